What follows belongs to an exercise in optimizing a design on an open flow for small area, a short achievable clock period and few clock cycles per item; a production flow would make more cautious choices.
Where RTL was checked, it was by simulation tests only, not by an equivalence proof against the original.
Runs are listed by start time; runs that overlapped did not see each other's results, and the first one shown may already differ from the original design.
Not every run is shown, and edits may drop behaviour that the tests do not exercise.
The RTL of runs 2 to 8, 11 to 15, 17 and 19 was laid out without a check of its function.
The clock input has no modelled driver; a real chip could not lean on it and would need a root buffer or a full tree.

--- flow/design.v ---
module intensity_kernel(clk, rst_n, s_axis_tdata, s_axis_tvalid, s_axis_tuser, s_axis_tlast, s_axis_tready, m_axis_tdata, m_axis_tvalid, m_axis_tuser, m_axis_tlast, m_axis_tready, org_pixels);
    input wire clk;
    input wire rst_n;
    input wire [PXL_D_WIDTH*3-1:0] s_axis_tdata;
    input wire s_axis_tvalid;
    input wire s_axis_tuser;
    input wire s_axis_tlast;
    output wire s_axis_tready;
    output wire [PXL_D_WIDTH-1:0] m_axis_tdata;
    output wire m_axis_tvalid;
    output wire m_axis_tuser;
    output wire m_axis_tlast;
    input wire m_axis_tready;
	output wire [PXL_D_WIDTH*3-1:0] org_pixels;
parameter PXL_D_WIDTH = 8;
parameter VERT_SIZE = 720;
wire [PXL_D_WIDTH-1:0] pxl_r;
wire [PXL_D_WIDTH-1:0] pxl_g;
wire [PXL_D_WIDTH-1:0] pxl_b;
assign pxl_r = s_axis_tdata[PXL_D_WIDTH*3-1:PXL_D_WIDTH*2];
assign pxl_g = s_axis_tdata[PXL_D_WIDTH*2-1:PXL_D_WIDTH*1];
assign pxl_b = s_axis_tdata[PXL_D_WIDTH*1-1:PXL_D_WIDTH*0];
reg [PXL_D_WIDTH-1:0] r0_pxl_r;
reg [PXL_D_WIDTH-1:0] r0_pxl_g;
reg [PXL_D_WIDTH-1:0] r0_pxl_b;
reg r0_s_axis_tvalid;
reg r0_s_axis_tuser;
reg r0_s_axis_tlast;
reg [PXL_D_WIDTH*3-1:0] r0_org_pixels;
reg [PXL_D_WIDTH*2-1:0] r1_pxl_r;
reg [PXL_D_WIDTH*2-1:0] r1_pxl_g;
reg [PXL_D_WIDTH*2-1:0] r1_pxl_b;
reg r1_s_axis_tvalid;
reg r1_s_axis_tuser;
reg r1_s_axis_tlast;
reg [PXL_D_WIDTH*3-1:0] r1_org_pixels;
reg [PXL_D_WIDTH*2-1:0] s2_pxl_rg;
reg [PXL_D_WIDTH*2-1:0] p2_pxl_b;
reg r2_s_axis_tvalid;
reg r2_s_axis_tuser;
reg r2_s_axis_tlast;
reg [PXL_D_WIDTH*3-1:0] r2_org_pixels;
reg [PXL_D_WIDTH*2-1:0] s3_pxl_rgb;
reg r3_s_axis_tvalid;
reg r3_s_axis_tuser;
reg r3_s_axis_tlast;
reg [PXL_D_WIDTH*3-1:0] r3_org_pixels;
reg [PXL_D_WIDTH-1:0] r4_pxl_intense;
reg r4_s_axis_tvalid;
reg r4_s_axis_tuser;
reg r4_s_axis_tlast;
reg [PXL_D_WIDTH*3-1:0] r4_org_pixels;
wire stall;
assign stall = ~m_axis_tready;
always @(posedge clk or negedge rst_n) begin
    if (!rst_n) begin
        r0_pxl_r <=  0;
        r0_pxl_g <=  0;
        r0_pxl_b <=  0;
        r0_s_axis_tvalid <=  0;
        r0_s_axis_tuser <=  0;
        r0_s_axis_tlast <=  0;
		r0_org_pixels <=  0;
        r1_pxl_r <=  0;
        r1_pxl_g <=  0;
        r1_pxl_b <=  0;
        r1_s_axis_tvalid <=  0;
        r1_s_axis_tuser <=  0;
        r1_s_axis_tlast <=  0;
		r1_org_pixels <=  0;
        s2_pxl_rg <=  0;
        p2_pxl_b  <=  0;
        r2_s_axis_tvalid <=  0;
        r2_s_axis_tuser <=  0;
        r2_s_axis_tlast <=  0;
		r2_org_pixels <=  0;
        s3_pxl_rgb <=  0;
        r3_s_axis_tvalid <=  0;
        r3_s_axis_tuser <=  0;
        r3_s_axis_tlast <=  0;
		r3_org_pixels <=  0;
        r4_pxl_intense <=  0;
        r4_s_axis_tvalid <=  0;
        r4_s_axis_tuser <=  0;
        r4_s_axis_tlast <=  0;
		r4_org_pixels <=  0;
    end else if (!stall) begin
        r0_pxl_r <=  pxl_r;
        r0_pxl_g <=  pxl_g;
        r0_pxl_b <=  pxl_b;
        r0_s_axis_tvalid <=  s_axis_tvalid;
        r0_s_axis_tuser <=  s_axis_tuser;
        r0_s_axis_tlast <=  s_axis_tlast;
		r0_org_pixels <= s_axis_tdata;
        r1_pxl_r <=  r0_pxl_r * 8'd77;
        r1_pxl_g <=  r0_pxl_g * 8'd151;
        r1_pxl_b <=  r0_pxl_b * 8'd28;
        r1_s_axis_tvalid <=  r0_s_axis_tvalid;
        r1_s_axis_tuser <=  r0_s_axis_tuser;
        r1_s_axis_tlast <=  r0_s_axis_tlast;
		r1_org_pixels <=  r0_org_pixels;
        s2_pxl_rg <=  r1_pxl_r + r1_pxl_g;
        p2_pxl_b  <=  r1_pxl_b;
        r2_s_axis_tvalid <=  r1_s_axis_tvalid;
        r2_s_axis_tuser <=  r1_s_axis_tuser;
        r2_s_axis_tlast <=  r1_s_axis_tlast;
		r2_org_pixels <=  r1_org_pixels;
        s3_pxl_rgb <=  s2_pxl_rg + p2_pxl_b;
        r3_s_axis_tvalid <=  r2_s_axis_tvalid;
        r3_s_axis_tuser <=  r2_s_axis_tuser;
        r3_s_axis_tlast <=  r2_s_axis_tlast;
		r3_org_pixels <=  r2_org_pixels;
        r4_pxl_intense <=  s3_pxl_rgb >> 8;
        r4_s_axis_tvalid <=  r3_s_axis_tvalid;
        r4_s_axis_tuser <=  r3_s_axis_tuser;
        r4_s_axis_tlast <=  r3_s_axis_tlast;
		r4_org_pixels <=  r3_org_pixels;
    end
end
assign s_axis_tready = m_axis_tready;
assign m_axis_tdata = r4_pxl_intense;
assign m_axis_tvalid = r4_s_axis_tvalid;
assign m_axis_tuser = r4_s_axis_tuser;
assign m_axis_tlast = r4_s_axis_tlast;
assign org_pixels = r4_org_pixels;
endmodule
module stencil_buf(clk, rst_n, s_axis_tdata, s_axis_tvalid, s_axis_tuser, s_axis_tlast, s_axis_tready, do_00, do_01, do_02, do_10, do_11, do_12, do_20, do_21, do_22, m_axis_tvalid, m_axis_tuser, m_axis_tlast, m_axis_tready, in_org_pixels, out_org_pixels);
    input wire clk;
    input wire rst_n;
    input wire [7:0] s_axis_tdata;
    input wire s_axis_tvalid;
    input wire s_axis_tuser;
    input wire s_axis_tlast;
    output wire s_axis_tready;
    output wire [PXL_D_WIDTH-1:0] do_00;
    output wire [PXL_D_WIDTH-1:0] do_01;
    output wire [PXL_D_WIDTH-1:0] do_02;
    output wire [PXL_D_WIDTH-1:0] do_10;
    output wire [PXL_D_WIDTH-1:0] do_11;
    output wire [PXL_D_WIDTH-1:0] do_12;
    output wire [PXL_D_WIDTH-1:0] do_20;
    output wire [PXL_D_WIDTH-1:0] do_21;
    output wire [PXL_D_WIDTH-1:0] do_22;
    output wire m_axis_tvalid;
    output wire m_axis_tuser;
    output wire m_axis_tlast;
    input wire m_axis_tready;
	input wire [PXL_D_WIDTH*3-1:0] in_org_pixels;
	output wire [PXL_D_WIDTH*3-1:0] out_org_pixels;
parameter PXL_D_WIDTH = 8;
parameter IN_HORZ_SIZE = 1280;
parameter IN_VERT_SIZE = 720;
integer i;
reg [7:0] st_buf [IN_HORZ_SIZE*2+2:0];
reg r0_s_axis_tvalid;
reg r0_s_axis_tuser;
reg r0_s_axis_tlast;
reg [PXL_D_WIDTH*3-1:0] r0_org_pixels;
wire stall;
assign stall = ~m_axis_tready;
always @(posedge clk or negedge rst_n) begin
    if (!rst_n) begin
        r0_s_axis_tvalid <=  1'b0;
        r0_s_axis_tuser <= 1'b0;
        r0_s_axis_tlast <= 1'b0;
		r0_org_pixels <=  0;
        for (i=0; i<IN_HORZ_SIZE*2+3; i = i+1) begin
            st_buf[i] <=  8'hff;
        end
    end else if (!stall) begin
        r0_s_axis_tvalid <=  s_axis_tvalid;
        if (s_axis_tvalid) begin
            st_buf[0] <=  s_axis_tdata;
            for (i=0; i<IN_HORZ_SIZE*2+2; i = i+1) begin
                st_buf[i+1] <=  st_buf[i];
            end
            r0_s_axis_tuser <=  s_axis_tuser;
            r0_s_axis_tlast <= s_axis_tlast;
			r0_org_pixels <=  in_org_pixels;
        end
    end
end
assign s_axis_tready = m_axis_tready;
assign do_00 = st_buf[2562];
assign do_01 = st_buf[2561];
assign do_02 = st_buf[2560];
assign do_10 = st_buf[1282];
assign do_11 = st_buf[1281];
assign do_12 = st_buf[1280];
assign do_20 = st_buf[2];
assign do_21 = st_buf[1];
assign do_22 = st_buf[0];
assign m_axis_tvalid = r0_s_axis_tvalid;
assign m_axis_tuser  = r0_s_axis_tuser;
assign m_axis_tlast  = r0_s_axis_tlast;
assign out_org_pixels = r0_org_pixels;
endmodule
module sharpening_kernel(
    input wire clk,
    input wire rst_n,
    input wire s_axis_tvalid,
    input wire s_axis_tuser,
    input wire s_axis_tlast,
    output wire s_axis_tready,
    input wire [PXL_D_WIDTH-1:0] din0,  
    input wire [PXL_D_WIDTH-1:0] din1,  
    input wire [PXL_D_WIDTH-1:0] din2,  
    input wire [PXL_D_WIDTH-1:0] din3,  
    input wire [PXL_D_WIDTH-1:0] din4,  
    output wire [PXL_D_WIDTH*3-1:0] m_axis_tdata,
    output wire m_axis_tvalid,
    output wire m_axis_tuser,
    output wire m_axis_tlast,
    input wire m_axis_tready,
    input wire [PXL_D_WIDTH*3-1:0] in_org_pixels,
    input wire hwsw_sel
);
parameter PXL_D_WIDTH = 8;
reg signed [PXL_D_WIDTH+2:0] detail_val;  
reg r0_s_axis_tvalid;
reg r0_s_axis_tuser;
reg r0_s_axis_tlast;
reg [PXL_D_WIDTH*3-1:0] r0_org_pixels;
reg [PXL_D_WIDTH-1:0] sharp_r, sharp_g, sharp_b;
reg r1_s_axis_tvalid;
reg r1_s_axis_tuser;
reg r1_s_axis_tlast;
reg [PXL_D_WIDTH*3-1:0] r1_org_pixels;
wire stall;
assign stall = ~m_axis_tready;
reg signed [11:0] temp_r, temp_g, temp_b; 
always @(*) begin
        temp_r = $signed({1'b0, r0_org_pixels[23:16]}) + detail_val;
        temp_g = $signed({1'b0, r0_org_pixels[15:8]}) + detail_val;
        temp_b = $signed({1'b0, r0_org_pixels[7:0]}) + detail_val;
end
always @(posedge clk or negedge rst_n) begin
    if (!rst_n) begin
        detail_val       <= '0;
        r0_s_axis_tvalid <= 1'b0;
        r0_s_axis_tuser  <= 1'b0;
        r0_s_axis_tlast  <= 1'b0;
        r0_org_pixels    <= '0;
        sharp_r          <= '0;
        sharp_g          <= '0;
        sharp_b          <= '0;
        r1_s_axis_tvalid <= 1'b0;
        r1_s_axis_tuser  <= 1'b0;
        r1_s_axis_tlast  <= 1'b0;
        r1_org_pixels    <= '0;
    end
    else if (!stall) begin
        detail_val <=  ($signed({1'b0, din0}) * 4) - 
                         ($signed({1'b0, din1}) + $signed({1'b0, din2}) + 
                          $signed({1'b0, din3}) + $signed({1'b0, din4}));
        r0_s_axis_tvalid <=  s_axis_tvalid;
        r0_s_axis_tuser  <=  s_axis_tuser;
        r0_s_axis_tlast  <=  s_axis_tlast;
        r0_org_pixels    <=  in_org_pixels;
        if (temp_r[11]) sharp_r <=  8'd0;        
        else if (temp_r > 255) sharp_r <=  8'd255;  
        else sharp_r <=  temp_r[7:0];
        if (temp_g[11]) sharp_g <=  8'd0;
        else if (temp_g > 255) sharp_g <=  8'd255;
        else sharp_g <=  temp_g[7:0];
        if (temp_b[11]) sharp_b <=  8'd0;
        else if (temp_b > 255) sharp_b <=  8'd255;
        else sharp_b <=  temp_b[7:0];
        r1_s_axis_tvalid <=  r0_s_axis_tvalid;
        r1_s_axis_tuser  <=  r0_s_axis_tuser;
        r1_s_axis_tlast  <=  r0_s_axis_tlast;
        r1_org_pixels    <=  r0_org_pixels;
    end
end
assign s_axis_tready = m_axis_tready;
assign m_axis_tdata  = (hwsw_sel) ? {sharp_r, sharp_g, sharp_b} : r1_org_pixels;
assign m_axis_tvalid = r1_s_axis_tvalid;
assign m_axis_tuser  = r1_s_axis_tuser;
assign m_axis_tlast  = r1_s_axis_tlast;
endmodule
module sharpening_hw(clk, rst_n, s_axis_tdata, s_axis_tvalid, s_axis_tuser, s_axis_tlast, s_axis_tready, m_axis_tdata, m_axis_tvalid, m_axis_tuser, m_axis_tlast, m_axis_tready, hwsw_sel);
    input wire clk;
    input wire rst_n;
    input wire [PXL_D_WIDTH*3-1:0] s_axis_tdata;
    input wire s_axis_tvalid;
    input wire s_axis_tuser;
    input wire s_axis_tlast;
    output wire s_axis_tready;
    output wire [PXL_D_WIDTH*3-1:0] m_axis_tdata;
    output wire m_axis_tvalid;
    output wire m_axis_tuser;
    output wire m_axis_tlast;
    input wire m_axis_tready;
    input wire hwsw_sel;
    wire [PXL_D_WIDTH-1:0] wire0_axis_tdata;
    wire wire0_axis_tvalid;
    wire wire0_axis_tuser;
    wire wire0_axis_tlast;
    wire wire0_axis_tready;
    wire [PXL_D_WIDTH*3-1:0] wire0_org_pixels;
    wire [PXL_D_WIDTH-1:0] wire1_axis_tdata;
    wire wire1_axis_tvalid;
    wire wire1_axis_tuser;
    wire wire1_axis_tlast;
    wire wire1_axis_tready;
    wire [PXL_D_WIDTH*3-1:0] wire1_org_pixels;
    wire [PXL_D_WIDTH-1:0] do_00;
    wire [PXL_D_WIDTH-1:0] do_01;
    wire [PXL_D_WIDTH-1:0] do_02;
    wire [PXL_D_WIDTH-1:0] do_10;
    wire [PXL_D_WIDTH-1:0] do_11;
    wire [PXL_D_WIDTH-1:0] do_12;
    wire [PXL_D_WIDTH-1:0] do_20;
    wire [PXL_D_WIDTH-1:0] do_21;
    wire [PXL_D_WIDTH-1:0] do_22;
parameter PXL_D_WIDTH = 8;
intensity_kernel ik0(.clk(clk), .rst_n(rst_n), .s_axis_tdata(s_axis_tdata), .s_axis_tvalid(s_axis_tvalid), .s_axis_tuser(s_axis_tuser), .s_axis_tlast(s_axis_tlast), .s_axis_tready(s_axis_tready), .m_axis_tdata(wire0_axis_tdata), .m_axis_tvalid(wire0_axis_tvalid), .m_axis_tuser(wire0_axis_tuser), .m_axis_tlast(wire0_axis_tlast), .m_axis_tready(wire0_axis_tready), .org_pixels(wire0_org_pixels));
stencil_buf sb0(.clk(clk), .rst_n(rst_n), .s_axis_tdata(wire0_axis_tdata), .s_axis_tvalid(wire0_axis_tvalid), .s_axis_tuser(wire0_axis_tuser), .s_axis_tlast(wire0_axis_tlast), .s_axis_tready(wire0_axis_tready), .do_00(do_00), .do_01(do_01), .do_02(do_02), .do_10(do_10), .do_11(do_11), .do_12(do_12), .do_20(do_20), .do_21(do_21), .do_22(do_22), .m_axis_tvalid(wire1_axis_tvalid), .m_axis_tuser(wire1_axis_tuser), .m_axis_tlast(wire1_axis_tlast), .m_axis_tready(wire1_axis_tready), .in_org_pixels(wire0_org_pixels), .out_org_pixels(wire1_org_pixels));
sharpening_kernel ek0(
    .clk(clk), 
    .rst_n(rst_n), 
    .s_axis_tvalid(wire1_axis_tvalid), 
    .s_axis_tuser(wire1_axis_tuser), 
    .s_axis_tlast(wire1_axis_tlast), 
    .s_axis_tready(wire1_axis_tready), 
    .din0(do_11),  
    .din1(do_01),  
    .din2(do_21),  
    .din3(do_10),  
    .din4(do_12),  
    .m_axis_tdata(m_axis_tdata), 
    .m_axis_tvalid(m_axis_tvalid), 
    .m_axis_tuser(m_axis_tuser), 
    .m_axis_tlast(m_axis_tlast), 
    .m_axis_tready(m_axis_tready), 
    .in_org_pixels(wire1_org_pixels), 
    .hwsw_sel(hwsw_sel)
);
endmodule
--- flow/run.sh ---
#!/bin/bash
# synth_recipe.tcl (not shown) runs the flow's synth.tcl, then flattens the netlist and writes it again
# the make line also repeats each setting of config.mk as NAME=value (left out here)
make -C /OpenROAD-flow-scripts/flow DESIGN_CONFIG=/design/flow/config.mk WORK_HOME=/design/flow/orfs CLKGATE_MAP_FILE= SYNTH_SCRIPT=/design/flow/synth_recipe.tcl finish
--- flow/config.mk ---
export PLATFORM = sky130hd
export DESIGN_NAME = sharpening_hw
export DESIGN_NICKNAME = sharpening_hw
export VERILOG_FILES = /design/flow/design.v
export SDC_FILE = /design/flow/constraint.sdc
export NUM_CORES = 8
export LEC_CHECK = 0
export CAP_MARGIN = 20
export CORE_MARGIN = 2
export CORE_UTILIZATION = 55
export SLEW_MARGIN = 20
--- flow/constraint.sdc ---
create_clock -name core_clock -period 5.0 [get_ports {clk}]
set_input_delay 1.0000 -clock core_clock [delete_from_list [all_inputs] [get_ports {clk}]]
set_output_delay 1.0000 -clock core_clock [all_outputs]
set_load 0.01 [all_outputs]
==> flow_summary.ini, run 1 <==
[synthesis]
synth_seq_area_share_pct = 67.9
yosys_warnings = 4
synth_nets = 88301
ys.flop_type = dfstp_2
ys_ff_latch = 20825
syn_area_sq_um = 805000
syn_avg_cell_area_sq_um = 9.14
syn_inst = 88067
synth_cell_type_count = 61
async_flop_share_pct = 100
synth-edff-count = 0

[detailed_routing]
num_vias = 524441
post_drt_wl_per_cell_microns = 13.0
drtAntennaViolNets = 0
via_per_inst = 4.84
totalWireLength_microns = 1410000
dr.first_iter.drc_count = 36271
route.detailed.drc = 0
drt_first_pass_iters = 6

[sta]
rsz0062_at_grt = false
hold_viol = 0
maxSlewViolCount = 0
finClkSkew_ns = 0.0479
fin_tns_setup_ns = 0
post-route-period-util_pct = 87.8
maxSlewHeadroom_pct = 27.8
final-setup-viol-count = 0
fmax_ghz = 0.228
tightest_slew_ns = 1.08
setup_ws_ns = 0.610
finalCriticalPeriod_ns = 4.39

[worst_setup_path]
rr_startpoint = sb0.st_buf[1][0]
end_kind = register
worst_setup_path_start_kind = register
worstPathCellList = ha_1 > inv_1 > fa_1 > inv_1 > a21oi_1 > o21bai_1 > xor2_1 > fa_1 > fa_1 > inv_1 > ha_1 > o21ai_1 > a21boi_0 > o21ai_1 > a21boi_1 > o21ai_0 > nand4b_1 > o311ai_1
crit_fanout = 3
cpPeakStageDelay_ns = 0.55
required_ns = 6.13
cp.arrival_ns = 5.52
r2r_slack_ns = 0.61
r2r_cells = 18
crit_type = reg -> reg
slowest_stage = dfstp_2
startpoint = sb0.st_buf[1][0]

[floorplanning]
die_y_microns = 1210
initial_utilization_pct = 55.1
rows = 444
core_area_sq_um = 1460000
dieArea_sq_um = 1470000
die_w_microns = 1210
io-pin-count = 59

[finish]
drive_gt1_share_pct = 28.9
syn_to_final_growth_pct = 12.4
final_net_count = 87576
finalCoreUtilization_pct = 61.9
finalInstanceArea_sq_um = 904000
nFillCells = 124752
ff_latch_area_sq_um = 547000
multi_input_area_sq_um = 240000

[global_route]
grt_remaining_overflow = 0
grt_pass1_wl_microns = 2510000
antenna_found_initial = 6
grt_max_degree = 199
track_usage_pct = 19.2
grt_pass1_vias = 531766

[hold_path]
whs_path_depth = 3
hold_class = in -> reg
worstHoldStart = m_axis_tready

[cts]
cts.reportedPaths.clkPinSlew_ns = 0.06
clkLatencyLatePin_ns = 1.30
cts-root-buf = clkbuf_16
cts_buffer_depth = 6
cts_tree = yes
htreeDepth = 8
cts_hold_repair.buffers = 1
cts.sinks = 20825
cts_resized = 0
cts_inserted_buffers = 2292
postCtsSetupRepairBufs = 0

[placement]
place.gp.congestion = 0.730
dpl.hpwl_microns = 790000
pre_cts_slack_ns = 0.660
numPortBuffers = 58
postPlaceCellArea_sq_um = 830000

[run]
maxCapViolCount = 0

[status]
status = finished clean
-- per-stage QoR --
stage	hold WS [ns]	std cells
2_1_floorplan	0.435	88067
3_3_place_gp	0.437	104448
3_5_place_dp	0.440	104448
4_1_cts	0.00661	108375
5_1_grt	0.0753	108380
6_report	0.155	108380
-- state kept, by name, summed over array words and instances (netlist names), 23 cells and up --
register / flops
sb0.r0_org_pixels: 24
sb0.st_buf: 20496
ik0.r3_org_pixels: 24
ek0.r1_org_pixels: 24
ek0.r0_org_pixels: 24
ik0.r2_org_pixels: 24
ik0.r1_org_pixels: 23
ik0.r4_org_pixels: 24
-- final cells by class --
class                           count  share of cell area [%]
Multi-Input combinational cell  62481                    26.5
Antenna cell                        5                 0.00138
Timing Repair Buffer             1588                    2.07
Sequential cell                 20825                    60.5
Inverter                          154                  0.0639
Clock buffer                     3467                    7.67
Tap cell                        19401                    2.68
Clock inverter                    459                   0.522
-- synthesized netlist by cell type, drive strengths merged, types with 42 or more instances --
| library cell | count | area share, % |
|---|---|---|
| inv | 154 | 0.072 |
| o21ai | 63 | 0.039 |
| dfrtp | 329 | 1.0 |
| nor2 | 47 | 0.022 |
| nand2 | 61595 | 29 |
| a21oi | 52 | 0.032 |
| dfstp | 20496 | 67 |
| fa | 49 | 0.12 |
| ha | 154 | 0.24 |
| xnor2 | 42 | 0.046 |
| buf | 672 | 0.35 |
| clkbuf | 3935 | 1.8 |
| mux2 | 263 | 0.37 |
-- metal layers --
metal	global-route usage [%]	share of wire, %	wire, microns
met1	27.7	50	701000
met2	31.6	45	638000
met3	2.32	2.7	37400
met4	4.36	2.2	30600
met5	0	0	0
-- critical path: cells and delay by family, from the launching register on --
family / cells / cell delay [ns]
adder cells (fa/ha/maj): 5 / 1.89
AO/OA/AOI/OAI: 8 / 1.23
flip-flops: 1 / 0.55
XOR/XNOR: 1 / 0.27
buffers and inverters: 3 / 0.19
AND/OR/NAND/NOR: 1 / 0.12
-- path summary, 6_finish.rpt --
| check | to |
|---|---|
| hold / removal | ek0.sharp_r[0] |
| min in group asynchronous | ik0.r4_pxl_intense[2] |
| hold reg to reg | sb0.st_buf[430][6] |
| setup reg to reg | ek0.detail_val[9] |
| max in group asynchronous | sb0.st_buf[985][7] |
| setup / recovery | ek0.detail_val[9] |
-- cells by family after synthesis --
logic type	after synthesis	share of synthesized area [%]
buffers and inverters	4761	2.26
DFF	20825	67.9
AOI/OAI and AO/OA	227	0.181
adders and majority gates	203	0.361
muxes	264	0.369
and+or+nand+nor	61730	28.8
xor gates and xnor gates	57	0.0620
-- cells in the final DEF (no fill, tap or decap), drive strengths merged, types with 15 or more instances in the layout --
master,instances
a21oi,52
clkinv,324
a211oi,17
clkinvlp,17
dfstp,20496
nand2,61595
clkbuf,3467
nor2,47
bufinv,89
fa,49
clkdlybuf4s50,56
ha,154
nor3,20
inv,183
dfrtp,329
xnor2,42
xor2,15
buf,1531
o21ai,63
mux2,263
a21o,25
Testbench counts, summed over its fixed seeds: cycles 41,024, pixels 40,960.
Power of run 1 is not shown: the default activity estimate is doubtful for this run.
==> run 2: changes to the inputs <==
==> flow/design.v (replaced) <==
module intensity_kernel(
    input  wire [23:0] rgb,
    output wire [7:0]  y
);
    wire [15:0] sum = 16'd77 * rgb[23:16] + 16'd151 * rgb[15:8] + 16'd28 * rgb[7:0];
    assign y = sum[15:8];
endmodule
module stencil_buf #(
    parameter W = 1280,
    parameter L = 40
) (
    input  wire       clk,
    input  wire       rst_n,
    input  wire       we,
    input  wire [7:0] y_in,
    output wire [7:0] y_m1,
    output wire [7:0] y_m1280,
    output wire [7:0] y_m1281,
    output wire [7:0] y_m1282,
    output wire [7:0] y_m2561
);
    localparam R = W / L;
    localparam NB = 8 * L * R;
    reg [NB-1:0] line1;
    reg [NB-1:0] line2;
    reg [7:0] ya;     
    reg [7:0] yb1;    
    reg [7:0] yb2;    
    reg [11:0] cnt;
    reg        full1;   
    reg        full2;   
    wire [7:0] tap1 = line1[NB-1 -: 8];
    wire [7:0] tap2 = line2[NB-1 -: 8];
    wire [7:0] t1m = full1 ? tap1 : 8'hff;
    wire [7:0] t2m = full2 ? tap2 : 8'hff;
    integer r, i;
    always @(posedge clk) begin
        for (r = 0; r < R; r = r + 1) begin
            for (i = 1; i < L; i = i + 1) begin
                line1[(r*L+i)*8 +: 8] <= line1[(r*L+i-1)*8 +: 8];
                line2[(r*L+i)*8 +: 8] <= line2[(r*L+i-1)*8 +: 8];
            end
            if (we) begin
                line1[(r*L)*8 +: 8] <= (r == 0) ? y_in : line1[((r-1)*L+L-1)*8 +: 8];
                line2[(r*L)*8 +: 8] <= (r == 0) ? yb1  : line2[((r-1)*L+L-1)*8 +: 8];
            end else begin
                line1[(r*L)*8 +: 8] <= line1[(r*L+L-1)*8 +: 8];
                line2[(r*L)*8 +: 8] <= line2[(r*L+L-1)*8 +: 8];
            end
        end
    end
    always @(posedge clk or negedge rst_n) begin
        if (!rst_n) begin
            ya    <= 8'hff;
            yb1   <= 8'hff;
            yb2   <= 8'hff;
            cnt   <= 12'd0;
            full1 <= 1'b0;
            full2 <= 1'b0;
        end else if (we) begin
            ya  <= y_in;
            yb1 <= t1m;
            yb2 <= yb1;
            if (!full2) cnt <= cnt + 12'd1;
            if (cnt == W - 1) full1 <= 1'b1;
            if (cnt == 2 * W) full2 <= 1'b1;
        end
    end
    assign y_m1    = ya;
    assign y_m1280 = t1m;
    assign y_m1281 = yb1;
    assign y_m1282 = yb2;
    assign y_m2561 = t2m;
endmodule
module sharpening_kernel(
    input  wire [7:0]  c,       
    input  wire [7:0]  up,      
    input  wire [7:0]  dn,      
    input  wire [7:0]  lf,      
    input  wire [7:0]  rt,      
    output wire signed [10:0] detail
);
    assign detail = $signed({1'b0, c, 2'b00}) -
                    $signed({3'b000, up} + {3'b000, dn} + {3'b000, lf} + {3'b000, rt});
endmodule
module sharpening_clamp(
    input  wire [23:0] rgb,
    input  wire signed [10:0] detail,
    output wire [23:0] sharp
);
    function [7:0] addclamp(input [7:0] v, input signed [10:0] d);
        reg signed [11:0] t;
        begin
            t = $signed({4'b0000, v}) + d;
            if (t[11]) addclamp = 8'd0;
            else if (t[10:8] != 3'b000) addclamp = 8'd255;
            else addclamp = t[7:0];
        end
    endfunction
    assign sharp = {addclamp(rgb[23:16], detail), addclamp(rgb[15:8], detail), addclamp(rgb[7:0], detail)};
endmodule
module sharpening_hw(clk, rst_n, s_axis_tdata, s_axis_tvalid, s_axis_tuser, s_axis_tlast, s_axis_tready, m_axis_tdata, m_axis_tvalid, m_axis_tuser, m_axis_tlast, m_axis_tready, hwsw_sel);
    input wire clk;
    input wire rst_n;
    input wire [23:0] s_axis_tdata;
    input wire s_axis_tvalid;
    input wire s_axis_tuser;
    input wire s_axis_tlast;
    output wire s_axis_tready;
    output wire [23:0] m_axis_tdata;
    output wire m_axis_tvalid;
    output wire m_axis_tuser;
    output wire m_axis_tlast;
    input wire m_axis_tready;
    input wire hwsw_sel;
    localparam W = 1280;
    localparam L = 40;
    reg        v0, v1, v3, ov, kv;
    reg [25:0] d0;               
    reg [25:0] d1;
    reg [7:0]  y1;
    reg [25:0] d3;
    reg signed [10:0] det3;
    reg [49:0] od, kd;           
    reg [5:0]  ph;
    reg        started;
    wire stall = kv;
    wire proc  = v1 & (ph == 6'd0) & ~stall;
    wire e1    = ~v1 | proc;
    wire e0    = ~v0 | e1;
    assign s_axis_tready = e0;
    wire [7:0] y0;
    intensity_kernel ik0(.rgb(d0[23:0]), .y(y0));
    wire [7:0] n_dn, n_rt, n_c, n_lf, n_up;
    stencil_buf #(.W(W), .L(L)) sb0(
        .clk(clk), .rst_n(rst_n), .we(proc), .y_in(y1),
        .y_m1(n_dn), .y_m1280(n_rt), .y_m1281(n_c), .y_m1282(n_lf), .y_m2561(n_up));
    wire signed [10:0] det;
    sharpening_kernel ek0(.c(n_c), .up(n_up), .dn(n_dn), .lf(n_lf), .rt(n_rt), .detail(det));
    wire [23:0] sharp3;
    sharpening_clamp ec0(.rgb(d3[23:0]), .detail(det3), .sharp(sharp3));
    wire [49:0] res3 = {d3[25:24], sharp3, d3[23:0]};
    wire pop = ov & m_axis_tready;
    wire in3 = v3 & ~stall;
    always @(posedge clk or negedge rst_n) begin
        if (!rst_n) begin
            v0 <= 1'b0;
            v1 <= 1'b0;
            v3 <= 1'b0;
            ov <= 1'b0;
            kv <= 1'b0;
            ph <= 6'd0;
            started <= 1'b0;
        end else begin
            if (e0) v0 <= s_axis_tvalid;
            if (e1) v1 <= v0;
            if (~stall) v3 <= proc;
            if (proc) started <= 1'b1;
            if (~proc & (started | (ph != 6'd0)))
                ph <= (ph == L - 1) ? 6'd0 : ph + 6'd1;
            if (~ov | pop) begin
                ov <= kv | in3;
                kv <= 1'b0;
            end else if (in3) begin
                kv <= 1'b1;
            end
        end
    end
    always @(posedge clk) begin
        if (e0) d0 <= {s_axis_tuser, s_axis_tlast, s_axis_tdata};
        if (e1) begin
            d1 <= d0;
            y1 <= y0;
        end
        if (~stall) begin
            d3 <= d1;
            det3 <= det;
        end
        if (~ov | pop) od <= kv ? kd : res3;
        else if (in3) kd <= res3;
    end
    assign m_axis_tvalid = ov;
    assign m_axis_tuser  = od[49];
    assign m_axis_tlast  = od[48];
    assign m_axis_tdata  = hwsw_sel ? od[47:24] : od[23:0];
endmodule
==> run 2 against run 1 <==
Now fails the layout checks on setup timing. Clock skew is 0.071 ns higher. Final cell count is 66% lower. Synthesized area is 46% lower. Count of clock-buffer cells in the layout is 830 lower. Register-to-register slack worse by 2.0 ns. Hold slack better by 0.11 ns. Die area is 46% lower. Sequential cell count is 98 lower. Critical path type unchanged.
==> flow_summary.ini, run 2 <==
[worst_setup_path]
end_kind = register
worst_setup_path_start_kind = register
crit_fanout = 5
slowest_stage = fa_1
crit_type = reg -> reg
r2r_slack_ns = -1.40
cpPeakStageDelay_ns = 0.54
required_ns = 5.96
cp.arrival_ns = 7.36
worstPathCellList = ha_1 > ha_2 > inv_2 > fa_1 > fa_1 > inv_2 > ha_4 > buf_4 > a311o_1 > xor2_1 > ha_1 > ha_4 > inv_2 > fa_1 > inv_2 > fa_1 > fa_1 > ha_4 > nand4_1 > and3_4 > a21oi_4 > o31a_1 > nor2_2 > xnor2_1
critPathMostFrequentCell = fa_1

[synthesis]
syn_area_sq_um = 431000
ys_ff_latch = 20727
synth.most_common_cell = dfxtp_1
netlist_top_cells_area = dfxtp_1, nand2_1, edfxtp_1, ha_1, fa_1
synth_seq_area_share_pct = 96.8
synth_cell_type_count = 76
ys.flop_type = dfxtp_1
syn_avg_cell_area_sq_um = 18.5
synth-edff-count = 197
ys_top_cells_by_count = dfxtp_1, nand2_1, edfxtp_1
syn_inst = 23276
post-synth-top-area-cell = dfxtp_1
async_flop_share_pct = 0.241
yosys_warnings = 3
synth_nets = 23513
synth_top_area_share_pct = 95.2

[finish]
final_net_count = 25397
top_regs = sb0.line1: 10240 flops, sb0.line2: 10240 flops
drive_gt1_share_pct = 12.2
syn_to_final_growth_pct = 17.8
final_cell_mix = dfxtp_1, clkbuf_16, nand2_1
layout_commonest_cell = dfxtp_1

[floorplanning]
dieArea_sq_um = 790000
die_w_microns = 889
core_area_sq_um = 782000
io-pin-count = 59
die_y_microns = 889
rows = 325
initial_utilization_pct = 55.1

[detailed_routing]
drtAntennaViolNets = 0
route.detailed.drc = 0
dr.first_iter.drc_count = 6169
totalWireLength_microns = 478000
num_vias = 149810
post_drt_wl_per_cell_microns = 12.9
drt_first_pass_iters = 5
via_per_inst = 4.04

[sta]
maxSlewViolCount = 0
fmax_ghz = 0.156
setup_ws_ns = -1.40
tightest_slew_ns = 1.03
hold_viol = 0
rsz0062_at_grt = true
finClkSkew_ns = 0.119
final-setup-viol-count = 8
hold-worst-slack_ns = 0.267
maxSlewHeadroom_pct = 30.8
post-route-period-util_pct = 128
finalCriticalPeriod_ns = 6.40

[global_route]
grt_remaining_overflow = 0
antenna_found_initial = 6
grt_max_degree = 115
grt_pass1_vias = 153936
track_usage_pct = 12.3
grt_pass1_wl_microns = 799000

[run]
maxCapViolCount = 0

[placement]
numPortBuffers = 58
dpl.hpwl_microns = 219000
place.gp.congestion = 0.711

[cts]
cts_inserted_buffers = 1848
cts_buffer_depth = 5
cts_tree = yes
clkLatencyLatePin_ns = 1.26
cts.reportedPaths.clkPinSlew_ns = 0.06
cts-root-buf = clkbuf_16
cts.sinks = 20727
htreeDepth = 7

[hold_path]
hold_class = reg -> reg

[status]
status = finished with violations
failed_checks = setup timing
run 2: final cells by class:
| type | count | area [sq um] |
|---|---|---|
| fill | 53871 | 274000 |
| clock buffer | 2637 | 54400 |
| sequential | 20727 | 417000 |
| multi-input combinational | 2277 | 12700 |
| antenna | 4 | 10.0 |
| timing repair buffer | 168 | 1550 |
| clock inverter | 653 | 8130 |
| inverter | 138 | 518 |
| tap | 10464 | 13100 |
run 2: cell families after synthesis:
group | synth area share (%)
AOI/OAI and AO/OA | 0.276
buffers and inverters | 0.267
and+or+nand+nor | 1.62
DFF | 96.8
muxes | 0.151
adders and majority gates | 0.724
xor gates and xnor gates | 0.128
run 2: path summary, 6_finish.rpt:
kind / start / endpoint / depth (start not counted)
setup / recovery: d0[20] / y1[5] / 24
hold / removal: sb0.line2[111] / sb0.line2[119] / 0
setup reg to reg: d0[20] / y1[5] / 24
hold reg to reg: sb0.line2[111] / sb0.line2[119] / 0
max in group asynchronous: rst_n / kv / 3
min in group asynchronous: rst_n / v3 / 3
run 2: timing repair:
item	in CTS	in global routing
pin swaps	5	12
endpoints found under the hold margin	26	0
endpoints found under the setup margin	8	8
hold buffers	1	0
gates resized for setup	11	25
buffers inserted	4	2
run 2: metal layers:
| metal | global-route usage, % | part of all wire (%) | routed length, microns |
|---|---|---|---|
| met5 | 0 | 0 | 0 |
| met4 | 5.92 | 3.7 | 17600 |
| met3 | 3.08 | 3.9 | 18700 |
| met2 | 16.5 | 38 | 184000 |
| met1 | 18.7 | 54 | 258000 |
run 2: critical path: cells and delay by family (launching register included):
kind            cells  cell delay [ns]
compound gates      3             0.72
xor+xnor            2             0.28
fa+ha+maj          11             4.09
buf+inv             5             0.30
flops               1             0.46
simple gates        3             0.35
run 2: through the flow:
step | area (sq um) | setup TNS, ns | setup WS, ns | util, % | std cells
6_report | 508000 | -10.41 | -1.40 | 64.9 | 37068
5_1_grt | 508000 | -12.06 | -1.64 | 64.9 | 37065
4_1_cts | 507000 | -10.64 | -1.43 | 64.9 | 37062
3_5_place_dp | 445000 | -11.50 | -1.65 | 56.9 | 33767
3_3_place_gp | 445000 | -11.72 | -1.66 | 56.9 | 33767
2_1_floorplan | 431000 | -8.85 | -1.28 | - | 23276
Power of run 2 is not shown: the default activity estimate is doubtful for this run.
==> run 3: changes to the inputs <==
==> flow/design.v (replaced) <==
module intensity_kernel(
    input  wire [23:0] rgb,
    output wire [14:0] pr,      
    output wire [15:0] pg,      
    output wire [10:0] pb       
);
    assign pr = 15'd77  * rgb[23:16];
    assign pg = 16'd151 * rgb[15:8];
    assign pb = 11'd7   * rgb[7:0];
endmodule
module intensity_sum(
    input  wire [14:0] pr,
    input  wire [15:0] pg,
    input  wire [10:0] pb,
    output wire [7:0]  y
);
    wire [15:0] sum = {1'b0, pr} + pg + {3'b000, pb, 2'b00};
    assign y = sum[15:8];
endmodule
module stencil_buf #(
    parameter W = 1280,
    parameter L = 40
) (
    input  wire       clk,
    input  wire       rst_n,
    input  wire       we,
    input  wire [7:0] y_in,
    output wire [7:0] y_m1,
    output wire [7:0] y_m1280,
    output wire [7:0] y_m1281,
    output wire [7:0] y_m1282,
    output wire [7:0] y_m2561
);
    localparam R = W / L;
    localparam NB = 8 * L * R;
    reg [NB-1:0] line1;
    reg [NB-1:0] line2;
    reg [7:0] ya0;    
    reg [7:0] ya1;    
    reg [7:0] yb0;    
    reg [7:0] yb1;    
    reg [7:0] yb2;    
    reg [7:0] yc;     
    reg [11:0] cnt;
    reg        full1;   
    reg        full2;   
    wire [7:0] tap1 = line1[NB-1 -: 8];
    wire [7:0] tap2 = line2[NB-1 -: 8];
    integer r, i;
    always @(posedge clk) begin
        for (r = 0; r < R; r = r + 1) begin
            for (i = 1; i < L; i = i + 1) begin
                line1[(r*L+i)*8 +: 8] <= line1[(r*L+i-1)*8 +: 8];
                line2[(r*L+i)*8 +: 8] <= line2[(r*L+i-1)*8 +: 8];
            end
            if (we) begin
                line1[(r*L)*8 +: 8] <= (r == 0) ? y_in : line1[((r-1)*L+L-1)*8 +: 8];
                line2[(r*L)*8 +: 8] <= (r == 0) ? yb0  : line2[((r-1)*L+L-1)*8 +: 8];
            end else begin
                line1[(r*L)*8 +: 8] <= line1[(r*L+L-1)*8 +: 8];
                line2[(r*L)*8 +: 8] <= line2[(r*L+L-1)*8 +: 8];
            end
        end
    end
    always @(posedge clk or negedge rst_n) begin
        if (!rst_n) begin
            ya0   <= 8'hff;
            ya1   <= 8'hff;
            yb0   <= 8'hff;
            yb1   <= 8'hff;
            yb2   <= 8'hff;
            yc    <= 8'hff;
            cnt   <= 12'd0;
            full1 <= 1'b0;
            full2 <= 1'b0;
        end else if (we) begin
            ya0 <= y_in;
            ya1 <= ya0;
            yb0 <= full1 ? tap1 : 8'hff;
            yb1 <= yb0;
            yb2 <= yb1;
            yc  <= full2 ? tap2 : 8'hff;
            if (!full2) cnt <= cnt + 12'd1;
            if (cnt == W - 1) full1 <= 1'b1;
            if (cnt == 2 * W) full2 <= 1'b1;
        end
    end
    assign y_m1    = ya1;
    assign y_m1280 = yb0;
    assign y_m1281 = yb1;
    assign y_m1282 = yb2;
    assign y_m2561 = yc;
endmodule
module sharpening_kernel(
    input  wire [7:0]  c,       
    input  wire [7:0]  up,      
    input  wire [7:0]  dn,      
    input  wire [7:0]  lf,      
    input  wire [7:0]  rt,      
    output wire signed [10:0] detail
);
    assign detail = $signed({1'b0, c, 2'b00}) -
                    $signed({3'b000, up} + {3'b000, dn} + {3'b000, lf} + {3'b000, rt});
endmodule
module sharpening_clamp(
    input  wire [23:0] rgb,
    input  wire signed [10:0] detail,
    output wire [23:0] sharp
);
    function [7:0] addclamp(input [7:0] v, input signed [10:0] d);
        reg signed [11:0] t;
        begin
            t = $signed({4'b0000, v}) + d;
            if (t[11]) addclamp = 8'd0;
            else if (t[10:8] != 3'b000) addclamp = 8'd255;
            else addclamp = t[7:0];
        end
    endfunction
    assign sharp = {addclamp(rgb[23:16], detail), addclamp(rgb[15:8], detail), addclamp(rgb[7:0], detail)};
endmodule
module sharpening_hw(clk, rst_n, s_axis_tdata, s_axis_tvalid, s_axis_tuser, s_axis_tlast, s_axis_tready, m_axis_tdata, m_axis_tvalid, m_axis_tuser, m_axis_tlast, m_axis_tready, hwsw_sel);
    input wire clk;
    input wire rst_n;
    input wire [23:0] s_axis_tdata;
    input wire s_axis_tvalid;
    input wire s_axis_tuser;
    input wire s_axis_tlast;
    output wire s_axis_tready;
    output wire [23:0] m_axis_tdata;
    output wire m_axis_tvalid;
    output wire m_axis_tuser;
    output wire m_axis_tlast;
    input wire m_axis_tready;
    input wire hwsw_sel;
    localparam W = 1280;
    localparam L = 40;
    reg        va, vb, v3, v4, ov, kv;
    reg [25:0] da, db, d3, d4;       
    reg [14:0] pra;
    reg [15:0] pga;
    reg [10:0] pba;
    reg [7:0]  yb;
    reg signed [10:0] det4;
    reg [49:0] od, kd;               
    reg [5:0]  ph;                   
    reg        started;
    reg        adv;                  
    reg        proc;                 
    wire [14:0] pr;
    wire [15:0] pg;
    wire [10:0] pb;
    intensity_kernel ik0(.rgb(s_axis_tdata), .pr(pr), .pg(pg), .pb(pb));
    wire [7:0] ysum;
    intensity_sum is0(.pr(pra), .pg(pga), .pb(pba), .y(ysum));
    wire [7:0] n_dn, n_rt, n_c, n_lf, n_up;
    stencil_buf #(.W(W), .L(L)) sb0(
        .clk(clk), .rst_n(rst_n), .we(proc), .y_in(yb),
        .y_m1(n_dn), .y_m1280(n_rt), .y_m1281(n_c), .y_m1282(n_lf), .y_m2561(n_up));
    wire signed [10:0] det;
    sharpening_kernel ek0(.c(n_c), .up(n_up), .dn(n_dn), .lf(n_lf), .rt(n_rt), .detail(det));
    wire [23:0] sharp4;
    sharpening_clamp ec0(.rgb(d4[23:0]), .detail(det4), .sharp(sharp4));
    wire [49:0] res4 = {d4[25:24], sharp4, d4[23:0]};
    wire pop  = ov & m_axis_tready;
    wire in_o = v4 & ~kv;
    wire load_o = ~ov | pop;
    wire       kv_n = load_o ? 1'b0 : (kv | in_o);
    wire       vb_n = adv ? va : vb;
    wire       ph_hold = proc | (~started & (ph == 6'd0));
    wire [5:0] ph_n = ph_hold ? ph : ((ph == L - 1) ? 6'd0 : ph + 6'd1);
    wire       ok_n = (ph_n == 6'd0) & ~kv_n;
    always @(posedge clk or negedge rst_n) begin
        if (!rst_n) begin
            va <= 1'b0;
            vb <= 1'b0;
            v3 <= 1'b0;
            v4 <= 1'b0;
            ov <= 1'b0;
            kv <= 1'b0;
            ph <= 6'd0;
            started <= 1'b0;
            adv <= 1'b1;
            proc <= 1'b0;
        end else begin
            if (adv) begin
                va <= s_axis_tvalid;
                vb <= va;
            end
            if (~kv) begin
                v3 <= proc;
                v4 <= v3;
            end
            if (proc) started <= 1'b1;
            ph <= ph_n;
            ov <= load_o ? (kv | in_o) : 1'b1;
            kv <= kv_n;
            adv  <= ~vb_n | ok_n;
            proc <= vb_n & ok_n;
        end
    end
    always @(posedge clk) begin
        if (adv) begin
            da  <= {s_axis_tuser, s_axis_tlast, s_axis_tdata};
            pra <= pr;
            pga <= pg;
            pba <= pb;
            db  <= da;
            yb  <= ysum;
        end
        if (~kv) begin
            d3   <= db;
            d4   <= d3;
            det4 <= det;
        end
        if (load_o) od <= kv ? kd : res4;
        else if (in_o) kd <= res4;
    end
    assign s_axis_tready = adv;
    assign m_axis_tvalid = ov;
    assign m_axis_tuser  = od[49];
    assign m_axis_tlast  = od[48];
    assign m_axis_tdata  = hwsw_sel ? od[47:24] : od[23:0];
endmodule
--- a/flow/config.mk
+++ b/flow/config.mk
@@ -8,4 +8,5 @@
 export CAP_MARGIN = 20
 export CORE_MARGIN = 2
 export CORE_UTILIZATION = 55
+export SETUP_SLACK_MARGIN = 2.2
 export SLEW_MARGIN = 20
==> run 3 against run 2 <==
The run now finishes clean. Sequential share of layout area decreased by 0.20 points. Hold slack got worse by 0.12 ns. Final cell count decreased by 2.0%.
==> flow_summary.ini, run 3 <==
[cts]
cts_tree = yes
cts_buffer_depth = 5
cts.reportedPaths.clkPinSlew_ns = 0.06
cts_inserted_buffers = 1866
cts-root-buf = clkbuf_16
htreeDepth = 7
cts.sinks = 20818
clkLatencyLatePin_ns = 1.27

[sta]
hold_viol = 0
final-setup-viol-count = 0
setup_ws_ns = 1.17
post-route-period-util_pct = 76.6
finalCriticalPeriod_ns = 3.83
fmax_ghz = 0.261
tightest_slew_ns = 0.954
hold-worst-slack_ns = 0.148
maxSlewViolCount = 0
maxSlewHeadroom_pct = 36.4
finClkSkew_ns = 0.102
rsz0062_at_grt = true

[global_route]
grt_pass1_wl_microns = 781000
antenna_found_initial = 27
grt_pass1_vias = 150421
grt_max_degree = 90
track_usage_pct = 11.9
grt_remaining_overflow = 0

[floorplanning]
die_y_microns = 892
die_w_microns = 892
dieArea_sq_um = 796000
rows = 326
io-pin-count = 59
core_area_sq_um = 787000
initial_utilization_pct = 55.1

[run]
maxCapViolCount = 0

[hold_path]
hold_class = in -> reg
worstHoldStart = s_axis_tdata[23]

[worst_setup_path]
required_ns = 5.90
slowest_stage = dfstp_2
crit_fanout = 5
worstPathCellList = ha_4 > a21o_1 > a21oi_2 > nor2b_1 > o21a_1 > o41ai_2 > xnor2_1 > fa_1 > fa_1 > inv_2 > ha_4 > or3_1 > o21ai_1 > a21oi_1 > xor2_1
end_kind = register
cp.arrival_ns = 4.73
crit_type = reg -> reg
rr_startpoint = sb0.yc[1]
worst_setup_path_start_kind = register
startpoint = sb0.yc[1]
cpPeakStageDelay_ns = 0.56

[synthesis]
synth_seq_area_share_pct = 96.8
synth.most_common_cell = dfxtp_1
syn_inst = 22415
async_flop_share_pct = 0.370
netlist_top_cells_area = dfxtp_1, edfxtp_1, mux2_2, ha_1, dfstp_2
synth-edff-count = 261
yosys_warnings = 3
synth_cell_type_count = 77
syn_area_sq_um = 434000
synth_top_area_share_pct = 94.5
ys.flop_type = dfxtp_1
ys_ff_latch = 20818
synth_nets = 22656
ys_top_cells_by_count = dfxtp_1, mux2_2, edfxtp_1
syn_avg_cell_area_sq_um = 19.3
post-synth-top-area-cell = dfxtp_1

[status]
status = finished clean

[detailed_routing]
drtAntennaViolNets = 0
num_vias = 146641
via_per_inst = 4.04
post_drt_wl_per_cell_microns = 12.7
dr.first_iter.drc_count = 6327
route.detailed.drc = 0
totalWireLength_microns = 461000
drt_first_pass_iters = 7

[placement]
pre_cts_slack_ns = -0.154
place.gp.congestion = 0.690
numPortBuffers = 58
postPlaceCellArea_sq_um = 448000
dpl.hpwl_microns = 212000

[finish]
final_cell_mix = dfxtp_1, clkbuf_16, mux2_2
finalInstanceArea_sq_um = 512000
drive_gt1_share_pct = 15.0
layout_commonest_cell = dfxtp_1
top_regs = sb0.line1: 10240 flops, sb0.line2: 10240 flops
finalCoreUtilization_pct = 65.1
syn_to_final_growth_pct = 18.1
final_net_count = 24576
==> run 3: cell types whose count changed after synthesis, moves of 15 or more <==
cell and delta:
buf_2 -90, ha_1 +16, inv_1 +24, nand2_1 -1530
xnor2_1 +15, edfxtp_1 +64, clkbuf_1 +44, dfstp_2 +25
mux2_2 +493, o21ai_0 +38
==> run 3: metrics by stage <==
stage          TNS, ns  std cells
2_1_floorplan        0      22415
3_3_place_gp    -0.285      32932
3_5_place_dp    -0.241      32932
4_1_cts              0      36303
5_1_grt              0      36311
6_report             0      36322
==> run 3: area by class of cell <==
| class | instances | area, sq um |
|---|---|---|
| repair buffers | 138 | 1430 |
| fillers | 53361 | 275000 |
| well taps | 10496 | 13100 |
| inverters | 161 | 607 |
| clock inverters | 651 | 8250 |
| diodes | 13 | 32.5 |
| flip-flops and latches | 20818 | 420000 |
| clock buffers | 2695 | 54900 |
| multi-input cells | 1350 | 13900 |
==> run 3: worst max-delay path, delay by kind of cell, from the launching register on <==
kind | cells | cell delay [ns]
flops | 1 | 0.56
simple gates | 2 | 0.41
xor+xnor | 2 | 0.32
compound gates | 6 | 0.91
buf+inv | 1 | 0.05
fa+ha+maj | 4 | 1.33
==> run 3: path summary, 6_finish.rpt <==
path | to | slack (ns) | cells past startpoint
max | det4[9] | 1.17 | 15
max reg2reg | det4[9] | 1.17 | 15
min in group asynchronous | ph[2] | 0.35 | 2
min reg2reg | sb0.line2[4542] | 0.25 | 0
min | da[23] | 0.15 | 1
max in group asynchronous | sb0.yc[5] | 3.67 | 3
==> run 3: kinds of logic (layout without fill, tap and decap cells) <==
| logic type | after synthesis | after routing | synth area share (%) |
|---|---|---|---|
| buf+inv | 248 | 3645 | 0.218 |
| xor+xnor | 74 | 74 | 0.149 |
| other cells | 0 | 13 | 0 |
| simple gates | 255 | 255 | 0.285 |
| mux | 553 | 553 | 1.44 |
| fa+ha+maj | 210 | 210 | 0.710 |
| flops | 20818 | 20818 | 96.8 |
| compound gates | 257 | 258 | 0.402 |
==> run 3: timing repair <==
action                                 4_1_cts  5_1_grt
gates cloned                                 1        1
setup endpoints to repair                   75       79
buffers inserted                            23        5
pin swaps                                   46       33
gates resized for setup                    258       62
endpoints found under the hold margin       14        0
hold buffers                                 1        0
==> run 3: metal layers <==
metal	part of all wire (%)	GRT usage (%)	vias up
li1	-	-	74322
met1	55	18.6	68741
met2	37	15.0	2099
met3	4.4	3.17	1475
met4	3.7	5.70	4
met5	0.0052	0	-
Power of run 3 is not shown: the default activity estimate is doubtful for this run.
==> run 4: changes to the inputs <==
--- a/flow/design.v
+++ b/flow/design.v
@@ -25,27 +25,25 @@
     input  wire       rst_n,
     input  wire       we,
     input  wire [7:0] y_in,
-    output wire [7:0] y_m1,
-    output wire [7:0] y_m1280,
-    output wire [7:0] y_m1281,
-    output wire [7:0] y_m1282,
-    output wire [7:0] y_m2561
+    output wire signed [10:0] d_p,
+    output wire [8:0] d_q
 );
     localparam R = W / L;
     localparam NB = 8 * L * R;
     reg [NB-1:0] line1;
     reg [NB-1:0] line2;
     reg [7:0] ya0;    
-    reg [7:0] ya1;    
     reg [7:0] yb0;    
     reg [7:0] yb1;    
-    reg [7:0] yb2;    
-    reg [7:0] yc;     
+    reg signed [10:0] dp;    
+    reg [8:0]  dq;           
     reg [11:0] cnt;
     reg        full1;   
     reg        full2;   
     wire [7:0] tap1 = line1[NB-1 -: 8];
     wire [7:0] tap2 = line2[NB-1 -: 8];
+    wire [7:0] t1m = full1 ? tap1 : 8'hff;
+    wire [7:0] t2m = full2 ? tap2 : 8'hff;
     integer r, i;
     always @(posedge clk) begin
         for (r = 0; r < R; r = r + 1) begin
@@ -65,42 +63,33 @@
     always @(posedge clk or negedge rst_n) begin
         if (!rst_n) begin
             ya0   <= 8'hff;
-            ya1   <= 8'hff;
             yb0   <= 8'hff;
             yb1   <= 8'hff;
-            yb2   <= 8'hff;
-            yc    <= 8'hff;
+            dp    <= 11'sd0;
+            dq    <= 9'd0;
             cnt   <= 12'd0;
             full1 <= 1'b0;
             full2 <= 1'b0;
         end else if (we) begin
             ya0 <= y_in;
-            ya1 <= ya0;
-            yb0 <= full1 ? tap1 : 8'hff;
+            yb0 <= t1m;
             yb1 <= yb0;
-            yb2 <= yb1;
-            yc  <= full2 ? tap2 : 8'hff;
+            dp  <= $signed({1'b0, yb0, 2'b00}) - $signed({3'b000, ya0} + {3'b000, yb1});
+            dq  <= {1'b0, t1m} + {1'b0, t2m};
             if (!full2) cnt <= cnt + 12'd1;
             if (cnt == W - 1) full1 <= 1'b1;
             if (cnt == 2 * W) full2 <= 1'b1;
         end
     end
-    assign y_m1    = ya1;
-    assign y_m1280 = yb0;
-    assign y_m1281 = yb1;
-    assign y_m1282 = yb2;
-    assign y_m2561 = yc;
+    assign d_p = dp;
+    assign d_q = dq;
 endmodule
 module sharpening_kernel(
-    input  wire [7:0]  c,       
-    input  wire [7:0]  up,      
-    input  wire [7:0]  dn,      
-    input  wire [7:0]  lf,      
-    input  wire [7:0]  rt,      
+    input  wire signed [10:0] d_p,    
+    input  wire [8:0]  d_q,           
     output wire signed [10:0] detail
 );
-    assign detail = $signed({1'b0, c, 2'b00}) -
-                    $signed({3'b000, up} + {3'b000, dn} + {3'b000, lf} + {3'b000, rt});
+    assign detail = d_p - $signed({2'b00, d_q});
 endmodule
 module sharpening_clamp(
     input  wire [23:0] rgb,
@@ -152,12 +141,12 @@
     intensity_kernel ik0(.rgb(s_axis_tdata), .pr(pr), .pg(pg), .pb(pb));
     wire [7:0] ysum;
     intensity_sum is0(.pr(pra), .pg(pga), .pb(pba), .y(ysum));
-    wire [7:0] n_dn, n_rt, n_c, n_lf, n_up;
+    wire signed [10:0] n_p;
+    wire [8:0] n_q;
     stencil_buf #(.W(W), .L(L)) sb0(
-        .clk(clk), .rst_n(rst_n), .we(proc), .y_in(yb),
-        .y_m1(n_dn), .y_m1280(n_rt), .y_m1281(n_c), .y_m1282(n_lf), .y_m2561(n_up));
+        .clk(clk), .rst_n(rst_n), .we(proc), .y_in(yb), .d_p(n_p), .d_q(n_q));
     wire signed [10:0] det;
-    sharpening_kernel ek0(.c(n_c), .up(n_up), .dn(n_dn), .lf(n_lf), .rt(n_rt), .detail(det));
+    sharpening_kernel ek0(.d_p(n_p), .d_q(n_q), .detail(det));
     wire [23:0] sharp4;
     sharpening_clamp ec0(.rgb(d4[23:0]), .detail(det4), .sharp(sharp4));
     wire [49:0] res4 = {d4[25:24], sharp4, d4[23:0]};
--- a/flow/config.mk
+++ b/flow/config.mk
@@ -5,8 +5,11 @@
 export SDC_FILE = /design/flow/constraint.sdc
 export NUM_CORES = 8
 export LEC_CHECK = 0
+export ABC_CLOCK_PERIOD_IN_PS = 2500
 export CAP_MARGIN = 20
 export CORE_MARGIN = 2
-export CORE_UTILIZATION = 55
-export SETUP_SLACK_MARGIN = 2.2
+export CORE_UTILIZATION = 70
+export CTS_CLUSTER_DIAMETER = 100
+export CTS_CLUSTER_SIZE = 28
+export SETUP_SLACK_MARGIN = 2.5
 export SLEW_MARGIN = 20
==> run 4 against run 3 <==
Via count shrank 6.1%. Clock skew is 0.056 ns lower. First-iteration DRC count increased by 4.9%. Core utilization rose by 11 points. Global-route usage increased by 2.7 points. Still clean on timing, DRC and antenna. Final cell count fell by 13%. Count of clock-buffer cells in the layout shrank 1832. Register-to-register slack improved by 0.74 ns. Cell area fell by 8.5%. Routed wire length increased by 0.46%. Non-clock buffer count up 42.
==> flow_summary.ini, run 4 <==
[floorplanning]
dieArea_sq_um = 626000
initial_utilization_pct = 70.2
rows = 289
core_area_sq_um = 618000
die_w_microns = 791
die_y_microns = 791
io-pin-count = 59

[sta]
fmax_ghz = 0.305
hold_viol = 0
tightest_slew_ns = 1.05
fin_tns_setup_ns = 0
finalCriticalPeriod_ns = 3.28
maxSlewViolCount = 0
finClkSkew_ns = 0.0461
rsz0062_at_grt = true
post-route-period-util_pct = 65.5
maxSlewHeadroom_pct = 30.1
final-setup-viol-count = 0

[synthesis]
synth_nets = 22679
ys_top_cells_by_count = dfxtp_1, mux2_2, edfxtp_1
ys.flop_type = dfxtp_1
synth_seq_area_share_pct = 96.7
synth.most_common_cell = dfxtp_1
synth_cell_type_count = 71
ys_ff_latch = 20814
post-synth-top-area-cell = dfxtp_1
netlist_top_cells_area = dfxtp_1, edfxtp_1, mux2_2, ha_1, dfrtp_1
yosys_warnings = 3
synth_top_area_share_pct = 94.5
syn_avg_cell_area_sq_um = 19.3
syn_area_sq_um = 434000
synth-edff-count = 261
async_flop_share_pct = 0.351
syn_inst = 22438

[cts]
cts.reportedPaths.clkPinSlew_ns = 0.10
htreeDepth = 6
cts_inserted_buffers = 815
clkLatencyLatePin_ns = 1.13
cts_buffer_depth = 4
cts.sinks = 20814
cts-root-buf = clkbuf_16
cts_tree = yes

[global_route]
grt_pass1_wl_microns = 746000
grt_remaining_overflow = 0
track_usage_pct = 14.6
antenna_found_initial = 21
grt_pass1_vias = 139097
grt_max_degree = 103

[worst_setup_path]
cpPeakStageDelay_ns = 0.55
startpoint = s_axis_tdata[15]
required_ns = 5.86
worst_setup_path_start_kind = input pin
rr_startpoint = sb0.yb1[0]
worstPathCellList = buf_8 > fa_1 > inv_2 > fa_2 > inv_2 > fa_2 > ha_4 > ha_4 > buf_12 > a21oi_4 > o21bai_4 > a211oi_4 > a21oi_2 > xor2_1
crit_fanout = 2
crit_buf_inv = 4
end_kind = register
cp.arrival_ns = 4.13
critPathTopFamily = adder cells
slowest_stage = fa_1
crit_type = in -> reg

[detailed_routing]
totalWireLength_microns = 463000
route.detailed.drc = 0
via_per_inst = 4.36
post_drt_wl_per_cell_microns = 14.7
dr.first_iter.drc_count = 6636
drt_first_pass_iters = 5
drtAntennaViolNets = 0
num_vias = 137629

[status]
status = finished clean

[finish]
finalInstanceArea_sq_um = 469000
layout_commonest_cell = dfxtp_1
final_net_count = 23587
top_regs = sb0.line1: 10240 flops, sb0.line2: 10240 flops
stdcell_count = 31584
syn_to_final_growth_pct = 8.01
final_cell_mix = dfxtp_1, clkbuf_16, mux2_2
drive_gt1_share_pct = 7.92

[placement]
dpl.hpwl_microns = 232000
numPortBuffers = 58
postPlaceCellArea_sq_um = 445000
place.gp.congestion = 0.721
dp_cells = 30600

[run]
maxCapViolCount = 0

[hold_path]
hold_class = in -> reg
worstHoldStart = s_axis_tdata[19]
[run 4: cell type report]
cell class,instances,area [sq um]
diodes,4,10.0
clock buffers,863,21000
clock inverters,40,624
fillers,35081,150000
inverters,157,597
multi-input cells,1378,14500
flip-flops and latches,20814,420000
well taps,8148,10200
repair buffers,180,1860
[run 4: what timing repair did]
action | 4_1_cts | 5_1_grt
gates resized for setup | 375 | 70
pin swaps | 95 | 59
setup buffers | 49 | 24
hold endpoints to repair | 19 | 0
gates cloned | 3 | 0
hold buffers | 1 | 0
setup endpoints to repair | 145 | 180
[run 4: cell families (layout without fill, tap and decap cells)]
logic type | Yosys count | in the layout | share of synthesized area [%]
flops | 20814 | 20814 | 96.7
mux | 569 | 569 | 1.47
compound gates | 258 | 258 | 0.391
simple gates | 251 | 251 | 0.290
buf+inv | 246 | 1240 | 0.226
fa+ha+maj | 210 | 210 | 0.687
xor+xnor | 90 | 90 | 0.182
other cells | 0 | 4 | 0
[run 4: path summary, 6_finish.rpt]
check / endpoint / slack [ns] / cells after the start
worst min-delay path: da[19] / 0.15 / 1
worst min register to register: sb0.line1[8909] / 0.29 / 0
max in group asynchronous: proc / 3.52 / 3
worst max-delay path: pga[14] / 1.72 / 14
min in group asynchronous: ov / 0.41 / 2
worst max register to register: sb0.dp[8] / 1.91 / 14
[run 4: worst register-to-register path, delay by kind of cell (launching register included)]
family	cells	cell delay, ns
AOI/OAI and AO/OA	4	0.74
xor gates and xnor gates	2	0.27
adders and majority gates	3	0.79
buffers and inverters	3	0.23
DFF	1	0.57
muxes	1	0.26
and+or+nand+nor	1	0.14
[run 4: through the flow]
stage	util [%]	setup slack, ns	hold slack [ns]
after floorplan	-	0.886	0.310
after global placement	72.0	0.118	0.310
after detailed placement	72.0	0.164	0.312
after CTS	75.7	1.80	0.0488
after global routing	75.8	1.76	0.0426
final	75.8	1.72	0.151
[run 4: per-layer routing]
metal / part of all wire (%) / up-vias / wire, microns / track usage (%)
li1: - / 70870 / - / -
met1: 55 / 64645 / 255000 / 23.7
met2: 39 / 1226 / 181000 / 20.5
met3: 3.2 / 886 / 14900 / 2.25
met4: 2.6 / 2 / 12000 / 3.95
met5: 0.0028 / - / 13 / 0
Power of run 4 is not shown: the default activity estimate is doubtful for this run.
==> run 5: changes to the inputs <==
--- a/flow/config.mk
+++ b/flow/config.mk
@@ -8,8 +8,8 @@
 export ABC_CLOCK_PERIOD_IN_PS = 2500
 export CAP_MARGIN = 20
 export CORE_MARGIN = 2
-export CORE_UTILIZATION = 70
-export CTS_CLUSTER_DIAMETER = 100
-export CTS_CLUSTER_SIZE = 28
+export CORE_UTILIZATION = 80
+export CTS_CLUSTER_DIAMETER = 80
+export CTS_CLUSTER_SIZE = 24
 export SETUP_SLACK_MARGIN = 2.5
 export SLEW_MARGIN = 20
==> run 5 against run 4 <==
The flow now stops in 3_5_place_dp. Synthesized area unchanged. Synthesized cell count is the same.
==> flow_summary.ini, run 5 <==
[floorplanning]
initial_utilization_pct = 80.3
die_w_microns = 740
die_y_microns = 740
rows = 270
io-pin-count = 59

[synthesis]
yosys_warnings = 3
ys.flop_type = dfxtp_1
netlist_top_cells_area = dfxtp_1, edfxtp_1, mux2_2, ha_1, dfrtp_1
syn_area_sq_um = 434000
ys_top_cells_by_count = dfxtp_1, mux2_2, edfxtp_1
syn_inst = 22438
synth.most_common_cell = dfxtp_1
synth-edff-count = 261
synth_top_area_share_pct = 94.5
async_flop_share_pct = 0.351
synth_seq_area_share_pct = 96.7
synth_nets = 22679
synth_cell_type_count = 71
post-synth-top-area-cell = dfxtp_1
syn_avg_cell_area_sq_um = 19.3
ys_ff_latch = 20814

[placement]
place.gp.congestion = 0.756
numPortBuffers = 58
dpl.hpwl_microns = 376000

[status]
status = aborted with a tool error
tool.error = [ERROR DPL-0033] detailed placement checks failed during check placement.
stop_stage = 3_5_place_dp
run 5: cell counts after synthesis:
Identical to the previous run, type by type.
run 5: how the worst min path moves through the flow:
stage / end / slack, ns / depth (start not counted)
after floorplan: sb0.line1[10000] / 0.31 / 0
after global placement: sb0.line2[753] / 0.31 / 0
run 5: logic make-up after synthesis:
| family | share of synthesized area, % |
|---|---|
| flip-flops | 96.7 |
| multiplexers | 1.47 |
| AO/OA/AOI/OAI | 0.391 |
| AND/OR/NAND/NOR | 0.290 |
| buffers and inverters | 0.226 |
| adder cells (fa/ha/maj) | 0.687 |
| XOR/XNOR | 0.182 |
run 5: stage by stage:
| step | cell area, sq um | TNS, ns |
|---|---|---|
| after floorplan | 434000 | 0 |
| after global placement | 444000 | -0.0405 |
==> run 6: changes to the inputs <==
==> flow/design.v (replaced) <==
module intensity_kernel(
    input  wire [23:0] rgb,
    output wire [7:0]  y
);
    wire [15:0] sum = 16'd77 * rgb[23:16] + 16'd151 * rgb[15:8] + 16'd28 * rgb[7:0];
    assign y = sum[15:8];
endmodule
module stencil_buf #(
    parameter W = 1280,
    parameter L = 40
) (
    input  wire       clk,
    input  wire       rst_n,
    input  wire       we,
    input  wire [7:0] y_in,
    output wire signed [10:0] detail
);
    localparam R = W / L;
    localparam NB = 8 * L * R;
    reg [NB-1:0] line1;
    reg [NB-1:0] line2;
    reg [7:0] yc;                
    reg [8:0] sh;                
    reg [8:0] sv;                
    reg signed [10:0] det;
    reg [11:0] cnt;
    reg        full1;   
    reg        full2;   
    wire       full1_n = full1 | (we & (cnt == W - 1));
    wire       full2_n = full2 | (we & (cnt == 2 * W));
    wire [7:0] pre1 = full1_n ? line1[NB-9 -: 8] : 8'hff;
    wire [7:0] pre2 = full2_n ? line2[NB-9 -: 8] : 8'hff;
    wire [7:0] t1m  = full1 ? line1[NB-1 -: 8] : 8'hff;
    integer r, i;
    always @(posedge clk) begin
        for (r = 0; r < R; r = r + 1) begin
            for (i = 1; i < L; i = i + 1) begin
                line1[(r*L+i)*8 +: 8] <= line1[(r*L+i-1)*8 +: 8];
                line2[(r*L+i)*8 +: 8] <= line2[(r*L+i-1)*8 +: 8];
            end
            if (we) begin
                line1[(r*L)*8 +: 8] <= (r == 0) ? y_in : line1[((r-1)*L+L-1)*8 +: 8];
                line2[(r*L)*8 +: 8] <= (r == 0) ? yc   : line2[((r-1)*L+L-1)*8 +: 8];
            end else begin
                line1[(r*L)*8 +: 8] <= line1[(r*L+L-1)*8 +: 8];
                line2[(r*L)*8 +: 8] <= line2[(r*L+L-1)*8 +: 8];
            end
        end
        sv <= {1'b0, pre1} + {1'b0, pre2};
        if (we) det <= $signed({1'b0, yc, 2'b00}) - $signed({2'b00, sh}) - $signed({2'b00, sv});
    end
    always @(posedge clk or negedge rst_n) begin
        if (!rst_n) begin
            yc    <= 8'hff;
            sh    <= 9'd510;
            cnt   <= 12'd0;
            full1 <= 1'b0;
            full2 <= 1'b0;
        end else if (we) begin
            yc <= t1m;
            sh <= {1'b0, y_in} + {1'b0, yc};
            if (!full2) cnt <= cnt + 12'd1;
            full1 <= full1_n;
            full2 <= full2_n;
        end
    end
    assign detail = det;
endmodule
module sharpening_kernel(
    input  wire [23:0] rgb,
    input  wire signed [10:0] detail,
    output wire [23:0] sharp
);
    function [7:0] addclamp(input [7:0] v, input signed [10:0] d);
        reg signed [11:0] t;
        begin
            t = $signed({4'b0000, v}) + d;
            if (t[11]) addclamp = 8'd0;
            else if (t[10:8] != 3'b000) addclamp = 8'd255;
            else addclamp = t[7:0];
        end
    endfunction
    assign sharp = {addclamp(rgb[23:16], detail), addclamp(rgb[15:8], detail), addclamp(rgb[7:0], detail)};
endmodule
module sharpening_hw(clk, rst_n, s_axis_tdata, s_axis_tvalid, s_axis_tuser, s_axis_tlast, s_axis_tready, m_axis_tdata, m_axis_tvalid, m_axis_tuser, m_axis_tlast, m_axis_tready, hwsw_sel);
    input wire clk;
    input wire rst_n;
    input wire [23:0] s_axis_tdata;
    input wire s_axis_tvalid;
    input wire s_axis_tuser;
    input wire s_axis_tlast;
    output wire s_axis_tready;
    output wire [23:0] m_axis_tdata;
    output wire m_axis_tvalid;
    output wire m_axis_tuser;
    output wire m_axis_tlast;
    input wire m_axis_tready;
    input wire hwsw_sel;
    localparam W = 1280;
    localparam L = 40;
    reg        vb, v3, ov, kv;
    reg [25:0] db, d3;               
    reg [7:0]  yb;
    reg [49:0] od, kd;               
    reg [5:0]  ph;                   
    reg        started;
    reg        adv;                  
    reg        proc;                 
    wire [7:0] y;
    intensity_kernel ik0(.rgb(s_axis_tdata), .y(y));
    wire signed [10:0] det3;
    stencil_buf #(.W(W), .L(L)) sb0(
        .clk(clk), .rst_n(rst_n), .we(proc), .y_in(yb), .detail(det3));
    wire [23:0] sharp3;
    sharpening_kernel ek0(.rgb(d3[23:0]), .detail(det3), .sharp(sharp3));
    wire [49:0] res3 = {d3[25:24], sharp3, d3[23:0]};
    wire pop  = ov & m_axis_tready;
    wire in_o = v3 & ~kv;
    wire load_o = ~ov | pop;
    wire       kv_n = load_o ? 1'b0 : (kv | in_o);
    wire       vb_n = adv ? s_axis_tvalid : vb;
    wire       ph_hold = proc | (~started & (ph == 6'd0));
    wire [5:0] ph_n = ph_hold ? ph : ((ph == L - 1) ? 6'd0 : ph + 6'd1);
    wire       ok_n = (ph_n == 6'd0) & ~kv_n;
    always @(posedge clk or negedge rst_n) begin
        if (!rst_n) begin
            vb <= 1'b0;
            v3 <= 1'b0;
            ov <= 1'b0;
            kv <= 1'b0;
            ph <= 6'd0;
            started <= 1'b0;
            adv <= 1'b1;
            proc <= 1'b0;
        end else begin
            vb <= vb_n;
            if (~kv) v3 <= proc;
            if (proc) started <= 1'b1;
            ph <= ph_n;
            ov <= load_o ? (kv | in_o) : 1'b1;
            kv <= kv_n;
            adv  <= ~vb_n | ok_n;
            proc <= vb_n & ok_n;
        end
    end
    always @(posedge clk) begin
        if (adv) begin
            db <= {s_axis_tuser, s_axis_tlast, s_axis_tdata};
            yb <= y;
        end
        if (~kv) d3 <= db;
        if (load_o) od <= kv ? kd : res3;
        else if (in_o) kd <= res3;
    end
    assign s_axis_tready = adv;
    assign m_axis_tvalid = ov;
    assign m_axis_tuser  = od[49];
    assign m_axis_tlast  = od[48];
    assign m_axis_tdata  = hwsw_sel ? od[47:24] : od[23:0];
endmodule
--- a/flow/config.mk
+++ b/flow/config.mk
@@ -8,8 +8,8 @@
 export ABC_CLOCK_PERIOD_IN_PS = 2500
 export CAP_MARGIN = 20
 export CORE_MARGIN = 2
-export CORE_UTILIZATION = 80
-export CTS_CLUSTER_DIAMETER = 80
+export CORE_UTILIZATION = 70
+export CTS_CLUSTER_DIAMETER = 100
 export CTS_CLUSTER_SIZE = 24
 export SETUP_SLACK_MARGIN = 2.5
 export SLEW_MARGIN = 20
==> run 6 against run 5 <==
Synthesized area fell by 0.85%. Synthesized cell count fell by 1.1%. Now fails the layout checks on antenna rules, setup timing.
==> flow_summary.ini, run 6 <==
[synthesis]
synth-simple-area-share_pct = 0.248
yosys_warnings = 3
syn_avg_cell_area_sq_um = 19.4
synth_cell_type_count = 73
synthAdderAreaFrac_pct = 0.717
syn_inst = 22199
synth_top_family_by_area = multiplexers
post-synth-top-area-cell = dfxtp_1
netlist_top_cells_area = dfxtp_1, mux2_2, edfxtp_1, ha_1, fa_1
ys_top_cells_by_count = dfxtp_1, mux2_2, inv_1
ys.flop_type = dfxtp_1
synth_nets = 22437
synth.most_common_cell = dfxtp_1
synth_seq_area_share_pct = 96.8
syn_area_sq_um = 430000
synth-compound-area-share_pct = 0.347
synth_xor_area_share_pct = 0.143
synth_top_area_share_pct = 95.4
ys_ff_latch = 20704
muxShareOfSynthArea_pct = 1.48
async_flop_share_pct = 0.213
synth-edff-count = 171

[worst_setup_path]
cp.arrival_ns = 6.25
slowest_stage = fa_2
worst_setup_path_start_kind = input pin
cpPeakStageDelay_ns = 0.55
required_ns = 5.90
crit_fanout = 4
worstPathCellList = buf_6 > buf_12 > fa_1 > ha_2 > inv_2 > fa_2 > inv_2 > ha_4 > inv_2 > fa_1 > fa_1 > inv_2 > fa_1 > inv_2 > fa_1 > inv_1 > ha_2 > or3_4 > o22a_1 > o21ai_4 > o21bai_1 > buf_4 > xor2_1
end_kind = register
crit_type = in -> reg

[sta]
fmax_ghz = 0.187
final-setup-viol-count = 8
finClkSkew_ns = 0.0443
post-route-period-util_pct = 107
maxSlewViolCount = 0
setup_ws_ns = -0.352
rsz0062_at_grt = true
maxSlewHeadroom_pct = 46.0
hold_viol = 0
fin_tns_setup_ns = -2.10
finalCriticalPeriod_ns = 5.35
tightest_slew_ns = 0.810

[floorplanning]
initial_utilization_pct = 70.3
core_area_sq_um = 612000
die_w_microns = 788
io-pin-count = 59
die_y_microns = 788
rows = 287
dieArea_sq_um = 621000

[detailed_routing]
num_vias = 137031
post_drt_wl_per_cell_microns = 14.8
via_per_inst = 4.35
totalWireLength_microns = 465000
drt_first_pass_iters = 5
drtAntennaViolNets = 1
dr.first_iter.drc_count = 6469
route.detailed.drc = 0

[placement]
numPortBuffers = 58
dpl.hpwl_microns = 230000
postPlaceCellArea_sq_um = 442000
place.gp.congestion = 0.740

[cts]
clkLatencyLatePin_ns = 1.15
cts.reportedPaths.clkPinSlew_ns = 0.10
cts.sinks = 20704
cts_tree = yes
cts-root-buf = clkbuf_16
cts_inserted_buffers = 933
cts_buffer_depth = 4
htreeDepth = 6

[global_route]
track_usage_pct = 14.8
grt_pass1_vias = 139737
antenna_found_initial = 30
grt_pass1_wl_microns = 753000
grt_remaining_overflow = 0
grt_max_degree = 96

[finish]
final_cell_mix = dfxtp_1, clkbuf_16, mux2_2
drive_gt1_share_pct = 8.47
final_net_count = 23541
finalInstanceArea_sq_um = 468000
top_regs = sb0.line1: 10240 flops, sb0.line2: 10240 flops
layout_commonest_cell = dfxtp_1
syn_to_final_growth_pct = 8.81
finalCoreUtilization_pct = 76.5

[hold_path]
hold_class = in -> reg

[status]
status = finished with violations
failed_checks = antenna rules, setup timing

[run]
maxCapViolCount = 0
==> run 6: cell types whose count changed after synthesis, sizes merged, moves of 13 or more <==
cell	before	now
dfrtp	48	27
ha	163	141
inv	156	174
edfxtp	261	171
o311a	0	15
or2	5	18
a21oi	80	43
fa	47	66
nor2	68	42
o21ai	79	28
==> run 6: layer usage <==
layer | wire length (microns) | global-route usage [%] | vias up
li1 | - | - | 70394
met1 | 254000 | 24.0 | 64421
met2 | 184000 | 21.0 | 1291
met3 | 15300 | 2.37 | 925
met4 | 11900 | 4.01 | 0
met5 | 0 | 0 | -
==> run 6: worst max-delay path, delay by kind of cell <==
kind | cells | cell delay, ns
compound gates | 3 | 0.56
simple gates | 1 | 0.38
buf+inv | 9 | 0.61
fa+ha+maj | 9 | 3.53
xor+xnor | 1 | 0.13
==> run 6: stage by stage <==
step                std cells  hold slack, ns  setup WS (ns)
detailed placement      30377           0.312          -2.06
finish                  31490           0.194         -0.352
global route            31480           0.114         -0.411
global placement        30377           0.310          -2.09
CTS                     31452          0.0688         -0.399
floorplan               22199           0.310         -0.970
==> run 6: what timing repair did <==
item / CTS / global route
pin swaps: 70 / 66
setup endpoints to repair: 362 / 190
hold buffers: 1 / 0
setup buffers: 53 / 24
gates resized for setup: 294 / 76
gates cloned: 3 / 2
endpoints found under the hold margin: 27 / 0
==> run 6: kinds of logic (layout without fill, tap and decap cells) <==
family                     count (synthesis)  in the layout
other                                      0             12
adders and majority gates                207            207
DFF                                    20704          20704
AOI/OAI and AO/OA                        197            200
xor gates and xnor gates                  70             70
and+or+nand+nor                          202            202
muxes                                    566            566
buffers and inverters                    253           1437
==> run 6: final cells by class <==
class / count / area [sq um]
sequential: 20704 / 416000
fill: 34262 / 144000
clock buffer: 972 / 23800
multi-input combinational: 1245 / 13800
tap: 8092 / 10100
timing repair buffer: 245 / 2320
clock inverter: 46 / 801
inverter: 174 / 656
antenna: 12 / 30.0
==> run 6: worst paths after layout <==
check	cells past startpoint	startpoint	to	slack, ns
max	23	s_axis_tdata[2]	yb[4]	-0.35
min	2	s_axis_tdata[2]	db[2]	0.19
max reg2reg	12	sb0.det[0]	od[44]	2.32
min reg2reg	0	sb0.line1[809]	sb0.line1[817]	0.30
max in group asynchronous	3	rst_n	proc	4.00
min in group asynchronous	3	rst_n	ov	0.50
Power of run 6 is not shown: the default activity estimate is doubtful for this run.
==> run 7: changes to the inputs <==
--- a/flow/design.v
+++ b/flow/design.v
@@ -1,8 +1,54 @@
 module intensity_kernel(
     input  wire [23:0] rgb,
+    output wire [15:0] s,
+    output wire [15:0] c
+);
+    function [10:0] m77(input [3:0] n);
+        case (n)
+            4'd0: m77 = 11'd0;     4'd1: m77 = 11'd77;    4'd2: m77 = 11'd154;   4'd3: m77 = 11'd231;
+            4'd4: m77 = 11'd308;   4'd5: m77 = 11'd385;   4'd6: m77 = 11'd462;   4'd7: m77 = 11'd539;
+            4'd8: m77 = 11'd616;   4'd9: m77 = 11'd693;   4'd10: m77 = 11'd770;  4'd11: m77 = 11'd847;
+            4'd12: m77 = 11'd924;  4'd13: m77 = 11'd1001; 4'd14: m77 = 11'd1078; default: m77 = 11'd1155;
+        endcase
+    endfunction
+    function [11:0] m151(input [3:0] n);
+        case (n)
+            4'd0: m151 = 12'd0;     4'd1: m151 = 12'd151;   4'd2: m151 = 12'd302;   4'd3: m151 = 12'd453;
+            4'd4: m151 = 12'd604;   4'd5: m151 = 12'd755;   4'd6: m151 = 12'd906;   4'd7: m151 = 12'd1057;
+            4'd8: m151 = 12'd1208;  4'd9: m151 = 12'd1359;  4'd10: m151 = 12'd1510; 4'd11: m151 = 12'd1661;
+            4'd12: m151 = 12'd1812; 4'd13: m151 = 12'd1963; 4'd14: m151 = 12'd2114; default: m151 = 12'd2265;
+        endcase
+    endfunction
+    function [8:0] m28(input [3:0] n);
+        case (n)
+            4'd0: m28 = 9'd0;    4'd1: m28 = 9'd28;   4'd2: m28 = 9'd56;   4'd3: m28 = 9'd84;
+            4'd4: m28 = 9'd112;  4'd5: m28 = 9'd140;  4'd6: m28 = 9'd168;  4'd7: m28 = 9'd196;
+            4'd8: m28 = 9'd224;  4'd9: m28 = 9'd252;  4'd10: m28 = 9'd280; 4'd11: m28 = 9'd308;
+            4'd12: m28 = 9'd336; 4'd13: m28 = 9'd364; 4'd14: m28 = 9'd392; default: m28 = 9'd420;
+        endcase
+    endfunction
+    function [31:0] csa(input [15:0] a, input [15:0] b, input [15:0] d);
+        csa = {(a & b | a & d | b & d) << 1, a ^ b ^ d};
+    endfunction
+    wire [15:0] t0 = {1'b0, m77(rgb[23:20]), 4'b0000};
+    wire [15:0] t1 = {5'b00000, m77(rgb[19:16])};
+    wire [15:0] t2 = {m151(rgb[15:12]), 4'b0000};
+    wire [15:0] t3 = {4'b0000, m151(rgb[11:8])};
+    wire [15:0] t4 = {3'b000, m28(rgb[7:4]), 4'b0000};
+    wire [15:0] t5 = {7'b0000000, m28(rgb[3:0])};
+    wire [31:0] l1a = csa(t0, t1, t2);
+    wire [31:0] l1b = csa(t3, t4, t5);
+    wire [31:0] l2  = csa(l1a[15:0], l1a[31:16], l1b[15:0]);
+    wire [31:0] l3  = csa(l2[15:0], l2[31:16], l1b[31:16]);
+    assign s = l3[15:0];
+    assign c = l3[31:16];
+endmodule
+module intensity_sum(
+    input  wire [15:0] s,
+    input  wire [15:0] c,
     output wire [7:0]  y
 );
-    wire [15:0] sum = 16'd77 * rgb[23:16] + 16'd151 * rgb[15:8] + 16'd28 * rgb[7:0];
+    wire [15:0] sum = s + c;
     assign y = sum[15:8];
 endmodule
 module stencil_buf #(
@@ -98,16 +144,19 @@
     input wire hwsw_sel;
     localparam W = 1280;
     localparam L = 40;
-    reg        vb, v3, ov, kv;
-    reg [25:0] db, d3;               
+    reg        va, vb, v3, ov, kv;
+    reg [25:0] da, db, d3;           
+    reg [15:0] sa, ca;
     reg [7:0]  yb;
     reg [49:0] od, kd;               
     reg [5:0]  ph;                   
     reg        started;
     reg        adv;                  
     reg        proc;                 
+    wire [15:0] ls, lc;
+    intensity_kernel ik0(.rgb(s_axis_tdata), .s(ls), .c(lc));
     wire [7:0] y;
-    intensity_kernel ik0(.rgb(s_axis_tdata), .y(y));
+    intensity_sum is0(.s(sa), .c(ca), .y(y));
     wire signed [10:0] det3;
     stencil_buf #(.W(W), .L(L)) sb0(
         .clk(clk), .rst_n(rst_n), .we(proc), .y_in(yb), .detail(det3));
@@ -118,12 +167,13 @@
     wire in_o = v3 & ~kv;
     wire load_o = ~ov | pop;
     wire       kv_n = load_o ? 1'b0 : (kv | in_o);
-    wire       vb_n = adv ? s_axis_tvalid : vb;
+    wire       vb_n = adv ? va : vb;
     wire       ph_hold = proc | (~started & (ph == 6'd0));
     wire [5:0] ph_n = ph_hold ? ph : ((ph == L - 1) ? 6'd0 : ph + 6'd1);
     wire       ok_n = (ph_n == 6'd0) & ~kv_n;
     always @(posedge clk or negedge rst_n) begin
         if (!rst_n) begin
+            va <= 1'b0;
             vb <= 1'b0;
             v3 <= 1'b0;
             ov <= 1'b0;
@@ -133,6 +183,7 @@
             adv <= 1'b1;
             proc <= 1'b0;
         end else begin
+            if (adv) va <= s_axis_tvalid;
             vb <= vb_n;
             if (~kv) v3 <= proc;
             if (proc) started <= 1'b1;
@@ -145,7 +196,10 @@
     end
     always @(posedge clk) begin
         if (adv) begin
-            db <= {s_axis_tuser, s_axis_tlast, s_axis_tdata};
+            da <= {s_axis_tuser, s_axis_tlast, s_axis_tdata};
+            sa <= ls;
+            ca <= lc;
+            db <= da;
             yb <= y;
         end
         if (~kv) d3 <= db;
==> run 7 against run 6 <==
Now clean on timing, DRC and antenna. Count of clock-buffer cells in the layout is 13 higher. Global-route usage is 0.27 points lower. Fmax is 70% higher. Core utilization is 0.24 points lower. Clock skew is 0.010 ns higher. Synthesized area is 0.21% higher. Register-to-register slack worse by 0.07 ns. Non-clock buffer count is 54 lower. Critical path type is now in -> out. Critical endpoint is now m_axis_tdata[7].
==> flow_summary.ini, run 7 <==
[status]
status = finished clean

[synthesis]
ys.flop_type = dfxtp_1
netlist_top_cells_area = dfxtp_1, edfxtp_1, mux2_2, ha_1, fa_1
synth-edff-count = 225
post-synth-top-area-cell = dfxtp_1
synth_top_area_share_pct = 95.2
syn_area_sq_um = 431000
syn_avg_cell_area_sq_um = 19.4
ys_ff_latch = 20759
syn_inst = 22202
synth_cell_type_count = 67
async_flop_share_pct = 0.217
synth_seq_area_share_pct = 97.0
ys_top_cells_by_count = dfxtp_1, mux2_2, edfxtp_1
yosys_warnings = 4
synth.most_common_cell = dfxtp_1
synth_nets = 22405

[sta]
fmax_ghz = 0.318
finClkSkew_ns = 0.0545
final-setup-viol-count = 0
fin_tns_setup_ns = 0
setup_ws_ns = 1.86
maxSlewHeadroom_pct = 37.3
finalCriticalPeriod_ns = 3.14
post-route-period-util_pct = 62.9
hold_viol = 0
rsz0062_at_grt = true
tightest_slew_ns = 0.938
maxSlewViolCount = 0

[global_route]
grt_pass1_vias = 139738
antenna_found_initial = 23
track_usage_pct = 14.6
grt_pass1_wl_microns = 745000
grt_max_degree = 80
grt_remaining_overflow = 0

[placement]
dp_cells = 30322
dpl.hpwl_microns = 221000
numPortBuffers = 58
pre_cts_slack_ns = 0.742
place.gp.congestion = 0.729

[worst_setup_path]
required_ns = 4.00
cp.arrival_ns = 2.14
worst_setup_path_start_kind = input pin
crit_fanout = 12
crit_type = in -> out
end_kind = output pin

[floorplanning]
initial_utilization_pct = 70.2
die_y_microns = 789
die_w_microns = 789
rows = 288
dieArea_sq_um = 622000
core_area_sq_um = 614000
io-pin-count = 59

[finish]
final_cell_mix = dfxtp_1, clkbuf_16, mux2_2
drive_gt1_share_pct = 8.54
stdcell_count = 31463
top_regs = sb0.line1: 10240 flops, sb0.line2: 10240 flops
final_net_count = 23450
syn_to_final_growth_pct = 8.75
layout_commonest_cell = dfxtp_1

[cts]
cts_tree = yes
cts.sinks = 20759
cts.reportedPaths.clkPinSlew_ns = 0.09
cts-root-buf = clkbuf_16
clkLatencyLatePin_ns = 1.16
cts_inserted_buffers = 935
htreeDepth = 6
cts_buffer_depth = 4

[detailed_routing]
route.detailed.drc = 0
highest_layer = met4
dr_wl_met2_microns = 180000
totalWireLength_microns = 455000
drtAntennaViolNets = 0
routed-wl-met3_microns = 14800
m1WireLength_microns = 249000
via_per_inst = 4.35
dr.first_iter.drc_count = 6630
num_vias = 136787
drt_first_pass_iters = 5
post_drt_wl_per_cell_microns = 14.5

[hold_path]
hold_class = in -> reg

[run]
maxCapViolCount = 0
## run 7: cell count changes after synthesis, moves of 11 or more
cell	previous run	this run
clkbuf_1	42	67
buf_2	26	15
xor2_1	17	28
o21ai_2	0	14
inv_1	174	97
nand2_1	47	60
nor2_1	41	53
edfxtp_1	171	225
a21oi_1	43	60
o21ai_0	27	53
fa_1	66	41
o311a_1	12	0
## run 7: stage by stage
step	util, %	hold WS (ns)	cell area (sq um)
final	76.3	0.145	469000
after global routing	76.3	0.0600	469000
after global placement	71.9	0.310	442000
after detailed placement	71.9	0.312	442000
after CTS	76.2	0.0937	468000
after floorplan	-	0.310	431000
## run 7: cell families after synthesis
group	share of synthesized area, %
AOI/OAI and AO/OA	0.314
buffers and inverters	0.165
and+or+nand+nor	0.246
DFF	97.0
adders and majority gates	0.571
xor gates and xnor gates	0.144
muxes	1.56
## run 7: what timing repair did
| action | in CTS | in global routing |
|---|---|---|
| pin swaps | 39 | 64 |
| gates resized for setup | 334 | 151 |
| hold buffers | 1 | 0 |
| hold endpoints to repair | 28 | 0 |
| endpoints found under the setup margin | 435 | 192 |
| buffers inserted | 66 | 36 |
| gates cloned | 4 | 1 |
## run 7: layout make-up
cell class	instances	area (sq um)
Tap cell	8120	10200
Clock buffer	985	24000
Timing Repair Buffer	191	1810
Antenna cell	8	20.0
Inverter	99	402
Multi-Input combinational cell	1261	13500
Fill cell	34462	146000
Sequential cell	20759	418000
Clock inverter	40	704
## run 7: worst paths after layout
kind                            slack, ns            start  cells past startpoint               to
worst max-delay path                 1.86         hwsw_sel                      4  m_axis_tdata[7]
worst min-delay path                 0.14  s_axis_tdata[1]                      1            da[1]
worst max register to register       2.25       sb0.det[0]                     12           od[47]
worst min register to register       0.29  sb0.line1[9337]                      0  sb0.line1[9345]
max in group asynchronous            3.70            rst_n                      3             proc
min in group asynchronous            0.60            rst_n                      3               ov
## run 7: metal layers
metal / up-vias / track usage [%]
met4: 0 / 4.07
li1: 70417 / -
met3: 869 / 2.36
met5: - / 0
met2: 1282 / 20.5
met1: 64219 / 23.6
## run 7: critical path, cell delays in order
cell             delay (ns)
clkdlybuf4s15_1        0.32
buf_12                 0.21
mux2_4                 0.42
buf_6                  0.16
Power of run 7 is not shown: the default activity estimate is doubtful for this run.
==> run 8: changes to the inputs <==
==> flow/flow/run.sh (new file) <==
#!/bin/bash
# The standard layout, with the data ports grouped on one edge (io.tcl runs
# just before the I/O pins are placed).
set -euo pipefail
export PRE_IO_PLACEMENT_TCL="$PWD/flow/io.tcl"
bash standard.sh > standard.log 2>&1
==> flow/flow/io.tcl (new file) <==
# Keep the ports together in the middle of the bottom edge, so the small input
# and output logic sits next to its pins and the clock pin is as close to the
# die centre as an edge allows.
set io_names {}
foreach p [concat [all_inputs] [all_outputs]] {
  set n [get_name $p]
  if {$n ne "rst_n"} { lappend io_names $n }
}
set die_x [expr {[[[ord::get_db_block] getDieArea] xMax] / 1000.0}]
set mid [expr {$die_x / 2.0}]
set_io_pin_constraint -pin_names $io_names -region bottom:[expr {$mid - 60}]-[expr {$mid + 60}]
==> flow/standard.sh (new file) <==
#!/bin/bash
# synth_recipe.tcl (not shown) runs the flow's synth.tcl, then flattens the netlist and writes it again
# the make line also repeats each setting of config.mk as NAME=value (left out here)
make -C /OpenROAD-flow-scripts/flow DESIGN_CONFIG=/design/flow/config.mk WORK_HOME=/design/flow/orfs CLKGATE_MAP_FILE= SYNTH_SCRIPT=/design/flow/synth_recipe.tcl "${@:-finish}"
removed: flow/run.sh
==> run 8 against run 7 <==
Sequential cell count unchanged. Critical endpoint is now m_axis_tdata[18]. Still clean on timing, DRC and antenna. Critical path depth shrank 2. Global-route usage decreased by 0.22 points. Largest cell class unchanged. Core utilization down 0.058 points. Final cell count decreased by 0.14%. Via count is essentially flat.
==> flow_summary.ini, run 8 <==
[global_route]
grt_pass1_vias = 138862
track_usage_pct = 14.3
grt_pass1_wl_microns = 739000
grt_max_degree = 94
antenna_found_initial = 20
grt_remaining_overflow = 0

[worst_setup_path]
required_ns = 4.00
crit_type = reg -> out
cp_num_cells = 2
critPathTopFamily = flip-flops
end_kind = output pin
r2r_cells = 14
crit_fanout = 1
worstPathCellList = mux2_4 > buf_6
crit_buf_inv = 1
slowest_stage = edfxtp_1
cp.arrival_ns = 2.00
cpPeakStageDelay_ns = 0.46
worst_setup_path_start_kind = register

[run]
maxCapViolCount = 0

[finish]
top_regs = sb0.line1: 10240 flops, sb0.line2: 10240 flops
final_cell_mix = dfxtp_1, clkbuf_16, mux2_2
syn_to_final_growth_pct = 8.66
final_net_count = 23417
drive_gt1_share_pct = 8.39
layout_commonest_cell = dfxtp_1

[synthesis]
syn_inst = 22202
synth.most_common_cell = dfxtp_1
synth_cell_type_count = 67
syn_area_sq_um = 431000
synth_top_family_by_area = multiplexers
synth-simple-area-share_pct = 0.246
muxShareOfSynthArea_pct = 1.56
netlist_top_cells_area = dfxtp_1, edfxtp_1, mux2_2, ha_1, fa_1
synthAdderAreaFrac_pct = 0.571
post-synth-top-area-cell = dfxtp_1
async_flop_share_pct = 0.217
synth_seq_area_share_pct = 97.0
ys_top_cells_by_count = dfxtp_1, mux2_2, edfxtp_1
ys_ff_latch = 20759
synth_nets = 22405
synth-compound-area-share_pct = 0.314
synth_top_area_share_pct = 95.2
synth_xor_area_share_pct = 0.144
ys.flop_type = dfxtp_1
yosys_warnings = 4
syn_avg_cell_area_sq_um = 19.4
synth-edff-count = 225

[cts]
cts_tree = yes
cts_buffer_depth = 4
cts_inserted_buffers = 935
cts.sinks = 20759
cts.reportedPaths.clkPinSlew_ns = 0.10
cts-root-buf = clkbuf_16
clkLatencyLatePin_ns = 1.13
htreeDepth = 6

[sta]
maxSlewViolCount = 0
final-setup-viol-count = 0
fin_tns_setup_ns = 0
finClkSkew_ns = 0.0385
finalCriticalPeriod_ns = 3.00
tightest_slew_ns = 0.999
hold_viol = 0
fmax_ghz = 0.333
maxSlewHeadroom_pct = 33.4
post-route-period-util_pct = 60.0
rsz0062_at_grt = true

[detailed_routing]
dr_wl_met2_microns = 177000
drtAntennaViolNets = 0
post_drt_wl_per_cell_microns = 14.3
routed-wl-met3_microns = 14600
dr.first_iter.drc_count = 6659
totalWireLength_microns = 451000
route.detailed.drc = 0
m1WireLength_microns = 247000
via_per_inst = 4.35
num_vias = 136792
highest_layer = met4
drt_first_pass_iters = 5

[floorplanning]
die_w_microns = 789
core_area_sq_um = 614000
dieArea_sq_um = 622000
initial_utilization_pct = 70.2
die_y_microns = 789
io-pin-count = 59
rows = 288

[placement]
numPortBuffers = 58
dpl.hpwl_microns = 216000
place.gp.congestion = 0.727

[hold_path]
hold_class = in -> reg
whs_path_depth = 1

[status]
status = finished clean
## run 8: stage by stage
step                      util (%)  area (sq um)  hold WS (ns)  cells  setup WS, ns
final                         76.2        468000         0.133  31420          2.00
after global routing          76.2        468000        0.0359  31418          1.90
after CTS                     76.1        468000        0.0462  31393          1.85
after detailed placement      71.9        442000         0.312  30313         0.277
after global placement        71.9        442000         0.310  30313         0.250
after floorplan                  -        431000         0.310  22202          1.55
## run 8: cell families after synthesis
| logic type | after synthesis |
|---|---|
| AOI/OAI and AO/OA | 207 |
| buffers and inverters | 185 |
| xor gates and xnor gates | 71 |
| adders and majority gates | 172 |
| muxes | 593 |
| and+or+nand+nor | 215 |
| DFF | 20759 |
## run 8: path summary, 6_finish.rpt
kind / endpoint / start / slack, ns
max reg2reg: od[26] / sb0.det[0] / 2.28
min in group asynchronous: sb0.cnt[1] / rst_n / 0.79
max: m_axis_tdata[18] / od[42] / 2.00
min: da[21] / s_axis_tdata[21] / 0.13
max in group asynchronous: proc / rst_n / 3.68
min reg2reg: sb0.line1[10131] / sb0.line1[10123] / 0.30
## run 8: timing repair
action | 4_1_cts | 5_1_grt
hold endpoints to repair | 29 | 0
gates resized for setup | 349 | 125
buffers inserted | 54 | 24
hold buffers | 2 | 0
setup endpoints to repair | 490 | 128
gates cloned | 4 | 0
pin swaps | 43 | 54
## run 8: final cells by class
cell class                      instances  area (sq um)
Antenna cell                            3          7.51
Clock buffer                          986         24200
Clock inverter                         34           507
Fill cell                           34544        146000
Inverter                               99           403
Multi-Input combinational cell       1260         13400
Sequential cell                     20759        418000
Tap cell                             8120         10200
Timing Repair Buffer                  159          1590
## run 8: worst reg2reg max path: stages (launching register included)
cell and delay (ns):
edfxtp_1 0.43, buf_6 0.12, buf_6 0.08, buf_6 0.09
ha_4 0.13, inv_2 0.03, fa_2 0.34, nor2b_2 0.13
o31a_1 0.21, o21ai_2 0.07, nand2_2 0.14, nor3_4 0.06
buf_4 0.16, a311o_2 0.43, o21ai_1 0.15
## run 8: routing by layer
| layer | up-vias | global-route usage, % |
|---|---|---|
| met1 | 64283 | 23.3 |
| met3 | 913 | 2.20 |
| met4 | 0 | 4.14 |
| met5 | - | 0 |
| li1 | 70324 | - |
| met2 | 1272 | 20.2 |
Power of run 8 is not shown: the default activity estimate is doubtful for this run.
==> run 9: changes to the inputs <==
--- a/flow/design.v
+++ b/flow/design.v
@@ -162,7 +162,7 @@
         .clk(clk), .rst_n(rst_n), .we(proc), .y_in(yb), .detail(det3));
     wire [23:0] sharp3;
     sharpening_kernel ek0(.rgb(d3[23:0]), .detail(det3), .sharp(sharp3));
-    wire [49:0] res3 = {d3[25:24], sharp3, d3[23:0]};
+    wire [49:0] res3 = {d3[25:24], ~sharp3, ~d3[23:0]};
     wire pop  = ov & m_axis_tready;
     wire in_o = v3 & ~kv;
     wire load_o = ~ov | pop;
@@ -210,5 +210,5 @@
     assign m_axis_tvalid = ov;
     assign m_axis_tuser  = od[49];
     assign m_axis_tlast  = od[48];
-    assign m_axis_tdata  = hwsw_sel ? od[47:24] : od[23:0];
-endmodule
+    assign m_axis_tdata  = ~(hwsw_sel ? od[47:24] : od[23:0]);
+endmodule
==> flow/flow/run.sh (replaced) <==
#!/bin/bash
# The standard layout, with the data ports grouped on one edge (io.tcl runs
# just before the I/O pins are placed) and clock tree synthesis without
# dummy loads.
set -euo pipefail
export PRE_IO_PLACEMENT_TCL="$PWD/flow/io.tcl"
export CTS_ARGS="-sink_clustering_enable -repair_clock_nets -sink_clustering_size 30 -sink_clustering_max_diameter 80 -dont_use_dummy_load"
bash standard.sh > standard.log 2>&1
--- a/flow/config.mk
+++ b/flow/config.mk
@@ -8,8 +8,6 @@
 export ABC_CLOCK_PERIOD_IN_PS = 2500
 export CAP_MARGIN = 20
 export CORE_MARGIN = 2
-export CORE_UTILIZATION = 70
-export CTS_CLUSTER_DIAMETER = 100
-export CTS_CLUSTER_SIZE = 24
+export CORE_UTILIZATION = 74
 export SETUP_SLACK_MARGIN = 2.5
 export SLEW_MARGIN = 20
==> run 9 against run 8 <==
Still clean. Non-clock buffer count rose by 24. Final cell count fell by 1.6%. First-iteration DRC count fell by 1.4%. Sequential share of layout area rose by 1.0 points. Die area fell by 5.4%. Critical path type unchanged. Largest cell class unchanged.
==> flow_summary.ini, run 9 <==
[worst_setup_path]
crit_fanout = 1
worstPathCellList = mux2i_1 > buf_2
slowest_stage = edfxtp_1
crit_type = reg -> out
required_ns = 4.00
cpPeakStageDelay_ns = 0.52
startpoint = od[25]
worst_setup_path_start_kind = register
rr_startpoint = proc
cp.arrival_ns = 1.97
end_kind = output pin

[synthesis]
synth.most_common_cell = dfxtp_1
syn_area_sq_um = 431000
yosys_warnings = 4
ys_ff_latch = 20759
syn_inst = 22283
muxShareOfSynthArea_pct = 1.46
netlist_top_cells_area = dfxtp_1, edfxtp_1, mux2_2, ha_1, fa_1
synth-compound-area-share_pct = 0.377
ys_top_cells_by_count = dfxtp_1, mux2_2, edfxtp_1
synth-simple-area-share_pct = 0.279
synth-edff-count = 225
synth_seq_area_share_pct = 97.0
syn_avg_cell_area_sq_um = 19.3
synth_top_area_share_pct = 95.1
synth_nets = 22486
synth_xor_area_share_pct = 0.136
post-synth-top-area-cell = dfxtp_1
synth_cell_type_count = 67
synth_top_family_by_area = multiplexers
async_flop_share_pct = 0.217
ys.flop_type = dfxtp_1
synthAdderAreaFrac_pct = 0.571

[cts]
cts_inserted_buffers = 768
cts.reportedPaths.clkPinSlew_ns = 0.11
htreeDepth = 6
clkLatencyLatePin_ns = 1.08
cts_buffer_depth = 4
cts-root-buf = clkbuf_16
cts_tree = yes
cts.sinks = 20759

[floorplanning]
dieArea_sq_um = 589000
rows = 280
die_w_microns = 767
core_area_sq_um = 581000
die_y_microns = 767
io-pin-count = 59
initial_utilization_pct = 74.2

[placement]
postPlaceCellArea_sq_um = 442000
place.gp.congestion = 0.764
dpl.hpwl_microns = 230000
numPortBuffers = 58

[detailed_routing]
drtAntennaViolNets = 0
drt_first_pass_iters = 5
dr.first_iter.drc_count = 6564
via_per_inst = 4.45
num_vias = 137417
post_drt_wl_per_cell_microns = 16.1
totalWireLength_microns = 498000
route.detailed.drc = 0

[finish]
syn_to_final_growth_pct = 7.41
top_regs = sb0.line1: 10240 flops, sb0.line2: 10240 flops
drive_gt1_share_pct = 7.64
finalInstanceArea_sq_um = 463000
final_net_count = 23346
nFillCells = 28815
final_cell_mix = dfxtp_1, clkbuf_16, mux2_2
layout_commonest_cell = dfxtp_1

[sta]
post-route-period-util_pct = 59.5
finalCriticalPeriod_ns = 2.97
finClkSkew_ns = 0.101
hold_viol = 0
tightest_slew_ns = 1.36
rsz0062_at_grt = true
fin_tns_setup_ns = 0
maxSlewViolCount = 0
final-setup-viol-count = 0
maxSlewHeadroom_pct = 9.04
fmax_ghz = 0.336

[hold_path]
worstHoldStart = s_axis_tdata[1]
hold_class = in -> reg

[global_route]
grt_pass1_wl_microns = 800000
track_usage_pct = 16.8
grt_pass1_vias = 143844
grt_remaining_overflow = 0
grt_max_degree = 103
antenna_found_initial = 24

[status]
status = finished clean

[run]
maxCapViolCount = 0
## run 9: changes by cell type after synthesis, sizes merged, moves of 16 or more
cell	previous run	this run
mux2	577	517
mux2i	13	41
o21ai	69	104
clkbuf	67	83
nand2	62	88
inv	99	125
## run 9: critical path, delay by kind of cell (launching register included)
family / cells / cell delay, ns
buffers and inverters: 1 / 0.16
flip-flops: 1 / 0.52
multiplexers: 1 / 0.21
## run 9: cells by family (layout without fill, tap and decap cells)
| logic type | count (synthesis) | after routing |
|---|---|---|
| muxes | 561 | 561 |
| buffers and inverters | 218 | 1076 |
| DFF | 20759 | 20759 |
| xor gates and xnor gates | 67 | 67 |
| other | 0 | 14 |
| AOI/OAI and AO/OA | 260 | 260 |
| and+or+nand+nor | 246 | 246 |
| adders and majority gates | 172 | 172 |
## run 9: repair_timing
action	in CTS	in global routing
resized for setup	345	162
cloned	3	1
endpoints found under the hold margin	0	28
pin swaps	77	76
buffers inserted	59	31
hold buffers	0	1
setup endpoints to repair	366	164
## run 9: per-stage QoR
| step | hold WS (ns) | cells | utilization [%] | worst slack, ns |
|---|---|---|---|---|
| floorplan | 0.310 | 22283 | - | 1.55 |
| global placement | 0.309 | 30033 | 76.1 | 0.629 |
| detailed placement | 0.312 | 30033 | 76.1 | 0.638 |
| CTS | 0.0740 | 30863 | 79.6 | 1.91 |
| global route | 0.134 | 30899 | 79.7 | 1.92 |
| finish | 0.212 | 30910 | 79.7 | 2.03 |
## run 9: path summary, 6_finish.rpt
check,endpoint,slack [ns],cells after the start
setup / recovery,m_axis_tdata[1],2.03,2
hold / removal,da[1],0.21,1
setup reg to reg,sb0.sv[8],2.12,15
hold reg to reg,sb0.line1[100],0.23,0
max in group asynchronous,ov,3.69,2
min in group asynchronous,va,0.85,2
## run 9: area by class of cell
cell class | count | area (sq um) | area share [%]
Multi-Input combinational cell | 1306 | 13800 | 2.97
Timing Repair Buffer | 183 | 1740 | 0.376
Sequential cell | 20759 | 418000 | 90.3
Clock buffer | 768 | 19200 | 4.15
Tap cell | 7755 | 9700 | 2.10
Antenna cell | 14 | 35.0 | 0.00757
Inverter | 125 | 498 | 0.108
## run 9: per-layer routing
metal	vias up	track usage, %	share of wire, %
met1	65289	26.4	52
met4	0	3.93	2.3
met3	839	1.98	2.7
met2	1189	25.6	43
li1	70100	-	-
met5	-	0	0
Testbench counts for the RTL of run 9, summed over its fixed seeds: cycles 40,992, pixels 40,960.
Power of run 9 is not shown: the default activity estimate is doubtful for this run.
==> run 10: changes to the inputs <==
==> flow/flow/run.sh (replaced) <==
#!/bin/bash
# The standard layout, with three changes:
# - the data ports grouped on one edge (io.tcl runs just before the I/O pins
#   are placed);
# - clock tree synthesis without dummy loads;
# - after clock tree synthesis, the tree's root buffer removed, so the clock
#   port drives the four first-level buffers directly (rootless.tcl). Global
#   routing then repairs timing on the changed tree as usual.
set -euo pipefail
export PRE_IO_PLACEMENT_TCL="$PWD/flow/io.tcl"
export CTS_ARGS="-sink_clustering_enable -repair_clock_nets -sink_clustering_size 30 -sink_clustering_max_diameter 80 -dont_use_dummy_load"
export POST_CTS_TCL="$PWD/flow/rootless.tcl"
bash standard.sh > standard.log 2>&1
==> flow/flow/rootless.tcl (new file) <==
proc remove_clock_root {} {
  set block [ord::get_db_block]
  set port_net [[$block findBTerm clk] getNet]
  set roots {}
  foreach it [$port_net getITerms] { lappend roots [$it getInst] }
  if {[llength $roots] != 1} { puts "ROOTLESS: port drives [llength $roots] cells, left as is"; return }
  set root [lindex $roots 0]
  set out_net ""
  foreach it [$root getITerms] {
    if {[$it isOutputSignal]} { set out_net [$it getNet] }
  }
  set loads {}
  foreach it [$out_net getITerms] {
    if {[$it getInst] ne $root} { lappend loads $it }
  }
  if {[llength $loads] > 4} { puts "ROOTLESS: root drives [llength $loads] pins, left as is"; return }
  puts "ROOTLESS: removing [$root getName] ([[$root getMaster] getName]), [llength $loads] loads move to the port"
  foreach it $loads { $it disconnect; $it connect $port_net }
  foreach it [$root getITerms] { $it disconnect }
  odb::dbInst_destroy $root
  odb::dbNet_destroy $out_net
}
remove_clock_root
==> run 10 against run 9 <==
Sequential cell count unchanged. Clock skew fell by 0.00082 ns. Sequential share of layout area is essentially flat. Highest routed layer unchanged.
==> flow_summary.ini, run 10 <==
[synthesis]
synth_nets = 22486
syn_inst = 22283
async_flop_share_pct = 0.217
post-synth-top-area-cell = dfxtp_1
netlist_top_cells_area = dfxtp_1, edfxtp_1, mux2_2, ha_1, fa_1
yosys_warnings = 4
synth_top_area_share_pct = 95.1
syn_area_sq_um = 431000
synth.most_common_cell = dfxtp_1
ys.flop_type = dfxtp_1
ys_top_cells_by_count = dfxtp_1, mux2_2, edfxtp_1
ys_ff_latch = 20759
synth_cell_type_count = 67
syn_avg_cell_area_sq_um = 19.3
synth_seq_area_share_pct = 97.0
synth-edff-count = 225

[cts]
cts.sinks = 20759
cts.reportedPaths.clkPinSlew_ns = 0.10
clkLatencyLatePin_ns = 0.82

[worst_setup_path]
end_kind = register
crit_fanout = 4
required_ns = 5.51
worst_setup_path_start_kind = input pin
rr_startpoint = proc
crit_type = in -> reg
startpoint = s_axis_tdata[20]
cp.arrival_ns = 3.41

[placement]
pre_cts_slack_ns = 0.638
dpl.hpwl_microns = 230000
place.gp.congestion = 0.764
numPortBuffers = 58
dp_cells = 30033

[global_route]
antenna_found_initial = 23
grt_pass1_vias = 143831
grt_remaining_overflow = 0
track_usage_pct = 16.8
grt_max_degree = 103
grt_pass1_wl_microns = 800000

[detailed_routing]
totalWireLength_microns = 499000
dr.first_iter.drc_count = 6683
post_drt_wl_per_cell_microns = 16.1
num_vias = 137465
route.detailed.drc = 0
drtAntennaViolNets = 0
via_per_inst = 4.45
drt_first_pass_iters = 5

[finish]
syn_to_final_growth_pct = 7.47
nFillCells = 28798
layout_commonest_cell = dfxtp_1
finalCoreUtilization_pct = 79.8
drive_gt1_share_pct = 7.74
stdcell_count = 30919
final_cell_mix = dfxtp_1, clkbuf_16, mux2_2
final_net_count = 23356
top_regs = sb0.line1: 10240 flops, sb0.line2: 10240 flops

[run]
maxCapViolCount = 0

[floorplanning]
initial_utilization_pct = 74.2
io-pin-count = 59
die_y_microns = 767
rows = 280
die_w_microns = 767
dieArea_sq_um = 589000
core_area_sq_um = 581000

[sta]
final-setup-viol-count = 0
tightest_slew_ns = 1.35
fin_tns_setup_ns = 0
hold_viol = 0
maxSlewHeadroom_pct = 10.1
finalCriticalPeriod_ns = 2.90
rsz0062_at_grt = true
setup_ws_ns = 2.10
post-route-period-util_pct = 58.0
maxSlewViolCount = 0
fmax_ghz = 0.345
finClkSkew_ns = 0.101

[hold_path]
hold_class = reg -> reg
worstHoldStart = sb0.line1[92]

[status]
status = finished clean
-- run 10: cell counts after synthesis --
No cell type changed its count.
-- run 10: through the flow --
step / cell area (sq um) / hold WS (ns)
floorplan: 432000 / 0.310
global placement: 442000 / 0.309
detailed placement: 442000 / 0.312
global route: 463000 / 0.219
finish: 463000 / 0.229
-- run 10: cell type report --
class | count | area (sq um) | share of cell area (%)
tap | 7755 | 9700 | 2.09
sequential | 20759 | 418000 | 90.2
inverter | 125 | 508 | 0.110
clock buffer | 767 | 19200 | 4.14
antenna | 13 | 32.5 | 0.00702
multi-input combinational | 1306 | 13800 | 2.98
timing repair buffer | 194 | 1940 | 0.419
-- run 10: routing by layer --
layer / GRT usage [%] / routed length [microns]
met1: 26.4 / 260000
met2: 25.6 / 214000
met3: 1.98 / 13800
met4: 3.86 / 11100
met5: 0 / 0
-- run 10: worst paths after layout --
check | slack, ns | to | cells past startpoint
setup / recovery | 2.10 | sa[7] | 10
hold / removal | 0.23 | sb0.line1[100] | 0
setup reg to reg | 2.12 | sb0.sv[4] | 17
hold reg to reg | 0.23 | sb0.line1[100] | 0
max in group asynchronous | 4.29 | ov | 1
min in group asynchronous | 0.25 | ph[4] | 1
-- run 10: cell families after synthesis --
| logic type | after synthesis | synth area share, % |
|---|---|---|
| flops | 20759 | 97.0 |
| buf+inv | 218 | 0.194 |
| simple gates | 246 | 0.279 |
| fa+ha+maj | 172 | 0.571 |
| compound gates | 260 | 0.377 |
| mux | 561 | 1.46 |
| xor+xnor | 67 | 0.136 |
-- run 10: worst max-delay path: stages --
cell and delay, ns:
buf_8 0.08, clkinvlp_4 0.11, ha_4 0.24, buf_6 0.13, mux2i_1 0.15, xor2_1 0.21, fa_1 0.49, fa_2 0.56
inv_2 0.04, fa_2 0.39
Power of run 10 is not shown: the default activity estimate is doubtful for this run.
==> run 11: changes to the inputs <==
--- a/flow/design.v
+++ b/flow/design.v
@@ -65,18 +65,22 @@
     localparam NB = 8 * L * R;
     reg [NB-1:0] line1;
     reg [NB-1:0] line2;
-    reg [7:0] yc;                
-    reg [8:0] sh;                
-    reg [8:0] sv;                
+    reg [7:0]         yc;    
+    reg signed [10:0] rh;    
+    reg [8:0]         sv;    
+    reg signed [10:0] zc;    
     reg signed [10:0] det;
     reg [11:0] cnt;
     reg        full1;   
     reg        full2;   
-    wire       full1_n = full1 | (we & (cnt == W - 1));
-    wire       full2_n = full2 | (we & (cnt == 2 * W));
+    reg        last1;   
+    reg        last2;   
+    wire       full1_n = full1 | (we & last1);
+    wire       full2_n = full2 | (we & last2);
+    wire [7:0] t1m  = full1 ? line1[NB-1 -: 8] : 8'hff;
+    wire [7:0] yc_n = we ? t1m : yc;
     wire [7:0] pre1 = full1_n ? line1[NB-9 -: 8] : 8'hff;
     wire [7:0] pre2 = full2_n ? line2[NB-9 -: 8] : 8'hff;
-    wire [7:0] t1m  = full1 ? line1[NB-1 -: 8] : 8'hff;
     integer r, i;
     always @(posedge clk) begin
         for (r = 0; r < R; r = r + 1) begin
@@ -93,21 +97,26 @@
             end
         end
         sv <= {1'b0, pre1} + {1'b0, pre2};
-        if (we) det <= $signed({1'b0, yc, 2'b00}) - $signed({2'b00, sh}) - $signed({2'b00, sv});
+        zc <= $signed({1'b0, pre1, 2'b00}) - $signed({3'b000, yc_n});
+        if (we) det <= rh - $signed({2'b00, sv});
     end
     always @(posedge clk or negedge rst_n) begin
         if (!rst_n) begin
             yc    <= 8'hff;
-            sh    <= 9'd510;
+            rh    <= 11'sd510;
             cnt   <= 12'd0;
             full1 <= 1'b0;
             full2 <= 1'b0;
+            last1 <= 1'b0;
+            last2 <= 1'b0;
         end else if (we) begin
             yc <= t1m;
-            sh <= {1'b0, y_in} + {1'b0, yc};
+            rh <= zc - $signed({3'b000, y_in});
             if (!full2) cnt <= cnt + 12'd1;
             full1 <= full1_n;
             full2 <= full2_n;
+            last1 <= (cnt == W - 2);
+            last2 <= (cnt == 2 * W - 1);
         end
     end
     assign detail = det;
@@ -144,17 +153,17 @@
     input wire hwsw_sel;
     localparam W = 1280;
     localparam L = 40;
-    reg        va, vb, v3, ov, kv;
-    reg [25:0] da, db, d3;           
+    reg        v0, va, vb, v3, v4, ov, kv;
+    reg [25:0] d0, da, db, d3;       
     reg [15:0] sa, ca;
     reg [7:0]  yb;
-    reg [49:0] od, kd;               
+    reg [49:0] d4, od, kd;           
     reg [5:0]  ph;                   
     reg        started;
-    reg        adv;                  
+    reg        e0n, ea, eb;          
     reg        proc;                 
     wire [15:0] ls, lc;
-    intensity_kernel ik0(.rgb(s_axis_tdata), .s(ls), .c(lc));
+    intensity_kernel ik0(.rgb(d0[23:0]), .s(ls), .c(lc));
     wire [7:0] y;
     intensity_sum is0(.s(sa), .c(ca), .y(y));
     wire signed [10:0] det3;
@@ -164,49 +173,71 @@
     sharpening_kernel ek0(.rgb(d3[23:0]), .detail(det3), .sharp(sharp3));
     wire [49:0] res3 = {d3[25:24], ~sharp3, ~d3[23:0]};
     wire pop  = ov & m_axis_tready;
-    wire in_o = v3 & ~kv;
+    wire in_o = v4 & ~kv;
     wire load_o = ~ov | pop;
     wire       kv_n = load_o ? 1'b0 : (kv | in_o);
-    wire       vb_n = adv ? va : vb;
+    wire       e0 = ~e0n;
+    wire       v0_n = e0 ? s_axis_tvalid : v0;
+    wire       va_n = ea ? v0 : va;
+    wire       vb_n = eb ? va : vb;
     wire       ph_hold = proc | (~started & (ph == 6'd0));
     wire [5:0] ph_n = ph_hold ? ph : ((ph == L - 1) ? 6'd0 : ph + 6'd1);
     wire       ok_n = (ph_n == 6'd0) & ~kv_n;
     always @(posedge clk or negedge rst_n) begin
         if (!rst_n) begin
+            v0 <= 1'b0;
             va <= 1'b0;
             vb <= 1'b0;
             v3 <= 1'b0;
+            v4 <= 1'b0;
             ov <= 1'b0;
             kv <= 1'b0;
             ph <= 6'd0;
             started <= 1'b0;
-            adv <= 1'b1;
+            e0n <= 1'b0;
+            ea <= 1'b1;
+            eb <= 1'b1;
             proc <= 1'b0;
         end else begin
-            if (adv) va <= s_axis_tvalid;
+            v0 <= v0_n;
+            va <= va_n;
             vb <= vb_n;
-            if (~kv) v3 <= proc;
+            if (~kv) begin
+                v3 <= proc;
+                v4 <= v3;
+            end
             if (proc) started <= 1'b1;
             ph <= ph_n;
             ov <= load_o ? (kv | in_o) : 1'b1;
             kv <= kv_n;
-            adv  <= ~vb_n | ok_n;
+            eb   <= ~vb_n | ok_n;
+            ea   <= ~va_n | ~vb_n | ok_n;
+            e0n  <= v0_n & va_n & vb_n & ~ok_n;
             proc <= vb_n & ok_n;
         end
     end
     always @(posedge clk) begin
-        if (adv) begin
-            da <= {s_axis_tuser, s_axis_tlast, s_axis_tdata};
+        if (e0) d0 <= {s_axis_tuser, s_axis_tlast, s_axis_tdata};
+        if (ea) begin
+            da <= d0;
             sa <= ls;
             ca <= lc;
+        end
+        if (eb) begin
             db <= da;
             yb <= y;
         end
-        if (~kv) d3 <= db;
-        if (load_o) od <= kv ? kd : res3;
-        else if (in_o) kd <= res3;
-    end
-    assign s_axis_tready = adv;
+        if (~kv) begin
+            d3 <= db;
+            d4 <= res3;
+        end
+        if (~load_o & in_o) kd <= d4;
+    end
+    always @(posedge clk or negedge rst_n) begin
+        if (!rst_n) od <= 50'd0;
+        else if (load_o) od <= kv ? kd : d4;
+    end
+    assign s_axis_tready = e0;
     assign m_axis_tvalid = ov;
     assign m_axis_tuser  = od[49];
     assign m_axis_tlast  = od[48];
==> run 11 against run 10 <==
The run now fails in 4_1_cts. Synthesized cell count up 1.4%. Synthesized area up 1.1%.
==> flow_summary.ini, run 11 <==
[placement]
numPortBuffers = 58
place.gp.congestion = 0.759
postPlaceCellArea_sq_um = 446000
dpl.hpwl_microns = 245000

[floorplanning]
rows = 281
die_y_microns = 771
die_w_microns = 771
initial_utilization_pct = 74.4
io-pin-count = 59

[status]
status = aborted with a tool error
tool.error = [ERROR DPL-0033] detailed placement checks failed during check placement.
stop_stage = 4_1_cts

[synthesis]
synth-edff-count = 251
syn_area_sq_um = 436000
syn_avg_cell_area_sq_um = 19.3
muxShareOfSynthArea_pct = 1.61
synthAdderAreaFrac_pct = 0.529
ys_top_cells_by_count = dfxtp_1, mux2_2, edfxtp_1
syn_inst = 22590
synth_cell_type_count = 77
synth.most_common_cell = dfxtp_1
netlist_top_cells_area = dfxtp_1, edfxtp_1, mux2_2, dfrtp_1, ha_1
synth_nets = 22785
synth-simple-area-share_pct = 0.355
synth_xor_area_share_pct = 0.141
async_flop_share_pct = 0.492
yosys_warnings = 4
synth_seq_area_share_pct = 96.8
synth_top_area_share_pct = 94.4
ys_ff_latch = 20914
ys.flop_type = dfxtp_1
synth-compound-area-share_pct = 0.413
synth_top_family_by_area = multiplexers
post-synth-top-area-cell = dfxtp_1

[cts]
cts.sinks = 20914
[run 11: cell types whose count changed after synthesis, moves of 10 or more]
cell      delta
nor2_1      +30
edfxtp_1    +26
mux2_2      +13
dfxtp_1     +71
o21ai_0     +27
buf_2       +46
o21ai_1     -16
nand3_1     +10
mux2i_1     +60
nand2_1     +32
inv_1       -27
dfrtp_1     +57
nor3_1      +10
clkbuf_1    -38
[run 11: per-stage QoR]
step	util [%]	instances	hold slack, ns	setup slack (ns)
floorplan	-	22590	0.310	2.41
global placement	76.1	30361	0.310	1.26
detailed placement	76.1	30361	0.312	1.22
[run 11: kinds of logic after synthesis]
group,Yosys count
AO/OA/AOI/OAI,290
buffers and inverters,193
XOR/XNOR,70
multiplexers,633
flip-flops,20914
AND/OR/NAND/NOR,326
adder cells (fa/ha/maj),164
[run 11: worst max path at each step]
stage,from,depth (start not counted),end
2_1_floorplan,hwsw_sel,3,m_axis_tdata[10]
3_3_place_gp,hwsw_sel,4,m_axis_tdata[0]
3_5_place_dp,hwsw_sel,4,m_axis_tdata[0]
==> run 12: changes to the inputs <==
--- a/flow/config.mk
+++ b/flow/config.mk
@@ -8,6 +8,6 @@
 export ABC_CLOCK_PERIOD_IN_PS = 2500
 export CAP_MARGIN = 20
 export CORE_MARGIN = 2
-export CORE_UTILIZATION = 74
+export CORE_UTILIZATION = 72
 export SETUP_SLACK_MARGIN = 2.5
 export SLEW_MARGIN = 20
==> run 12 against run 11 <==
The run now finishes clean. Synthesized cell count did not move. Synthesized area is the same.
==> flow_summary.ini, run 12 <==
[detailed_routing]
post_drt_wl_per_cell_microns = 15.3
dr.first_iter.drc_count = 6184
drtAntennaViolNets = 0
route.detailed.drc = 0
via_per_inst = 4.40
totalWireLength_microns = 482000
num_vias = 138496
drt_first_pass_iters = 5

[global_route]
grt_max_degree = 101
track_usage_pct = 15.6
gr-usage-met1_pct = 25.1
antenna_found_initial = 23
grt_remaining_overflow = 0
grt.busiest_layer = met1
grt_pass1_wl_microns = 778000
grt_pass1_vias = 142336
grtUsageMet2_pct = 23.1
grtUsageMet3_pct = 2.01

[hold_path]
hold_class = reg -> reg

[synthesis]
synth_seq_area_share_pct = 96.8
syn_avg_cell_area_sq_um = 19.3
post-synth-top-area-cell = dfxtp_1
syn_inst = 22590
synth_cell_type_count = 77
ys_top_cells_by_count = dfxtp_1, mux2_2, edfxtp_1
ys.flop_type = dfxtp_1
async_flop_share_pct = 0.492
synth.most_common_cell = dfxtp_1
netlist_top_cells_area = dfxtp_1, edfxtp_1, mux2_2, dfrtp_1, ha_1
yosys_warnings = 4
synth_top_area_share_pct = 94.4
ys_ff_latch = 20914
synth-edff-count = 251
synth_nets = 22785
syn_area_sq_um = 436000

[finish]
nFillCells = 32146
final_cell_mix = dfxtp_1, clkbuf_16, mux2_2
syn_to_final_growth_pct = 7.12
layout_commonest_cell = dfxtp_1
drive_gt1_share_pct = 6.59
ff_latch_area_sq_um = 422000
finalCoreUtilization_pct = 77.5
final_net_count = 23606
top_regs = sb0.line1: 10240 flops, sb0.line2: 10240 flops
multi_input_area_sq_um = 13900

[worst_setup_path]
crit_type = in -> out
cpPeakStageDelay_ns = 0.26
slowest_stage = mux2i_4
critPathMostFrequentCell = buf_16
required_ns = 4.00
cp.arrival_ns = 1.72
worstPathCellList = buf_16 > buf_16 > mux2i_4 > buf_2
crit_fanout = 7
end_kind = output pin
worst_setup_path_start_kind = input pin

[sta]
hold_viol = 0
post-route-period-util_pct = 54.4
fmax_ghz = 0.368
finalCriticalPeriod_ns = 2.72
maxSlewHeadroom_pct = 24.9
setup_ws_ns = 2.28
maxSlewViolCount = 0
tightest_slew_ns = 1.09
final-setup-viol-count = 0
rsz0062_at_grt = true
fin_tns_setup_ns = 0
finClkSkew_ns = 0.0953

[placement]
numPortBuffers = 58
pre_cts_slack_ns = 1.32
dpl.hpwl_microns = 237000
place.gp.congestion = 0.751

[floorplanning]
die_y_microns = 782
core_area_sq_um = 603000
rows = 285
die_w_microns = 782
dieArea_sq_um = 612000
io-pin-count = 59
initial_utilization_pct = 72.3

[cts]
cts.reportedPaths.clkPinSlew_ns = 0.10
clkLatencyLatePin_ns = 0.83
cts.sinks = 20914

[run]
maxCapViolCount = 0

[status]
status = finished clean
-- run 12: cell counts after synthesis --
Identical to the previous run, type by type.
-- run 12: kinds of logic (layout without fill, tap and decap cells) --
logic type / count (synthesis) / after routing / synth area share, %
mux: 633 / 633 / 1.61
other cells: 0 / 4 / 0
flops: 20914 / 20914 / 96.8
simple gates: 326 / 326 / 0.355
xor+xnor: 70 / 70 / 0.141
buf+inv: 193 / 1012 / 0.181
fa+ha+maj: 164 / 164 / 0.529
compound gates: 290 / 290 / 0.413
-- run 12: routing by layer --
layer	share of wire [%]	wire length, microns
met1	54	258000
met2	41	198000
met3	3.0	14200
met4	2.4	11600
met5	0	0
-- run 12: through the flow --
stage | hold WS (ns) | instances | instance area (sq um)
detailed placement | 0.312 | 30613 | 447000
global route | 0.249 | 31446 | 467000
global placement | 0.310 | 30613 | 447000
finish | 0.250 | 31449 | 467000
floorplan | 0.310 | 22590 | 436000
-- run 12: critical path, delay by kind of cell --
family                 cells  cell delay, ns
multiplexers               1            0.26
buffers and inverters      3            0.45
-- run 12: worst paths after layout --
path	start	to	cells after the start	slack, ns
max in group asynchronous	rst_n	od[8]	3	2.81
min reg2reg	sb0.line1[34]	sb0.line1[42]	0	0.25
min in group asynchronous	rst_n	sb0.full1	2	1.18
min	sb0.line1[34]	sb0.line1[42]	0	0.25
max	hwsw_sel	m_axis_tdata[7]	4	2.28
max reg2reg	sb0.det[6]	d4[29]	9	2.53
-- run 12: final cells by class --
cell class / instances / share of cell area, %
clock buffers: 777 / 4.17
diodes: 4 / 0.00214
flip-flops and latches: 20914 / 90.3
repair buffers: 135 / 0.282
well taps: 8036 / 2.15
inverters: 100 / 0.0823
multi-input cells: 1483 / 2.97
Power of run 12 is not shown: the default activity estimate is doubtful for this run.
==> run 13: changes to the inputs <==
--- a/flow/design.v
+++ b/flow/design.v
@@ -3,39 +3,27 @@
     output wire [15:0] s,
     output wire [15:0] c
 );
-    function [10:0] m77(input [3:0] n);
-        case (n)
-            4'd0: m77 = 11'd0;     4'd1: m77 = 11'd77;    4'd2: m77 = 11'd154;   4'd3: m77 = 11'd231;
-            4'd4: m77 = 11'd308;   4'd5: m77 = 11'd385;   4'd6: m77 = 11'd462;   4'd7: m77 = 11'd539;
-            4'd8: m77 = 11'd616;   4'd9: m77 = 11'd693;   4'd10: m77 = 11'd770;  4'd11: m77 = 11'd847;
-            4'd12: m77 = 11'd924;  4'd13: m77 = 11'd1001; 4'd14: m77 = 11'd1078; default: m77 = 11'd1155;
-        endcase
-    endfunction
-    function [11:0] m151(input [3:0] n);
-        case (n)
-            4'd0: m151 = 12'd0;     4'd1: m151 = 12'd151;   4'd2: m151 = 12'd302;   4'd3: m151 = 12'd453;
-            4'd4: m151 = 12'd604;   4'd5: m151 = 12'd755;   4'd6: m151 = 12'd906;   4'd7: m151 = 12'd1057;
-            4'd8: m151 = 12'd1208;  4'd9: m151 = 12'd1359;  4'd10: m151 = 12'd1510; 4'd11: m151 = 12'd1661;
-            4'd12: m151 = 12'd1812; 4'd13: m151 = 12'd1963; 4'd14: m151 = 12'd2114; default: m151 = 12'd2265;
-        endcase
-    endfunction
-    function [8:0] m28(input [3:0] n);
-        case (n)
-            4'd0: m28 = 9'd0;    4'd1: m28 = 9'd28;   4'd2: m28 = 9'd56;   4'd3: m28 = 9'd84;
-            4'd4: m28 = 9'd112;  4'd5: m28 = 9'd140;  4'd6: m28 = 9'd168;  4'd7: m28 = 9'd196;
-            4'd8: m28 = 9'd224;  4'd9: m28 = 9'd252;  4'd10: m28 = 9'd280; 4'd11: m28 = 9'd308;
-            4'd12: m28 = 9'd336; 4'd13: m28 = 9'd364; 4'd14: m28 = 9'd392; default: m28 = 9'd420;
-        endcase
-    endfunction
+    wire [3:0] r_hi = rgb[23:20];
+    wire [3:0] r_lo = rgb[19:16];
+    wire [3:0] g_hi = rgb[15:12];
+    wire [3:0] g_lo = rgb[11:8];
+    wire [3:0] b_hi = rgb[7:4];
+    wire [3:0] b_lo = rgb[3:0];
+    wire [10:0] p_r_hi = (r_hi[3] ? (r_hi[2] ? (r_hi[1] ? (r_hi[0] ? 11'd1155 : 11'd1078) : (r_hi[0] ? 11'd1001 : 11'd924)) : (r_hi[1] ? (r_hi[0] ? 11'd847 : 11'd770) : (r_hi[0] ? 11'd693 : 11'd616))) : (r_hi[2] ? (r_hi[1] ? (r_hi[0] ? 11'd539 : 11'd462) : (r_hi[0] ? 11'd385 : 11'd308)) : (r_hi[1] ? (r_hi[0] ? 11'd231 : 11'd154) : (r_hi[0] ? 11'd77 : 11'd0))));
+    wire [10:0] p_r_lo = (r_lo[3] ? (r_lo[2] ? (r_lo[1] ? (r_lo[0] ? 11'd1155 : 11'd1078) : (r_lo[0] ? 11'd1001 : 11'd924)) : (r_lo[1] ? (r_lo[0] ? 11'd847 : 11'd770) : (r_lo[0] ? 11'd693 : 11'd616))) : (r_lo[2] ? (r_lo[1] ? (r_lo[0] ? 11'd539 : 11'd462) : (r_lo[0] ? 11'd385 : 11'd308)) : (r_lo[1] ? (r_lo[0] ? 11'd231 : 11'd154) : (r_lo[0] ? 11'd77 : 11'd0))));
+    wire [11:0] p_g_hi = (g_hi[3] ? (g_hi[2] ? (g_hi[1] ? (g_hi[0] ? 12'd2265 : 12'd2114) : (g_hi[0] ? 12'd1963 : 12'd1812)) : (g_hi[1] ? (g_hi[0] ? 12'd1661 : 12'd1510) : (g_hi[0] ? 12'd1359 : 12'd1208))) : (g_hi[2] ? (g_hi[1] ? (g_hi[0] ? 12'd1057 : 12'd906) : (g_hi[0] ? 12'd755 : 12'd604)) : (g_hi[1] ? (g_hi[0] ? 12'd453 : 12'd302) : (g_hi[0] ? 12'd151 : 12'd0))));
+    wire [11:0] p_g_lo = (g_lo[3] ? (g_lo[2] ? (g_lo[1] ? (g_lo[0] ? 12'd2265 : 12'd2114) : (g_lo[0] ? 12'd1963 : 12'd1812)) : (g_lo[1] ? (g_lo[0] ? 12'd1661 : 12'd1510) : (g_lo[0] ? 12'd1359 : 12'd1208))) : (g_lo[2] ? (g_lo[1] ? (g_lo[0] ? 12'd1057 : 12'd906) : (g_lo[0] ? 12'd755 : 12'd604)) : (g_lo[1] ? (g_lo[0] ? 12'd453 : 12'd302) : (g_lo[0] ? 12'd151 : 12'd0))));
+    wire [8:0] p_b_hi = (b_hi[3] ? (b_hi[2] ? (b_hi[1] ? (b_hi[0] ? 9'd420 : 9'd392) : (b_hi[0] ? 9'd364 : 9'd336)) : (b_hi[1] ? (b_hi[0] ? 9'd308 : 9'd280) : (b_hi[0] ? 9'd252 : 9'd224))) : (b_hi[2] ? (b_hi[1] ? (b_hi[0] ? 9'd196 : 9'd168) : (b_hi[0] ? 9'd140 : 9'd112)) : (b_hi[1] ? (b_hi[0] ? 9'd84 : 9'd56) : (b_hi[0] ? 9'd28 : 9'd0))));
+    wire [8:0] p_b_lo = (b_lo[3] ? (b_lo[2] ? (b_lo[1] ? (b_lo[0] ? 9'd420 : 9'd392) : (b_lo[0] ? 9'd364 : 9'd336)) : (b_lo[1] ? (b_lo[0] ? 9'd308 : 9'd280) : (b_lo[0] ? 9'd252 : 9'd224))) : (b_lo[2] ? (b_lo[1] ? (b_lo[0] ? 9'd196 : 9'd168) : (b_lo[0] ? 9'd140 : 9'd112)) : (b_lo[1] ? (b_lo[0] ? 9'd84 : 9'd56) : (b_lo[0] ? 9'd28 : 9'd0))));
     function [31:0] csa(input [15:0] a, input [15:0] b, input [15:0] d);
         csa = {(a & b | a & d | b & d) << 1, a ^ b ^ d};
     endfunction
-    wire [15:0] t0 = {1'b0, m77(rgb[23:20]), 4'b0000};
-    wire [15:0] t1 = {5'b00000, m77(rgb[19:16])};
-    wire [15:0] t2 = {m151(rgb[15:12]), 4'b0000};
-    wire [15:0] t3 = {4'b0000, m151(rgb[11:8])};
-    wire [15:0] t4 = {3'b000, m28(rgb[7:4]), 4'b0000};
-    wire [15:0] t5 = {7'b0000000, m28(rgb[3:0])};
+    wire [15:0] t0 = {1'b0, p_r_hi, 4'b0000};
+    wire [15:0] t1 = {5'b00000, p_r_lo};
+    wire [15:0] t2 = {p_g_hi, 4'b0000};
+    wire [15:0] t3 = {4'b0000, p_g_lo};
+    wire [15:0] t4 = {3'b000, p_b_hi, 4'b0000};
+    wire [15:0] t5 = {7'b0000000, p_b_lo};
     wire [31:0] l1a = csa(t0, t1, t2);
     wire [31:0] l1b = csa(t3, t4, t5);
     wire [31:0] l2  = csa(l1a[15:0], l1a[31:16], l1b[15:0]);
--- a/flow/flow/run.sh
+++ b/flow/flow/run.sh
@@ -8,6 +8,6 @@
 #   routing then repairs timing on the changed tree as usual.
 set -euo pipefail
 export PRE_IO_PLACEMENT_TCL="$PWD/flow/io.tcl"
-export CTS_ARGS="-sink_clustering_enable -repair_clock_nets -sink_clustering_size 30 -sink_clustering_max_diameter 80 -dont_use_dummy_load"
+export CTS_ARGS="-sink_clustering_enable -repair_clock_nets -sink_clustering_size 28 -sink_clustering_max_diameter 60 -dont_use_dummy_load"
 export POST_CTS_TCL="$PWD/flow/rootless.tcl"
 bash standard.sh > standard.log 2>&1
==> run 13 against run 12 <==
Register-to-register slack worse by 0.75 ns. Critical path depth is 3 higher. Critical path type is now reg -> reg. Fmax is 15% lower. Worst setup slack worse by 0.50 ns. Core utilization is 0.29 points higher. Clock skew is 0.049 ns higher. First-iteration DRC count is 14% lower. Die area is 0.31% lower. Routed wire length is 1.3% lower. Via count is 0.30% lower. Global-route usage is 0.12 points lower. Sequential share of layout area is 0.44 points lower.
==> flow_summary.ini, run 13 <==
[status]
status = finished clean

[floorplanning]
die_w_microns = 781
initial_utilization_pct = 72.2
dieArea_sq_um = 610000
die_y_microns = 781
core_area_sq_um = 602000
rows = 285
io-pin-count = 59

[synthesis]
syn_inst = 22500
post-synth-top-area-cell = dfxtp_1
async_flop_share_pct = 0.494
ys.flop_type = dfxtp_1
syn_avg_cell_area_sq_um = 19.3
yosys_warnings = 4
synth_seq_area_share_pct = 96.8
ys_top_cells_by_count = dfxtp_1, mux2_2, edfxtp_1
synth-edff-count = 251
synth_nets = 22704
ys_ff_latch = 20854
syn_area_sq_um = 434000
synth_cell_type_count = 69
synth_top_area_share_pct = 94.5
synth.most_common_cell = dfxtp_1
netlist_top_cells_area = dfxtp_1, edfxtp_1, mux2_2, dfrtp_1, ha_1

[sta]
hold-worst-slack_ns = 0.225
hold_viol = 0
fin_tns_setup_ns = 0
maxSlewHeadroom_pct = 40.2
final-setup-viol-count = 0
fmax_ghz = 0.311
finalCriticalPeriod_ns = 3.22
tightest_slew_ns = 0.892
post-route-period-util_pct = 64.3
rsz0062_at_grt = true
maxSlewViolCount = 0
finClkSkew_ns = 0.144

[global_route]
grt_remaining_overflow = 0
antenna_found_initial = 24
grt_pass1_vias = 142450
grt_max_degree = 101
grt_pass1_wl_microns = 775000
track_usage_pct = 15.5

[run]
maxCapViolCount = 0

[hold_path]
hold_class = reg -> reg

[cts]
clkLatencyLatePin_ns = 0.85
cts.reportedPaths.clkPinSlew_ns = 0.10
cts.sinks = 20854

[detailed_routing]
drt_first_pass_iters = 5
via_per_inst = 4.39
num_vias = 138077
drtAntennaViolNets = 0
route.detailed.drc = 0
totalWireLength_microns = 476000
dr.first_iter.drc_count = 5312
post_drt_wl_per_cell_microns = 15.1

[finish]
syn_to_final_growth_pct = 7.67
drive_gt1_share_pct = 7.41
final_cell_mix = dfxtp_1, clkbuf_16, mux2_2
layout_commonest_cell = dfxtp_1
stdcell_count = 31449
top_regs = sb0.line1: 10240 flops, sb0.line2: 10240 flops
final_net_count = 23618

[worst_setup_path]
required_ns = 5.46
cp.arrival_ns = 3.68
end_kind = register
crit_fanout = 4
worst_setup_path_start_kind = register
crit_type = reg -> reg

[placement]
dpl.hpwl_microns = 233000
numPortBuffers = 58
dp_cells = 30510
place.gp.congestion = 0.778
## run 13: metal layers
metal / global-route usage (%) / routed length (microns)
met1: 25.0 / 257000
met2: 22.8 / 194000
met3: 2.13 / 14300
met4: 3.62 / 10600
met5: 0 / 67
## run 13: path summary, 6_finish.rpt
| path | end | start | slack [ns] | depth (start not counted) |
|---|---|---|---|---|
| setup / recovery | sa[8] | d0[20] | 1.78 | 7 |
| hold / removal | sb0.line1[953] | sb0.line1[945] | 0.22 | 0 |
| setup reg to reg | sa[8] | d0[20] | 1.78 | 7 |
| hold reg to reg | sb0.line1[953] | sb0.line1[945] | 0.22 | 0 |
| max in group asynchronous | od[30] | rst_n | 2.76 | 3 |
| min in group asynchronous | v4 | rst_n | 1.11 | 2 |
## run 13: per-stage QoR
stage	setup WS (ns)	util, %	area [sq um]
after global placement	1.32	74.0	445000
after detailed placement	1.32	74.0	445000
after global routing	1.71	77.8	468000
after floorplan	2.03	-	435000
final	1.78	77.8	468000
## run 13: area by class of cell
type | count | area (sq um)
flip-flops and latches | 20854 | 421000
fillers | 32069 | 134000
clock buffers | 835 | 20900
multi-input cells | 1418 | 14000
well taps | 8036 | 10100
repair buffers | 175 | 1760
inverters | 129 | 495
repair inverters | 1 | 5.00
diodes | 1 | 2.50
## run 13: kinds of logic (layout without fill, tap and decap cells)
| group | Yosys count | count (layout) | synth area share, % |
|---|---|---|---|
| multiplexers | 612 | 612 | 1.58 |
| AND/OR/NAND/NOR | 301 | 301 | 0.338 |
| adder cells (fa/ha/maj) | 173 | 173 | 0.557 |
| other | 0 | 1 | 0 |
| buffers and inverters | 228 | 1140 | 0.213 |
| AO/OA/AOI/OAI | 257 | 257 | 0.365 |
| XOR/XNOR | 75 | 75 | 0.151 |
| flip-flops | 20854 | 20854 | 96.8 |
## run 13: critical path: stages (launching register included)
cell      delay [ns]
edfxtp_1        0.52
inv_4           0.15
ha_4            0.22
mux4_2          0.50
fa_1            0.54
fa_1            0.44
inv_2           0.07
fa_2            0.42
Power of run 13 is not shown: the default activity estimate is doubtful for this run.
==> run 14: changes to the inputs <==
==> flow/flow/io.tcl (replaced) <==
# Keep the ports together in the middle of the bottom edge, so the small input
# and output logic sits next to its pins and the clock pin is as close to the
# die centre as an edge allows. hwsw_sel, which selects every bit of
# m_axis_tdata, sits in the middle of those pins.
set die_x [expr {[[[ord::get_db_block] getDieArea] xMax] / 1000.0}]
set mid [expr {$die_x / 2.0}]
set sel_names {}
for {set i 0} {$i < 12} {incr i} { lappend sel_names "m_axis_tdata\[$i\]" }
lappend sel_names hwsw_sel
for {set i 12} {$i < 24} {incr i} { lappend sel_names "m_axis_tdata\[$i\]" }
set other_names {}
foreach p [concat [all_inputs] [all_outputs]] {
  set n [get_name $p]
  if {$n ne "rst_n" && [lsearch -exact $sel_names $n] < 0} { lappend other_names $n }
}
set half [expr {[llength $other_names] / 2}]
set_io_pin_constraint -pin_names $sel_names -region bottom:[expr {$mid - 30}]-[expr {$mid + 30}] -group -order
set_io_pin_constraint -pin_names [lrange $other_names 0 [expr {$half - 1}]] -region bottom:[expr {$mid - 90}]-[expr {$mid - 32}]
set_io_pin_constraint -pin_names [lrange $other_names $half end] -region bottom:[expr {$mid + 32}]-[expr {$mid + 90}]
==> run 14 against run 13 <==
Global-route usage shrank 0.20 points. First-iteration DRC count grew 6.1%. Synthesized cell count is the same. Sequential cell count is the same. Die area is the same. Non-clock buffer count grew 18. Clock skew shrank 0.032 ns. Count of clock-buffer cells in the layout grew 3. Register-to-register slack gained 0.13 ns. Critical endpoint unchanged. Largest cell class unchanged.
==> flow_summary.ini, run 14 <==
[sta]
fmax_ghz = 0.324
finalCriticalPeriod_ns = 3.09
maxSlewHeadroom_pct = 33.9
hold_viol = 0
maxSlewViolCount = 0
post-route-period-util_pct = 61.7
setup_ws_ns = 1.91
finClkSkew_ns = 0.112
final-setup-viol-count = 0
rsz0062_at_grt = true
fin_tns_setup_ns = 0
tightest_slew_ns = 0.992

[synthesis]
synth_nets = 22704
ys_ff_latch = 20854
netlist_top_cells_area = dfxtp_1, edfxtp_1, mux2_2, dfrtp_1, ha_1
synth_cell_type_count = 69
ys.flop_type = dfxtp_1
syn_avg_cell_area_sq_um = 19.3
post-synth-top-area-cell = dfxtp_1
synth.most_common_cell = dfxtp_1
synth_seq_area_share_pct = 96.8
ys_top_cells_by_count = dfxtp_1, mux2_2, edfxtp_1
synth_top_area_share_pct = 94.5
synth-edff-count = 251
syn_area_sq_um = 434000
yosys_warnings = 4
syn_inst = 22500
async_flop_share_pct = 0.494

[floorplanning]
rows = 285
initial_utilization_pct = 72.2
core_area_sq_um = 602000
io-pin-count = 59
die_y_microns = 781
die_w_microns = 781
dieArea_sq_um = 610000

[detailed_routing]
totalWireLength_microns = 470000
post_drt_wl_per_cell_microns = 14.9
num_vias = 138029
via_per_inst = 4.39
dr.first_iter.drc_count = 5638
drt_first_pass_iters = 7
drtAntennaViolNets = 0
route.detailed.drc = 0

[global_route]
antenna_found_initial = 25
grt_remaining_overflow = 0
grt_pass1_vias = 141151
grt_max_degree = 101
track_usage_pct = 15.3
grt_pass1_wl_microns = 766000

[status]
status = finished clean

[worst_setup_path]
cp.arrival_ns = 3.58
crit_fanout = 5
cpPeakStageDelay_ns = 0.54
worst_setup_path_start_kind = register
required_ns = 5.49
slowest_stage = fa_1
end_kind = register
crit_type = reg -> reg
r2r_cells = 7
worstPathCellList = inv_2 > ha_4 > mux4_2 > fa_1 > fa_1 > inv_1 > fa_2
critPathMostFrequentCell = fa_1

[placement]
dpl.hpwl_microns = 230000
postPlaceCellArea_sq_um = 445000
place.gp.congestion = 0.738
numPortBuffers = 58
pre_cts_slack_ns = 1.32

[finish]
final_cell_mix = dfxtp_1, clkbuf_16, mux2_2
layout_commonest_cell = dfxtp_1
final_net_count = 23639
finalCoreUtilization_pct = 77.8
finalInstanceArea_sq_um = 468000
syn_to_final_growth_pct = 7.73
drive_gt1_share_pct = 7.56
top_regs = sb0.line1: 10240 flops, sb0.line2: 10240 flops

[hold_path]
whs_path_depth = 0
hold_class = reg -> reg

[run]
maxCapViolCount = 0

[cts]
cts.reportedPaths.clkPinSlew_ns = 0.10
clkLatencyLatePin_ns = 0.84
cts.sinks = 20854
[run 14: cell counts after synthesis]
No cell type changed its count.
[run 14: cells by family after synthesis]
family | after synthesis | synth area share (%)
XOR/XNOR | 75 | 0.151
buffers and inverters | 228 | 0.213
multiplexers | 612 | 1.58
AO/OA/AOI/OAI | 257 | 0.365
adder cells (fa/ha/maj) | 173 | 0.557
AND/OR/NAND/NOR | 301 | 0.338
flip-flops | 20854 | 96.8
[run 14: final cells by class]
cell class              count  area (sq um)
clock buffers             838         21000
flip-flops and latches  20854        421000
inverters                 129           498
multi-input cells        1419         14100
repair buffers            193          1850
fillers                 32089        134000
diodes                      5          12.5
well taps                8036         10100
[run 14: final timing paths]
check,from,endpoint,slack (ns)
worst min register to register,sb0.line1[256],sb0.line1[264],0.25
min in group asynchronous,rst_n,sb0.last1,0.30
max in group asynchronous,rst_n,ea,3.66
worst max-delay path,d0[20],sa[8],1.91
worst max register to register,d0[20],sa[8],1.91
worst min-delay path,sb0.line1[256],sb0.line1[264],0.25
[run 14: per-layer routing]
layer  track usage (%)  vias up  part of all wire, %
li1                  -    71055                    -
met1              24.9    64917                   54
met2              22.2     1183                   40
met3              2.14      874                  3.0
met4              3.65        0                  2.3
met5                 0        -                    0
[run 14: critical path, delay by kind of cell, from the launching register on]
kind,cells,cell delay [ns]
flops,1,0.47
buf+inv,2,0.20
fa+ha+maj,4,1.64
mux,1,0.50
[run 14: per-stage QoR]
step	hold WS, ns	instances
global route	0.248	31470
detailed placement	0.312	30512
global placement	0.310	30512
finish	0.248	31474
floorplan	0.310	22500
Power of run 14 is not shown: the default activity estimate is doubtful for this run.
==> run 15: changes to the inputs <==
--- a/flow/design.v
+++ b/flow/design.v
@@ -1,7 +1,6 @@
-module intensity_kernel(
+module intensity_lut(
     input  wire [23:0] rgb,
-    output wire [15:0] s,
-    output wire [15:0] c
+    output wire [63:0] p       
 );
     wire [3:0] r_hi = rgb[23:20];
     wire [3:0] r_lo = rgb[19:16];
@@ -15,6 +14,19 @@
     wire [11:0] p_g_lo = (g_lo[3] ? (g_lo[2] ? (g_lo[1] ? (g_lo[0] ? 12'd2265 : 12'd2114) : (g_lo[0] ? 12'd1963 : 12'd1812)) : (g_lo[1] ? (g_lo[0] ? 12'd1661 : 12'd1510) : (g_lo[0] ? 12'd1359 : 12'd1208))) : (g_lo[2] ? (g_lo[1] ? (g_lo[0] ? 12'd1057 : 12'd906) : (g_lo[0] ? 12'd755 : 12'd604)) : (g_lo[1] ? (g_lo[0] ? 12'd453 : 12'd302) : (g_lo[0] ? 12'd151 : 12'd0))));
     wire [8:0] p_b_hi = (b_hi[3] ? (b_hi[2] ? (b_hi[1] ? (b_hi[0] ? 9'd420 : 9'd392) : (b_hi[0] ? 9'd364 : 9'd336)) : (b_hi[1] ? (b_hi[0] ? 9'd308 : 9'd280) : (b_hi[0] ? 9'd252 : 9'd224))) : (b_hi[2] ? (b_hi[1] ? (b_hi[0] ? 9'd196 : 9'd168) : (b_hi[0] ? 9'd140 : 9'd112)) : (b_hi[1] ? (b_hi[0] ? 9'd84 : 9'd56) : (b_hi[0] ? 9'd28 : 9'd0))));
     wire [8:0] p_b_lo = (b_lo[3] ? (b_lo[2] ? (b_lo[1] ? (b_lo[0] ? 9'd420 : 9'd392) : (b_lo[0] ? 9'd364 : 9'd336)) : (b_lo[1] ? (b_lo[0] ? 9'd308 : 9'd280) : (b_lo[0] ? 9'd252 : 9'd224))) : (b_lo[2] ? (b_lo[1] ? (b_lo[0] ? 9'd196 : 9'd168) : (b_lo[0] ? 9'd140 : 9'd112)) : (b_lo[1] ? (b_lo[0] ? 9'd84 : 9'd56) : (b_lo[0] ? 9'd28 : 9'd0))));
+    assign p = {p_r_hi, p_r_lo, p_g_hi, p_g_lo, p_b_hi, p_b_lo};
+endmodule
+module intensity_kernel(
+    input  wire [63:0] p,
+    output wire [15:0] s,
+    output wire [15:0] c
+);
+    wire [10:0] p_r_hi = p[63:53];
+    wire [10:0] p_r_lo = p[52:42];
+    wire [11:0] p_g_hi = p[41:30];
+    wire [11:0] p_g_lo = p[29:18];
+    wire [8:0]  p_b_hi = p[17:9];
+    wire [8:0]  p_b_lo = p[8:0];
     function [31:0] csa(input [15:0] a, input [15:0] b, input [15:0] d);
         csa = {(a & b | a & d | b & d) << 1, a ^ b ^ d};
     endfunction
@@ -45,7 +57,8 @@
 ) (
     input  wire       clk,
     input  wire       rst_n,
-    input  wire       we,
+    input  wire       we,       
+    input  wire       we_n,     
     input  wire [7:0] y_in,
     output wire signed [10:0] detail
 );
@@ -63,12 +76,15 @@
     reg        full2;   
     reg        last1;   
     reg        last2;   
-    wire       full1_n = full1 | (we & last1);
-    wire       full2_n = full2 | (we & last2);
+    reg        next1;   
+    reg        next2;   
+    reg        rwe, rwen;
+    wire       last1_n = we ? (cnt == W - 2) : last1;
+    wire       last2_n = we ? (cnt == 2 * W - 1) : last2;
     wire [7:0] t1m  = full1 ? line1[NB-1 -: 8] : 8'hff;
-    wire [7:0] yc_n = we ? t1m : yc;
-    wire [7:0] pre1 = full1_n ? line1[NB-9 -: 8] : 8'hff;
-    wire [7:0] pre2 = full2_n ? line2[NB-9 -: 8] : 8'hff;
+    wire [7:0] pre1 = next1 ? line1[NB-9 -: 8] : 8'hff;
+    wire [7:0] pre2 = next2 ? line2[NB-9 -: 8] : 8'hff;
+    wire signed [10:0] pre1x4 = $signed({1'b0, pre1, 2'b00});
     integer r, i;
     always @(posedge clk) begin
         for (r = 0; r < R; r = r + 1) begin
@@ -76,16 +92,15 @@
                 line1[(r*L+i)*8 +: 8] <= line1[(r*L+i-1)*8 +: 8];
                 line2[(r*L+i)*8 +: 8] <= line2[(r*L+i-1)*8 +: 8];
             end
-            if (we) begin
-                line1[(r*L)*8 +: 8] <= (r == 0) ? y_in : line1[((r-1)*L+L-1)*8 +: 8];
-                line2[(r*L)*8 +: 8] <= (r == 0) ? yc   : line2[((r-1)*L+L-1)*8 +: 8];
-            end else begin
-                line1[(r*L)*8 +: 8] <= line1[(r*L+L-1)*8 +: 8];
-                line2[(r*L)*8 +: 8] <= line2[(r*L+L-1)*8 +: 8];
-            end
-        end
+            line1[(r*L)*8 +: 8] <= ({8{rwe}} & ((r == 0) ? y_in : line1[((r-1)*L+L-1)*8 +: 8]))
+                                 | ({8{rwen}} & line1[(r*L+L-1)*8 +: 8]);
+            line2[(r*L)*8 +: 8] <= ({8{rwe}} & ((r == 0) ? yc : line2[((r-1)*L+L-1)*8 +: 8]))
+                                 | ({8{rwen}} & line2[(r*L+L-1)*8 +: 8]);
+        end
+        rwe  <= we_n;
+        rwen <= ~we_n;
         sv <= {1'b0, pre1} + {1'b0, pre2};
-        zc <= $signed({1'b0, pre1, 2'b00}) - $signed({3'b000, yc_n});
+        zc <= we ? pre1x4 - $signed({3'b000, t1m}) : pre1x4 - $signed({3'b000, yc});
         if (we) det <= rh - $signed({2'b00, sv});
     end
     always @(posedge clk or negedge rst_n) begin
@@ -97,14 +112,20 @@
             full2 <= 1'b0;
             last1 <= 1'b0;
             last2 <= 1'b0;
-        end else if (we) begin
-            yc <= t1m;
-            rh <= zc - $signed({3'b000, y_in});
-            if (!full2) cnt <= cnt + 12'd1;
-            full1 <= full1_n;
-            full2 <= full2_n;
-            last1 <= (cnt == W - 2);
-            last2 <= (cnt == 2 * W - 1);
+            next1 <= 1'b0;
+            next2 <= 1'b0;
+        end else begin
+            next1 <= next1 | (we_n & last1_n);
+            next2 <= next2 | (we_n & last2_n);
+            if (we) begin
+                yc <= t1m;
+                rh <= zc - $signed({3'b000, y_in});
+                if (!full2) cnt <= cnt + 12'd1;
+                full1 <= full1 | last1;
+                full2 <= full2 | last2;
+                last1 <= last1_n;
+                last2 <= last2_n;
+            end
         end
     end
     assign detail = det;
@@ -143,6 +164,7 @@
     localparam L = 40;
     reg        v0, va, vb, v3, v4, ov, kv;
     reg [25:0] d0, da, db, d3;       
+    reg [63:0] p0;                   
     reg [15:0] sa, ca;
     reg [7:0]  yb;
     reg [49:0] d4, od, kd;           
@@ -150,13 +172,16 @@
     reg        started;
     reg        e0n, ea, eb;          
     reg        proc;                 
+    wire [63:0] lp;
+    intensity_lut il0(.rgb(s_axis_tdata), .p(lp));
     wire [15:0] ls, lc;
-    intensity_kernel ik0(.rgb(d0[23:0]), .s(ls), .c(lc));
+    intensity_kernel ik0(.p(p0), .s(ls), .c(lc));
     wire [7:0] y;
     intensity_sum is0(.s(sa), .c(ca), .y(y));
     wire signed [10:0] det3;
+    wire proc_n;
     stencil_buf #(.W(W), .L(L)) sb0(
-        .clk(clk), .rst_n(rst_n), .we(proc), .y_in(yb), .detail(det3));
+        .clk(clk), .rst_n(rst_n), .we(proc), .we_n(proc_n), .y_in(yb), .detail(det3));
     wire [23:0] sharp3;
     sharpening_kernel ek0(.rgb(d3[23:0]), .detail(det3), .sharp(sharp3));
     wire [49:0] res3 = {d3[25:24], ~sharp3, ~d3[23:0]};
@@ -171,6 +196,7 @@
     wire       ph_hold = proc | (~started & (ph == 6'd0));
     wire [5:0] ph_n = ph_hold ? ph : ((ph == L - 1) ? 6'd0 : ph + 6'd1);
     wire       ok_n = (ph_n == 6'd0) & ~kv_n;
+    assign     proc_n = vb_n & ok_n;
     always @(posedge clk or negedge rst_n) begin
         if (!rst_n) begin
             v0 <= 1'b0;
@@ -201,11 +227,14 @@
             eb   <= ~vb_n | ok_n;
             ea   <= ~va_n | ~vb_n | ok_n;
             e0n  <= v0_n & va_n & vb_n & ~ok_n;
-            proc <= vb_n & ok_n;
+            proc <= proc_n;
         end
     end
     always @(posedge clk) begin
-        if (e0) d0 <= {s_axis_tuser, s_axis_tlast, s_axis_tdata};
+        if (e0) begin
+            d0 <= {s_axis_tuser, s_axis_tlast, s_axis_tdata};
+            p0 <= lp;
+        end
         if (ea) begin
             da <= d0;
             sa <= ls;
==> run 15 against run 14 <==
Die area up 0.17%. Worst setup slack gained 0.28 ns. Synthesized cell count increased by 0.62%. First-iteration DRC count increased by 7.5%. Sequential share of layout area grew 0.46 points. Cell area decreased by 0.12%. Via count increased by 2.1%. Critical path type is now in -> out.
==> flow_summary.ini, run 15 <==
[floorplanning]
die_w_microns = 781
core_area_sq_um = 602000
rows = 285
dieArea_sq_um = 611000
die_y_microns = 781
initial_utilization_pct = 72.3
io-pin-count = 59

[worst_setup_path]
worstPathCellList = buf_12 > buf_12 > buf_12 > mux2i_4 > buf_6
critPathTopFamily = buffers and inverters
required_ns = 4.00
cp.arrival_ns = 1.80
r2r_slack_ns = 2.58
crit_fanout = 8
critPathMostFrequentCell = buf_12
slowest_stage = mux2i_4
crit_buf_inv = 4
worst_setup_path_start_kind = input pin
cpPeakStageDelay_ns = 0.27
crit_type = in -> out
end_kind = output pin

[synthesis]
syn_avg_cell_area_sq_um = 19.2
synth-compound-area-share_pct = 1.48
syn_area_sq_um = 435000
ys_ff_latch = 20910
netlist_top_cells_area = dfxtp_1, edfxtp_1, a22o_1, dfrtp_1, ha_1
synth_nets = 22838
ys_top_cells_by_count = dfxtp_1, a22o_1, edfxtp_1
async_flop_share_pct = 0.502
synth_seq_area_share_pct = 97.0
synth_top_family_by_area = compound AO/OA/AOI/OAI gates
synth_top_area_share_pct = 94.3
synth.most_common_cell = dfxtp_1
synth_cell_type_count = 87
synth_xor_area_share_pct = 0.127
synthAdderAreaFrac_pct = 0.542
ys.flop_type = dfxtp_1
post-synth-top-area-cell = dfxtp_1
synth-edff-count = 303
yosys_warnings = 4
syn_inst = 22639
muxShareOfSynthArea_pct = 0.260
synth-simple-area-share_pct = 0.341

[sta]
hold_viol = 0
tightest_slew_ns = 1.02
fmax_ghz = 0.357
final-setup-viol-count = 0
post-route-period-util_pct = 56.1
fin_tns_setup_ns = 0
finClkSkew_ns = 0.104
finalCriticalPeriod_ns = 2.80
maxSlewViolCount = 0
maxSlewHeadroom_pct = 32.0
rsz0062_at_grt = true

[detailed_routing]
totalWireLength_microns = 513000
route.detailed.drc = 0
dr.first_iter.drc_count = 6062
post_drt_wl_per_cell_microns = 16.3
num_vias = 140939
drtAntennaViolNets = 0
via_per_inst = 4.48
drt_first_pass_iters = 5

[global_route]
grt_max_degree = 115
grt_pass1_wl_microns = 823000
track_usage_pct = 16.7
grt_pass1_vias = 147248
antenna_found_initial = 12
grt_remaining_overflow = 0

[finish]
finalCoreUtilization_pct = 77.6
nFillCells = 31430
final_cell_mix = dfxtp_1, clkbuf_16, a22o_1
layout_commonest_cell = dfxtp_1
final_net_count = 23646
stdcell_count = 31485
finalInstanceArea_sq_um = 467000
syn_to_final_growth_pct = 7.41
top_regs = sb0.line1: 10240 flops, sb0.line2: 10240 flops, p0: 52 flops
drive_gt1_share_pct = 4.48

[run]
maxCapViolCount = 0

[placement]
dpl.hpwl_microns = 249000
numPortBuffers = 58
dp_cells = 30604
place.gp.congestion = 0.738
postPlaceCellArea_sq_um = 446000

[hold_path]
hold_class = reg -> reg

[cts]
cts.reportedPaths.clkPinSlew_ns = 0.10
cts.sinks = 20910
clkLatencyLatePin_ns = 0.88

[status]
status = finished clean
## run 15: final timing paths
kind | from | endpoint | cells past startpoint
max | hwsw_sel | m_axis_tdata[3] | 5
min | sb0.line1[9735] | sb0.line1[9743] | 0
max reg2reg | sb0.det[3] | d4[41] | 8
min reg2reg | sb0.line1[9735] | sb0.line1[9743] | 0
max in group asynchronous | rst_n | od[1] | 3
min in group asynchronous | rst_n | sb0.cnt[0] | 2
## run 15: kinds of logic (layout without fill, tap and decap cells)
group	after synthesis	in the layout
flops	20910	20910
compound gates	819	819
simple gates	303	303
buf+inv	275	1081
fa+ha+maj	168	168
mux	101	101
xor+xnor	63	63
other cells	0	4
## run 15: routing by layer
metal / part of all wire (%) / vias to the layer above / global-route usage (%)
met1: 53 / 67016 / 26.4
li1: - / 71827 / -
met5: 0 / - / 0
met4: 2.2 / 0 / 3.84
met3: 2.7 / 885 / 2.00
met2: 42 / 1211 / 25.3
## run 15: stage by stage
stage          hold slack (ns)  setup slack, ns
6_report                 0.273             2.20
3_3_place_gp             0.310             1.37
2_1_floorplan            0.310             2.39
3_5_place_dp             0.312             1.35
5_1_grt                  0.275             2.17
## run 15: area by class of cell
type                            instances  area, sq um  share of cell area, %
Tap cell                             8036        10100                   2.15
Timing Repair Buffer                  119         1220                  0.261
Multi-Input combinational cell       1454        12400                   2.66
Clock buffer                          841        21000                   4.50
Antenna cell                            4         10.0                0.00214
Inverter                              120          458                 0.0980
Sequential cell                     20910       422000                   90.3
Timing Repair inverter                  1         5.00                0.00107
## run 15: worst reg2reg max path, delay by kind of cell (launching register included)
family / cells / cell delay [ns]
AOI/OAI and AO/OA: 5 / 0.93
DFF: 1 / 0.56
adders and majority gates: 1 / 0.36
buffers and inverters: 1 / 0.23
and+or+nand+nor: 1 / 0.08
Power of run 15 is not shown: the default activity estimate is doubtful for this run.
==> run 16: changes to the inputs <==
--- a/flow/design.v
+++ b/flow/design.v
@@ -60,7 +60,8 @@
     input  wire       we,       
     input  wire       we_n,     
     input  wire [7:0] y_in,
-    output wire signed [10:0] detail
+    output wire signed [10:0] d_h,
+    output wire [8:0] d_v
 );
     localparam R = W / L;
     localparam NB = 8 * L * R;
@@ -70,7 +71,6 @@
     reg signed [10:0] rh;    
     reg [8:0]         sv;    
     reg signed [10:0] zc;    
-    reg signed [10:0] det;
     reg [11:0] cnt;
     reg        full1;   
     reg        full2;   
@@ -101,7 +101,6 @@
         rwen <= ~we_n;
         sv <= {1'b0, pre1} + {1'b0, pre2};
         zc <= we ? pre1x4 - $signed({3'b000, t1m}) : pre1x4 - $signed({3'b000, yc});
-        if (we) det <= rh - $signed({2'b00, sv});
     end
     always @(posedge clk or negedge rst_n) begin
         if (!rst_n) begin
@@ -128,23 +127,30 @@
             end
         end
     end
-    assign detail = det;
+    assign d_h = rh;
+    assign d_v = sv;
 endmodule
 module sharpening_kernel(
     input  wire [23:0] rgb,
-    input  wire signed [10:0] detail,
+    input  wire signed [10:0] d_h,    
+    input  wire [8:0]  d_v,           
+    output wire [35:0] t              
+);
+    function [11:0] add3(input [7:0] v, input signed [10:0] h, input [8:0] u);
+        add3 = $signed({4'b0000, v}) + h - $signed({3'b000, u});
+    endfunction
+    assign t = {add3(rgb[23:16], d_h, d_v), add3(rgb[15:8], d_h, d_v), add3(rgb[7:0], d_h, d_v)};
+endmodule
+module sharpening_clamp(
+    input  wire [35:0] t,
     output wire [23:0] sharp
 );
-    function [7:0] addclamp(input [7:0] v, input signed [10:0] d);
-        reg signed [11:0] t;
-        begin
-            t = $signed({4'b0000, v}) + d;
-            if (t[11]) addclamp = 8'd0;
-            else if (t[10:8] != 3'b000) addclamp = 8'd255;
-            else addclamp = t[7:0];
-        end
+    function [7:0] clamp(input [11:0] v);
+        if (v[11]) clamp = 8'd0;
+        else if (v[10:8] != 3'b000) clamp = 8'd255;
+        else clamp = v[7:0];
     endfunction
-    assign sharp = {addclamp(rgb[23:16], detail), addclamp(rgb[15:8], detail), addclamp(rgb[7:0], detail)};
+    assign sharp = {clamp(t[35:24]), clamp(t[23:12]), clamp(t[11:0])};
 endmodule
 module sharpening_hw(clk, rst_n, s_axis_tdata, s_axis_tvalid, s_axis_tuser, s_axis_tlast, s_axis_tready, m_axis_tdata, m_axis_tvalid, m_axis_tuser, m_axis_tlast, m_axis_tready, hwsw_sel);
     input wire clk;
@@ -162,12 +168,13 @@
     input wire hwsw_sel;
     localparam W = 1280;
     localparam L = 40;
-    reg        v0, va, vb, v3, v4, ov, kv;
+    reg        v0, va, vb, v3, ov, kv;
     reg [25:0] d0, da, db, d3;       
     reg [63:0] p0;                   
     reg [15:0] sa, ca;
     reg [7:0]  yb;
-    reg [49:0] d4, od, kd;           
+    reg [35:0] t3;                   
+    reg [49:0] od, kd;               
     reg [5:0]  ph;                   
     reg        started;
     reg        e0n, ea, eb;          
@@ -178,15 +185,18 @@
     intensity_kernel ik0(.p(p0), .s(ls), .c(lc));
     wire [7:0] y;
     intensity_sum is0(.s(sa), .c(ca), .y(y));
-    wire signed [10:0] det3;
+    wire signed [10:0] d_h;
+    wire [8:0] d_v;
     wire proc_n;
     stencil_buf #(.W(W), .L(L)) sb0(
-        .clk(clk), .rst_n(rst_n), .we(proc), .we_n(proc_n), .y_in(yb), .detail(det3));
+        .clk(clk), .rst_n(rst_n), .we(proc), .we_n(proc_n), .y_in(yb), .d_h(d_h), .d_v(d_v));
     wire [23:0] sharp3;
-    sharpening_kernel ek0(.rgb(d3[23:0]), .detail(det3), .sharp(sharp3));
+    wire [35:0] tb;
+    sharpening_kernel ek0(.rgb(db[23:0]), .d_h(d_h), .d_v(d_v), .t(tb));
+    sharpening_clamp ec0(.t(t3), .sharp(sharp3));
     wire [49:0] res3 = {d3[25:24], ~sharp3, ~d3[23:0]};
     wire pop  = ov & m_axis_tready;
-    wire in_o = v4 & ~kv;
+    wire in_o = v3 & ~kv;
     wire load_o = ~ov | pop;
     wire       kv_n = load_o ? 1'b0 : (kv | in_o);
     wire       e0 = ~e0n;
@@ -203,7 +213,6 @@
             va <= 1'b0;
             vb <= 1'b0;
             v3 <= 1'b0;
-            v4 <= 1'b0;
             ov <= 1'b0;
             kv <= 1'b0;
             ph <= 6'd0;
@@ -216,10 +225,7 @@
             v0 <= v0_n;
             va <= va_n;
             vb <= vb_n;
-            if (~kv) begin
-                v3 <= proc;
-                v4 <= v3;
-            end
+            if (~kv) v3 <= proc;
             if (proc) started <= 1'b1;
             ph <= ph_n;
             ov <= load_o ? (kv | in_o) : 1'b1;
@@ -246,13 +252,13 @@
         end
         if (~kv) begin
             d3 <= db;
-            d4 <= res3;
-        end
-        if (~load_o & in_o) kd <= d4;
+            t3 <= tb;
+        end
+        if (~load_o & in_o) kd <= res3;
     end
     always @(posedge clk or negedge rst_n) begin
         if (!rst_n) od <= 50'd0;
-        else if (load_o) od <= kv ? kd : d4;
+        else if (load_o) od <= kv ? kd : res3;
     end
     assign s_axis_tready = e0;
     assign m_axis_tvalid = ov;
==> run 16 against run 15 <==
Register-to-register slack got worse by 0.29 ns. Global-route usage decreased by 0.38 points. Routed wire length fell by 2.3%. Fmax rose by 3.3%. Critical path type is now reg -> reg. Critical endpoint is now t3[22]. Largest cell class unchanged.
==> flow_summary.ini, run 16 <==
[synthesis]
muxShareOfSynthArea_pct = 0.202
synth_seq_area_share_pct = 97.0
synth-edff-count = 278
synth_top_area_share_pct = 94.4
ys_ff_latch = 20884
synth_top_family_by_area = compound AO/OA/AOI/OAI gates
post-synth-top-area-cell = dfxtp_1
synth-simple-area-share_pct = 0.358
synth-compound-area-share_pct = 1.42
netlist_top_cells_area = dfxtp_1, edfxtp_1, a22o_1, dfrtp_1, ha_1
syn_area_sq_um = 435000
async_flop_share_pct = 0.498
synth_xor_area_share_pct = 0.145
synth_nets = 22885
synth_cell_type_count = 66
synthAdderAreaFrac_pct = 0.629
syn_inst = 22668
synth.most_common_cell = dfxtp_1
syn_avg_cell_area_sq_um = 19.2
ys.flop_type = dfxtp_1
yosys_warnings = 5
ys_top_cells_by_count = dfxtp_1, a22o_1, edfxtp_1

[sta]
hold_viol = 0
rsz0062_at_grt = true
maxSlewViolCount = 0
final-setup-viol-count = 0
fmax_ghz = 0.369
post-route-period-util_pct = 54.2
fin_tns_setup_ns = 0
finClkSkew_ns = 0.120
tightest_slew_ns = 1.04
finalCriticalPeriod_ns = 2.71
maxSlewHeadroom_pct = 30.7

[detailed_routing]
via_per_inst = 4.46
dr.first_iter.drc_count = 5924
totalWireLength_microns = 501000
post_drt_wl_per_cell_microns = 15.9
drtAntennaViolNets = 0
route.detailed.drc = 0
drt_first_pass_iters = 5
num_vias = 140634

[finish]
final_net_count = 23692
top_regs = sb0.line1: 10240 flops, sb0.line2: 10240 flops, p0: 52 flops
layout_commonest_cell = dfxtp_1
syn_to_final_growth_pct = 7.46
drive_gt1_share_pct = 4.64
final_cell_mix = dfxtp_1, clkbuf_16, a22o_1
nFillCells = 31946

[worst_setup_path]
crit_fanout = 4
rr_startpoint = sb0.rh[1]
end_kind = register
required_ns = 5.53
r2r-end = t3[22]
crit_type = reg -> reg
r2r_slack_ns = 2.29
worst_setup_path_start_kind = register
r2r_cells = 10
startpoint = sb0.rh[1]
cp.arrival_ns = 3.24

[global_route]
grt_pass1_wl_microns = 804000
grt_remaining_overflow = 0
track_usage_pct = 16.3
grt_pass1_vias = 144250
grt_max_degree = 121
antenna_found_initial = 18

[hold_path]
hold_class = reg -> reg
worstHoldStart = sb0.line2[8529]
whs_path_depth = 0
min_to = sb0.line2[8537]

[floorplanning]
die_y_microns = 781
initial_utilization_pct = 72.2
io-pin-count = 59
rows = 285
core_area_sq_um = 602000
die_w_microns = 781
dieArea_sq_um = 610000

[placement]
place.gp.congestion = 0.755
dpl.hpwl_microns = 245000
numPortBuffers = 58

[cts]
cts.sinks = 20884
cts.reportedPaths.clkPinSlew_ns = 0.10
clkLatencyLatePin_ns = 0.87

[status]
status = finished clean

[run]
maxCapViolCount = 0
[run 16: area by class of cell]
cell class,count,area (sq um),area share [%]
tap,8036,10100,2.15
sequential,20884,421000,90.2
multi-input combinational,1454,12600,2.70
inverter,169,652,0.140
clock buffer,841,21000,4.51
antenna,5,12.5,0.00268
timing repair buffer,125,1270,0.272
[run 16: worst max-delay path, cell delays in order, from the launching register on]
cell     delay, ns
dfstp_2       0.54
inv_4         0.05
fa_1          0.51
inv_2         0.06
fa_2          0.36
a21oi_2       0.16
o21a_1        0.22
o21ai_2       0.10
a31o_2        0.25
a21oi_2       0.14
xnor2_1       0.07
[run 16: cells by family after synthesis]
kind of cell    after synthesis
fa+ha+maj                   186
buf+inv                     330
flops                     20884
compound gates              790
simple gates                329
mux                          77
xor+xnor                     72
[run 16: per-stage QoR]
step | cell area, sq um | setup slack [ns] | cells | utilization [%] | hold WS (ns)
final | 467000 | 2.29 | 31514 | 77.6 | 0.268
after global routing | 467000 | 2.20 | 31512 | 77.6 | 0.272
after detailed placement | 445000 | 1.27 | 30627 | 74.0 | 0.312
after global placement | 445000 | 1.29 | 30627 | 74.0 | 0.310
after floorplan | 435000 | 1.87 | 22668 | - | 0.310
[run 16: routing by layer]
| layer | share of wire (%) | GRT usage (%) |
|---|---|---|
| met3 | 2.8 | 2.07 |
| met4 | 2.3 | 3.83 |
| met2 | 42 | 24.2 |
| met1 | 53 | 26.1 |
| met5 | 0 | 0 |
[run 16: how the worst max path moves through the flow]
| stage | end | cells past startpoint |
|---|---|---|
| floorplan | kd[0] | 4 |
| finish | t3[22] | 10 |
| global route | t3[23] | 11 |
| detailed placement | m_axis_tdata[15] | 4 |
| global placement | m_axis_tdata[15] | 4 |
Testbench counts for the RTL of run 16, summed over its fixed seeds: cycles 41,000, pixels 40,960.
Power of run 16 is not shown: the default activity estimate is doubtful for this run.
==> run 17: changes to the inputs <==
--- a/flow/design.v
+++ b/flow/design.v
@@ -1,6 +1,6 @@
-module intensity_lut(
+module intensity_kernel(
     input  wire [23:0] rgb,
-    output wire [63:0] p       
+    output wire [47:0] v       
 );
     wire [3:0] r_hi = rgb[23:20];
     wire [3:0] r_lo = rgb[19:16];
@@ -14,19 +14,6 @@
     wire [11:0] p_g_lo = (g_lo[3] ? (g_lo[2] ? (g_lo[1] ? (g_lo[0] ? 12'd2265 : 12'd2114) : (g_lo[0] ? 12'd1963 : 12'd1812)) : (g_lo[1] ? (g_lo[0] ? 12'd1661 : 12'd1510) : (g_lo[0] ? 12'd1359 : 12'd1208))) : (g_lo[2] ? (g_lo[1] ? (g_lo[0] ? 12'd1057 : 12'd906) : (g_lo[0] ? 12'd755 : 12'd604)) : (g_lo[1] ? (g_lo[0] ? 12'd453 : 12'd302) : (g_lo[0] ? 12'd151 : 12'd0))));
     wire [8:0] p_b_hi = (b_hi[3] ? (b_hi[2] ? (b_hi[1] ? (b_hi[0] ? 9'd420 : 9'd392) : (b_hi[0] ? 9'd364 : 9'd336)) : (b_hi[1] ? (b_hi[0] ? 9'd308 : 9'd280) : (b_hi[0] ? 9'd252 : 9'd224))) : (b_hi[2] ? (b_hi[1] ? (b_hi[0] ? 9'd196 : 9'd168) : (b_hi[0] ? 9'd140 : 9'd112)) : (b_hi[1] ? (b_hi[0] ? 9'd84 : 9'd56) : (b_hi[0] ? 9'd28 : 9'd0))));
     wire [8:0] p_b_lo = (b_lo[3] ? (b_lo[2] ? (b_lo[1] ? (b_lo[0] ? 9'd420 : 9'd392) : (b_lo[0] ? 9'd364 : 9'd336)) : (b_lo[1] ? (b_lo[0] ? 9'd308 : 9'd280) : (b_lo[0] ? 9'd252 : 9'd224))) : (b_lo[2] ? (b_lo[1] ? (b_lo[0] ? 9'd196 : 9'd168) : (b_lo[0] ? 9'd140 : 9'd112)) : (b_lo[1] ? (b_lo[0] ? 9'd84 : 9'd56) : (b_lo[0] ? 9'd28 : 9'd0))));
-    assign p = {p_r_hi, p_r_lo, p_g_hi, p_g_lo, p_b_hi, p_b_lo};
-endmodule
-module intensity_kernel(
-    input  wire [63:0] p,
-    output wire [15:0] s,
-    output wire [15:0] c
-);
-    wire [10:0] p_r_hi = p[63:53];
-    wire [10:0] p_r_lo = p[52:42];
-    wire [11:0] p_g_hi = p[41:30];
-    wire [11:0] p_g_lo = p[29:18];
-    wire [8:0]  p_b_hi = p[17:9];
-    wire [8:0]  p_b_lo = p[8:0];
     function [31:0] csa(input [15:0] a, input [15:0] b, input [15:0] d);
         csa = {(a & b | a & d | b & d) << 1, a ^ b ^ d};
     endfunction
@@ -39,15 +26,14 @@
     wire [31:0] l1a = csa(t0, t1, t2);
     wire [31:0] l1b = csa(t3, t4, t5);
     wire [31:0] l2  = csa(l1a[15:0], l1a[31:16], l1b[15:0]);
-    wire [31:0] l3  = csa(l2[15:0], l2[31:16], l1b[31:16]);
-    assign s = l3[15:0];
-    assign c = l3[31:16];
+    assign v = {l2, l1b[31:16]};
 endmodule
 module intensity_sum(
-    input  wire [15:0] s,
-    input  wire [15:0] c,
+    input  wire [47:0] v,
     output wire [7:0]  y
 );
+    wire [15:0] s = v[47:32] ^ v[31:16] ^ v[15:0];
+    wire [15:0] c = (v[47:32] & v[31:16] | v[47:32] & v[15:0] | v[31:16] & v[15:0]) << 1;
     wire [15:0] sum = s + c;
     assign y = sum[15:8];
 endmodule
@@ -133,24 +119,28 @@
 module sharpening_kernel(
     input  wire [23:0] rgb,
     input  wire signed [10:0] d_h,    
+    output wire [35:0] u              
+);
+    function [11:0] add2(input [7:0] v, input signed [10:0] h);
+        add2 = $signed({4'b0000, v}) + h;
+    endfunction
+    assign u = {add2(rgb[23:16], d_h), add2(rgb[15:8], d_h), add2(rgb[7:0], d_h)};
+endmodule
+module sharpening_clamp(
+    input  wire [35:0] u,
     input  wire [8:0]  d_v,           
-    output wire [35:0] t              
-);
-    function [11:0] add3(input [7:0] v, input signed [10:0] h, input [8:0] u);
-        add3 = $signed({4'b0000, v}) + h - $signed({3'b000, u});
+    output wire [23:0] sharp
+);
+    function [7:0] subclamp(input [11:0] a, input [8:0] b);
+        reg [11:0] v;
+        begin
+            v = a - {3'b000, b};
+            if (v[11]) subclamp = 8'd0;
+            else if (v[10:8] != 3'b000) subclamp = 8'd255;
+            else subclamp = v[7:0];
+        end
     endfunction
-    assign t = {add3(rgb[23:16], d_h, d_v), add3(rgb[15:8], d_h, d_v), add3(rgb[7:0], d_h, d_v)};
-endmodule
-module sharpening_clamp(
-    input  wire [35:0] t,
-    output wire [23:0] sharp
-);
-    function [7:0] clamp(input [11:0] v);
-        if (v[11]) clamp = 8'd0;
-        else if (v[10:8] != 3'b000) clamp = 8'd255;
-        else clamp = v[7:0];
-    endfunction
-    assign sharp = {clamp(t[35:24]), clamp(t[23:12]), clamp(t[11:0])};
+    assign sharp = {subclamp(u[35:24], d_v), subclamp(u[23:12], d_v), subclamp(u[11:0], d_v)};
 endmodule
 module sharpening_hw(clk, rst_n, s_axis_tdata, s_axis_tvalid, s_axis_tuser, s_axis_tlast, s_axis_tready, m_axis_tdata, m_axis_tvalid, m_axis_tuser, m_axis_tlast, m_axis_tready, hwsw_sel);
     input wire clk;
@@ -170,30 +160,28 @@
     localparam L = 40;
     reg        v0, va, vb, v3, ov, kv;
     reg [25:0] d0, da, db, d3;       
-    reg [63:0] p0;                   
-    reg [15:0] sa, ca;
+    reg [47:0] la;                   
     reg [7:0]  yb;
-    reg [35:0] t3;                   
+    reg [35:0] u3;                   
+    reg [8:0]  v3d;                  
     reg [49:0] od, kd;               
     reg [5:0]  ph;                   
     reg        started;
     reg        e0n, ea, eb;          
     reg        proc;                 
-    wire [63:0] lp;
-    intensity_lut il0(.rgb(s_axis_tdata), .p(lp));
-    wire [15:0] ls, lc;
-    intensity_kernel ik0(.p(p0), .s(ls), .c(lc));
+    wire [47:0] lv;
+    intensity_kernel ik0(.rgb(d0[23:0]), .v(lv));
     wire [7:0] y;
-    intensity_sum is0(.s(sa), .c(ca), .y(y));
+    intensity_sum is0(.v(la), .y(y));
     wire signed [10:0] d_h;
     wire [8:0] d_v;
     wire proc_n;
     stencil_buf #(.W(W), .L(L)) sb0(
         .clk(clk), .rst_n(rst_n), .we(proc), .we_n(proc_n), .y_in(yb), .d_h(d_h), .d_v(d_v));
     wire [23:0] sharp3;
-    wire [35:0] tb;
-    sharpening_kernel ek0(.rgb(db[23:0]), .d_h(d_h), .d_v(d_v), .t(tb));
-    sharpening_clamp ec0(.t(t3), .sharp(sharp3));
+    wire [35:0] ub;
+    sharpening_kernel ek0(.rgb(db[23:0]), .d_h(d_h), .u(ub));
+    sharpening_clamp ec0(.u(u3), .d_v(v3d), .sharp(sharp3));
     wire [49:0] res3 = {d3[25:24], ~sharp3, ~d3[23:0]};
     wire pop  = ov & m_axis_tready;
     wire in_o = v3 & ~kv;
@@ -237,14 +225,10 @@
         end
     end
     always @(posedge clk) begin
-        if (e0) begin
-            d0 <= {s_axis_tuser, s_axis_tlast, s_axis_tdata};
-            p0 <= lp;
-        end
+        if (e0) d0 <= {s_axis_tuser, s_axis_tlast, s_axis_tdata};
         if (ea) begin
             da <= d0;
-            sa <= ls;
-            ca <= lc;
+            la <= lv;
         end
         if (eb) begin
             db <= da;
@@ -252,7 +236,8 @@
         end
         if (~kv) begin
             d3 <= db;
-            t3 <= tb;
+            u3 <= ub;
+            v3d <= d_v;
         end
         if (~load_o & in_o) kd <= res3;
     end
==> flow/flow/run.sh (replaced) <==
#!/bin/bash
# The standard layout, with these changes:
# - the data ports grouped on one edge (io.tcl runs just before the I/O pins
#   are placed);
# - the m_axis_tdata output multiplexers and their output registers pulled
#   next to the ports' output buffers before detailed placement
#   (place_out.tcl);
# - clock tree synthesis without dummy loads;
# - after clock tree synthesis, the tree's root buffer removed, so the clock
#   port drives the four first-level buffers directly (rootless.tcl). Global
#   routing then repairs timing on the changed tree as usual.
set -euo pipefail
export PRE_IO_PLACEMENT_TCL="$PWD/flow/io.tcl"
export PRE_DETAIL_PLACE_TCL="$PWD/flow/place_out.tcl"
export CTS_ARGS="-sink_clustering_enable -repair_clock_nets -sink_clustering_size 28 -sink_clustering_max_diameter 60 -dont_use_dummy_load"
export POST_CTS_TCL="$PWD/flow/rootless.tcl"
bash standard.sh > standard.log 2>&1
==> flow/flow/place_out.tcl (new file) <==
# Pull each m_axis_tdata output multiplexer, and the two output registers it
# selects between, next to the port's output buffer; detailed placement then
# legalises them. The ports sit together on one edge (io.tcl), so this keeps
# the hwsw_sel and output-register paths to the ports short.
proc out_driver {net} {
  foreach it [$net getITerms] {
    if {[$it isOutputSignal]} { return [$it getInst] }
  }
  return ""
}
proc pull_output_logic {} {
  set block [ord::get_db_block]
  set row_h 2720
  set moved 0
  foreach bt [$block getBTerms] {
    if {![string match "m_axis_tdata*" [$bt getName]]} continue
    set obuf [out_driver [$bt getNet]]
    if {$obuf eq ""} continue
    set mux ""
    foreach it [$obuf getITerms] {
      if {[$it isInputSignal] && [$it getNet] ne "NULL"} { set mux [out_driver [$it getNet]] }
    }
    if {$mux eq "" || ![string match "*mux2*" [[$mux getMaster] getName]]} continue
    set bb [$bt getBBox]
    set x [$bb xMin]
    set y [lindex [$obuf getLocation] 1]
    $obuf setLocation $x $y
    $mux setLocation $x [expr {$y + $row_h}]
    incr moved
    set k 2
    foreach it [$mux getITerms] {
      if {![$it isInputSignal] || [$it getNet] eq "NULL"} continue
      set d [out_driver [$it getNet]]
      if {$d ne "" && [string match "od*" [$d getName]]} {
        $d setLocation $x [expr {$y + $k * $row_h}]
        incr k
      }
    }
  }
  puts "pull_output_logic: moved $moved output multiplexers"
}
pull_output_logic
==> run 17 against run 16 <==
Still clean. Final cell count rose by 0.68%. Count of clock-buffer cells in the layout is 3 lower. Critical path depth down 3. Non-clock buffer count rose by 107. Clock skew grew 0.013 ns. Critical path type is now in -> reg. Critical endpoint is now od[41].
==> flow_summary.ini, run 17 <==
[synthesis]
synth_seq_area_share_pct = 96.8
ys.flop_type = dfxtp_1
yosys_warnings = 5
synth_top_area_share_pct = 94.5
ys_top_cells_by_count = dfxtp_1, a22o_1, edfxtp_1
synth.most_common_cell = dfxtp_1
netlist_top_cells_area = dfxtp_1, edfxtp_1, a22o_1, dfrtp_1, ha_1
syn_inst = 22780
synth_nets = 23000
syn_area_sq_um = 435000
post-synth-top-area-cell = dfxtp_1
ys_ff_latch = 20853
async_flop_share_pct = 0.499
synth_cell_type_count = 84
syn_avg_cell_area_sq_um = 19.1
synth-edff-count = 247

[finish]
top_regs = sb0.line1: 10240 flops, sb0.line2: 10240 flops
syn_to_final_growth_pct = 7.79
final_net_count = 23910
drive_gt1_share_pct = 5.48
layout_commonest_cell = dfxtp_1
final_cell_mix = dfxtp_1, clkbuf_16, a22o_1

[cts]
cts.sinks = 20853
cts.reportedPaths.clkPinSlew_ns = 0.10
clkLatencyLatePin_ns = 0.87

[sta]
finalCriticalPeriod_ns = 2.77
finClkSkew_ns = 0.133
hold_viol = 0
post-route-period-util_pct = 55.4
maxSlewHeadroom_pct = 29.9
maxSlewViolCount = 0
fmax_ghz = 0.361
fin_tns_setup_ns = 0
final-setup-viol-count = 0
rsz0062_at_grt = true
tightest_slew_ns = 1.05

[detailed_routing]
post_drt_wl_per_cell_microns = 15.9
drtAntennaViolNets = 0
drt_first_pass_iters = 5
num_vias = 142327
route.detailed.drc = 0
dr.first_iter.drc_count = 6223
totalWireLength_microns = 504000
via_per_inst = 4.49

[worst_setup_path]
worst_setup_path_start_kind = input pin
crit_fanout = 5
end_kind = register
required_ns = 5.67
cp.arrival_ns = 3.44
crit_type = in -> reg

[floorplanning]
die_y_microns = 781
dieArea_sq_um = 610000
io-pin-count = 59
die_w_microns = 781
core_area_sq_um = 602000
initial_utilization_pct = 72.2
rows = 285

[run]
maxCapViolCount = 0

[global_route]
grt_pass1_vias = 147133
grt_max_degree = 107
antenna_found_initial = 18
grt_remaining_overflow = 0
grt_pass1_wl_microns = 813000
track_usage_pct = 16.4

[placement]
numPortBuffers = 58
dpl.hpwl_microns = 245000
place.gp.congestion = 0.777

[hold_path]
hold_class = reg -> reg

[status]
status = finished clean
## run 17: kinds of logic after synthesis
| logic type | after synthesis | share of synthesized area [%] |
|---|---|---|
| fa+ha+maj | 189 | 0.606 |
| buf+inv | 307 | 0.267 |
| simple gates | 399 | 0.455 |
| compound gates | 885 | 1.58 |
| xor+xnor | 94 | 0.189 |
| flops | 20853 | 96.8 |
| mux | 53 | 0.143 |
## run 17: final timing paths
check	slack, ns	cells after the start	start	to
max reg2reg	2.27	12	la[3]	yb[1]
min	0.25	0	sb0.line1[8691]	sb0.line1[8699]
max	2.23	7	m_axis_tready	od[41]
min reg2reg	0.25	0	sb0.line1[8691]	sb0.line1[8699]
min in group asynchronous	1.07	2	rst_n	od[28]
max in group asynchronous	2.95	3	rst_n	va
## run 17: cell type report
cell class,instances,area [sq um]
well taps,8036,10100
inverters,142,549
diodes,3,7.51
clock buffers,838,21000
flip-flops and latches,20853,421000
fillers,31834,134000
multi-input cells,1623,14100
repair buffers,232,2250
## run 17: metal layers
layer | up-vias | GRT usage (%) | part of all wire (%)
li1 | 72442 | - | -
met1 | 67545 | 26.1 | 53
met2 | 1366 | 24.4 | 42
met3 | 972 | 2.05 | 2.9
met4 | 2 | 4.23 | 2.6
met5 | - | 0 | 0.0014
## run 17: metrics by stage
step	area, sq um	hold WS, ns	worst slack, ns	instances	utilization, %
2_1_floorplan	435000	0.310	2.42	22780	-
3_3_place_gp	445000	0.310	1.54	30738	74.0
3_5_place_dp	445000	0.312	1.45	30738	74.0
5_1_grt	468000	0.251	2.14	31724	77.8
6_report	468000	0.253	2.23	31727	77.8
## run 17: critical path, stage by stage
cell	delay [ns]
clkdlybuf4s50_1	0.49
nor2b_1	0.49
nor2_1	0.25
a31o_2	0.30
or3_4	0.46
or2_2	0.35
o31ai_4	0.09
Power of run 17 is not shown: the default activity estimate is doubtful for this run.
==> run 18: changes to the inputs <==
==> flow/design.v: back to that of run 16 <==
==> flow/flow/run.sh (replaced) <==
#!/bin/bash
# The standard layout, with these changes:
# - the data ports grouped on one edge (io.tcl runs just before the I/O pins
#   are placed);
# - clock tree synthesis without dummy loads;
# - after clock tree synthesis, the tree's root buffer removed, so the clock
#   port drives the four first-level buffers directly (rootless.tcl). Global
#   routing then repairs timing on the changed tree as usual;
# - also after clock tree synthesis, port buffers that placement left as
#   delay cells replaced by plain buffers (portbuf.tcl).
set -euo pipefail
export PRE_IO_PLACEMENT_TCL="$PWD/flow/io.tcl"
export CTS_ARGS="-sink_clustering_enable -repair_clock_nets -sink_clustering_size 28 -sink_clustering_max_diameter 60 -dont_use_dummy_load"
export POST_CTS_TCL="$PWD/flow/post_cts.tcl"
bash standard.sh > standard.log 2>&1
==> flow/flow/portbuf.tcl (new file) <==
# Port buffers that placement left as delay cells become plain buffers; the
# timing repair after global routing then sizes them as it does any buffer.
proc plain_port_buffers {} {
  set n 0
  foreach inst [[ord::get_db_block] getInsts] {
    set name [$inst getName]
    if {![regexp {^(input|output)[0-9]+$} $name]} continue
    if {[string match "*clkdlybuf*" [[$inst getMaster] getName]] || [string match "*dlygate*" [[$inst getMaster] getName]]} {
      $inst swapMaster [[ord::get_db] findMaster sky130_fd_sc_hd__buf_4]
      incr n
    }
  }
  puts "plain_port_buffers: $n port buffers replaced"
}
plain_port_buffers
==> flow/flow/post_cts.tcl (new file) <==
source [file join [file dirname [info script]] rootless.tcl]
source [file join [file dirname [info script]] portbuf.tcl]
removed: flow/flow/place_out.tcl
==> run 18 against run 17 <==
Via count is 1.2% lower. Worst setup slack better by 0.059 ns. Count of clock-buffer cells in the layout is 3 higher. Die area hardly changed. Final cell count is 0.67% lower. Hold slack better by 0.015 ns. Routed wire length is 0.57% lower. Critical path depth is 3 higher.
==> flow_summary.ini, run 18 <==
[synthesis]
yosys_warnings = 5
ys_ff_latch = 20884
syn_avg_cell_area_sq_um = 19.2
syn_inst = 22668
post-synth-top-area-cell = dfxtp_1
ys_top_cells_by_count = dfxtp_1, a22o_1, edfxtp_1
synth_top_area_share_pct = 94.4
syn_area_sq_um = 435000
synth_nets = 22885
ys.flop_type = dfxtp_1
synth-edff-count = 278
synth_cell_type_count = 66
synth_seq_area_share_pct = 97.0
synth.most_common_cell = dfxtp_1
netlist_top_cells_area = dfxtp_1, edfxtp_1, a22o_1, dfrtp_1, ha_1
async_flop_share_pct = 0.498

[cts]
clkLatencyLatePin_ns = 0.87
cts.sinks = 20884
cts.reportedPaths.clkPinSlew_ns = 0.10

[finish]
final_net_count = 23692
layout_commonest_cell = dfxtp_1
top_regs = sb0.line1: 10240 flops, sb0.line2: 10240 flops, p0: 52 flops
final_cell_mix = dfxtp_1, clkbuf_16, a22o_1
syn_to_final_growth_pct = 7.45
drive_gt1_share_pct = 4.76
nFillCells = 31961

[worst_setup_path]
crit_fanout = 4
crit_type = reg -> reg
worst_setup_path_start_kind = register
required_ns = 5.53
cp.arrival_ns = 3.24
end_kind = register

[floorplanning]
die_w_microns = 781
core_area_sq_um = 602000
io-pin-count = 59
initial_utilization_pct = 72.2
rows = 285
dieArea_sq_um = 610000
die_y_microns = 781

[sta]
fmax_ghz = 0.369
tightest_slew_ns = 1.05
hold_viol = 0
maxSlewViolCount = 0
fin_tns_setup_ns = 0
finClkSkew_ns = 0.120
post-route-period-util_pct = 54.2
finalCriticalPeriod_ns = 2.71
final-setup-viol-count = 0
maxSlewHeadroom_pct = 29.7
rsz0062_at_grt = true

[global_route]
grt_remaining_overflow = 0
grt_pass1_wl_microns = 804000
track_usage_pct = 16.3
antenna_found_initial = 17
grt_max_degree = 121
grt_pass1_vias = 144245

[detailed_routing]
totalWireLength_microns = 501000
via_per_inst = 4.46
dr.first_iter.drc_count = 6010
route.detailed.drc = 0
drtAntennaViolNets = 0
post_drt_wl_per_cell_microns = 15.9
num_vias = 140577
drt_first_pass_iters = 5

[placement]
place.gp.congestion = 0.755
dpl.hpwl_microns = 245000
numPortBuffers = 58

[hold_path]
hold_class = reg -> reg

[run]
maxCapViolCount = 0

[status]
status = finished clean
run 18: cell count changes after synthesis, sizes merged, moves of 18 or more:
cell    change
edfxtp     +31
o21ai      -54
mux2i      +27
nor2       +20
o21bai     +26
ha         -21
nand2      -48
fa         +18
inv        +27
run 18: critical path, stage by stage (launching register included):
cell	delay, ns
dfstp_2	0.54
inv_4	0.05
fa_1	0.51
inv_2	0.06
fa_2	0.36
a21oi_2	0.16
o21a_1	0.22
o21ai_2	0.10
a31o_2	0.25
a21oi_2	0.14
xnor2_1	0.07
run 18: path summary, 6_finish.rpt:
| check | startpoint | to | slack [ns] | cells past startpoint |
|---|---|---|---|---|
| min in group asynchronous | rst_n | sb0.cnt[4] | 1.08 | 2 |
| worst min register to register | sb0.line2[8529] | sb0.line2[8537] | 0.27 | 0 |
| worst max register to register | sb0.rh[1] | t3[22] | 2.29 | 10 |
| max in group asynchronous | rst_n | od[38] | 2.82 | 3 |
| worst min-delay path | sb0.line2[8529] | sb0.line2[8537] | 0.27 | 0 |
| worst max-delay path | sb0.rh[1] | t3[22] | 2.29 | 10 |
run 18: cells by family (layout without fill, tap and decap cells):
| kind of cell | after synthesis | after routing | share of synthesized area, % |
|---|---|---|---|
| adders and majority gates | 186 | 186 | 0.629 |
| buffers and inverters | 330 | 1135 | 0.287 |
| xor gates and xnor gates | 72 | 72 | 0.145 |
| and+or+nand+nor | 329 | 329 | 0.358 |
| AOI/OAI and AO/OA | 790 | 790 | 1.42 |
| muxes | 77 | 77 | 0.202 |
| other | 0 | 5 | 0 |
| DFF | 20884 | 20884 | 97.0 |
run 18: stage by stage:
stage | setup slack (ns) | utilization [%] | std cells | hold slack (ns) | instance area (sq um)
6_report | 2.29 | 77.6 | 31514 | 0.268 | 467000
3_5_place_dp | 1.27 | 74.0 | 30627 | 0.312 | 445000
3_3_place_gp | 1.29 | 74.0 | 30627 | 0.310 | 445000
2_1_floorplan | 1.87 | - | 22668 | 0.310 | 435000
5_1_grt | 2.20 | 77.6 | 31512 | 0.272 | 467000
run 18: layout make-up:
cell class              count  area, sq um  share of cell area [%]
flip-flops and latches  20884       421000                    90.2
diodes                      5         12.5                 0.00268
repair buffers            125         1200                   0.257
well taps                8036        10100                    2.15
inverters                 169          652                   0.140
clock buffers             841        21000                    4.51
multi-input cells        1454        12600                    2.70
run 18: routing by layer:
layer,vias up,global-route usage (%),wire [microns]
li1,71705,-,-
met1,66825,26.1,267000
met2,1170,24.2,209000
met3,877,2.07,14300
met4,0,3.83,11700
met5,-,0,0
Testbench counts for the RTL of run 18, summed over its fixed seeds: cycles 41,000, pixels 40,960.
Power of run 18 is not shown: the default activity estimate is doubtful for this run.
==> run 19: changes to the inputs <==
--- a/flow/design.v
+++ b/flow/design.v
@@ -67,8 +67,10 @@
     localparam NB = 8 * L * R;
     reg [NB-1:0] line1;
     reg [NB-1:0] line2;
-    reg [7:0]         yc;    
-    reg signed [10:0] rh;    
+    reg [7:0]         ycn;
+    reg [10:0]        rhx;
+    wire [7:0]         yc = ~ycn;                     
+    wire signed [10:0] rh = $signed(rhx ^ 11'h1fe);   
     reg [8:0]         sv;    
     reg signed [10:0] zc;    
     reg [11:0] cnt;
@@ -104,8 +106,8 @@
     end
     always @(posedge clk or negedge rst_n) begin
         if (!rst_n) begin
-            yc    <= 8'hff;
-            rh    <= 11'sd510;
+            ycn   <= 8'h00;
+            rhx   <= 11'h000;
             cnt   <= 12'd0;
             full1 <= 1'b0;
             full2 <= 1'b0;
@@ -117,8 +119,8 @@
             next1 <= next1 | (we_n & last1_n);
             next2 <= next2 | (we_n & last2_n);
             if (we) begin
-                yc <= t1m;
-                rh <= zc - $signed({3'b000, y_in});
+                ycn <= ~t1m;
+                rhx <= (zc - $signed({3'b000, y_in})) ^ 11'h1fe;
                 if (!full2) cnt <= cnt + 12'd1;
                 full1 <= full1 | last1;
                 full2 <= full2 | last2;
@@ -177,7 +179,7 @@
     reg [49:0] od, kd;               
     reg [5:0]  ph;                   
     reg        started;
-    reg        e0n, ea, eb;          
+    reg        e0n, ean, ebn;
     reg        proc;                 
     wire [63:0] lp;
     intensity_lut il0(.rgb(s_axis_tdata), .p(lp));
@@ -201,6 +203,8 @@
     wire       kv_n = load_o ? 1'b0 : (kv | in_o);
     wire       e0 = ~e0n;
     wire       v0_n = e0 ? s_axis_tvalid : v0;
+    wire       ea = ~ean;
+    wire       eb = ~ebn;
     wire       va_n = ea ? v0 : va;
     wire       vb_n = eb ? va : vb;
     wire       ph_hold = proc | (~started & (ph == 6'd0));
@@ -218,8 +222,8 @@
             ph <= 6'd0;
             started <= 1'b0;
             e0n <= 1'b0;
-            ea <= 1'b1;
-            eb <= 1'b1;
+            ean <= 1'b0;
+            ebn <= 1'b0;
             proc <= 1'b0;
         end else begin
             v0 <= v0_n;
@@ -230,8 +234,8 @@
             ph <= ph_n;
             ov <= load_o ? (kv | in_o) : 1'b1;
             kv <= kv_n;
-            eb   <= ~vb_n | ok_n;
-            ea   <= ~va_n | ~vb_n | ok_n;
+            ebn  <= vb_n & ~ok_n;
+            ean  <= va_n & vb_n & ~ok_n;
             e0n  <= v0_n & va_n & vb_n & ~ok_n;
             proc <= proc_n;
         end
==> run 19 against run 18 <==
Synthesized area about the same. Critical path depth unchanged. Still clean. Core utilization hardly changed. Critical path type unchanged. Fmax shrank 3.0%.
==> flow_summary.ini, run 19 <==
[synthesis]
synth-edff-count = 278
syn_area_sq_um = 434000
synth_nets = 22829
netlist_top_cells_area = dfxtp_1, edfxtp_1, a22o_1, dfrtp_1, ha_1
synth_cell_type_count = 68
synth_seq_area_share_pct = 97.0
post-synth-top-area-cell = dfxtp_1
ys.flop_type = dfxtp_1
syn_inst = 22612
ys_top_cells_by_count = dfxtp_1, a22o_1, edfxtp_1
async_flop_share_pct = 0.498
syn_avg_cell_area_sq_um = 19.2
synth_top_area_share_pct = 94.5
synth.most_common_cell = dfxtp_1
yosys_warnings = 5
ys_ff_latch = 20884

[floorplanning]
initial_utilization_pct = 72.2
io-pin-count = 59
dieArea_sq_um = 609000
die_w_microns = 781
core_area_sq_um = 602000
die_y_microns = 781
rows = 285

[sta]
fmax_ghz = 0.358
maxSlewViolCount = 0
hold_viol = 0
post-route-period-util_pct = 55.9
fin_tns_setup_ns = 0
finalCriticalPeriod_ns = 2.80
tightest_slew_ns = 1.11
maxSlewHeadroom_pct = 25.8
finClkSkew_ns = 0.126
final-setup-viol-count = 0
rsz0062_at_grt = true

[worst_setup_path]
end_kind = register
crit_fanout = 4
cp.arrival_ns = 3.29
r2r_slack_ns = 2.20
required_ns = 5.49
crit_type = reg -> reg
r2r-end = t3[33]
r2r_cells = 10
worst_setup_path_start_kind = register
rr_startpoint = sb0.rhx[1]

[detailed_routing]
post_drt_wl_per_cell_microns = 15.9
drt_first_pass_iters = 5
drtAntennaViolNets = 0
num_vias = 139871
route.detailed.drc = 0
totalWireLength_microns = 501000
via_per_inst = 4.44
dr.first_iter.drc_count = 6041

[placement]
numPortBuffers = 58
place.gp.congestion = 0.751
dpl.hpwl_microns = 245000

[status]
status = finished clean

[finish]
syn_to_final_growth_pct = 7.48
layout_commonest_cell = dfxtp_1
drive_gt1_share_pct = 4.67
nFillCells = 31755
final_cell_mix = dfxtp_1, clkbuf_16, a22o_1
top_regs = sb0.line1: 10240 flops, sb0.line2: 10240 flops, p0: 52 flops
final_net_count = 23646

[global_route]
grt_pass1_vias = 144243
track_usage_pct = 16.4
grt_remaining_overflow = 0
grt_max_degree = 112
antenna_found_initial = 12
grt_pass1_wl_microns = 804000

[hold_path]
whs_path_depth = 0
worstHoldStart = sb0.line2[9857]
min_to = sb0.line2[9865]
hold_class = reg -> reg

[cts]
clkLatencyLatePin_ns = 0.86
cts.sinks = 20884
cts.reportedPaths.clkPinSlew_ns = 0.10

[run]
maxCapViolCount = 0
[run 19: changes by cell type in the layout (fill, tap and decap cells not counted), moves of 11 or more]
cell and delta:
inv_1 -49, dfstp_2 -18, nor2_1 -18, a22o_1 -15
dfrtp_1 +22, buf_6 +11, o21ai_0 +19, nand2_1 +23
a21oi_1 +19
[run 19: kinds of logic after synthesis]
kind of cell | after synthesis | synth area share (%)
buffers and inverters | 278 | 0.246
muxes | 73 | 0.192
and+or+nand+nor | 309 | 0.335
AOI/OAI and AO/OA | 806 | 1.43
adders and majority gates | 186 | 0.629
xor gates and xnor gates | 76 | 0.153
DFF | 20884 | 97.0
[run 19: routing by layer]
metal,track usage [%],vias to the layer above,share of wire (%)
met4,3.84,0,2.3
li1,-,71606,-
met1,26.2,66319,53
met3,2.03,846,2.7
met2,24.2,1100,42
met5,0,-,0
[run 19: through the flow]
stage	hold WS, ns	cell area [sq um]	setup WS, ns	std cells	util (%)
final	0.272	467000	2.20	31468	77.6
after global routing	0.271	467000	2.08	31464	77.6
after global placement	0.310	445000	1.13	30581	74.0
after detailed placement	0.312	445000	1.15	30581	74.0
after floorplan	0.310	435000	1.87	22612	-
[run 19: layout make-up]
class / count / area, sq um / share of cell area (%)
sequential: 20884 / 421000 / 90.3
clock buffer: 840 / 21000 / 4.50
multi-input combinational: 1450 / 12600 / 2.70
tap: 8036 / 10100 / 2.15
timing repair buffer: 133 / 1290 / 0.277
inverter: 120 / 460 / 0.0986
antenna: 5 / 12.5 / 0.00268
[run 19: critical path: stages (launching register included)]
cell and delay, ns:
dfrtp_1 0.37, inv_4 0.06, fa_2 0.61, buf_6 0.11, ha_4 0.20, a211oi_4 0.24, o21bai_4 0.10, a2111oi_4 0.48
o41ai_4 0.12, a21oi_2 0.16, xnor2_1 0.08
[run 19: worst max path at each step]
stage	start	end	slack, ns	depth (start not counted)
floorplan	m_axis_tready	kd[0]	1.87	4
global placement	hwsw_sel	m_axis_tdata[23]	1.13	4
detailed placement	hwsw_sel	m_axis_tdata[7]	1.15	4
global route	sb0.rhx[1]	t3[9]	2.08	10
finish	sb0.rhx[1]	t3[33]	2.20	10
Power of run 19 is not shown: the default activity estimate is doubtful for this run.
==> run 20: changes to the inputs <==
--- a/flow/design.v
+++ b/flow/design.v
@@ -1,6 +1,6 @@
-module intensity_lut(
+module intensity_kernel(
     input  wire [23:0] rgb,
-    output wire [63:0] p       
+    output wire [47:0] v       
 );
     wire [3:0] r_hi = rgb[23:20];
     wire [3:0] r_lo = rgb[19:16];
@@ -14,19 +14,6 @@
     wire [11:0] p_g_lo = (g_lo[3] ? (g_lo[2] ? (g_lo[1] ? (g_lo[0] ? 12'd2265 : 12'd2114) : (g_lo[0] ? 12'd1963 : 12'd1812)) : (g_lo[1] ? (g_lo[0] ? 12'd1661 : 12'd1510) : (g_lo[0] ? 12'd1359 : 12'd1208))) : (g_lo[2] ? (g_lo[1] ? (g_lo[0] ? 12'd1057 : 12'd906) : (g_lo[0] ? 12'd755 : 12'd604)) : (g_lo[1] ? (g_lo[0] ? 12'd453 : 12'd302) : (g_lo[0] ? 12'd151 : 12'd0))));
     wire [8:0] p_b_hi = (b_hi[3] ? (b_hi[2] ? (b_hi[1] ? (b_hi[0] ? 9'd420 : 9'd392) : (b_hi[0] ? 9'd364 : 9'd336)) : (b_hi[1] ? (b_hi[0] ? 9'd308 : 9'd280) : (b_hi[0] ? 9'd252 : 9'd224))) : (b_hi[2] ? (b_hi[1] ? (b_hi[0] ? 9'd196 : 9'd168) : (b_hi[0] ? 9'd140 : 9'd112)) : (b_hi[1] ? (b_hi[0] ? 9'd84 : 9'd56) : (b_hi[0] ? 9'd28 : 9'd0))));
     wire [8:0] p_b_lo = (b_lo[3] ? (b_lo[2] ? (b_lo[1] ? (b_lo[0] ? 9'd420 : 9'd392) : (b_lo[0] ? 9'd364 : 9'd336)) : (b_lo[1] ? (b_lo[0] ? 9'd308 : 9'd280) : (b_lo[0] ? 9'd252 : 9'd224))) : (b_lo[2] ? (b_lo[1] ? (b_lo[0] ? 9'd196 : 9'd168) : (b_lo[0] ? 9'd140 : 9'd112)) : (b_lo[1] ? (b_lo[0] ? 9'd84 : 9'd56) : (b_lo[0] ? 9'd28 : 9'd0))));
-    assign p = {p_r_hi, p_r_lo, p_g_hi, p_g_lo, p_b_hi, p_b_lo};
-endmodule
-module intensity_kernel(
-    input  wire [63:0] p,
-    output wire [15:0] s,
-    output wire [15:0] c
-);
-    wire [10:0] p_r_hi = p[63:53];
-    wire [10:0] p_r_lo = p[52:42];
-    wire [11:0] p_g_hi = p[41:30];
-    wire [11:0] p_g_lo = p[29:18];
-    wire [8:0]  p_b_hi = p[17:9];
-    wire [8:0]  p_b_lo = p[8:0];
     function [31:0] csa(input [15:0] a, input [15:0] b, input [15:0] d);
         csa = {(a & b | a & d | b & d) << 1, a ^ b ^ d};
     endfunction
@@ -39,15 +26,14 @@
     wire [31:0] l1a = csa(t0, t1, t2);
     wire [31:0] l1b = csa(t3, t4, t5);
     wire [31:0] l2  = csa(l1a[15:0], l1a[31:16], l1b[15:0]);
-    wire [31:0] l3  = csa(l2[15:0], l2[31:16], l1b[31:16]);
-    assign s = l3[15:0];
-    assign c = l3[31:16];
+    assign v = {l2, l1b[31:16]};
 endmodule
 module intensity_sum(
-    input  wire [15:0] s,
-    input  wire [15:0] c,
+    input  wire [47:0] v,
     output wire [7:0]  y
 );
+    wire [15:0] s = v[47:32] ^ v[31:16] ^ v[15:0];
+    wire [15:0] c = (v[47:32] & v[31:16] | v[47:32] & v[15:0] | v[31:16] & v[15:0]) << 1;
     wire [15:0] sum = s + c;
     assign y = sum[15:8];
 endmodule
@@ -135,13 +121,19 @@
 module sharpening_kernel(
     input  wire [23:0] rgb,
     input  wire signed [10:0] d_h,    
+    output wire [35:0] u              
+);
+    function [11:0] add2(input [7:0] v, input signed [10:0] h);
+        add2 = $signed({4'b0000, v}) + h;
+    endfunction
+    assign u = {add2(rgb[23:16], d_h), add2(rgb[15:8], d_h), add2(rgb[7:0], d_h)};
+endmodule
+module sharpening_sub(
+    input  wire [35:0] u,
     input  wire [8:0]  d_v,           
     output wire [35:0] t              
 );
-    function [11:0] add3(input [7:0] v, input signed [10:0] h, input [8:0] u);
-        add3 = $signed({4'b0000, v}) + h - $signed({3'b000, u});
-    endfunction
-    assign t = {add3(rgb[23:16], d_h, d_v), add3(rgb[15:8], d_h, d_v), add3(rgb[7:0], d_h, d_v)};
+    assign t = {u[35:24] - {3'b000, d_v}, u[23:12] - {3'b000, d_v}, u[11:0] - {3'b000, d_v}};
 endmodule
 module sharpening_clamp(
     input  wire [35:0] t,
@@ -170,35 +162,35 @@
     input wire hwsw_sel;
     localparam W = 1280;
     localparam L = 40;
-    reg        v0, va, vb, v3, ov, kv;
-    reg [25:0] d0, da, db, d3;       
-    reg [63:0] p0;                   
-    reg [15:0] sa, ca;
+    reg        v0, va, vb, v3, v4, ov, kv;
+    reg [25:0] d0, da, db, d3, d4;   
+    reg [47:0] la;                   
     reg [7:0]  yb;
-    reg [35:0] t3;                   
+    reg [35:0] u3;                   
+    reg [8:0]  v3d;                  
+    reg [35:0] t4;                   
     reg [49:0] od, kd;               
     reg [5:0]  ph;                   
     reg        started;
     reg        e0n, ean, ebn;
     reg        proc;                 
-    wire [63:0] lp;
-    intensity_lut il0(.rgb(s_axis_tdata), .p(lp));
-    wire [15:0] ls, lc;
-    intensity_kernel ik0(.p(p0), .s(ls), .c(lc));
+    wire [47:0] lv;
+    intensity_kernel ik0(.rgb(d0[23:0]), .v(lv));
     wire [7:0] y;
-    intensity_sum is0(.s(sa), .c(ca), .y(y));
+    intensity_sum is0(.v(la), .y(y));
     wire signed [10:0] d_h;
     wire [8:0] d_v;
     wire proc_n;
     stencil_buf #(.W(W), .L(L)) sb0(
         .clk(clk), .rst_n(rst_n), .we(proc), .we_n(proc_n), .y_in(yb), .d_h(d_h), .d_v(d_v));
-    wire [23:0] sharp3;
-    wire [35:0] tb;
-    sharpening_kernel ek0(.rgb(db[23:0]), .d_h(d_h), .d_v(d_v), .t(tb));
-    sharpening_clamp ec0(.t(t3), .sharp(sharp3));
-    wire [49:0] res3 = {d3[25:24], ~sharp3, ~d3[23:0]};
+    wire [35:0] ub, t3;
+    sharpening_kernel ek0(.rgb(db[23:0]), .d_h(d_h), .u(ub));
+    sharpening_sub es0(.u(u3), .d_v(v3d), .t(t3));
+    wire [23:0] sharp4;
+    sharpening_clamp ec0(.t(t4), .sharp(sharp4));
+    wire [49:0] res4 = {d4[25:24], ~sharp4, ~d4[23:0]};
     wire pop  = ov & m_axis_tready;
-    wire in_o = v3 & ~kv;
+    wire in_o = v4 & ~kv;
     wire load_o = ~ov | pop;
     wire       kv_n = load_o ? 1'b0 : (kv | in_o);
     wire       e0 = ~e0n;
@@ -217,6 +209,7 @@
             va <= 1'b0;
             vb <= 1'b0;
             v3 <= 1'b0;
+            v4 <= 1'b0;
             ov <= 1'b0;
             kv <= 1'b0;
             ph <= 6'd0;
@@ -229,7 +222,10 @@
             v0 <= v0_n;
             va <= va_n;
             vb <= vb_n;
-            if (~kv) v3 <= proc;
+            if (~kv) begin
+                v3 <= proc;
+                v4 <= v3;
+            end
             if (proc) started <= 1'b1;
             ph <= ph_n;
             ov <= load_o ? (kv | in_o) : 1'b1;
@@ -241,14 +237,10 @@
         end
     end
     always @(posedge clk) begin
-        if (e0) begin
-            d0 <= {s_axis_tuser, s_axis_tlast, s_axis_tdata};
-            p0 <= lp;
-        end
+        if (e0) d0 <= {s_axis_tuser, s_axis_tlast, s_axis_tdata};
         if (ea) begin
             da <= d0;
-            sa <= ls;
-            ca <= lc;
+            la <= lv;
         end
         if (eb) begin
             db <= da;
@@ -256,13 +248,16 @@
         end
         if (~kv) begin
             d3 <= db;
-            t3 <= tb;
-        end
-        if (~load_o & in_o) kd <= res3;
+            u3 <= ub;
+            v3d <= d_v;
+            d4 <= d3;
+            t4 <= t3;
+        end
+        if (~load_o & in_o) kd <= res4;
     end
     always @(posedge clk or negedge rst_n) begin
         if (!rst_n) od <= 50'd0;
-        else if (load_o) od <= kv ? kd : res3;
+        else if (load_o) od <= kv ? kd : res4;
     end
     assign s_axis_tready = e0;
     assign m_axis_tvalid = ov;
--- a/flow/flow/run.sh
+++ b/flow/flow/run.sh
@@ -10,6 +10,6 @@
 #   delay cells replaced by plain buffers (portbuf.tcl).
 set -euo pipefail
 export PRE_IO_PLACEMENT_TCL="$PWD/flow/io.tcl"
-export CTS_ARGS="-sink_clustering_enable -repair_clock_nets -sink_clustering_size 28 -sink_clustering_max_diameter 60 -dont_use_dummy_load"
+export CTS_ARGS="-sink_clustering_enable -repair_clock_nets -sink_clustering_size 26 -sink_clustering_max_diameter 50 -dont_use_dummy_load"
 export POST_CTS_TCL="$PWD/flow/post_cts.tcl"
 bash standard.sh > standard.log 2>&1
==> run 20 against run 19 <==
Cell area is 0.90% higher. Still clean. Synthesized cell count increased by 1.1%. Via count grew 3.6%. Sequential cell count up 32.
==> flow_summary.ini, run 20 <==
[synthesis]
synth_cell_type_count = 71
syn_inst = 22854
synth_top_area_share_pct = 94.1
ys_ff_latch = 20916
netlist_top_cells_area = dfxtp_1, edfxtp_1, a22o_1, dfrtp_1, ha_1
syn_avg_cell_area_sq_um = 19.1
syn_area_sq_um = 436000
async_flop_share_pct = 0.502
ys_top_cells_by_count = dfxtp_1, a22o_1, edfxtp_1
synth_nets = 23076
synth_seq_area_share_pct = 96.8
ys.flop_type = dfxtp_1
synth-edff-count = 309
synth.most_common_cell = dfxtp_1
post-synth-top-area-cell = dfxtp_1
yosys_warnings = 5

[global_route]
track_usage_pct = 18.4
grt_max_degree = 112
grt_remaining_overflow = 0
grt_pass1_wl_microns = 896000
grt_pass1_vias = 155846
antenna_found_initial = 17

[hold_path]
hold_class = reg -> reg

[sta]
maxSlewViolCount = 0
maxSlewHeadroom_pct = 32.1
tightest_slew_ns = 1.02
setup_ws_ns = 2.34
rsz0062_at_grt = true
final-setup-viol-count = 0
finClkSkew_ns = 0.133
post-route-period-util_pct = 53.2
hold_viol = 0
fmax_ghz = 0.376
finalCriticalPeriod_ns = 2.66
fin_tns_setup_ns = 0

[finish]
final_net_count = 23981
nFillCells = 29933
drive_gt1_share_pct = 5.16
top_regs = sb0.line1: 10240 flops, sb0.line2: 10240 flops
final_cell_mix = dfxtp_1, clkbuf_16, a22o_1
layout_commonest_cell = dfxtp_1
syn_to_final_growth_pct = 7.95

[status]
status = finished clean

[detailed_routing]
num_vias = 144848
route.detailed.drc = 0
totalWireLength_microns = 562000
via_per_inst = 4.56
dr.first_iter.drc_count = 7146
drtAntennaViolNets = 0
drt_first_pass_iters = 5
post_drt_wl_per_cell_microns = 17.7

[worst_setup_path]
end_kind = output pin
crit_type = in -> out
crit_fanout = 7
cp.arrival_ns = 1.66
worst_setup_path_start_kind = input pin
required_ns = 4.00

[cts]
clkLatencyLatePin_ns = 0.89
cts.reportedPaths.clkPinSlew_ns = 0.09
cts.sinks = 20916

[floorplanning]
initial_utilization_pct = 72.4
dieArea_sq_um = 612000
die_w_microns = 782
die_y_microns = 782
rows = 285
io-pin-count = 59
core_area_sq_um = 603000

[placement]
numPortBuffers = 58
place.gp.congestion = 0.753
dpl.hpwl_microns = 255000
pre_cts_slack_ns = 1.35

[run]
maxCapViolCount = 0
[run 20: cell count changes in the layout (fill, tap and decap cells not counted), moves of 12 or more]
| cell | delta |
|---|---|
| fa_1 | -16 |
| clkbuf_16 | +86 |
| nor2_1 | +31 |
| nor3_1 | +17 |
| buf_4 | +15 |
| edfxtp_1 | +31 |
| ha_1 | +17 |
| o21ai_0 | -13 |
| o22ai_1 | +12 |
| inv_1 | +25 |
[run 20: area by class of cell]
cell class | count | area (sq um) | area share [%]
multi-input cells | 1618 | 13500 | 2.87
well taps | 8036 | 10100 | 2.13
flip-flops and latches | 20916 | 422000 | 89.7
inverters | 151 | 584 | 0.124
diodes | 4 | 10.0 | 0.00212
repair buffers | 146 | 1360 | 0.289
clock buffers | 926 | 23200 | 4.92
[run 20: per-stage QoR]
step / hold WS, ns / cell area (sq um) / instances / utilization, %
6_report: 0.265 / 471000 / 31797 / 78.1
5_1_grt: 0.262 / 471000 / 31794 / 78.1
3_5_place_dp: 0.312 / 447000 / 30806 / 74.1
3_3_place_gp: 0.309 / 447000 / 30806 / 74.1
2_1_floorplan: 0.310 / 437000 / 22854 / -
[run 20: kinds of logic after synthesis]
kind of cell             Yosys count  synth area share (%)
flip-flops                     20916                  96.8
AO/OA/AOI/OAI                    864                  1.52
AND/OR/NAND/NOR                  396                 0.433
buffers and inverters            320                 0.277
adder cells (fa/ha/maj)          191                 0.610
XOR/XNOR                          93                 0.187
multiplexers                      74                 0.181
[run 20: final timing paths]
kind / startpoint / to / slack (ns) / cells after the start
max in group asynchronous: rst_n / od[14] / 2.89 / 3
min: sb0.line1[9848] / sb0.line1[9856] / 0.27 / 0
max reg2reg: d0[17] / la[21] / 2.43 / 7
min in group asynchronous: rst_n / od[47] / 1.14 / 2
min reg2reg: sb0.line1[9848] / sb0.line1[9856] / 0.27 / 0
max: hwsw_sel / m_axis_tdata[23] / 2.34 / 4
[run 20: worst max-delay path, stage by stage]
cell and delay, ns:
buf_16 0.11, buf_12 0.16, mux2i_4 0.24, buf_2 0.15
[run 20: layer usage]
layer | routed length [microns] | vias up | global-route usage [%]
li1 | - | 72659 | -
met4 | 13100 | 0 | 4.34
met2 | 255000 | 1360 | 29.3
met5 | 0 | - | 0
met3 | 15500 | 962 | 2.29
met1 | 279000 | 69867 | 27.6
Testbench counts for the RTL of run 20, summed over its fixed seeds: cycles 41,008, pixels 40,960.
Power of run 20 is not shown: the default activity estimate is doubtful for this run.
==> run 21: changes to the inputs <==
==> flow/flow/run.sh (replaced) <==
#!/bin/bash
# The standard layout, with these changes:
# - the data ports grouped on one edge (io.tcl runs just before the I/O pins
#   are placed);
# - clock tree synthesis without dummy loads;
# - after clock tree synthesis, the tree's root buffer removed, so the clock
#   port drives the four first-level buffers directly (rootless.tcl). Global
#   routing then repairs timing on the changed tree as usual;
# - also after clock tree synthesis, port buffers that placement left as
#   delay cells replaced by plain buffers (portbuf.tcl), and any register
#   that placement moved far from its clock tree leaf buffer reattached to
#   the nearest one (leafsinks.tcl).
set -euo pipefail
export PRE_IO_PLACEMENT_TCL="$PWD/flow/io.tcl"
export CTS_ARGS="-sink_clustering_enable -repair_clock_nets -sink_clustering_size 28 -sink_clustering_max_diameter 60 -dont_use_dummy_load"
export POST_CTS_TCL="$PWD/flow/post_cts.tcl"
bash standard.sh > standard.log 2>&1
==> flow/flow/leafsinks.tcl (new file) <==
# Detailed placement after clock tree synthesis can move a register far from
# the leaf buffer of the cluster it was put in, which leaves that leaf net
# long and its clock slew high. Such a register's clock pin moves to the
# nearest leaf buffer.
proc inst_xy {inst} {
  lassign [$inst getLocation] x y
  set m [$inst getMaster]
  return [list [expr {$x + [$m getWidth] / 2}] [expr {$y + [$m getHeight] / 2}]]
}
proc fix_far_leaf_sinks {{max_um 80} {max_sinks 32}} {
  set block [ord::get_db_block]
  set dbu [$block getDbUnitsPerMicron]
  set lim [expr {$max_um * $dbu}]
  set leaves {}
  foreach net [$block getNets] {
    if {![string match "clknet_leaf_*" [$net getName]]} continue
    set drv ""
    set n 0
    foreach it [$net getITerms] {
      if {[$it isOutputSignal]} { set drv [$it getInst] } else { incr n }
    }
    if {$drv eq ""} continue
    lappend leaves [list $net $drv {*}[inst_xy $drv]]
    set count([$net getName]) $n
  }
  set moved 0
  foreach leaf $leaves {
    lassign $leaf net drv dx dy
    foreach it [$net getITerms] {
      if {[$it isOutputSignal]} continue
      lassign [inst_xy [$it getInst]] sx sy
      if {abs($sx - $dx) + abs($sy - $dy) <= $lim} continue
      set best ""
      set bestd 1e18
      foreach other $leaves {
        lassign $other onet odrv ox oy
        if {$count([$onet getName]) >= $max_sinks} continue
        set d [expr {abs($sx - $ox) + abs($sy - $oy)}]
        if {$d < $bestd} { set bestd $d; set best $onet }
      }
      if {$best eq "" || $best eq $net} continue
      $it disconnect
      $it connect $best
      incr count([$net getName]) -1
      incr count([$best getName])
      incr moved
      puts "fix_far_leaf_sinks: [[$it getInst] getName] from [$net getName] to [$best getName] ([expr {$bestd / $dbu}] um)"
    }
  }
  puts "fix_far_leaf_sinks: $moved clock pins moved"
}
fix_far_leaf_sinks
==> flow/flow/post_cts.tcl (replaced) <==
source [file join [file dirname [info script]] rootless.tcl]
source [file join [file dirname [info script]] portbuf.tcl]
source [file join [file dirname [info script]] leafsinks.tcl]
==> run 21 against run 20 <==
First-iteration DRC count increased by 2.0%. Worst setup slack worse by 0.046 ns. Hold slack worse by 0.033 ns. Critical path depth stayed put. Cell area is 0.44% lower. Register-to-register slack about the same. Global-route usage shrank 0.35 points. Clock skew up 0.011 ns. Highest routed layer unchanged.
==> flow_summary.ini, run 21 <==
[detailed_routing]
post_drt_wl_per_cell_microns = 17.4
drtAntennaViolNets = 0
num_vias = 143731
totalWireLength_microns = 552000
via_per_inst = 4.53
drt_first_pass_iters = 5
route.detailed.drc = 0
dr.first_iter.drc_count = 7289

[global_route]
antenna_found_initial = 16
grt_pass1_wl_microns = 879000
grt_max_degree = 112
track_usage_pct = 18.1
grt_remaining_overflow = 0
grt_pass1_vias = 153567

[floorplanning]
die_w_microns = 782
die_y_microns = 782
initial_utilization_pct = 72.4
io-pin-count = 59
rows = 285
core_area_sq_um = 603000
dieArea_sq_um = 612000

[finish]
layout_commonest_cell = dfxtp_1
syn_to_final_growth_pct = 7.48
finalInstanceArea_sq_um = 469000
final_net_count = 23911
finalCoreUtilization_pct = 77.8
drive_gt1_share_pct = 4.84
final_cell_mix = dfxtp_1, clkbuf_16, a22o_1
top_regs = sb0.line1: 10240 flops, sb0.line2: 10240 flops

[worst_setup_path]
r2r-end = la[21]
rr_startpoint = d0[17]
r2r_slack_ns = 2.44
end_kind = output pin
cp.arrival_ns = 1.71
crit_fanout = 7
worst_setup_path_start_kind = input pin
r2r_cells = 7
crit_type = in -> out
required_ns = 4.00

[sta]
maxSlewViolCount = 0
final-setup-viol-count = 0
maxSlewHeadroom_pct = 32.6
fmax_ghz = 0.369
post-route-period-util_pct = 54.2
finalCriticalPeriod_ns = 2.71
hold_viol = 0
tightest_slew_ns = 1.01
fin_tns_setup_ns = 0
finClkSkew_ns = 0.144
rsz0062_at_grt = true
setup_ws_ns = 2.29

[status]
status = finished clean

[placement]
numPortBuffers = 58
postPlaceCellArea_sq_um = 447000
dpl.hpwl_microns = 255000
place.gp.congestion = 0.753
pre_cts_slack_ns = 1.35

[synthesis]
ys.flop_type = dfxtp_1
synth.most_common_cell = dfxtp_1
async_flop_share_pct = 0.502
syn_area_sq_um = 436000
ys_ff_latch = 20916
syn_avg_cell_area_sq_um = 19.1
synth_top_area_share_pct = 94.1
netlist_top_cells_area = dfxtp_1, edfxtp_1, a22o_1, dfrtp_1, ha_1
synth-edff-count = 309
syn_inst = 22854
yosys_warnings = 5
ys_top_cells_by_count = dfxtp_1, a22o_1, edfxtp_1
synth_seq_area_share_pct = 96.8
post-synth-top-area-cell = dfxtp_1
synth_cell_type_count = 71
synth_nets = 23076

[hold_path]
hold_class = reg -> reg
worstHoldStart = sb0.line1[15]
min_to = sb0.line1[23]
whs_path_depth = 0

[run]
maxCapViolCount = 0

[cts]
cts.sinks = 20916
clkLatencyLatePin_ns = 0.88
cts.reportedPaths.clkPinSlew_ns = 0.10
-- run 21: cell counts after synthesis --
Identical to the previous run, type by type.
-- run 21: metrics by stage --
stage          cells  hold slack [ns]
6_report       31726            0.232
2_1_floorplan  22854            0.310
3_3_place_gp   30806            0.309
3_5_place_dp   30806            0.312
5_1_grt        31724            0.232
-- run 21: worst max-delay path, stage by stage --
cell and delay (ns):
buf_16 0.11, buf_12 0.16, mux2i_2 0.26, buf_2 0.17
-- run 21: worst max path at each step --
| stage | startpoint | to | depth (start not counted) |
|---|---|---|---|
| floorplan | m_axis_tready | kd[0] | 3 |
| global placement | hwsw_sel | m_axis_tdata[6] | 4 |
| detailed placement | hwsw_sel | m_axis_tdata[10] | 4 |
| finish | hwsw_sel | m_axis_tdata[23] | 4 |
| global route | hwsw_sel | m_axis_tdata[23] | 4 |
-- run 21: cells by family (layout without fill, tap and decap cells) --
logic type,count (synthesis),after routing,share of synthesized area (%)
DFF,20916,20916,96.8
adders and majority gates,191,191,0.610
AOI/OAI and AO/OA,864,864,1.52
and+or+nand+nor,396,396,0.433
other,0,3,0
buffers and inverters,320,1153,0.277
xor gates and xnor gates,93,93,0.187
muxes,74,74,0.181
-- run 21: cell type report --
class	count	area, sq um
Tap cell	8036	10100
Antenna cell	3	7.51
Sequential cell	20916	422000
Timing Repair Buffer	159	1450
Fill cell	30380	134000
Inverter	151	584
Multi-Input combinational cell	1618	13400
Clock buffer	843	21100
-- run 21: routing by layer --
metal / share of wire, % / GRT usage [%] / up-vias
met2: 45 / 28.5 / 1280
met4: 2.3 / 4.05 / 0
met3: 2.7 / 2.16 / 926
met1: 50 / 27.5 / 69040
met5: 0 / 0 / -
li1: - / - / 72485
Power of run 21 is not shown: the default activity estimate is doubtful for this run.
==> run 22: changes to the inputs <==
--- a/flow/flow/run.sh
+++ b/flow/flow/run.sh
@@ -2,6 +2,8 @@
 # The standard layout, with these changes:
 # - the data ports grouped on one edge (io.tcl runs just before the I/O pins
 #   are placed);
+# - the m_axis_tdata output buffers and multiplexers placed at their ports
+#   before detailed placement (place_out.tcl);
 # - clock tree synthesis without dummy loads;
 # - after clock tree synthesis, the tree's root buffer removed, so the clock
 #   port drives the four first-level buffers directly (rootless.tcl). Global
@@ -12,6 +14,7 @@
 #   the nearest one (leafsinks.tcl).
 set -euo pipefail
 export PRE_IO_PLACEMENT_TCL="$PWD/flow/io.tcl"
+export PRE_DETAIL_PLACE_TCL="$PWD/flow/place_out.tcl"
 export CTS_ARGS="-sink_clustering_enable -repair_clock_nets -sink_clustering_size 28 -sink_clustering_max_diameter 60 -dont_use_dummy_load"
 export POST_CTS_TCL="$PWD/flow/post_cts.tcl"
 bash standard.sh > standard.log 2>&1
==> flow/flow/place_out.tcl (new file) <==
# Put each m_axis_tdata output buffer at its port and the output multiplexer
# that drives it just above; detailed placement then legalises them. The
# ports sit together on one edge (io.tcl), so this keeps the hwsw_sel paths to
# the ports short.
proc out_driver {net} {
  foreach it [$net getITerms] {
    if {[$it isOutputSignal]} { return [$it getInst] }
  }
  return ""
}
proc pull_output_logic {} {
  set block [ord::get_db_block]
  set row_h 2720
  set moved 0
  foreach bt [$block getBTerms] {
    if {![string match "m_axis_tdata*" [$bt getName]]} continue
    set obuf [out_driver [$bt getNet]]
    if {$obuf eq ""} continue
    set mux ""
    foreach it [$obuf getITerms] {
      if {[$it isInputSignal] && [$it getNet] ne "NULL"} { set mux [out_driver [$it getNet]] }
    }
    if {$mux eq "" || ![string match "*mux2*" [[$mux getMaster] getName]]} continue
    set bb [$bt getBBox]
    set x [$bb xMin]
    set y [lindex [$obuf getLocation] 1]
    $obuf setLocation $x $y
    $mux setLocation $x [expr {$y + $row_h}]
    incr moved
  }
  puts "pull_output_logic: placed $moved output buffers and multiplexers"
}
pull_output_logic
==> run 22 against run 21 <==
Critical path depth unchanged. Count of clock-buffer cells in the layout stayed put. Final cell count barely moved. Worst setup slack better by 0.065 ns. Synthesized cell count unchanged. Synthesized area is the same. Global-route usage decreased by 0.074 points. Critical path type unchanged. Critical endpoint is now m_axis_tdata[6].
==> flow_summary.ini, run 22 <==
[synthesis]
syn_avg_cell_area_sq_um = 19.1
yosys_warnings = 5
post-synth-top-area-cell = dfxtp_1
ys.flop_type = dfxtp_1
async_flop_share_pct = 0.502
synth_seq_area_share_pct = 96.8
syn_inst = 22854
synth_nets = 23076
ys_top_cells_by_count = dfxtp_1, a22o_1, edfxtp_1
ys_ff_latch = 20916
synth_cell_type_count = 71
synth_top_area_share_pct = 94.1
synth-edff-count = 309
netlist_top_cells_area = dfxtp_1, edfxtp_1, a22o_1, dfrtp_1, ha_1
synth.most_common_cell = dfxtp_1
syn_area_sq_um = 436000

[detailed_routing]
drtAntennaViolNets = 0
num_vias = 143918
totalWireLength_microns = 551000
via_per_inst = 4.54
post_drt_wl_per_cell_microns = 17.4
drt_first_pass_iters = 5
route.detailed.drc = 0
dr.first_iter.drc_count = 6978

[floorplanning]
dieArea_sq_um = 612000
core_area_sq_um = 603000
initial_utilization_pct = 72.4
rows = 285
die_y_microns = 782
die_w_microns = 782
io-pin-count = 59

[global_route]
gr-usage-met1_pct = 27.4
grt_pass1_vias = 153345
track_usage_pct = 18.0
antenna_found_initial = 5
grt_remaining_overflow = 0
grt_pass1_wl_microns = 877000
grtUsageMet2_pct = 28.5
grt.busiest_layer = met2
grt_max_degree = 112
grtUsageMet3_pct = 2.02

[sta]
maxSlewViolCount = 0
finClkSkew_ns = 0.141
maxSlewHeadroom_pct = 32.4
final-setup-viol-count = 0
rsz0062_at_grt = true
fin_tns_setup_ns = 0
tightest_slew_ns = 1.01
fmax_ghz = 0.378
finalCriticalPeriod_ns = 2.64
post-route-period-util_pct = 52.9
hold_viol = 0

[worst_setup_path]
worst_setup_path_start_kind = input pin
crit_type = in -> out
worstPathCellList = buf_16 > buf_16 > mux2i_4 > buf_6
critPathMostFrequentCell = buf_16
required_ns = 4.00
cpPeakStageDelay_ns = 0.24
crit_fanout = 8
slowest_stage = mux2i_4
end_kind = output pin
cp.arrival_ns = 1.64

[finish]
final_cell_mix = dfxtp_1, clkbuf_16, a22o_1
top_regs = sb0.line1: 10240 flops, sb0.line2: 10240 flops
layout_commonest_cell = dfxtp_1
final_net_count = 23918
syn_to_final_growth_pct = 7.53
drive_gt1_share_pct = 4.92

[cts]
cts.sinks = 20916
clkLatencyLatePin_ns = 0.89
cts.reportedPaths.clkPinSlew_ns = 0.10

[status]
status = finished clean

[run]
maxCapViolCount = 0

[placement]
numPortBuffers = 58
dpl.hpwl_microns = 256000
place.gp.congestion = 0.753

[hold_path]
hold_class = reg -> reg
[run 22: critical path, delay by kind of cell]
kind,cells,cell delay (ns)
buf+inv,3,0.39
mux,1,0.24
[run 22: area by class of cell]
class / count / area [sq um]
diodes: 3 / 7.51
clock buffers: 843 / 21100
fillers: 30341 / 134000
multi-input cells: 1618 / 13500
flip-flops and latches: 20916 / 422000
inverters: 151 / 584
well taps: 8036 / 10100
repair buffers: 166 / 1540
[run 22: per-stage QoR]
| stage | std cells | worst slack (ns) | cell area, sq um | hold slack [ns] | utilization (%) |
|---|---|---|---|---|---|
| after floorplan | 22854 | 1.97 | 437000 | 0.310 | - |
| after global placement | 30806 | 1.37 | 447000 | 0.309 | 74.1 |
| after detailed placement | 30806 | 1.33 | 447000 | 0.312 | 74.1 |
| after global routing | 31730 | 2.31 | 469000 | 0.267 | 77.8 |
| final | 31733 | 2.36 | 469000 | 0.258 | 77.8 |
[run 22: path summary, 6_finish.rpt]
check | startpoint | to | slack (ns) | depth (start not counted)
worst max-delay path | hwsw_sel | m_axis_tdata[6] | 2.36 | 4
worst min-delay path | sb0.line2[625] | sb0.line2[633] | 0.26 | 0
worst max register to register | d0[17] | la[21] | 2.40 | 7
worst min register to register | sb0.line2[625] | sb0.line2[633] | 0.26 | 0
max in group asynchronous | rst_n | od[46] | 2.83 | 3
min in group asynchronous | rst_n | sb0.cnt[0] | 1.13 | 2
[run 22: logic make-up (layout without fill, tap and decap cells)]
| kind of cell | count (synthesis) | after routing | synth area share [%] |
|---|---|---|---|
| muxes | 74 | 74 | 0.181 |
| buffers and inverters | 320 | 1160 | 0.277 |
| xor gates and xnor gates | 93 | 93 | 0.187 |
| adders and majority gates | 191 | 191 | 0.610 |
| DFF | 20916 | 20916 | 96.8 |
| AOI/OAI and AO/OA | 864 | 864 | 1.52 |
| other | 0 | 3 | 0 |
| and+or+nand+nor | 396 | 396 | 0.433 |
[run 22: layer usage]
layer  vias to the layer above  share of wire [%]
li1                      72508                  -
met1                     69271                 50
met2                      1205                 45
met3                       934                2.5
met4                         0                2.2
met5                         -                  0
Power of run 22 is not shown: the default activity estimate is doubtful for this run.
==> run 23: changes to the inputs <==
--- a/flow/config.mk
+++ b/flow/config.mk
@@ -9,5 +9,5 @@
 export CAP_MARGIN = 20
 export CORE_MARGIN = 2
 export CORE_UTILIZATION = 72
-export SETUP_SLACK_MARGIN = 2.5
+export SETUP_SLACK_MARGIN = 2.75
 export SLEW_MARGIN = 20
==> run 23 against run 22 <==
Count of clock-buffer cells in the layout is 3 lower. Clock skew is 0.0023 ns lower. Final cell count is 0.18% higher. Via count is 0.61% lower. Critical path depth stayed put. First-iteration DRC count is 3.5% lower. Synthesized cell count stayed put. Core utilization is 0.19 points higher. Cell area is 0.25% higher. Die area stayed put. Worst setup slack worse by 0.026 ns. Largest cell class unchanged.
==> flow_summary.ini, run 23 <==
[status]
status = finished clean

[placement]
postPlaceCellArea_sq_um = 447000
numPortBuffers = 58
place.gp.congestion = 0.768
dpl.hpwl_microns = 249000

[global_route]
grt_pass1_vias = 148502
grt_remaining_overflow = 0
grt_max_degree = 129
track_usage_pct = 16.8
grt_pass1_wl_microns = 830000
antenna_found_initial = 6

[detailed_routing]
drtAntennaViolNets = 0
route.detailed.drc = 0
drt_first_pass_iters = 7
post_drt_wl_per_cell_microns = 16.3
totalWireLength_microns = 519000
via_per_inst = 4.50
dr.first_iter.drc_count = 6734
num_vias = 143034

[sta]
finClkSkew_ns = 0.139
rsz0062_at_grt = true
maxSlewHeadroom_pct = 37.3
maxSlewViolCount = 0
hold-worst-slack_ns = 0.253
tightest_slew_ns = 0.941
fmax_ghz = 0.375
finalCriticalPeriod_ns = 2.67
fin_tns_setup_ns = 0
final-setup-viol-count = 0
hold_viol = 0
post-route-period-util_pct = 53.4

[synthesis]
synth_nets = 23076
ys.flop_type = dfxtp_1
syn_inst = 22854
async_flop_share_pct = 0.502
yosys_warnings = 5
synth.most_common_cell = dfxtp_1
synth_seq_area_share_pct = 96.8
netlist_top_cells_area = dfxtp_1, edfxtp_1, a22o_1, dfrtp_1, ha_1
post-synth-top-area-cell = dfxtp_1
synth-edff-count = 309
ys_ff_latch = 20916
syn_avg_cell_area_sq_um = 19.1
syn_area_sq_um = 436000
synth_top_area_share_pct = 94.1
synth_cell_type_count = 71
ys_top_cells_by_count = dfxtp_1, a22o_1, edfxtp_1

[finish]
ff_latch_area_sq_um = 422000
final_cell_mix = dfxtp_1, clkbuf_16, a22o_1
layout_commonest_cell = dfxtp_1
final_net_count = 23974
top_regs = sb0.line1: 10240 flops, sb0.line2: 10240 flops
syn_to_final_growth_pct = 7.80
drive_gt1_share_pct = 5.57
nFillCells = 31200
multi_input_area_sq_um = 14100
finalInstanceArea_sq_um = 470000
finalCoreUtilization_pct = 78.0

[worst_setup_path]
r2r_cells = 7
required_ns = 4.00
cp.arrival_ns = 1.67
worst_setup_path_start_kind = input pin
end_kind = output pin
crit_fanout = 7
crit_type = in -> out

[floorplanning]
rows = 285
core_area_sq_um = 603000
dieArea_sq_um = 612000
die_w_microns = 782
initial_utilization_pct = 72.4
io-pin-count = 59
die_y_microns = 782

[cts]
cts.sinks = 20916
cts.reportedPaths.clkPinSlew_ns = 0.09
clkLatencyLatePin_ns = 0.87

[hold_path]
whs_path_depth = 0
hold_class = reg -> reg

[run]
maxCapViolCount = 0
==> run 23: metrics by stage <==
step	std cells	worst slack, ns
after floorplan	22854	1.97
after global placement	30805	1.31
after detailed placement	30805	1.29
after global routing	31788	2.32
final	31789	2.33
==> run 23: logic make-up (layout without fill, tap and decap cells) <==
| logic type | Yosys count | count (layout) | synth area share [%] |
|---|---|---|---|
| other | 0 | 3 | 0 |
| adders and majority gates | 191 | 191 | 0.610 |
| xor gates and xnor gates | 93 | 93 | 0.187 |
| and+or+nand+nor | 396 | 396 | 0.433 |
| DFF | 20916 | 20916 | 96.8 |
| AOI/OAI and AO/OA | 864 | 864 | 1.52 |
| muxes | 74 | 74 | 0.181 |
| buffers and inverters | 320 | 1216 | 0.277 |
==> run 23: layer usage <==
metal  up-vias  GRT usage, %  part of all wire [%]
met4         0          4.05                   2.3
met2      1236          25.6                    43
met3       898          1.99                   2.6
li1      72637             -                     -
met5         -             0                     0
met1     68263          26.4                    52
==> run 23: worst max-delay path: stages <==
cell,delay [ns]
buf_16,0.10
clkbuf_16,0.19
mux2i_4,0.25
buf_6,0.13
==> run 23: worst paths after layout <==
path                       slack, ns               end            start
max                             2.33  m_axis_tdata[14]         hwsw_sel
min                             0.25   sb0.line1[9887]  sb0.line1[9879]
max reg2reg                     2.41            la[25]           d0[20]
min reg2reg                     0.25   sb0.line1[9887]  sb0.line1[9879]
max in group asynchronous       3.01             od[8]            rst_n
min in group asynchronous       1.10        sb0.cnt[2]            rst_n
==> run 23: cell type report <==
type / count / share of cell area, %
diodes: 3 / 0.00160
flip-flops and latches: 20916 / 89.8
repair buffers: 225 / 0.457
well taps: 8036 / 2.14
inverters: 151 / 0.129
multi-input cells: 1618 / 3.01
clock buffers: 840 / 4.47
Power of run 23 is not shown: the default activity estimate is doubtful for this run.

==> what the ideal ports hide <==
In the flow no input, the clock included, has a driving cell. The finished layouts below were timed again as built, in two steps. Step 1 assumes that a clkbuf_16 drives the clock port and a buf_2 every other input. Step 2 adds t to the input delays and takes it off the output delays; t is the mean of the earliest and latest rising clock arrival at the registers after step 1. Input paths then give back, and output paths get back, about the clock's delay inside the block. a / b / c = ideal / step 1 / step 2; a / b = the first two.
| run | t (ns) | setup slack, ns | worst setup path at the end | worst slew at a driven data input, ns | cell pins on the clock port's net |
|---|---|---|---|---|---|
| run 1 | 1.441 | 0.610 / 0.610 / 0.610 | register to register | 0.08 | 1 |
| run 2 | 1.331 | -1.400 / -1.400 / -1.400 | register to register | 0.09 | 1 |
| run 3 | 1.324 | 1.171 / 1.171 / 0.279 | input to register | 0.15 | 1 |
| run 4 | 1.226 | 1.724 / 1.644 / 0.579 | input to register | 0.55 | 1 |
| run 6 | 1.256 | -0.352 / -0.315 / -1.570 | input to register | 0.23 | 1 |
| run 7 | 1.253 | 1.856 / 1.814 / 1.304 | input to register | 0.10 | 1 |
| run 8 | 1.199 | 1.999 / 1.910 / 1.318 | input to register | 0.11 | 1 |
| run 9 | 1.145 | 2.027 / 1.940 / 1.242 | input to register | 0.21 | 1 |
| run 10 | 1.014 | 2.100 / 2.080 / 1.181 | input to register | 0.39 | 4 |
| run 12 | 1.004 | 2.280 / 2.194 / 1.828 | input, reset recovery | 0.20 | 4 |
| run 13 | 1.012 | 1.784 / 1.784 / 1.780 | input, reset recovery | 0.20 | 4 |
| run 14 | 1.006 | 1.914 / 1.914 / 1.914 | register to register | 0.37 | 4 |
| run 15 | 1.028 | 2.197 / 2.135 / 1.784 | input, reset recovery | 0.16 | 4 |
| run 16 | 1.026 | 2.288 / 2.213 / 1.792 | input to register | 0.17 | 4 |
| run 17 | 1.006 | 2.230 / 2.151 / 1.412 | input to register | 0.22 | 4 |
| run 18 | 1.026 | 2.288 / 2.207 / 1.873 | input, reset recovery | 0.17 | 4 |
| run 19 | 1.012 | 2.204 / 2.071 / 2.053 | input, reset recovery | 0.15 | 4 |
| run 20 | 1.026 | 2.338 / 2.156 / 1.892 | input, reset recovery | 0.19 | 4 |
| run 21 | 1.012 | 2.291 / 2.169 / 1.889 | input, reset recovery | 0.19 | 4 |
| run 22 | 1.028 | 2.357 / 2.208 / 1.835 | input, reset recovery | 0.20 | 4 |
| run 23 | 1.012 | 2.331 / 2.206 / 2.046 | input, reset recovery | 0.17 | 4 |
The setup slack of run 6, which loses most, moves by +0.037 ns with the drivers and by -1.218 ns with both steps. The worst setup slack also covers recovery checks on asynchronous resets.
